What follows belongs to an exercise in optimizing a design on an open flow for small area, a short achievable clock period and few clock cycles per item; a production flow would make more cautious choices.
Where RTL was checked, it was by simulation tests only, not by an equivalence proof against the original.
Runs are listed by start time; runs that overlapped did not see each other's results, and the first one shown may already differ from the original design.
Not every run is shown, and edits may drop behaviour that the tests do not exercise.
For runs 2 and 3, only the layout was checked, not whether the RTL still works.
Power and IR drop assume default switching activity.

**run.sh**
```bash
#!/bin/bash
# synth_recipe.tcl (not shown) runs the flow's synth.tcl, then flattens the netlist and writes it again
# the make line also repeats each setting of config.mk as NAME=value (left out here)
make -C /OpenROAD-flow-scripts/flow DESIGN_CONFIG=/design/flow/config.mk WORK_HOME=/design/flow/orfs CLKGATE_MAP_FILE= SYNTH_SCRIPT=/design/flow/synth_recipe.tcl finish
```
**config.mk**
```make
export PLATFORM = sky130hd
export DESIGN_NAME = RV32I
export DESIGN_NICKNAME = RV32I
export VERILOG_FILES = /design/flow/design.v
export SDC_FILE = /design/flow/constraint.sdc
export NUM_CORES = 8
export LEC_CHECK = 0
export CAP_MARGIN = 20
export CORE_MARGIN = 2
export CORE_UTILIZATION = 40
export SLEW_MARGIN = 20
```
**constraint.sdc**
```tcl
create_clock -name core_clock -period 11.0 [get_ports {clk}]
set_input_delay 2.2000 -clock core_clock [delete_from_list [all_inputs] [get_ports {clk}]]
set_output_delay 2.2000 -clock core_clock [all_outputs]
set_load 0.01 [all_outputs]
```
**design.v**
```verilog
`timescale 1ns / 1ps
module PC_gen(clk,br_ctrl,rst,pc_br,pc);
    input clk, rst,br_ctrl;
    input [31:0] pc_br;
    output reg[31:0] pc;
     always @ (posedge clk) begin  
    if(rst)  
      pc <= 0;
    else if(br_ctrl == 1)
      pc <= pc_br;  
    else  
      pc <= pc + 4;  
  end  
endmodule
`timescale 1ns / 1ps
module Read(clk,PC,br_ctrl,rst,ins_dec_in,
            alu_out,alu_reg_w_en,alu_rd,
            wb_val,wb_en,wb_reg,
            alu_in1,alu_in2,alu_in3,ins_dec_out,pc2
            );
    input clk,rst,wb_en,alu_reg_w_en,br_ctrl;
    input [31:0]ins_dec_in,alu_out,wb_val,PC;
    input[4:0] wb_reg,alu_rd;
    output reg[31:0] ins_dec_out,alu_in3,pc2, alu_in1,alu_in2;
    localparam [31:0] nop = 32'h00000033;
    reg[4:0] r1,r2;
    wire[31:0] rso1,rso2;
    regf regfile(clk,rst,wb_en,br_ctrl,
        r1,r2,wb_reg,
        wb_val,
        rso1,rso2);
    reg[31:0] hz1,hz2;
    reg [31:0] imm1,imm2,imm3,imm4,imm5;
    always@(posedge clk) begin
        ins_dec_out <= (rst == 1 || br_ctrl == 1) ? nop : ins_dec_in;
        pc2 <= PC;
        r1 <= ins_dec_in[19:15];
        r2 <= ins_dec_in[24:20];
        imm1 <= {ins_dec_in[31:12],12'b0};  
        imm2 <= {{12{ins_dec_in[31]}},ins_dec_in[19:12],ins_dec_in[20],ins_dec_in[30:21],1'b0};        
        imm3 <= {{20{ins_dec_in[31]}},ins_dec_in[7],ins_dec_in[30:25],ins_dec_in[11:8],1'b0};   
        imm4 <= {{20{ins_dec_in[31]}},ins_dec_in[31:20]};         
        imm5 <= {{20{ins_dec_in[31]}},ins_dec_in[31:25],ins_dec_in[11:7]};          
    end
    always@(*)begin
        casez(ins_dec_out[6:0])
            7'b0110011:begin alu_in3 = 0 ; end    
            7'b0010011:begin alu_in3 = imm4 ; end    
            7'b0000011:begin alu_in3 = imm4 ; end    
            7'b0100011:begin alu_in3 = imm5 ; end  
            7'b0110111:begin alu_in3 = imm1 ;  end   
            7'b0010111:begin alu_in3 = imm1 ;  end   
            7'b1101111:begin alu_in3 = imm2 ;  end 
            7'b1100111:begin alu_in3 = imm4 ; end  
            7'b1100011:begin alu_in3 = imm3 ; end  
            default: begin
                alu_in3 = 0;
            end
        endcase
     hz1  = r1 == 0 ? 0: (wb_en == 1 ? (wb_reg == r1 ? wb_val : rso1) : rso1 );
     hz2  = r2 == 0 ? 0: (wb_en == 1 ? (wb_reg == r2 ? wb_val : rso2) : rso2 );
     if(br_ctrl == 1)begin
        alu_in1=0;
        alu_in2=0;
     end
     else begin
         alu_in1 = r1 == 0 ? 0 :(alu_reg_w_en == 1 ? (alu_rd == r1 ? alu_out : hz1) : hz1 );
         alu_in2 = r2 == 0 ? 0 :(alu_reg_w_en == 1 ? (alu_rd == r2 ? alu_out : hz2) : hz2 );
     end
    end
endmodule
module regf( clk,rst,wen1,br_ctrl,
        rs1,rs2,wr1,
        wval1,
        rso1,rso2);
    input clk,rst,wen1,br_ctrl;
    input[4:0] rs1,rs2,wr1;
    input[31:0] wval1;
    output [31:0] rso1,rso2;
    reg[31:0] mem[0:31];
    integer i;
    always@(posedge clk)begin
        if(rst==1)begin
            for (i = 0; i < 32; i = i + 1)
                mem[i] <= 0;
        end
        else begin
            if(wen1==1)begin
                mem[wr1] <= wr1==0? 0: wval1;
            end
            else begin
                mem[0] <= 0;
            end
        end
    end
    assign rso1 = mem[rs1];
    assign rso2 = mem[rs2];
endmodule
`timescale 1ns / 1ps
module ALU(clk,rst,ins_dec_out,alu_in1,alu_in2,alu_in3,pc2,
        alu_out,alu_reg_w_en,alu_rd,
        f3,d_r_en,d_w_en,d_add,
        br_ctrl,pc_out);
    input[31:0] ins_dec_out,alu_in1, alu_in2,pc2,alu_in3 ;
    input clk,rst;
    output reg [4:0] alu_rd;
    output reg [31:0] alu_out,d_add,pc_out;
    output reg alu_reg_w_en, d_w_en, d_r_en,br_ctrl;
    output reg [2:0] f3;
    reg[31:0] arg1,arg2,ins,pc_in,in1,in2,in3;
    reg[6:0] op,f7;
    reg[4:0] rd;
    reg lr,al;
    wire[31:0] sum,diff,shift_out,xor_out,and_out,or_out;
    wire[31:0] s_comp, us_comp;
    shift    shf   (lr,al,arg1,arg2,shift_out);
    adder    add12 (arg1,arg2,sum,diff);
    compare  comp  (arg1,arg2,s_comp,us_comp);
    gate_l   g1    (arg1,arg2,xor_out,or_out,and_out);
    wire[31:0] pc_sum1,pc_sum2;
    PCadder pca(pc_in,in3,pc_sum1,pc_sum2);
    localparam [31:0] nop = 32'h00000033;
    always@(posedge clk) begin
    if(rst==1 || br_ctrl ==1) begin
            ins <=nop;
        end
        else begin
            ins  <= ins_dec_out;
            in1 <= alu_in1;
            in2 <= alu_in2;
            in3 <= alu_in3;
            pc_in <= pc2;
        end
   end
   always@(*)begin
     f3 = ins[14:12];
     op = ins[6:0];
     rd = ins[11:7];
     f7 = ins[31:25];
       lr = f3==3'b001 ? 1'b1 : 1'b0;
       al = f7==7'b0   ? 1'b0 : 1'b1;
       alu_rd = rd;
       arg1 = in1;
       arg2 = in3;
       d_r_en = 0;
       d_w_en = 0;
       alu_reg_w_en = 0;
       alu_out = 0;
       br_ctrl = 0;
       pc_out = 0;
       d_add = sum;
       casez(op)
            7'b0110011:begin
                arg1 = in1;
                arg2 = in2;
                alu_reg_w_en = 1'b1;
                case(f3)
                    3'b000:begin alu_out = (f7==7'b0)?sum:diff; end         
                    3'b001:begin alu_out=shift_out  ;end            
                    3'b010:begin alu_out=s_comp;end    
                    3'b011:begin alu_out=us_comp; end  
                    3'b100:begin alu_out=xor_out ;end                       
                    3'b101:begin alu_out=shift_out; end                      
                    3'b110:begin alu_out=or_out ;end                        
                    3'b111:begin alu_out=and_out ;end
                    default:begin alu_out=sum;end                       
                endcase
            end
            7'b0010011: begin
                arg1= in1;
                arg2= in3;
                alu_reg_w_en = 1'b1;
                casez(f3)
                    3'b000:begin alu_out = sum; end  
                    3'b010:begin alu_out={31'b0,s_comp[0]};end    
                    3'b011:begin alu_out={31'b0,us_comp[0]}; end  
                    3'b100:begin alu_out=xor_out; end  
                    3'b110:begin alu_out=or_out; end   
                    3'b111:begin alu_out=and_out; end  
                    3'b001:begin alu_out=shift_out;  end  
                    3'b101:begin alu_out=shift_out;  end   
                    default:begin alu_out =sum ; end
                endcase
            end
            7'b0000011:begin
                arg1=in1;
                arg2=in3;
                d_r_en =1'b1;
                d_add = sum;
            end
            7'b0100011:begin
                arg1=in1;
                arg2=in3;
                d_w_en =1'b1;
                d_add = sum;
                alu_out = in2;
            end
            7'b0110111:begin  
                alu_reg_w_en = 1;
                alu_out = in3;
            end
            7'b0010111:begin 
                arg1=pc_in;
                arg2=in3;
                alu_reg_w_en = 1;
                alu_out = sum;
             end
             7'b1101111:begin  
                arg1=pc_in;
                arg2=in3;
                alu_reg_w_en = 1;
                alu_out = pc_sum2; 
                pc_out = sum;
                br_ctrl = 1;
             end
             7'b1100111:begin  
                arg1=in1;
                arg2=in3;
                alu_reg_w_en = 1;
                alu_out = pc_sum2; 
                pc_out = {sum[31:1],1'b0};
                br_ctrl = 1;
             end
             7'b1100011:begin  
                arg1=in1;
                arg2=in2;
                pc_out = pc_sum1;
                case(f3)
                    3'b000:begin
                        br_ctrl = in1 == in2 ? 1: 0;
                    end
                    3'b001:begin
                        br_ctrl = in1 != in2 ? 1: 0;
                    end
                    3'b100:begin
                        br_ctrl = s_comp[0];
                    end
                    3'b101:begin
                        br_ctrl = ~s_comp[0];
                    end
                    3'b110:begin
                        br_ctrl = us_comp[0];
                    end
                    3'b111:begin
                        br_ctrl = ~us_comp[0];
                    end
                    default:begin
                        br_ctrl = 0;
                    end
                endcase
            end
            default:begin
            end
        endcase
    end
endmodule
module adder(arg1,arg2,sum,diff);
    input[31:0] arg1,arg2;
    output[31:0] sum,diff;
    assign sum  = $signed(($signed(arg1) + $signed(arg2)));
    assign diff = $signed(($signed(arg1) - $signed(arg2)));
endmodule
module PCadder(PC,arg,sum1,sum2);
    input[31:0] PC,arg;
    output[31:0] sum1,sum2;
    assign sum1  = $signed(($signed(PC) + $signed(arg)));
    assign sum2 = $signed(($signed(PC) + 4));
endmodule
module shift(lr,al,arg1,arg2,shift_out);
    input lr,al;
    input[31:0] arg1,arg2;
    output[31:0] shift_out;
    wire[31:0] sll,srl,sra;
    assign sll = arg1 << arg2[4:0];
    assign srl = arg1 >> arg2[4:0];
    assign sra = $signed(arg1)>>>arg2[4:0];
    assign shift_out = (lr == 1'b1 ? sll : (al == 1'b0 ? srl : sra ) );
endmodule
module compare(arg1,arg2,s_comp,us_comp);
    input[31:0] arg1,arg2;
    output[31:0] s_comp, us_comp;
    assign s_comp = ($signed(arg1) < $signed(arg2)) ? 1 : 0;
    assign us_comp = (arg1 < arg2) ? 1 : 0;
endmodule
module gate_l(in1,in2,xor_out,or_out,and_out);
    input[31:0] in1,in2;
    output[31:0] xor_out,or_out,and_out;
    assign xor_out = in1 ^ in2;
    assign and_out = in1 & in2;
    assign or_out = in1 | in2;
endmodule
`timescale 1ns / 1ps
module DataMem(clk,rst,d_r_en,d_w_en,f3,d_add,data_in,d_out,ld,
               mem_addr,mem_re,mem_we,mem_wstrb,mem_wdata,mem_rdata);
    input clk,rst,d_w_en,d_r_en;
    input [2:0] f3;
    input [31:0]d_add,data_in;
    output reg[31:0] d_out;
    output reg ld;
    output [31:0] mem_addr,mem_wdata;
    output mem_re,mem_we;
    output reg [3:0] mem_wstrb;
    input [31:0] mem_rdata;
    reg[31:0] d_reg;
    reg[1:0] a_lo;
    assign mem_addr  = d_add;
    assign mem_re    = d_r_en;
    assign mem_we    = d_w_en;
    assign mem_wdata = data_in << {d_add[1:0],3'b000};
    always@(*)begin
        casez(f3[1:0])
            2'b00:   mem_wstrb = 4'b0001 << d_add[1:0];
            2'b01:   mem_wstrb = d_add[1] ? 4'b1100 : 4'b0011;
            default: mem_wstrb = 4'b1111;
        endcase
    end
    always@(posedge clk)begin
        if(rst)begin
             d_reg<=0;
             ld<=0;
             a_lo<=0;
        end
        else begin
            ld<=d_r_en & ~d_w_en;
            a_lo<=d_add[1:0];
            if(d_w_en==1'b1)
                d_reg<=0;
            else
                d_reg<=data_in;
        end
    end
    always@(*)begin
        if(ld)
            d_out = mem_rdata >> {a_lo,3'b000};
        else
            d_out = d_reg;
    end
endmodule
`timescale 1ns / 1ps
module Control(clk,rst,
                alu_rd,d_out,alu_reg_w_en,
                f3_in,d_r_en,d_w_en,ld,
                wb_en,wb_reg,wb_val);
    input [4:0] alu_rd;
    input[2:0] f3_in;
    input [31:0] d_out;
    input rst,clk,d_r_en,d_w_en,alu_reg_w_en,ld;
    reg[2:0]f3;
    output reg wb_en;
    output reg [4:0] wb_reg;
    output reg [31:0] wb_val;
    always@(posedge clk)begin
            wb_reg <= alu_rd;
            wb_en <= rst==1 ? 0 : (d_r_en | alu_reg_w_en) ;
            f3<=f3_in;
    end
   always@(*)begin
        if(ld == 0)
            wb_val = d_out;
        else begin
            casez(f3)
                3'b000:begin
                    wb_val = {{24{d_out[7]}},d_out[7:0]};
                end
                3'b001:begin
                    wb_val = {{16{d_out[15]}},d_out[15:0]};
                end
                3'b010:begin
                   wb_val = d_out ;
                end
                3'b100:begin
                    wb_val = {24'b0,d_out[7:0]};
                end
                3'b101:begin
                    wb_val = {16'b0,d_out[15:0]};
                end
                default: begin
                    wb_val = 0;
                end
            endcase
        end
    end
endmodule
`timescale 1ns / 100ps
module RV32I(
    input         clk,
    input         rst,
    output [31:0] imem_addr,
    input  [31:0] imem_rdata,
    output [31:0] dmem_addr,
    output        dmem_re,
    output        dmem_we,
    output [3:0]  dmem_wstrb,
    output [31:0] dmem_wdata,
    input  [31:0] dmem_rdata,
    output        wb_valid,
    output [4:0]  wb_rd,
    output [31:0] wb_data
    );
    wire[31:0] PC;
    wire [31:0]ins_dec_in,alu_out,alu_in1,alu_in2,alu_in3,ins_dec_out,wb_val,d_add,d_out,pc2,pc_out;
    wire [2:0] f3;
    wire[4:0]wb_reg,alu_rd;
    wire wb_en,alu_reg_w_en,d_r_en,d_w_en,br_ctrl,ld;
    assign imem_addr  = PC;
    assign ins_dec_in = imem_rdata;
    assign wb_valid = wb_en & (wb_reg != 5'd0);
    assign wb_rd    = wb_reg;
    assign wb_data  = wb_val;
    PC_gen pcgen(clk,br_ctrl,rst,pc_out,PC);
    Read r1(clk,PC,br_ctrl,rst,ins_dec_in,
            alu_out,alu_reg_w_en,alu_rd,
            wb_val,wb_en,wb_reg,
            alu_in1,alu_in2,alu_in3,ins_dec_out,pc2
            );
    ALU alu1(clk,rst,ins_dec_out,alu_in1,alu_in2,alu_in3,pc2,
        alu_out,alu_reg_w_en,alu_rd,
        f3,d_r_en,d_w_en,d_add,
        br_ctrl,pc_out);
    DataMem data(clk,rst,d_r_en,d_w_en,f3,d_add,alu_out,d_out,ld,
        dmem_addr,dmem_re,dmem_we,dmem_wstrb,dmem_wdata,dmem_rdata);
    Control ctrl(clk,rst,
                alu_rd,d_out,alu_reg_w_en,
                f3,d_r_en,d_w_en,ld,
                wb_en,wb_reg,wb_val);
endmodule
```
==> results by group, run 1 <==
Status
  • Outcome: timing/DRC/antenna clean

Clock tree
  • CTS tree: yes
  • Clk slew on worst S/H paths: 50 ps
  • Setup bufs post-CTS: 0
  • H-tree depth: 4
  • Clock sinks: 1329
  • CTS Hold Buffers Added: 0
  • CTS buffer count: 149
  • Clock Root Buffer: clkbuf_16
  • Max Root-Sink Buffers: 3
  • Post-CTS sizing: 0
  • Clock latency (worst-skew pair): 850 ps

Global routing
  • Largest net degree at the start of global routing: 149
  • First-pass GRT wire length: 513000 um
  • Total GRT Usage: 36.7%
  • Grt met1 use: 44.1%
  • Met2 usage: 56.3%
  • Initial antenna violation count: 18
  • GR Util met3: 10.3%
  • Vias in the first global route: 61300
  • Total gr overflow: 0
  • GRT Max-Usage Layer: met2

Timing
  • Tmin final: 10800 ps
  • Final hold vios: 0
  • Count of pins over their slew limit: 0
  • RSZ-0062 raised after global routing: no
  • Achievable frequency: 92.6 MHz
  • Slew HR: 8.53%
  • Endpoints failing setup: 0
  • Fin crit share: 98.2%
  • Final Skew: 113 ps
  • Worst Tran Pin Value: 1370 ps
  • Setup_tns: 0 ps

Floorplanning
  • Chip Width: 450 um
  • Core Footprint: 197000 um^2
  • Starting density of the core: 40.3%
  • Die Ht: 450 um
  • Full die area: 202000 um^2
  • I/O pin count: 206
  • Row count: 163

Place
  • Hpwl dp: 258000 um
  • GP Congestion: 1.10
  • Port Buffer Count: 205

Detailed routing
  • DRT iter0 DRCs: 9257
  • Drt wl/cell: 39.4 um
  • Vias post-DR: 64000
  • Post-route antenna net violation count: 0
  • WL final: 378000 um
  • Vias/cell: 6.67
  • Drt pass-1 iters: 6
  • DRC Markers: 0

Logic synthesis
  • Adder-cell share of the synthesized area: 2.04%
  • Register bit total from synthesis: 1329
  • Post-Syn Area: 79400 um^2
  • Post-synth EDFFs: 1152
  • Sequential fraction of the synthesis area: 48.0%
  • Synth Instances: 6777
  • Synth Area per Inst: 11.7 um^2
  • Mux contribution to synthesized area: 21.9%
  • Largest family of logic cells by synthesized area: multiplexers
  • XOR/XNOR Fraction of Synth Area: 2.05%
  • Yosys cell types: 115
  • Share of async-settable or async-resettable flops after synthesis: 0%
  • Complex-gate fraction of the synthesized area: 9.57%
  • Ys flop type: edfxtp_1
  • Post-Synth Simple-Gate Area: 12.6%
  • Synth warnings: 6

Finish
  • Filler Cell Count: 18100
  • Max FFs per register: 1024
  • Multi-input gate area: 38600 um^2
  • # nets final: 7028
  • Final Core Density: 45.4%
  • Reg area: 38200 um^2
  • Share of cells above drive strength 1: 19.2%
  • Biggest register: r1.regfile.mem
  • Area Overhead vs Synth: 12.8%
  • Most frequent cells in the layout: nor2_1, edfxtp_1, mux4_2
  • Most common cell after layout, fill and taps aside: nor2_1

Setup path
  • CP Max Fanout: 19
  • Startpoint types: register
  • CP Data Arrival Time: 8600 ps
  • CP required: 8800 ps
  • Crit Path Category: register to output pin
  • Crit. End Element: output pin
  • Reg2Reg Depth: 18

Flow run
  • Max-cap check violation count: 0

Worst hold path
  • Type of the worst min-delay path: register to register
  • Hold Crit Depth: 0

Power and ir drop
  • Power Dens Cells: 166 nW/um^2
  • Max IR drop VDD: 156 uV
  • Pleak: 31.1 nW
==> cell usage after synthesis, types with 102 or more instances <==
cell	instances	area (um^2)
edfxtp_1	1152	34600
nand2_1	517	1940
nor2_1	1349	5060
a21oi_1	267	1340
ha_1	128	1600
nand3_1	107	536
xnor2_1	102	893
buf_1	110	413
inv_1	163	612
dfxtp_1	177	3540
clkbuf_1	448	1680
mux4_2	674	15200
mux2i_1	156	1560
o21ai_0	171	856
==> logic make-up (layout without fill, tap and decap cells) <==
group	count (synthesis)	in the layout
AOI/OAI and AO/OA	1118	1118
muxes	883	883
DFF	1329	1329
other	1	45
xor gates and xnor gates	183	183
adders and majority gates	129	129
buffers and inverters	776	917
and+or+nand+nor	2358	2358
==> stage by stage <==
stage	instance area (um^2)	power [mW]	setup WS [ps]	cells	hold WS, ps
6_report	89600	14.9	195	9602	373
4_1_cts	89500	14.8	624	9589	377
5_1_grt	89500	15.2	353	9589	391
3_5_place_dp	84900	10.0	1500	9322	370
3_3_place_gp	84900	10.0	1550	9322	367
2_1_floorplan	79500	8.05	1940	6808	329
==> critical path, cell delays in order (launching register included) <==
cell and delay [ps]:
dfxtp_1 410, and4bb_1 860, nand3_2 410, buf_4 390, mux2i_4 310, ha_1 680, nand3b_1 220, a31oi_1 500
o211ai_2 310, a41o_1 340, nand2_1 60, o21ai_0 70, o21ai_0 760, nand4_1 900, mux2i_1 800, o21ai_0 210
clkdlybuf4s50_1 520
==> final cells by class <==
class                           count  area share [%]
Antenna cell                       13          0.0363
Clock buffer                      194            4.43
Clock inverter                     73           0.692
Inverter                          170           0.719
Multi-Input combinational cell   4703            43.1
Sequential cell                  1329            42.6
Tap cell                         2640            3.69
Timing Repair Buffer              480            4.69
==> worst paths after layout <==
check                    from        endpoint  slack [ps]
setup / recovery  alu1.ins[3]  dmem_wdata[16]         200
hold / removal    pcgen.pc[8]       r1.pc2[8]         370
setup reg to reg  alu1.ins[3]    alu1.in3[11]        3670
hold reg to reg   pcgen.pc[8]       r1.pc2[8]         370
==> power by group <==
part	internal, mW	total [mW]	switching [mW]
Combinational	1.37	4.13	2.76
Clock	2.62	4.82	2.20
Sequential	5.70	5.95	0.250
Total	9.69	14.9	5.21
==> routing by layer <==
layer  vias up  share of wire (%)
li1      25700                  -
met1     32600                 35
met2      4601                 45
met3      1088                 11
met4         8                9.0
met5         -              0.013
Testbench counts, summed over its fixed seeds: cycles 92,299, instrs 73,713.
==> run 2, diff against run 1 <==
==> design.v (replaced) <==
`timescale 1ns / 1ps
module RV32I(
    input         clk,
    input         rst,
    output [31:0] imem_addr,
    input  [31:0] imem_rdata,
    output [31:0] dmem_addr,
    output        dmem_re,
    output        dmem_we,
    output [3:0]  dmem_wstrb,
    output [31:0] dmem_wdata,
    input  [31:0] dmem_rdata,
    output        wb_valid,
    output [4:0]  wb_rd,
    output [31:0] wb_data
    );
    reg  [31:0] pc_q, tgt_q;
    reg         redir_q;
    reg  [31:0] ir_d, pc_d;
    reg         v_d;
    reg  [31:0] a_e, b_e, t_e;
    reg  [4:0]  rd_e;
    reg         wen_e, ld_e, st_e, br_e, jmp_e, sub_e;
    reg  [2:0]  f3_e;
    reg         s_add_e, s_lt_e, s_ltu_e, s_xor_e, s_or_e, s_and_e,
                s_sll_e, s_sr_e, s_sra_e, s_t_e;
    reg         fa_m, fa_l, fa_w, fa_r;
    reg         fb_m, fb_l, fb_w, fb_r;
    reg         ft_m, ft_l, ft_w, ft_r;
    reg  [31:0] m_res, m_wdata;
    reg  [4:0]  m_rd;
    reg         m_wen, m_ld, m_re, m_we;
    reg  [3:0]  m_wstrb;
    reg  [2:0]  m_f3;
    reg  [31:0] l_res;
    reg  [4:0]  l_rd;
    reg         l_wen, l_ld;
    reg  [2:0]  l_f3;
    reg  [1:0]  l_alo;
    reg  [31:0] w_data;
    reg  [4:0]  w_rd;
    reg         w_wen;
    reg  [31:0] rf [1:31];
    wire [31:0] pc_f = redir_q ? tgt_q : pc_q;
    assign imem_addr  = pc_f;
    assign dmem_addr  = m_res;
    assign dmem_re    = m_re;
    assign dmem_we    = m_we;
    assign dmem_wstrb = m_wstrb;
    assign dmem_wdata = m_wdata;
    assign wb_valid   = w_wen;
    assign wb_rd      = w_rd;
    assign wb_data    = w_data;
    wire [31:0] opa = ({32{fa_m}} & m_res) | ({32{fa_l}} & l_res) |
                      ({32{fa_w}} & w_data) | ({32{fa_r}} & a_e);
    wire [31:0] opb = ({32{fb_m}} & m_res) | ({32{fb_l}} & l_res) |
                      ({32{fb_w}} & w_data) | ({32{fb_r}} & b_e);
    wire [31:0] opt = ({32{ft_m}} & m_res) | ({32{ft_l}} & l_res) |
                      ({32{ft_w}} & w_data) | ({32{ft_r}} & t_e);
    wire [31:0] sum = opa + (opb ^ {32{sub_e}}) + {31'b0, sub_e};
    wire        ltu = (opa < opb);
    wire        lt  = ltu ^ opa[31] ^ opb[31];
    wire        eq  = (opa == opb);
    reg  [31:0] sh_in, shl;
    integer k;
    always @(*) begin
        for (k = 0; k < 32; k = k + 1)
            sh_in[k] = s_sll_e ? opa[31-k] : opa[k];
    end
    wire [32:0] sh33 = $signed({s_sra_e & opa[31], sh_in}) >>> opb[4:0];
    wire [31:0] shr  = sh33[31:0];
    always @(*) begin
        for (k = 0; k < 32; k = k + 1)
            shl[k] = shr[31-k];
    end
    wire [31:0] res =
          ({32{s_add_e}} & sum)
        | ({32{s_lt_e}}  & {31'b0, lt})
        | ({32{s_ltu_e}} & {31'b0, ltu})
        | ({32{s_xor_e}} & (opa ^ opb))
        | ({32{s_or_e}}  & (opa | opb))
        | ({32{s_and_e}} & (opa & opb))
        | ({32{s_sll_e}} & shl)
        | ({32{s_sr_e}}  & shr)
        | ({32{s_t_e}}   & t_e);
    reg taken;
    always @(*) begin
        case (f3_e)
            3'b000:  taken = eq;
            3'b001:  taken = ~eq;
            3'b100:  taken = lt;
            3'b101:  taken = ~lt;
            3'b110:  taken = ltu;
            default: taken = ~ltu;
        endcase
    end
    wire redirect = jmp_e | (br_e & taken);
    wire [31:0] st_data = f3_e[1] ? opt :
                          f3_e[0] ? {opt[15:0], opt[15:0]} :
                                    {4{opt[7:0]}};
    wire [3:0]  st_strb = f3_e[1] ? 4'b1111 :
                          f3_e[0] ? (sum[1] ? 4'b1100 : 4'b0011) :
                                    (4'b0001 << sum[1:0]);
    reg  [31:0] ld_val;
    wire [31:0] ld_sh = dmem_rdata >> {l_alo, 3'b000};
    always @(*) begin
        case (l_f3)
            3'b000:  ld_val = {{24{ld_sh[7]}},  ld_sh[7:0]};
            3'b001:  ld_val = {{16{ld_sh[15]}}, ld_sh[15:0]};
            3'b100:  ld_val = {24'b0, ld_sh[7:0]};
            3'b101:  ld_val = {16'b0, ld_sh[15:0]};
            default: ld_val = dmem_rdata;
        endcase
    end
    wire [6:0] op  = ir_d[6:0];
    wire [2:0] f3  = ir_d[14:12];
    wire [4:0] rs1 = ir_d[19:15];
    wire [4:0] rs2 = ir_d[24:20];
    wire [4:0] rd  = ir_d[11:7];
    wire d_lui   = (op[6:2] == 5'b01101);
    wire d_auipc = (op[6:2] == 5'b00101);
    wire d_jal   = (op[6:2] == 5'b11011);
    wire d_jalr  = (op[6:2] == 5'b11001);
    wire d_br    = (op[6:2] == 5'b11000);
    wire d_ld    = (op[6:2] == 5'b00000);
    wire d_st    = (op[6:2] == 5'b01000);
    wire d_opi   = (op[6:2] == 5'b00100);
    wire d_op    = (op[6:2] == 5'b01100);
    wire d_alu   = d_op | d_opi;
    wire d_wen   = (d_lui | d_auipc | d_jal | d_jalr | d_ld | d_alu) & (rd != 5'd0);
    wire use1    = ~(d_lui | d_auipc | d_jal);
    wire use2    = d_op | d_br;           
    wire use2t   = d_st;                  
    wire [31:0] imm_i = {{20{ir_d[31]}}, ir_d[31:20]};
    wire [31:0] imm_s = {{20{ir_d[31]}}, ir_d[31:25], ir_d[11:7]};
    wire [31:0] imm_b = {{20{ir_d[31]}}, ir_d[7], ir_d[30:25], ir_d[11:8], 1'b0};
    wire [31:0] imm_u = {ir_d[31:12], 12'b0};
    wire [31:0] imm_j = {{12{ir_d[31]}}, ir_d[19:12], ir_d[20], ir_d[30:21], 1'b0};
    wire [31:0] imm   = d_st ? imm_s :
                        (d_lui | d_auipc) ? imm_u :
                        d_jal ? imm_j : imm_i;
    wire [31:0] rf1 = (rs1 == 5'd0) ? 32'd0 :
                      (w_wen && w_rd == rs1) ? w_data : rf[rs1];
    wire [31:0] rf2 = (rs2 == 5'd0) ? 32'd0 :
                      (w_wen && w_rd == rs2) ? w_data : rf[rs2];
    wire [31:0] pc_add = pc_d + (d_br ? imm_b : 32'd4);
    wire hz1   = use1 & m_ld & m_wen & (m_rd == rs1);
    wire hz2   = (use2 | use2t) & m_ld & m_wen & (m_rd == rs2);
    wire stall = v_d & (hz1 | hz2);
    wire go_e  = v_d & ~redirect & ~stall;
    wire a_m = use1 & wen_e & (rd_e == rs1);
    wire a_l = use1 & m_wen & (m_rd == rs1);
    wire a_w = use1 & l_wen & (l_rd == rs1);
    wire b_m = use2 & wen_e & (rd_e == rs2);
    wire b_l = use2 & m_wen & (m_rd == rs2);
    wire b_w = use2 & l_wen & (l_rd == rs2);
    wire t_m = use2t & wen_e & (rd_e == rs2);
    wire t_l = use2t & m_wen & (m_rd == rs2);
    wire t_w = use2t & l_wen & (l_rd == rs2);
    always @(posedge clk) begin
        if (rst) begin
            pc_q    <= 32'd0;
            redir_q <= 1'b0;
        end else begin
            redir_q <= redirect;
            if (!stall)
                pc_q <= pc_f + 32'd4;
        end
        if (redirect)
            tgt_q <= jmp_e ? {sum[31:1], 1'b0} : t_e;
        if (rst || redirect)
            v_d <= 1'b0;
        else if (!stall)
            v_d <= 1'b1;
        if (!stall) begin
            ir_d <= imem_rdata;
            pc_d <= pc_f;
        end
        if (rst || !go_e) begin
            wen_e <= 1'b0;
            ld_e  <= 1'b0;
            st_e  <= 1'b0;
            br_e  <= 1'b0;
            jmp_e <= 1'b0;
        end else begin
            wen_e <= d_wen;
            ld_e  <= d_ld;
            st_e  <= d_st;
            br_e  <= d_br;
            jmp_e <= d_jal | d_jalr;
        end
        a_e   <= (d_jal | d_auipc) ? pc_d : d_lui ? 32'd0 : rf1;
        b_e   <= use2 ? rf2 : imm;
        t_e   <= d_st ? rf2 : pc_add;
        rd_e  <= rd;
        f3_e  <= f3;
        sub_e <= d_op & (f3 == 3'b000) & ir_d[30];
        s_add_e <= (~d_alu & ~d_jal & ~d_jalr) | (d_alu & (f3 == 3'b000));
        s_lt_e  <= d_alu & (f3 == 3'b010);
        s_ltu_e <= d_alu & (f3 == 3'b011);
        s_xor_e <= d_alu & (f3 == 3'b100);
        s_or_e  <= d_alu & (f3 == 3'b110);
        s_and_e <= d_alu & (f3 == 3'b111);
        s_sll_e <= d_alu & (f3 == 3'b001);
        s_sr_e  <= d_alu & (f3 == 3'b101);
        s_sra_e <= ir_d[30] & (f3 == 3'b101);
        s_t_e   <= d_jal | d_jalr;
        fa_m <= a_m;
        fa_l <= ~a_m & a_l;
        fa_w <= ~a_m & ~a_l & a_w;
        fa_r <= ~a_m & ~a_l & ~a_w;
        fb_m <= b_m;
        fb_l <= ~b_m & b_l;
        fb_w <= ~b_m & ~b_l & b_w;
        fb_r <= ~b_m & ~b_l & ~b_w;
        ft_m <= t_m;
        ft_l <= ~t_m & t_l;
        ft_w <= ~t_m & ~t_l & t_w;
        ft_r <= ~t_m & ~t_l & ~t_w;
        if (rst) begin
            m_wen <= 1'b0;
            m_ld  <= 1'b0;
            m_re  <= 1'b0;
            m_we  <= 1'b0;
        end else begin
            m_wen <= wen_e;
            m_ld  <= ld_e;
            m_re  <= ld_e;
            m_we  <= st_e;
        end
        m_res   <= res;
        m_rd    <= rd_e;
        m_f3    <= f3_e;
        m_wdata <= st_data;
        m_wstrb <= st_strb;
        l_wen <= ~rst & m_wen;
        l_ld  <= m_ld;
        l_res <= m_res;
        l_rd  <= m_rd;
        l_f3  <= m_f3;
        l_alo <= m_res[1:0];
        w_wen  <= ~rst & l_wen;
        w_rd   <= l_rd;
        w_data <= l_ld ? ld_val : l_res;
    end
    integer i;
    always @(posedge clk) begin
        for (i = 1; i < 32; i = i + 1)
            if (rst || (w_wen && w_rd == i[4:0]))
                rf[i] <= rst ? 32'd0 : w_data;
    end
endmodule
--- a/config.mk
+++ b/config.mk
@@ -8,4 +8,5 @@
 export CAP_MARGIN = 20
 export CORE_MARGIN = 2
 export CORE_UTILIZATION = 40
+export SETUP_SLACK_MARGIN = 5
 export SLEW_MARGIN = 20
==> run 2 against run 1 <==
  * Critical path depth is 1 lower
  * Synthesized cell count down 13%
  * Final cell count is 13% lower
  * Critical endpoint is now m_res[23]
  * Critical path type is now register to register
  * Still clean on timing, DRC and antenna
  * Combinational power decreased by 19%
  * Global-route usage up 2.5 points
  * Wire length fell by 6.5%
  * Core utilization rose by 1.2 points
==> results by group, run 2 <==
Status
  • Outcome: timing/DRC/antenna clean

Finish
  • # nets final: 6253 (-11%)
  • Biggest register: rf
  • Max FFs per register: 992 (-3.1%)
  • Share of cells above drive strength 1: 11.4% (-7.8 points)
  • Most common cell after layout, fill and taps aside: edfxtp_1
  • Filler Cell Count: 15300 (-16%)
  • Non-Filler Cell Area, Final: 79000 um^2 (-12%)
  • Area Overhead vs Synth: 15.8%
  • Most frequent cells in the layout: edfxtp_1, a22oi_1, nand2_1

Clock tree
  • CTS Hold Buffers Added: 0 (unchanged)
  • Setup bufs post-CTS: 0 (unchanged)
  • CTS buffer count: 150 (+0.67%)
  • Max Root-Sink Buffers: 3 (unchanged)
  • Clock sinks: 1411 (+6.2%)
  • Post-CTS sizing: 0 (unchanged)
  • Clock Root Buffer: clkbuf_16
  • Clock latency (worst-skew pair): 870 ps (+20 ps)
  • H-tree depth: 4 (unchanged)
  • CTS tree: yes
  • Clk slew on worst S/H paths: 70 ps (+20 ps)

Timing
  • Achievable frequency: 180 MHz (+94%)
  • Tmin final: 5560 ps (-5250 ps)
  • Final Skew: 105 ps (-8.33 ps)
  • Endpoints failing setup: 0 (unchanged)
  • Worst Tran Pin Value: 1290 ps (-78.4 ps)
  • RSZ-0062 raised after global routing: no
  • Count of pins over their slew limit: 0 (unchanged)
  • Fin crit share: 50.5% (-48 points)
  • Slew HR: 13.6% (+5.0 points)
  • Setup_tns: 0 ps (unchanged)
  • Final WS setup: 5440 ps (+5250 ps)
  • Final hold vios: 0 (unchanged)

Floorplanning
  • I/O pin count: 206 (unchanged)
  • Full die area: 174000 um^2 (-14%)
  • Die Ht: 417 um (-7.3%)
  • Chip Width: 417 um (-7.3%)
  • Starting density of the core: 40.3% (about the same)
  • Row count: 151 (-7.4%)
  • Core Footprint: 169000 um^2 (-14%)

Setup path
  • Startpoint types: register
  • Crit Path Category: register to register
  • CP required: 11470 ps (+2670 ps)
  • Crit. End Element: register
  • CP Max Fanout: 41 (+22)
  • CP Data Arrival Time: 6020 ps (-2580 ps)

Place
  • Hpwl dp: 218000 um (-15%)
  • DP Area: 73600 um^2 (-13%)
  • Port Buffer Count: 203 (-0.98%)
  • GP Congestion: 1.06 (-2.9%)
  • Worst slack at placement: 5890 ps (+4390 ps)

Detailed routing
  • DRT iter0 DRCs: 13800 (+49%)
  • Vias post-DR: 61800 (-3.5%)
  • Drt pass-1 iters: 13 (+7)
  • Post-route antenna net violation count: 0 (unchanged)
  • Drt wl/cell: 42.2 um (+7.1%)
  • DRC Markers: 0 (unchanged)
  • Vias/cell: 7.37 (+11%)
  • WL final: 354000 um (-6.5%)

Logic synthesis
  • Yosys cell types: 98 (-15%)
  • Post-synth EDFFs: 1086 (-5.7%)
  • Cell taking the most area after synthesis: edfxtp_1
  • Synth warnings: 34 (+28)
  • Synth Area per Inst: 11.6 um^2 (-1.2%)
  • Post-Syn Area: 68200 um^2 (-14%)
  • Ys flop type: edfxtp_1
  • Sequential fraction of the synthesis area: 57.4% (+9.3 points)
  • Share of async-settable or async-resettable flops after synthesis: 0% (unchanged)
  • Synth Instances: 5887 (-13%)
  • Register bit total from synthesis: 1411 (+6.2%)
  • Count leader, synth: edfxtp_1
  • Synth top area share: 47.8% (+4.3 points)
  • Synth area leaders: edfxtp_1, a22oi_1, dfxtp_1
  • Commonest cells post-synth: edfxtp_1, a22oi_1, nand2_1, nor2_1, dfxtp_1

Power and ir drop
  • Pleak: 29.3 nW (-5.8%)
  • Max IR drop VDD: 160 uV (+2.7%)
  • Power Dens Cells: 213 nW/um^2 (+28%)

Global routing
  • Total GRT Usage: 39.2% (+2.5 points)
  • Vias in the first global route: 56400 (-8.0%)
  • Total gr overflow: 0 (unchanged)
  • First-pass GRT wire length: 471000 um (-8.3%)
  • Largest net degree at the start of global routing: 68 (-54%)
  • Initial antenna violation count: 14 (-4)

Worst hold path
  • Type of the worst min-delay path: register to register

Flow run
  • Max-cap check violation count: 0 (unchanged)
[run 2: worst paths after layout]
kind / start / end / slack (ps) / cells after the start
hold reg to reg: m_f3[0] / l_f3[0] / 330 / 0
setup reg to reg: w_data[2] / m_res[23] / 5440 / 15
setup / recovery: w_data[2] / m_res[23] / 5440 / 15
hold / removal: m_f3[0] / l_f3[0] / 330 / 0
[run 2: final cells by class]
| class | count | area, um^2 | share of cell area [%] |
|---|---|---|---|
| Clock buffer | 182 | 3940 | 4.99 |
| Clock inverter | 94 | 1280 | 1.62 |
| Multi-Input combinational cell | 3933 | 27700 | 35.1 |
| Sequential cell | 1411 | 39100 | 49.5 |
| Tap cell | 2218 | 2780 | 3.51 |
| Antenna cell | 15 | 37.5 | 0.0475 |
| Timing Repair Buffer | 405 | 3590 | 4.54 |
| Inverter | 127 | 482 | 0.610 |
[run 2: cells by family (layout without fill, tap and decap cells)]
| kind of cell | after synthesis | after routing | synth area share (%) |
|---|---|---|---|
| AO/OA/AOI/OAI | 1965 | 1965 | 20.8 |
| AND/OR/NAND/NOR | 1451 | 1451 | 10.1 |
| flip-flops | 1411 | 1411 | 57.4 |
| buffers and inverters | 543 | 808 | 3.23 |
| multiplexers | 201 | 201 | 3.56 |
| adder cells (fa/ha/maj) | 159 | 159 | 2.94 |
| XOR/XNOR | 157 | 157 | 2.02 |
| other | 0 | 15 | 0 |
[run 2: critical path, cell delays in order, from the launching register on]
cell	delay, ps
dfxtp_1	810
a22oi_1	240
nand2_1	120
buf_4	450
inv_2	420
xnor2_1	230
ha_1	370
and2_1	160
nand2_1	60
a211oi_2	290
nor4_2	90
nor2_2	330
a21oi_1	240
and3_1	240
o21ai_0	510
o2111ai_1	600
[run 2: power by group]
| part | internal, mW | switching, mW | total, mW | leakage, nW |
|---|---|---|---|---|
| clock network | 3.06 | 2.35 | 5.41 | 2.52 |
| logic | 1.04 | 2.32 | 3.36 | 12.9 |
| registers | 6.99 | 1.06 | 8.05 | 13.8 |
[run 2: routing by layer]
metal	track usage, %	wire length [um]	part of all wire [%]	vias to the layer above
met5	0.111	109	0.031	-
met4	30.6	34600	9.8	14
met3	16.8	58400	17	1835
met2	54.4	141000	40	6663
met1	47.5	119000	34	29800
li1	-	-	-	23500
[run 2: per-stage QoR]
step                hold WS [ps]  power (mW)  util [%]  cells
floorplan                    310        9.09         -   5887
global placement             311        11.1      43.5   8091
detailed placement           316        11.2      43.5   8092
CTS                          332        16.5      46.6   8368
global route                 345        17.1      46.6   8371
finish                       330        16.8      46.7   8385
==> run 3, diff against run 2 <==
--- a/design.v
+++ b/design.v
@@ -16,9 +16,8 @@
     );
     reg  [31:0] pc_q, tgt_q;
     reg         redir_q;
-    reg  [31:0] ir_d, pc_d;
-    reg         v_d;
     reg  [31:0] a_e, b_e, t_e;
+    reg  [12:0] i_e;
     reg  [4:0]  rd_e;
     reg         wen_e, ld_e, st_e, br_e, jmp_e, sub_e;
     reg  [2:0]  f3_e;
@@ -61,6 +60,7 @@
     wire        ltu = (opa < opb);
     wire        lt  = ltu ^ opa[31] ^ opb[31];
     wire        eq  = (opa == opb);
+    wire [31:0] tadd = t_e + {{19{i_e[12]}}, i_e};
     reg  [31:0] sh_in, shl;
     integer k;
     always @(*) begin
@@ -82,7 +82,7 @@
         | ({32{s_and_e}} & (opa & opb))
         | ({32{s_sll_e}} & shl)
         | ({32{s_sr_e}}  & shr)
-        | ({32{s_t_e}}   & t_e);
+        | ({32{s_t_e}}   & tadd);
     reg taken;
     always @(*) begin
         case (f3_e)
@@ -112,11 +112,12 @@
             default: ld_val = dmem_rdata;
         endcase
     end
-    wire [6:0] op  = ir_d[6:0];
-    wire [2:0] f3  = ir_d[14:12];
-    wire [4:0] rs1 = ir_d[19:15];
-    wire [4:0] rs2 = ir_d[24:20];
-    wire [4:0] rd  = ir_d[11:7];
+    wire [31:0] ins = imem_rdata;
+    wire [6:0] op  = ins[6:0];
+    wire [2:0] f3  = ins[14:12];
+    wire [4:0] rs1 = ins[19:15];
+    wire [4:0] rs2 = ins[24:20];
+    wire [4:0] rd  = ins[11:7];
     wire d_lui   = (op[6:2] == 5'b01101);
     wire d_auipc = (op[6:2] == 5'b00101);
     wire d_jal   = (op[6:2] == 5'b11011);
@@ -131,11 +132,11 @@
     wire use1    = ~(d_lui | d_auipc | d_jal);
     wire use2    = d_op | d_br;           
     wire use2t   = d_st;                  
-    wire [31:0] imm_i = {{20{ir_d[31]}}, ir_d[31:20]};
-    wire [31:0] imm_s = {{20{ir_d[31]}}, ir_d[31:25], ir_d[11:7]};
-    wire [31:0] imm_b = {{20{ir_d[31]}}, ir_d[7], ir_d[30:25], ir_d[11:8], 1'b0};
-    wire [31:0] imm_u = {ir_d[31:12], 12'b0};
-    wire [31:0] imm_j = {{12{ir_d[31]}}, ir_d[19:12], ir_d[20], ir_d[30:21], 1'b0};
+    wire [31:0] imm_i = {{20{ins[31]}}, ins[31:20]};
+    wire [31:0] imm_s = {{20{ins[31]}}, ins[31:25], ins[11:7]};
+    wire [31:0] imm_u = {ins[31:12], 12'b0};
+    wire [31:0] imm_j = {{12{ins[31]}}, ins[19:12], ins[20], ins[30:21], 1'b0};
+    wire [12:0] imm_b = {ins[31], ins[7], ins[30:25], ins[11:8], 1'b0};
     wire [31:0] imm   = d_st ? imm_s :
                         (d_lui | d_auipc) ? imm_u :
                         d_jal ? imm_j : imm_i;
@@ -143,11 +144,10 @@
                       (w_wen && w_rd == rs1) ? w_data : rf[rs1];
     wire [31:0] rf2 = (rs2 == 5'd0) ? 32'd0 :
                       (w_wen && w_rd == rs2) ? w_data : rf[rs2];
-    wire [31:0] pc_add = pc_d + (d_br ? imm_b : 32'd4);
     wire hz1   = use1 & m_ld & m_wen & (m_rd == rs1);
     wire hz2   = (use2 | use2t) & m_ld & m_wen & (m_rd == rs2);
-    wire stall = v_d & (hz1 | hz2);
-    wire go_e  = v_d & ~redirect & ~stall;
+    wire stall = hz1 | hz2;
+    wire go_e  = ~redirect & ~stall;
     wire a_m = use1 & wen_e & (rd_e == rs1);
     wire a_l = use1 & m_wen & (m_rd == rs1);
     wire a_w = use1 & l_wen & (l_rd == rs1);
@@ -163,19 +163,10 @@
             redir_q <= 1'b0;
         end else begin
             redir_q <= redirect;
-            if (!stall)
-                pc_q <= pc_f + 32'd4;
+            pc_q    <= stall ? pc_f : pc_f + 32'd4;
         end
         if (redirect)
-            tgt_q <= jmp_e ? {sum[31:1], 1'b0} : t_e;
-        if (rst || redirect)
-            v_d <= 1'b0;
-        else if (!stall)
-            v_d <= 1'b1;
-        if (!stall) begin
-            ir_d <= imem_rdata;
-            pc_d <= pc_f;
-        end
+            tgt_q <= jmp_e ? {sum[31:1], 1'b0} : tadd;
         if (rst || !go_e) begin
             wen_e <= 1'b0;
             ld_e  <= 1'b0;
@@ -189,12 +180,13 @@
             br_e  <= d_br;
             jmp_e <= d_jal | d_jalr;
         end
-        a_e   <= (d_jal | d_auipc) ? pc_d : d_lui ? 32'd0 : rf1;
+        a_e   <= (d_jal | d_auipc) ? pc_f : d_lui ? 32'd0 : rf1;
         b_e   <= use2 ? rf2 : imm;
-        t_e   <= d_st ? rf2 : pc_add;
+        t_e   <= d_st ? rf2 : pc_f;
+        i_e   <= d_br ? imm_b : 13'd4;
         rd_e  <= rd;
         f3_e  <= f3;
-        sub_e <= d_op & (f3 == 3'b000) & ir_d[30];
+        sub_e <= d_op & (f3 == 3'b000) & ins[30];
         s_add_e <= (~d_alu & ~d_jal & ~d_jalr) | (d_alu & (f3 == 3'b000));
         s_lt_e  <= d_alu & (f3 == 3'b010);
         s_ltu_e <= d_alu & (f3 == 3'b011);
@@ -203,7 +195,7 @@
         s_and_e <= d_alu & (f3 == 3'b111);
         s_sll_e <= d_alu & (f3 == 3'b001);
         s_sr_e  <= d_alu & (f3 == 3'b101);
-        s_sra_e <= ir_d[30] & (f3 == 3'b101);
+        s_sra_e <= ins[30] & (f3 == 3'b101);
         s_t_e   <= d_jal | d_jalr;
         fa_m <= a_m;
         fa_l <= ~a_m & a_l;
==> flow/run.sh (new file) <==
#!/bin/bash
# Layout flow: the standard synthesis, then the standard ORFS steps with
# two changes in how the layout is made:
#   - timing repair aims for a larger setup slack (SETUP_SLACK_MARGIN),
#   - the port buffers are buf_4 cells instead of the default pick.
# Each tool's output goes to a log file of its own in this folder.
set -euo pipefail
W=$(pwd)
MARGIN=${MARGIN:-7}

# standard synthesis, unchanged
bash standard.sh synth > synth.log 2>&1

# remaining steps
make -C "$FLOW_HOME" DESIGN_CONFIG="$FLOW_CONFIG" WORK_HOME="$W/orfs" \
  CLKGATE_MAP_FILE= SYNTH_SCRIPT="$W/synth_recipe.tcl" \
  SETUP_SLACK_MARGIN=$MARGIN \
  "BUFFER_PORTS_ARGS=-buffer_cell sky130_fd_sc_hd__buf_4" \
  finish > layout.log 2>&1

R="$W/orfs/results/$FLOW_PLATFORM/RV32I/base"
: # left out here: write the final layout as DEF
==> standard.sh (new file) <==
#!/bin/bash
# synth_recipe.tcl (not shown) runs the flow's synth.tcl, then flattens the netlist and writes it again
# the make line also repeats each setting of config.mk as NAME=value (left out here)
make -C /OpenROAD-flow-scripts/flow DESIGN_CONFIG=/design/flow/config.mk WORK_HOME=/design/flow/orfs CLKGATE_MAP_FILE= SYNTH_SCRIPT=/design/flow/synth_recipe.tcl "${@:-finish}"
--- a/config.mk
+++ b/config.mk
@@ -8,5 +8,4 @@
 export CAP_MARGIN = 20
 export CORE_MARGIN = 2
 export CORE_UTILIZATION = 40
-export SETUP_SLACK_MARGIN = 5
 export SLEW_MARGIN = 20
removed: run.sh
==> run 3 against run 2 <==
  * Still clean on timing, DRC and antenna
  * First-iteration DRC count rose by 17%
  * Largest cell class unchanged
  * Largest power group unchanged
  * Critical endpoint is now imem_addr[26]
  * Setup slack improved by 1000 ps
  * Register-to-register slack improved by 1200 ps
  * Cell area rose by 7.0%
  * Die area fell by 1.7%
==> results by group, run 3 <==
Place
  • Hpwl dp: 220000 um (+0.69%)
  • GP Congestion: 1.09 (+2.4%)
  • Port Buffer Count: 203 (unchanged)

Clock tree
  • Clock sinks: 1360 (-3.6%)
  • CTS buffer count: 146 (-2.7%)
  • H-tree depth: 4 (unchanged)
  • Clk slew on worst S/H paths: 60 ps (about the same)
  • Clock latency (worst-skew pair): 860 ps (about the same)
  • Clock Root Buffer: clkbuf_16
  • CTS tree: yes
  • Max Root-Sink Buffers: 3 (unchanged)

Setup path
  • Worst R2R Setup Slack: 6600 ps (+1160 ps)
  • CP max stage cell: dfxtp_4
  • Slowest stage delay, CP: 510 ps (-300 ps)
  • Worst r2r src: fb_w
  • CP Data Arrival Time: 2350 ps (-3670 ps)
  • Reg2Reg Depth: 14 (-1)
  • Crit Path Category: register to output pin
  • CP required: 8800 ps (-2670 ps)
  • CP Max Fanout: 5 (-88%)
  • FF-to-FF End: m_res[10]
  • CP Cell Sequence: buf_12 > buf_16 > mux2i_1 > buf_4 > clkinvlp_4 > buf_6
  • Crit. End Element: output pin
  • Startpoint types: register

Global routing
  • First-pass GRT wire length: 502000 um (+6.8%)
  • Total gr overflow: 0 (unchanged)
  • Initial antenna violation count: 26 (+12)
  • Largest net degree at the start of global routing: 65 (-4.4%)
  • Vias in the first global route: 59100 (+4.7%)
  • Total GRT Usage: 43.0% (+3.8 points)

Floorplanning
  • Die Ht: 413 um (-0.84%)
  • Row count: 150 (-0.66%)
  • Starting density of the core: 40.2% (-0.10 points)
  • I/O pin count: 206 (unchanged)
  • Chip Width: 413 um (-0.84%)
  • Core Footprint: 167000 um^2 (-1.4%)
  • Full die area: 171000 um^2 (-1.7%)

Finish
  • Area Overhead vs Synth: 26.1%
  • Max FFs per register: 992 (unchanged)
  • Most common cell after layout, fill and taps aside: edfxtp_1
  • # nets final: 6608 (+5.7%)
  • Biggest register: rf
  • Share of cells above drive strength 1: 25.1% (+14 points)
  • Most frequent cells in the layout: edfxtp_1, a22oi_1, buf_4

Detailed routing
  • Post-route antenna net violation count: 0 (unchanged)
  • Vias post-DR: 66800 (+8.1%)
  • DRC Markers: 0 (unchanged)
  • Drt pass-1 iters: 14 (+1)
  • WL final: 386000 um (+9.3%)
  • Drt wl/cell: 44.2 um (+4.9%)
  • DRT iter0 DRCs: 16100 (+17%)
  • Vias/cell: 7.64 (+3.7%)

Logic synthesis
  • Commonest cells post-synth: edfxtp_1, a22oi_1, nand2_1, dfxtp_1, clkbuf_1
  • Ys flop type: edfxtp_1
  • Yosys cell types: 104 (+6.1%)
  • Share of async-settable or async-resettable flops after synthesis: 0% (unchanged)
  • Synth Area per Inst: 11.4 um^2 (-1.6%)
  • Cell taking the most area after synthesis: edfxtp_1
  • Count leader, synth: edfxtp_1
  • Synth warnings: 34 (unchanged)
  • Synth top area share: 45.9% (-2.0 points)
  • Post-Syn Area: 67000 um^2 (-1.7%)
  • Synth Instances: 5884 (-0.051%)
  • Sequential fraction of the synthesis area: 55.9% (-1.5 points)
  • Post-synth EDFFs: 1024 (-5.7%)
  • Register bit total from synthesis: 1360 (-3.6%)
  • Synth area leaders: edfxtp_1, a22oi_1, dfxtp_1

Timing
  • Achievable frequency: 220 MHz (+22%)
  • Setup_tns: 0 ps (unchanged)
  • RSZ-0062 raised after global routing: yes
  • Worst Tran Pin Value: 1200 ps (-92.4 ps)
  • Final Skew: 79.0 ps (-25.8 ps)
  • Endpoints failing setup: 0 (unchanged)
  • Fin crit share: 41.3% (-9.2 points)
  • Final hold vios: 0 (unchanged)
  • Count of pins over their slew limit: 0 (unchanged)
  • Tmin final: 4550 ps (-1010 ps)
  • Slew HR: 19.9% (+6.4 points)

Worst hold path
  • Type of the worst min-delay path: register to register
  • Origin of the worst min-delay path: m_f3[1]
  • Hold Crit Depth: 0 (unchanged)
  • Worst Hold Path EP: l_f3[1]

Power and ir drop
  • Power Dens Cells: 202 nW/um^2 (-5.0%)
  • Pleak: 31.2 nW (+6.7%)
  • Max IR drop VDD: 174 uV (+8.9%)
  • Overall Power: 17.1 mW (+1.6%)

Flow run
  • Max-cap check violation count: 0 (unchanged)

Status
  • Outcome: timing/DRC/antenna clean
-- run 3: repair_timing --
| item | in CTS | in global routing |
|---|---|---|
| resized for setup | 509 | 301 |
| cloned | 36 | 9 |
| pin swaps | 92 | 139 |
| buffers inserted | 178 | 157 |
| hold buffers | 0 | 0 |
| endpoints found under the setup margin | 305 | 189 |
-- run 3: metal layers --
| layer | global-route usage (%) | wire (um) | part of all wire (%) | vias to the layer above |
|---|---|---|---|---|
| li1 | - | - | - | 24500 |
| met1 | 53.0 | 128000 | 33 | 31900 |
| met2 | 56.2 | 144000 | 37 | 8114 |
| met3 | 22.5 | 75100 | 19 | 2267 |
| met4 | 31.9 | 39200 | 10 | 28 |
| met5 | 0.678 | 427 | 0.11 | - |
-- run 3: layout make-up --
class	count	area, um^2
fill	14400	82300
tap	2204	2760
clock inverter	79	890
inverter	145	598
multi-input combinational	3960	30600
clock buffer	191	3970
timing repair buffer	769	8100
antenna	30	75.1
sequential	1360	37500
timing repair inverter	1	8.76
-- run 3: worst max path at each step --
stage                         startpoint       endpoint  slack (ps)  depth (start not counted)
after floorplan                      rst      rf[21][0]        6480                          4
final                            redir_q  imem_addr[26]        6450                          6
after global routing             redir_q   imem_addr[7]        6460                          5
after CTS                        redir_q  imem_addr[16]        6490                          4
after global placement    imem_rdata[24]        t_e[15]        4770                         10
after detailed placement  imem_rdata[24]        t_e[15]        4780                         10
-- run 3: worst max-delay path, delay by kind of cell (launching register included) --
family / cells / cell delay (ps)
buffers and inverters: 5 / 810
DFF: 1 / 510
muxes: 1 / 190
-- run 3: cells by family (layout without fill, tap and decap cells) --
logic type	count (synthesis)	after routing	synth area share [%]
muxes	171	171	3.00
DFF	1360	1360	55.9
and+or+nand+nor	1417	1433	10.5
other	0	30	0
xor gates and xnor gates	151	151	1.97
AOI/OAI and AO/OA	2046	2046	22.0
buffers and inverters	580	1185	3.65
adders and majority gates	159	159	2.99
-- run 3: metrics by stage --
stage / hold slack [ps] / worst slack, ps / utilization [%] / cells / instance area [um^2]
2_1_floorplan: 310 / 6480 / - / 5884 / 68500
3_3_place_gp: 315 / 4770 / 43.2 / 8057 / 72100
3_5_place_dp: 326 / 4780 / 43.2 / 8057 / 72100
4_1_cts: 339 / 6490 / 48.8 / 8541 / 81500
5_1_grt: 342 / 6460 / 50.6 / 8710 / 84500
6_report: 338 / 6450 / 50.7 / 8739 / 84500
-- run 3: power breakdown --
group          leakage (nW)  switching [mW]  internal [mW]
registers              13.2           0.994           6.76
logic                  15.7            2.86           1.41
clock network          2.33            2.32           2.74
==> run 4, diff against run 3 <==
--- a/design.v
+++ b/design.v
@@ -14,12 +14,12 @@
     output [4:0]  wb_rd,
     output [31:0] wb_data
     );
-    reg  [31:0] pc_q, tgt_q;
-    reg         redir_q;
+    reg  [31:0] pc_f;
+    reg         kill_e;
     reg  [31:0] a_e, b_e, t_e;
     reg  [12:0] i_e;
     reg  [4:0]  rd_e;
-    reg         wen_e, ld_e, st_e, br_e, jmp_e, sub_e;
+    reg         wen_e, ld_e, st_e, br_e, p_e, jmp_e, sub_e;
     reg  [2:0]  f3_e;
     reg         s_add_e, s_lt_e, s_ltu_e, s_xor_e, s_or_e, s_and_e,
                 s_sll_e, s_sr_e, s_sra_e, s_t_e;
@@ -39,8 +39,7 @@
     reg  [31:0] w_data;
     reg  [4:0]  w_rd;
     reg         w_wen;
-    reg  [31:0] rf [1:31];
-    wire [31:0] pc_f = redir_q ? tgt_q : pc_q;
+    reg  [32*32-1:32] rfv;      
     assign imem_addr  = pc_f;
     assign dmem_addr  = m_res;
     assign dmem_re    = m_re;
@@ -94,7 +93,8 @@
             default: taken = ~ltu;
         endcase
     end
-    wire redirect = jmp_e | (br_e & taken);
+    wire redirect = ~kill_e & (jmp_e | (br_e & (taken ^ p_e)));
+    wire [31:0] target = jmp_e ? {sum[31:1], 1'b0} : tadd;
     wire [31:0] st_data = f3_e[1] ? opt :
                           f3_e[0] ? {opt[15:0], opt[15:0]} :
                                     {4{opt[7:0]}};
@@ -112,6 +112,7 @@
             default: ld_val = dmem_rdata;
         endcase
     end
+    wire [31:0] l_val = l_ld ? ld_val : l_res;
     wire [31:0] ins = imem_rdata;
     wire [6:0] op  = ins[6:0];
     wire [2:0] f3  = ins[14:12];
@@ -137,53 +138,63 @@
     wire [31:0] imm_u = {ins[31:12], 12'b0};
     wire [31:0] imm_j = {{12{ins[31]}}, ins[19:12], ins[20], ins[30:21], 1'b0};
     wire [12:0] imm_b = {ins[31], ins[7], ins[30:25], ins[11:8], 1'b0};
+    wire        d_bp  = d_br & ins[31];
+    wire [13:0] bp_lo = {1'b0, pc_f[12:0]} + {1'b0, imm_b};
+    wire [18:0] pc_hm = pc_f[31:13] - 19'd1;
+    wire [31:0] bp_tgt = {bp_lo[13] ? pc_f[31:13] : pc_hm, bp_lo[12:0]};
     wire [31:0] imm   = d_st ? imm_s :
                         (d_lui | d_auipc) ? imm_u :
                         d_jal ? imm_j : imm_i;
-    wire [31:0] rf1 = (rs1 == 5'd0) ? 32'd0 :
-                      (w_wen && w_rd == rs1) ? w_data : rf[rs1];
-    wire [31:0] rf2 = (rs2 == 5'd0) ? 32'd0 :
-                      (w_wen && w_rd == rs2) ? w_data : rf[rs2];
+    reg  [31:0] rf1, rf2;
+    integer j;
+    always @(*) begin
+        rf1 = 32'd0;
+        rf2 = 32'd0;
+        for (j = 1; j < 32; j = j + 1) begin
+            rf1 = rf1 | ({32{rs1 == j[4:0]}} & rfv[32*j +: 32]);
+            rf2 = rf2 | ({32{rs2 == j[4:0]}} & rfv[32*j +: 32]);
+        end
+    end
     wire hz1   = use1 & m_ld & m_wen & (m_rd == rs1);
     wire hz2   = (use2 | use2t) & m_ld & m_wen & (m_rd == rs2);
     wire stall = hz1 | hz2;
-    wire go_e  = ~redirect & ~stall;
-    wire a_m = use1 & wen_e & (rd_e == rs1);
+    wire e_wen = wen_e & ~kill_e;
+    wire a_m = use1 & e_wen & (rd_e == rs1);
     wire a_l = use1 & m_wen & (m_rd == rs1);
     wire a_w = use1 & l_wen & (l_rd == rs1);
-    wire b_m = use2 & wen_e & (rd_e == rs2);
+    wire b_m = use2 & e_wen & (rd_e == rs2);
     wire b_l = use2 & m_wen & (m_rd == rs2);
     wire b_w = use2 & l_wen & (l_rd == rs2);
-    wire t_m = use2t & wen_e & (rd_e == rs2);
+    wire t_m = use2t & e_wen & (rd_e == rs2);
     wire t_l = use2t & m_wen & (m_rd == rs2);
     wire t_w = use2t & l_wen & (l_rd == rs2);
     always @(posedge clk) begin
-        if (rst) begin
-            pc_q    <= 32'd0;
-            redir_q <= 1'b0;
-        end else begin
-            redir_q <= redirect;
-            pc_q    <= stall ? pc_f : pc_f + 32'd4;
-        end
-        if (redirect)
-            tgt_q <= jmp_e ? {sum[31:1], 1'b0} : tadd;
-        if (rst || !go_e) begin
+        if (rst)
+            pc_f <= 32'd0;
+        else if (redirect)
+            pc_f <= target;
+        else if (!stall)
+            pc_f <= d_bp ? bp_tgt : pc_f + 32'd4;
+        kill_e <= ~rst & redirect;
+        if (rst || stall) begin
             wen_e <= 1'b0;
             ld_e  <= 1'b0;
             st_e  <= 1'b0;
             br_e  <= 1'b0;
+            p_e   <= 1'b0;
             jmp_e <= 1'b0;
         end else begin
             wen_e <= d_wen;
             ld_e  <= d_ld;
             st_e  <= d_st;
             br_e  <= d_br;
+            p_e   <= d_bp;
             jmp_e <= d_jal | d_jalr;
         end
         a_e   <= (d_jal | d_auipc) ? pc_f : d_lui ? 32'd0 : rf1;
         b_e   <= use2 ? rf2 : imm;
         t_e   <= d_st ? rf2 : pc_f;
-        i_e   <= d_br ? imm_b : 13'd4;
+        i_e   <= (d_br & ~d_bp) ? imm_b : 13'd4;
         rd_e  <= rd;
         f3_e  <= f3;
         sub_e <= d_op & (f3 == 3'b000) & ins[30];
@@ -215,10 +226,10 @@
             m_re  <= 1'b0;
             m_we  <= 1'b0;
         end else begin
-            m_wen <= wen_e;
-            m_ld  <= ld_e;
-            m_re  <= ld_e;
-            m_we  <= st_e;
+            m_wen <= e_wen;
+            m_ld  <= ld_e & ~kill_e;
+            m_re  <= ld_e & ~kill_e;
+            m_we  <= st_e & ~kill_e;
         end
         m_res   <= res;
         m_rd    <= rd_e;
@@ -233,12 +244,12 @@
         l_alo <= m_res[1:0];
         w_wen  <= ~rst & l_wen;
         w_rd   <= l_rd;
-        w_data <= l_ld ? ld_val : l_res;
+        w_data <= l_val;
     end
     integer i;
     always @(posedge clk) begin
         for (i = 1; i < 32; i = i + 1)
-            if (rst || (w_wen && w_rd == i[4:0]))
-                rf[i] <= rst ? 32'd0 : w_data;
+            if (rst || (l_wen && l_rd == i[4:0]))
+                rfv[32*i +: 32] <= rst ? 32'd0 : l_val;
     end
 endmodule
==> run 4 against run 3 <==
  * Maximum frequency up 6.4%
  * Non-clock buffer count down 154
  * Combinational power down 17%
  * Setup slack better by 280 ps
  * Clock skew down 21 ps
  * Core utilization down 0.89 points
  * Die area down 4.3%
  * Highest routed layer unchanged
  * First-iteration DRC count down 18%
  * Synthesized cell count down 6.2%
==> results by group, run 4 <==
Global routing
  • Total gr overflow: 0 (unchanged)
  • Total GRT Usage: 41.7% (-1.2 points)
  • Initial antenna violation count: 23 (-12%)
  • First-pass GRT wire length: 470000 um (-6.5%)
  • Vias in the first global route: 56100 (-5.0%)
  • Largest net degree at the start of global routing: 59 (-9.2%)

Timing
  • Endpoints failing setup: 0 (unchanged)
  • Setup_tns: 0 ps (unchanged)
  • Fin crit share: 38.8% (-2.5 points)
  • Worst Tran Pin Value: 1300 ps (+98.6 ps)
  • Slew HR: 13.3% (-6.6 points)
  • Final hold vios: 0 (unchanged)
  • Final Skew: 57.8 ps (-21.1 ps)
  • RSZ-0062 raised after global routing: yes
  • Count of pins over their slew limit: 0 (unchanged)
  • Tmin final: 4270 ps (-275 ps)
  • Achievable frequency: 234 MHz (+6.4%)

Place
  • Hpwl dp: 215000 um (-2.4%)
  • Port Buffer Count: 203 (unchanged)
  • GP Congestion: 1.03 (-5.9%)
  • DP Area: 68900 um^2 (-4.4%)

Logic synthesis
  • Synth top area share: 46.5% (+0.58 points)
  • Post-Syn Area: 64100 um^2 (-4.3%)
  • Share of async-settable or async-resettable flops after synthesis: 0% (unchanged)
  • Register bit total from synthesis: 1329 (-2.3%)
  • Post-synth EDFFs: 992 (-3.1%)
  • Synth Instances: 5517 (-6.2%)
  • Sequential fraction of the synthesis area: 57.0% (+1.1 points)
  • Synth area leaders: edfxtp_1, dfxtp_1, a22oi_1
  • Yosys cell types: 84 (-19%)
  • Count leader, synth: edfxtp_1
  • Commonest cells post-synth: edfxtp_1, a22oi_1, nand2_1, dfxtp_1, clkbuf_1
  • Synth warnings: 1 (-97%)
  • Cell taking the most area after synthesis: edfxtp_1
  • Synth Area per Inst: 11.6 um^2 (+2.0%)
  • Ys flop type: edfxtp_1

Finish
  • Non-Filler Cell Area, Final: 79000 um^2 (-6.5%)
  • Most frequent cells in the layout: edfxtp_1, a22oi_1, buf_4
  • Max FFs per register: 992 (unchanged)
  • Filler Cell Count: 13900 (-3.8%)
  • Multi-input gate area: 28600 um^2 (-6.6%)
  • # nets final: 6140 (-7.1%)
  • Most common cell after layout, fill and taps aside: edfxtp_1
  • Biggest register: rfv
  • Reg area: 36600 um^2 (-2.5%)
  • Area Overhead vs Synth: 23.2%
  • Share of cells above drive strength 1: 23.3% (-1.8 points)

Setup path
  • CP Data Arrival Time: 5000 ps (+2650 ps)
  • Worst r2r src: fa_m
  • FF-to-FF End: pc_f[18]
  • Crit. End Element: register
  • Slowest stage delay, CP: 560 ps (+50 ps)
  • CP required: 11730 ps (+2930 ps)
  • CP Buf/Inv Count: 6 (+1)
  • CP Max Fanout: 5 (unchanged)
  • CP delay by family, top: compound AO/OA/AOI/OAI gates
  • CP max stage cell: a311o_2
  • Reg2Reg Depth: 17 (+3)
  • Crit Path Category: register to register
  • CP Cell Sequence: buf_12 > a22o_4 > or2_4 > ha_4 > nor4_4 > buf_6 > nand4_1 > buf_6 > inv_4 > o41ai_4 > a311o_2 > a2111o_1 > buf_4 > buf_4 > o211ai_4 > nand2_1 > o211a_1
  • Startpoint types: register
  • Worst R2R Setup Slack: 6730 ps (+130 ps)

Clock tree
  • Clock Root Buffer: clkbuf_16
  • CTS tree: yes
  • H-tree depth: 4 (unchanged)
  • CTS buffer count: 149 (+2.1%)
  • CTS Hold Buffers Added: 0 (unchanged)
  • Clk slew on worst S/H paths: 60 ps (about the same)
  • Max Root-Sink Buffers: 3 (unchanged)
  • Clock sinks: 1329 (-2.3%)
  • Clock latency (worst-skew pair): 850 ps (about the same)

Worst hold path
  • Hold Crit Depth: 0 (unchanged)
  • Worst Hold Path EP: l_f3[2]
  • Origin of the worst min-delay path: m_f3[2]
  • Type of the worst min-delay path: register to register

Floorplanning
  • Chip Width: 404 um (-2.2%)
  • Full die area: 164000 um^2 (-4.3%)
  • Row count: 146 (-2.7%)
  • Core Footprint: 159000 um^2 (-4.9%)
  • I/O pin count: 206 (unchanged)
  • Die Ht: 404 um (-2.2%)
  • Starting density of the core: 40.4% (+0.22 points)

Detailed routing
  • DRT iter0 DRCs: 13200 (-18%)
  • Drt pass-1 iters: 13 (-1)
  • Vias/cell: 7.43 (-2.8%)
  • Vias post-DR: 60300 (-9.8%)
  • DRC Markers: 0 (unchanged)
  • Post-route antenna net violation count: 0 (unchanged)
  • Drt wl/cell: 43.6 um (-1.3%)
  • WL final: 354000 um (-8.4%)

Power and ir drop
  • Pleak: 29.2 nW (-6.5%)
  • Power Dens Cells: 207 nW/um^2 (+2.5%)
  • Max IR drop VDD: 186 uV (+7.1%)

Status
  • Outcome: timing/DRC/antenna clean

Flow run
  • Max-cap check violation count: 0 (unchanged)
run 4: kinds of logic after synthesis:
logic type               count (synthesis)  synth area share (%)
XOR/XNOR                               142                  1.94
AO/OA/AOI/OAI                         1911                  22.2
buffers and inverters                  504                  2.99
flip-flops                            1329                  57.0
other                                    1               0.00585
adder cells (fa/ha/maj)                174                  3.43
AND/OR/NAND/NOR                       1326                  9.80
multiplexers                           130                  2.69
run 4: worst max path at each step:
stage / start / endpoint / cells after the start
after global placement: fb_m / pc_f[14] / 14
final: fa_m / pc_f[18] / 17
after CTS: fb_r / m_res[30] / 16
after floorplan: imem_rdata[8] / pc_f[25] / 14
after detailed placement: fb_m / pc_f[14] / 14
after global routing: fa_m / pc_f[18] / 17
run 4: report_power, final:
part / switching (mW) / internal, mW
clock: 2.27 / 2.96
combinational: 2.38 / 1.17
sequential: 0.958 / 6.64
total: 5.61 / 10.8
run 4: cell type report:
cell class	instances	area share [%]
flip-flops and latches	1329	46.3
multi-input cells	3690	36.2
repair buffers	615	7.11
clock buffers	179	5.05
well taps	2072	3.28
clock inverters	97	1.40
inverters	114	0.600
diodes	15	0.0475
repair inverters	1	0.00633
run 4: repair_timing:
item,4_1_cts,5_1_grt
gates resized for setup,402,155
setup endpoints to repair,1158,431
setup buffers,169,71
pin swaps,96,93
gates cloned,19,3
run 4: through the flow:
step	setup slack [ps]	utilization (%)	total power, mW	hold slack (ps)	cells
global route	6710	49.8	16.7	332	8101
floorplan	6520	-	8.68	310	5517
global placement	5060	43.4	10.5	312	7559
CTS	6860	48.9	15.9	329	8023
finish	6730	49.8	16.4	329	8112
detailed placement	5050	43.4	10.5	315	7559
run 4: metal layers:
| layer | up-vias | share of wire (%) | track usage, % |
|---|---|---|---|
| met1 | 29000 | 32 | 47.6 |
| met3 | 1993 | 16 | 18.1 |
| met2 | 6326 | 40 | 59.5 |
| li1 | 22900 | - | - |
| met4 | 20 | 11 | 36.4 |
| met5 | - | 0.079 | 0.803 |
Testbench counts for the RTL of run 4, summed over its fixed seeds: cycles 81,095, instrs 73,713.
==> run 5, diff against run 4 <==
--- a/design.v
+++ b/design.v
@@ -23,9 +23,6 @@
     reg  [2:0]  f3_e;
     reg         s_add_e, s_lt_e, s_ltu_e, s_xor_e, s_or_e, s_and_e,
                 s_sll_e, s_sr_e, s_sra_e, s_t_e;
-    reg         fa_m, fa_l, fa_w, fa_r;
-    reg         fb_m, fb_l, fb_w, fb_r;
-    reg         ft_m, ft_l, ft_w, ft_r;
     reg  [31:0] m_res, m_wdata;
     reg  [4:0]  m_rd;
     reg         m_wen, m_ld, m_re, m_we;
@@ -49,14 +46,12 @@
     assign wb_valid   = w_wen;
     assign wb_rd      = w_rd;
     assign wb_data    = w_data;
-    wire [31:0] opa = ({32{fa_m}} & m_res) | ({32{fa_l}} & l_res) |
-                      ({32{fa_w}} & w_data) | ({32{fa_r}} & a_e);
-    wire [31:0] opb = ({32{fb_m}} & m_res) | ({32{fb_l}} & l_res) |
-                      ({32{fb_w}} & w_data) | ({32{fb_r}} & b_e);
-    wire [31:0] opt = ({32{ft_m}} & m_res) | ({32{ft_l}} & l_res) |
-                      ({32{ft_w}} & w_data) | ({32{ft_r}} & t_e);
-    wire [31:0] sum = opa + (opb ^ {32{sub_e}}) + {31'b0, sub_e};
-    wire        ltu = (opa < opb);
+    wire [31:0] opa = a_e;
+    wire [31:0] opb = b_e;
+    wire [31:0] opt = t_e;
+    wire [32:0] sum33 = {1'b0, opa} + {1'b0, opb ^ {32{sub_e}}} + {32'b0, sub_e};
+    wire [31:0] sum = sum33[31:0];
+    wire        ltu = ~sum33[32];
     wire        lt  = ltu ^ opa[31] ^ opb[31];
     wire        eq  = (opa == opb);
     wire [31:0] tadd = t_e + {{19{i_e[12]}}, i_e};
@@ -191,13 +186,21 @@
             p_e   <= d_bp;
             jmp_e <= d_jal | d_jalr;
         end
-        a_e   <= (d_jal | d_auipc) ? pc_f : d_lui ? 32'd0 : rf1;
-        b_e   <= use2 ? rf2 : imm;
-        t_e   <= d_st ? rf2 : pc_f;
+        a_e   <= ({32{a_m}} & res) | ({32{~a_m & a_l}} & m_res) |
+                 ({32{~a_m & ~a_l & a_w}} & l_val) |
+                 ({32{~a_m & ~a_l & ~a_w}} &
+                  ((d_jal | d_auipc) ? pc_f : d_lui ? 32'd0 : rf1));
+        b_e   <= ({32{b_m}} & res) | ({32{~b_m & b_l}} & m_res) |
+                 ({32{~b_m & ~b_l & b_w}} & l_val) |
+                 ({32{~b_m & ~b_l & ~b_w}} & (use2 ? rf2 : imm));
+        t_e   <= ({32{t_m}} & res) | ({32{~t_m & t_l}} & m_res) |
+                 ({32{~t_m & ~t_l & t_w}} & l_val) |
+                 ({32{~t_m & ~t_l & ~t_w}} & (d_st ? rf2 : pc_f));
         i_e   <= (d_br & ~d_bp) ? imm_b : 13'd4;
         rd_e  <= rd;
         f3_e  <= f3;
-        sub_e <= d_op & (f3 == 3'b000) & ins[30];
+        sub_e <= d_br | (d_alu & (f3 == 3'b010 || f3 == 3'b011)) |
+                 (d_op & (f3 == 3'b000) & ins[30]);
         s_add_e <= (~d_alu & ~d_jal & ~d_jalr) | (d_alu & (f3 == 3'b000));
         s_lt_e  <= d_alu & (f3 == 3'b010);
         s_ltu_e <= d_alu & (f3 == 3'b011);
@@ -208,18 +211,6 @@
         s_sr_e  <= d_alu & (f3 == 3'b101);
         s_sra_e <= ins[30] & (f3 == 3'b101);
         s_t_e   <= d_jal | d_jalr;
-        fa_m <= a_m;
-        fa_l <= ~a_m & a_l;
-        fa_w <= ~a_m & ~a_l & a_w;
-        fa_r <= ~a_m & ~a_l & ~a_w;
-        fb_m <= b_m;
-        fb_l <= ~b_m & b_l;
-        fb_w <= ~b_m & ~b_l & b_w;
-        fb_r <= ~b_m & ~b_l & ~b_w;
-        ft_m <= t_m;
-        ft_l <= ~t_m & t_l;
-        ft_w <= ~t_m & ~t_l & t_w;
-        ft_r <= ~t_m & ~t_l & ~t_w;
         if (rst) begin
             m_wen <= 1'b0;
             m_ld  <= 1'b0;
==> flow/run.sh (replaced) <==
#!/bin/bash
# Layout flow: the standard synthesis, then the standard ORFS steps with
# two changes in how the layout is made:
#   - timing repair aims for a larger setup slack (SETUP_SLACK_MARGIN),
#   - the port buffers are buf_2 cells instead of the default pick.
# Each tool's output goes to a log file of its own in this folder.
set -euo pipefail
W=$(pwd)
MARGIN=${MARGIN:-7}

# standard synthesis, unchanged
bash standard.sh synth > synth.log 2>&1

# remaining steps
make -C "$FLOW_HOME" DESIGN_CONFIG="$FLOW_CONFIG" WORK_HOME="$W/orfs" \
  CLKGATE_MAP_FILE= SYNTH_SCRIPT="$W/synth_recipe.tcl" \
  SETUP_SLACK_MARGIN=$MARGIN \
  "BUFFER_PORTS_ARGS=-buffer_cell sky130_fd_sc_hd__buf_2" \
  finish > layout.log 2>&1

R="$W/orfs/results/$FLOW_PLATFORM/RV32I/base"
: # left out here: write the final layout as DEF
--- a/config.mk
+++ b/config.mk
@@ -8,4 +8,5 @@
 export CAP_MARGIN = 20
 export CORE_MARGIN = 2
 export CORE_UTILIZATION = 40
+export CTS_BUF_LIST = sky130_fd_sc_hd__clkbuf_4 sky130_fd_sc_hd__clkbuf_8
 export SLEW_MARGIN = 20
==> run 5 against run 4 <==
  * Synthesized cell count grew 0.62%
  * Register-to-register slack improved by 70 ps
  * Core utilization rose by 0.79 points
  * Critical path type is now primary input to register
  * Critical endpoint is now t_e[1]
  * Largest cell class unchanged
  * Highest routed layer unchanged
==> results by group, run 5 <==
Status
  • Outcome: timing/DRC/antenna clean

Finish
  • # nets final: 6303 (+2.7%)
  • Max FFs per register: 992 (unchanged)
  • Biggest register: rfv
  • Most common cell after layout, fill and taps aside: edfxtp_1
  • Most frequent cells in the layout: edfxtp_1, a22oi_1, nand2_1
  • Share of cells above drive strength 1: 27.6% (+4.4 points)
  • Final Core Density: 50.6% (+0.79 points)
  • Area Overhead vs Synth: 25.6%

Place
  • Port Buffer Count: 203 (unchanged)
  • Hpwl dp: 219000 um (+1.9%)
  • Worst slack at placement: 4530 ps (-522 ps)
  • GP Congestion: 1.05 (+2.7%)

Setup path
  • Crit Path Category: primary input to register
  • Slowest stage delay, CP: 890 ps (+330 ps)
  • CP Cell Sequence: buf_16 > nand3b_1 > buf_4 > buf_4 > nor2_4 > buf_6 > a22oi_2 > and4_1 > nand4_1 > or3_4 > nand2_2 > nand2_2 > a222oi_1 > nand2_1
  • CP delay by family, top: simple AND/OR/NAND/NOR gates
  • CP Data Arrival Time: 5140 ps (+140 ps)
  • CP Buf/Inv Count: 4 (-2)
  • Startpoint types: primary input
  • CP required: 11800 ps (+70 ps)
  • CP Max Fanout: 9 (+4)
  • Crit. End Element: register
  • CP max stage cell: a222oi_1

Detailed routing
  • Post-route antenna net violation count: 0 (unchanged)
  • Drt pass-1 iters: 14 (+1)
  • DRT iter0 DRCs: 15300 (+16%)
  • DRC Markers: 0 (unchanged)
  • Vias post-DR: 62400 (+3.5%)
  • Drt wl/cell: 44.2 um (+1.4%)
  • WL final: 370000 um (+4.6%)
  • Vias/cell: 7.45 (+0.26%)

Logic synthesis
  • Commonest cells post-synth: edfxtp_1, a22oi_1, nand2_1, dfxtp_1, nor2_1
  • Synth top area share: 46.7% (+0.26 points)
  • Synth warnings: 1 (unchanged)
  • Register bit total from synthesis: 1317 (-0.90%)
  • Post-Syn Area: 63800 um^2 (-0.55%)
  • Synth Instances: 5551 (+0.62%)
  • Yosys cell types: 94 (+12%)
  • Cell taking the most area after synthesis: edfxtp_1
  • Share of async-settable or async-resettable flops after synthesis: 0% (unchanged)
  • Count leader, synth: edfxtp_1
  • Ys flop type: edfxtp_1
  • Post-synth EDFFs: 992 (unchanged)
  • Sequential fraction of the synthesis area: 56.9% (-0.064 points)
  • Synth area leaders: edfxtp_1, a22oi_1, dfxtp_1
  • Synth Area per Inst: 11.5 um^2 (-1.2%)

Power and ir drop
  • Pleak: 30.2 nW (+3.4%)
  • Power Dens Cells: 198 nW/um^2 (-4.4%)
  • Overall Power: 15.9 mW (-3.1%)
  • Max IR drop VDD: 151 uV (-19%)

Timing
  • Setup_tns: 0 ps (unchanged)
  • Achievable frequency: 231 MHz (-1.4%)
  • Tmin final: 4340 ps (+62.6 ps)
  • Final WS setup: 6660 ps (-62.6 ps)
  • Hold_ws: 329 ps (+0.417 ps)
  • Fin crit share: 39.4% (+0.57 points)
  • Final hold vios: 0 (unchanged)
  • Final Skew: 108 ps (+49.7 ps)
  • RSZ-0062 raised after global routing: yes
  • Endpoints failing setup: 0 (unchanged)
  • Slew HR: 10.7% (-2.7 points)
  • Worst Tran Pin Value: 1330 ps (+35.1 ps)
  • Count of pins over their slew limit: 0 (unchanged)

Global routing
  • Total gr overflow: 0 (unchanged)
  • Total GRT Usage: 43.1% (+1.4 points)
  • Vias in the first global route: 56200 (+0.19%)
  • Largest net degree at the start of global routing: 54 (-8.5%)
  • Initial antenna violation count: 26 (+13%)
  • First-pass GRT wire length: 479000 um (+2.1%)

Floorplanning
  • Row count: 146 (unchanged)
  • Chip Width: 403 um (-0.27%)
  • I/O pin count: 206 (unchanged)
  • Die Ht: 403 um (-0.27%)
  • Full die area: 163000 um^2 (-0.54%)
  • Core Footprint: 158000 um^2 (-0.23%)
  • Starting density of the core: 40.3% (-0.13 points)

Clock tree
  • Clock Root Buffer: clkbuf_8
  • H-tree depth: 4 (unchanged)
  • Clock sinks: 1317 (-0.90%)
  • CTS tree: yes
  • Clock latency (worst-skew pair): 1050 ps (+200 ps)
  • Clk slew on worst S/H paths: 60 ps (about the same)
  • CTS buffer count: 216 (+45%)
  • Max Root-Sink Buffers: 3 (unchanged)

Worst hold path
  • Type of the worst min-delay path: register to register

Flow run
  • Max-cap check violation count: 0 (unchanged)
-- run 5: cell count changes in the layout (fill, tap and decap cells not counted), sizes merged, moves of 28 or more --
cell	change
nor3	+59
buf	+96
a22oi	+183
a222oi	+42
a211oi	+43
nand3	-84
clkbuf	+141
ha	-31
a221oi	-166
nand2	+48
nor2	+36
a31oi	-28
and3	+28
a22o	-194
-- run 5: logic make-up after synthesis --
group	Yosys count	synth area share [%]
AO/OA/AOI/OAI	1849	21.3
XOR/XNOR	150	2.06
adder cells (fa/ha/maj)	143	2.84
buffers and inverters	533	3.33
flip-flops	1317	56.9
multiplexers	140	2.96
other	1	0.00588
AND/OR/NAND/NOR	1418	10.6
-- run 5: timing repair --
action                                  4_1_cts  5_1_grt
cloned                                       18       18
pin swaps                                    98      138
endpoints found under the setup margin      475      119
buffers inserted                            174      117
hold buffers                                  0        0
gates resized for setup                     437      275
-- run 5: stage by stage --
stage	cell area [um^2]	std cells
after floorplan	65900	5551
after global placement	68700	7608
after detailed placement	68800	7609
after CTS	77200	8203
after global routing	80000	8353
final	80100	8373
-- run 5: path summary, 6_finish.rpt --
path                                startpoint      end  slack, ps  depth (start not counted)
worst max register to register         a_e[19]  pc_f[3]       6800                         11
worst min-delay path                   m_f3[1]  l_f3[1]        330                          0
worst max-delay path            imem_rdata[22]   t_e[1]       6660                         14
worst min register to register         m_f3[1]  l_f3[1]        330                          0
-- run 5: cell type report --
cell class,instances,area (um^2)
fillers,13600,78300
clock inverters,99,853
flip-flops and latches,1317,36400
repair inverters,1,5.00
clock buffers,303,3720
well taps,2072,2590
inverters,129,492
multi-input cells,3703,28700
repair buffers,726,7260
diodes,23,57.6
-- run 5: per-layer routing --
layer  global-route usage (%)  up-vias  share of wire [%]
met4                     37.0       22                 12
met2                     61.1     7099                 40
met5                    0.773        -               0.15
li1                         -    23200                  -
met3                     20.7     2337                 17
met1                     48.4    29700                 31
-- run 5: power by group --
group          internal, mW  leakage (nW)  total, mW  switching, mW
clock network          2.43          2.41       4.62           2.20
registers              6.60          12.8       7.48          0.879
logic                  1.16          14.9       3.77           2.61
total                  10.2          30.2       15.9           5.69
Testbench counts for the RTL of run 5, summed over its fixed seeds: cycles 81,095, instrs 73,713.
==> run 6, diff against run 5 <==
--- a/design.v
+++ b/design.v
@@ -16,6 +16,7 @@
     );
     reg  [31:0] pc_f;
     reg         kill_e;
+    reg         rst_q;      
     reg  [31:0] a_e, b_e, t_e;
     reg  [12:0] i_e;
     reg  [4:0]  rd_e;
@@ -23,6 +24,9 @@
     reg  [2:0]  f3_e;
     reg         s_add_e, s_lt_e, s_ltu_e, s_xor_e, s_or_e, s_and_e,
                 s_sll_e, s_sr_e, s_sra_e, s_t_e;
+    reg         fa_m, fa_l, fa_w, fa_r;
+    reg         fb_m, fb_l, fb_w, fb_r;
+    reg         ft_m, ft_l, ft_w, ft_r;
     reg  [31:0] m_res, m_wdata;
     reg  [4:0]  m_rd;
     reg         m_wen, m_ld, m_re, m_we;
@@ -46,9 +50,12 @@
     assign wb_valid   = w_wen;
     assign wb_rd      = w_rd;
     assign wb_data    = w_data;
-    wire [31:0] opa = a_e;
-    wire [31:0] opb = b_e;
-    wire [31:0] opt = t_e;
+    wire [31:0] opa = ({32{fa_m}} & m_res) | ({32{fa_l}} & l_res) |
+                      ({32{fa_w}} & w_data) | ({32{fa_r}} & a_e);
+    wire [31:0] opb = ({32{fb_m}} & m_res) | ({32{fb_l}} & l_res) |
+                      ({32{fb_w}} & w_data) | ({32{fb_r}} & b_e);
+    wire [31:0] opt = ({32{ft_m}} & m_res) | ({32{ft_l}} & l_res) |
+                      ({32{ft_w}} & w_data) | ({32{ft_r}} & t_e);
     wire [32:0] sum33 = {1'b0, opa} + {1'b0, opb ^ {32{sub_e}}} + {32'b0, sub_e};
     wire [31:0] sum = sum33[31:0];
     wire        ltu = ~sum33[32];
@@ -152,7 +159,7 @@
     end
     wire hz1   = use1 & m_ld & m_wen & (m_rd == rs1);
     wire hz2   = (use2 | use2t) & m_ld & m_wen & (m_rd == rs2);
-    wire stall = hz1 | hz2;
+    wire stall = hz1 | hz2 | rst_q;
     wire e_wen = wen_e & ~kill_e;
     wire a_m = use1 & e_wen & (rd_e == rs1);
     wire a_l = use1 & m_wen & (m_rd == rs1);
@@ -164,6 +171,7 @@
     wire t_l = use2t & m_wen & (m_rd == rs2);
     wire t_w = use2t & l_wen & (l_rd == rs2);
     always @(posedge clk) begin
+        rst_q <= rst;
         if (rst)
             pc_f <= 32'd0;
         else if (redirect)
@@ -186,16 +194,9 @@
             p_e   <= d_bp;
             jmp_e <= d_jal | d_jalr;
         end
-        a_e   <= ({32{a_m}} & res) | ({32{~a_m & a_l}} & m_res) |
-                 ({32{~a_m & ~a_l & a_w}} & l_val) |
-                 ({32{~a_m & ~a_l & ~a_w}} &
-                  ((d_jal | d_auipc) ? pc_f : d_lui ? 32'd0 : rf1));
-        b_e   <= ({32{b_m}} & res) | ({32{~b_m & b_l}} & m_res) |
-                 ({32{~b_m & ~b_l & b_w}} & l_val) |
-                 ({32{~b_m & ~b_l & ~b_w}} & (use2 ? rf2 : imm));
-        t_e   <= ({32{t_m}} & res) | ({32{~t_m & t_l}} & m_res) |
-                 ({32{~t_m & ~t_l & t_w}} & l_val) |
-                 ({32{~t_m & ~t_l & ~t_w}} & (d_st ? rf2 : pc_f));
+        a_e   <= (d_jal | d_auipc) ? pc_f : d_lui ? 32'd0 : rf1;
+        b_e   <= use2 ? rf2 : imm;
+        t_e   <= d_st ? rf2 : pc_f;
         i_e   <= (d_br & ~d_bp) ? imm_b : 13'd4;
         rd_e  <= rd;
         f3_e  <= f3;
@@ -211,6 +212,18 @@
         s_sr_e  <= d_alu & (f3 == 3'b101);
         s_sra_e <= ins[30] & (f3 == 3'b101);
         s_t_e   <= d_jal | d_jalr;
+        fa_m <= a_m;
+        fa_l <= ~a_m & a_l;
+        fa_w <= ~a_m & ~a_l & a_w;
+        fa_r <= ~a_m & ~a_l & ~a_w;
+        fb_m <= b_m;
+        fb_l <= ~b_m & b_l;
+        fb_w <= ~b_m & ~b_l & b_w;
+        fb_r <= ~b_m & ~b_l & ~b_w;
+        ft_m <= t_m;
+        ft_l <= ~t_m & t_l;
+        ft_w <= ~t_m & ~t_l & t_w;
+        ft_r <= ~t_m & ~t_l & ~t_w;
         if (rst) begin
             m_wen <= 1'b0;
             m_ld  <= 1'b0;
@@ -240,7 +253,7 @@
     integer i;
     always @(posedge clk) begin
         for (i = 1; i < 32; i = i + 1)
-            if (rst || (l_wen && l_rd == i[4:0]))
-                rfv[32*i +: 32] <= rst ? 32'd0 : l_val;
+            if (rst_q || (l_wen && l_rd == i[4:0]))
+                rfv[32*i +: 32] <= rst_q ? 32'd0 : l_val;
     end
 endmodule
==> run 6 against run 5 <==
  * Die area about the same
  * Largest cell class unchanged
  * Synthesized cell count decreased by 1.6%
  * Area after synthesis hardly changed
  * Setup slack got worse by 280 ps
  * Global-route usage is 2.2 points lower
  * Sequential cell count grew 13
  * Highest routed layer unchanged
  * Clock skew fell by 7.6 ps
  * Via count shrank 3.7%
  * Still clean
  * Sequential share of layout area grew 3.0 points
  * Critical path depth is 2 higher
  * First-iteration DRC count down 16%
  * Wire length shrank 6.1%
==> results by group, run 6 <==
Status
  • Outcome: timing/DRC/antenna clean

Logic synthesis
  • Sequential fraction of the synthesis area: 57.4% (+0.44 points)
  • Synth Instances: 5461 (-1.6%)
  • Register bit total from synthesis: 1330 (+0.99%)
  • Synth warnings: 1 (unchanged)
  • Ys flop type: edfxtp_1
  • Post-Syn Area: 63700 um^2 (about the same)
  • Share of async-settable or async-resettable flops after synthesis: 0% (unchanged)
  • Count leader, synth: edfxtp_1
  • Synth area leaders: edfxtp_1, dfxtp_1, a22oi_1
  • Post-synth EDFFs: 992 (unchanged)
  • Cell taking the most area after synthesis: edfxtp_1
  • Yosys cell types: 93 (-1.1%)
  • Synth Area per Inst: 11.7 um^2 (+1.6%)
  • Commonest cells post-synth: edfxtp_1, a22oi_1, nand2_1, clkbuf_1, dfxtp_1
  • Synth top area share: 46.7% (about the same)

Setup path
  • CP Launch Point: fa_w
  • CP required: 11830 ps (+30 ps)
  • Crit. End Element: register
  • Startpoint types: register
  • Worst r2r src: fa_w
  • Crit Path Category: register to register
  • CP Data Arrival Time: 5440 ps (+300 ps)
  • CP Max Fanout: 16 (+7)

Power and ir drop
  • Switching pwr: 5.51 mW (-3.1%)
  • Switch share: 35.4% (-0.40 points)
  • Sequential share of power: 48.4% (+1.3 points)
  • Internal: 10.0 mW (-1.4%)
  • Logic pwr share: 22.0% (-1.8 points)
  • Power Dens Cells: 205 nW/um^2 (+3.6%)
  • Overall Power: 15.6 mW (-2.0%)
  • Max IR drop VDD: 165 uV (+9.7%)
  • Clock power frac: 29.6% (+0.5 points)
  • Pleak: 27.9 nW (-7.5%)

Finish
  • Reg area: 36700 um^2 (+0.76%)
  • Filler Cell Count: 14200 (+4.6%)
  • Most frequent cells in the layout: edfxtp_1, a22oi_1, nand2_1
  • Most common cell after layout, fill and taps aside: edfxtp_1
  • Share of cells above drive strength 1: 23.3% (-4.4 points)
  • Biggest register: rfv
  • Multi-input gate area: 27200 um^2 (-5.3%)
  • Non-Filler Cell Area, Final: 75700 um^2 (-5.4%)
  • Area Overhead vs Synth: 18.8%
  • Max FFs per register: 992 (unchanged)
  • # nets final: 6007 (-4.7%)

Timing
  • Worst Tran Pin Value: 1220 ps (-118 ps)
  • Achievable frequency: 217 MHz (-6.1%)
  • Final Skew: 99.9 ps (-7.60 ps)
  • RSZ-0062 raised after global routing: yes
  • Slew HR: 18.8% (+8.2 points)
  • Endpoints failing setup: 0 (unchanged)
  • Final hold vios: 0 (unchanged)
  • Setup_tns: 0 ps (unchanged)
  • Hold_ws: 326 ps (-3.10 ps)
  • Count of pins over their slew limit: 0 (unchanged)
  • Fin crit share: 42.0% (+2.6 points)
  • Tmin final: 4620 ps (+281 ps)

Global routing
  • Met2 usage: 57.3% (-3.8 points)
  • Total GRT Usage: 40.9% (-2.2 points)
  • Grt met1 use: 48.2% (-0.26 points)
  • GRT Max-Usage Layer: met2
  • GR Util met3: 18.4% (-2.3 points)
  • Vias in the first global route: 54900 (-2.3%)
  • Largest net degree at the start of global routing: 54 (unchanged)
  • First-pass GRT wire length: 459000 um (-4.3%)
  • Initial antenna violation count: 29 (+12%)
  • Total gr overflow: 0 (unchanged)

Flow run
  • Max-cap check violation count: 0 (unchanged)

Floorplanning
  • Chip Width: 403 um (about the same)
  • Die Ht: 403 um (about the same)
  • I/O pin count: 206 (unchanged)
  • Core Footprint: 158000 um^2 (unchanged)
  • Row count: 146 (unchanged)
  • Starting density of the core: 40.2% (about the same)
  • Full die area: 163000 um^2 (about the same)

Detailed routing
  • Vias/cell: 7.44 (-0.12%)
  • Vias post-DR: 60000 (-3.7%)
  • Post-route antenna net violation count: 0 (unchanged)
  • Drt pass-1 iters: 12 (-2)
  • WL final: 348000 um (-6.1%)
  • DRT iter0 DRCs: 12800 (-16%)
  • DRC Markers: 0 (unchanged)
  • Drt wl/cell: 43.1 um (-2.6%)

Worst hold path
  • Origin of the worst min-delay path: m_f3[0]
  • Type of the worst min-delay path: register to register

Place
  • DP Area: 68000 um^2 (-1.2%)
  • Hpwl dp: 208000 um (-5.1%)
  • Port Buffer Count: 203 (unchanged)
  • GP Congestion: 1.09 (+3.9%)

Clock tree
  • Clock Root Buffer: clkbuf_8
  • Max Root-Sink Buffers: 3 (unchanged)
  • Clock sinks: 1330 (+0.99%)
  • CTS tree: yes
  • Clock latency (worst-skew pair): 1050 ps (about the same)
  • Clk slew on worst S/H paths: 60 ps (about the same)
  • CTS buffer count: 216 (unchanged)
  • H-tree depth: 4 (unchanged)
run 6: cell count changes in the layout (fill, tap and decap cells not counted), moves of 34 or more:
cell | previous run | this run
a221oi_1 | 30 | 210
a22o_1 | 24 | 200
a22oi_1 | 833 | 710
nand2_1 | 490 | 371
buf_4 | 324 | 241
nand3_1 | 111 | 179
buf_12 | 78 | 20
a31oi_1 | 27 | 76
a222oi_1 | 111 | 64
o21ai_1 | 49 | 11
and3_1 | 51 | 17
run 6: path summary, 6_finish.rpt:
check             endpoint  slack (ps)  depth (start not counted)
setup / recovery  pc_f[29]        6380                         16
hold / removal     l_f3[0]         330                          0
setup reg to reg  pc_f[29]        6380                         16
hold reg to reg    l_f3[0]         330                          0
run 6: metal layers:
metal	vias up	part of all wire (%)
met5	-	0.22
met4	38	10
met3	1885	16
met2	6329	40
met1	29200	33
li1	22600	-
run 6: cell type report:
class | count | share of cell area [%]
Sequential cell | 1330 | 48.4
Multi-Input combinational cell | 3615 | 35.9
Timing Repair Buffer | 524 | 5.53
Clock buffer | 292 | 4.81
Tap cell | 2072 | 3.42
Clock inverter | 103 | 1.14
Inverter | 110 | 0.671
Antenna cell | 23 | 0.0760
Timing Repair inverter | 1 | 0.0149
run 6: stage by stage:
stage	setup slack (ps)	std cells	util, %
6_report	6380	8070	47.8
5_1_grt	6350	8052	47.8
4_1_cts	6540	7965	46.9
3_5_place_dp	4890	7497	42.9
3_3_place_gp	4910	7497	42.9
2_1_floorplan	6490	5461	-
run 6: critical path, cell delays in order, from the launching register on:
cell,delay (ps)
dfxtp_4,350
buf_12,160
a22oi_2,540
nand2_2,140
buf_4,190
ha_1,300
nor4_2,450
nand4_1,170
nor2_1,300
xnor2_1,170
or3_1,200
o41ai_4,100
a311o_2,470
buf_6,160
or3_4,450
nand3_4,170
a211oi_2,110
run 6: cell families (layout without fill, tap and decap cells):
kind of cell / after synthesis / in the layout / share of synthesized area (%)
AOI/OAI and AO/OA: 1854 / 1854 / 21.8
DFF: 1330 / 1330 / 57.4
adders and majority gates: 143 / 143 / 2.84
and+or+nand+nor: 1330 / 1332 / 9.92
xor gates and xnor gates: 148 / 148 / 2.03
muxes: 137 / 137 / 2.92
buffers and inverters: 518 / 1030 / 3.14
other: 1 / 24 / 0.00588
run 6: power groups by stage:
stage | Clock (mW) | Combinational [mW] | Sequential, mW
6_report | 4.61 | 3.42 | 7.52
3_5_place_dp | 0 | 2.91 | 7.53
5_1_grt | 4.80 | 3.46 | 7.55
4_1_cts | 4.58 | 3.06 | 7.44
2_1_floorplan | 0 | 1.45 | 7.20
3_3_place_gp | 0 | 2.90 | 7.52
run 6: timing repair:
action	4_1_cts	5_1_grt
setup endpoints to repair	483	458
buffers inserted	64	74
pin swaps	58	49
gates resized for setup	275	166
hold buffers	0	0
gates cloned	9	8
Testbench counts for the RTL of run 6, summed over its fixed seeds: cycles 81,143, instrs 73,713.
==> run 7, diff against run 6 <==
--- a/config.mk
+++ b/config.mk
@@ -8,5 +8,7 @@
 export CAP_MARGIN = 20
 export CORE_MARGIN = 2
 export CORE_UTILIZATION = 40
-export CTS_BUF_LIST = sky130_fd_sc_hd__clkbuf_4 sky130_fd_sc_hd__clkbuf_8
+export CTS_BUF_LIST = sky130_fd_sc_hd__clkbuf_8 sky130_fd_sc_hd__clkbuf_16
+export CTS_CLUSTER_DIAMETER = 100
+export CTS_CLUSTER_SIZE = 24
 export SLEW_MARGIN = 20
==> run 7 against run 6 <==
  * Still clean
  * Highest routed layer unchanged
  * Sequential share of layout area is 0.80 points higher
  * Maximum frequency decreased by 1.3%
  * Count of clock-buffer cells in the layout down 225
  * Critical endpoint is now pc_f[28]
  * Critical path type unchanged
==> results by group, run 7 <==
Global routing
  • GR Util met3: 17.4% (-0.96 points)
  • Largest net degree at the start of global routing: 54 (unchanged)
  • GRT Max-Usage Layer: met2
  • Grt met1 use: 48.0% (-0.18 points)
  • Vias in the first global route: 54100 (-1.5%)
  • Initial antenna violation count: 23 (-21%)
  • Total GRT Usage: 40.8% (-0.11 points)
  • First-pass GRT wire length: 458000 um (-0.13%)
  • Met2 usage: 58.2% (+0.83 points)
  • Total gr overflow: 0 (unchanged)

Clock tree
  • CTS buffer count: 67 (-69%)
  • CTS Hold Buffers Added: 0 (unchanged)
  • Max Root-Sink Buffers: 3 (unchanged)
  • Clock Root Buffer: clkbuf_16
  • CTS tree: yes
  • Clk slew on worst S/H paths: 100 ps (+40 ps)
  • H-tree depth: 3 (-1)
  • Clock sinks: 1330 (unchanged)
  • Clock latency (worst-skew pair): 750 ps (-300 ps)

Floorplanning
  • Die Ht: 403 um (unchanged)
  • Core Footprint: 158000 um^2 (unchanged)
  • Chip Width: 403 um (unchanged)
  • Full die area: 163000 um^2 (unchanged)
  • I/O pin count: 206 (unchanged)
  • Row count: 146 (unchanged)
  • Starting density of the core: 40.2% (unchanged)

Setup path
  • Crit Path Category: register to register
  • CP Max Fanout: 16 (unchanged)
  • CP max stage cell: ha_1
  • Crit. End Element: register
  • Startpoint types: register
  • Slowest stage delay, CP: 480 ps (-60 ps)
  • CP required: 11630 ps (-200 ps)
  • CP Data Arrival Time: 5310 ps (-130 ps)
  • CP Cell Sequence: buf_4 > clkbuf_16 > a22oi_1 > nand2_1 > ha_1 > nor4_1 > nand4_1 > nor2_1 > xnor2_1 > or3_1 > o41ai_4 > a311o_2 > buf_6 > o21ai_4 > buf_12 > nand3_4 > o32ai_2

Logic synthesis
  • Synth area leaders: edfxtp_1, dfxtp_1, a22oi_1
  • Post-synth EDFFs: 992 (unchanged)
  • Register bit total from synthesis: 1330 (unchanged)
  • Synth Area per Inst: 11.7 um^2 (unchanged)
  • Cell taking the most area after synthesis: edfxtp_1
  • Synth Instances: 5461 (unchanged)
  • Yosys cell types: 93 (unchanged)
  • Post-Syn Area: 63700 um^2 (unchanged)
  • Synth warnings: 1 (unchanged)
  • Commonest cells post-synth: edfxtp_1, a22oi_1, nand2_1, clkbuf_1, dfxtp_1
  • Sequential fraction of the synthesis area: 57.4% (unchanged)
  • Share of async-settable or async-resettable flops after synthesis: 0% (unchanged)
  • Synth top area share: 46.7% (unchanged)
  • Ys flop type: edfxtp_1
  • Count leader, synth: edfxtp_1

Detailed routing
  • Vias post-DR: 59200 (-1.3%)
  • WL final: 347000 um (-0.24%)
  • DRC Markers: 0 (unchanged)
  • Drt pass-1 iters: 12 (unchanged)
  • DRT iter0 DRCs: 12800 (+0.22%)
  • Vias/cell: 7.60 (+2.1%)
  • Drt wl/cell: 44.5 um (+3.2%)
  • Post-route antenna net violation count: 0 (unchanged)

Timing
  • Tmin final: 4680 ps (+59.7 ps)
  • Final hold vios: 0 (unchanged)
  • Count of pins over their slew limit: 0 (unchanged)
  • Final WS setup: 6320 ps (-59.7 ps)
  • Achievable frequency: 214 MHz (-1.3%)
  • Slew HR: 20.7% (+1.9 points)
  • Endpoints failing setup: 0 (unchanged)
  • Final Skew: 63.3 ps (-36.7 ps)
  • Fin crit share: 42.5% (+0.54 points)
  • Worst Tran Pin Value: 1190 ps (-28.3 ps)
  • RSZ-0062 raised after global routing: yes
  • Setup_tns: 0 ps (unchanged)
  • Hold_ws: 337 ps (+11.1 ps)

Finish
  • Share of cells above drive strength 1: 20.2% (-3.1 points)
  • Max FFs per register: 992 (unchanged)
  • Biggest register: rfv
  • Most common cell after layout, fill and taps aside: edfxtp_1
  • Filler Cell Count: 14200 (-0.13%)
  • Non-Filler Cell Area, Final: 74300 um^2 (-1.8%)
  • Area Overhead vs Synth: 16.6%
  • # nets final: 5885 (-2.0%)
  • Most frequent cells in the layout: edfxtp_1, a22oi_1, nand2_1

Power and ir drop
  • Pleak: 26.9 nW (-3.6%)
  • Max IR drop VDD: 125 uV (-25%)
  • Overall Power: 13.9 mW (-11%)
  • Power Dens Cells: 187 nW/um^2 (-9.1%)

Status
  • Outcome: timing/DRC/antenna clean

Worst hold path
  • Type of the worst min-delay path: register to register

Flow run
  • Max-cap check violation count: 0 (unchanged)

Place
  • Hpwl dp: 208000 um (unchanged)
  • DP Area: 68000 um^2 (unchanged)
  • Port Buffer Count: 203 (unchanged)
  • Worst slack at placement: 4890 ps (unchanged)
  • GP Congestion: 1.09 (unchanged)
==> run 7: cell counts after synthesis <==
Identical to the previous run, type by type.
==> run 7: final timing paths <==
path | slack (ps) | cells after the start | to | startpoint
worst max-delay path | 6320 | 17 | pc_f[28] | fb_r
worst max register to register | 6320 | 17 | pc_f[28] | fb_r
worst min register to register | 340 | 0 | l_f3[0] | m_f3[0]
worst min-delay path | 340 | 0 | l_f3[0] | m_f3[0]
==> run 7: report_power, final <==
part | internal (mW) | total [mW] | switching [mW]
combinational | 1.04 | 3.49 | 2.46
clock | 1.15 | 2.89 | 1.74
sequential | 6.62 | 7.50 | 0.871
==> run 7: cells by family (layout without fill, tap and decap cells) <==
kind of cell / after synthesis / in the layout / share of synthesized area, %
AO/OA/AOI/OAI: 1854 / 1854 / 21.8
XOR/XNOR: 148 / 148 / 2.03
adder cells (fa/ha/maj): 143 / 143 / 2.84
buffers and inverters: 518 / 752 / 3.14
flip-flops: 1330 / 1330 / 57.4
multiplexers: 137 / 137 / 2.92
other: 1 / 29 / 0.00588
AND/OR/NAND/NOR: 1330 / 1334 / 9.92
==> run 7: worst max-delay path: cells and delay by family, from the launching register on <==
kind / cells / cell delay [ps]
xor gates and xnor gates: 1 / 160
buffers and inverters: 4 / 660
and+or+nand+nor: 6 / 1640
AOI/OAI and AO/OA: 5 / 1250
adders and majority gates: 1 / 480
DFF: 1 / 360
==> run 7: routing by layer <==
metal | share of wire (%) | routed length [um]
met5 | 0.10 | 348
met4 | 11 | 37000
met3 | 16 | 55800
met2 | 40 | 140000
met1 | 33 | 114000
==> run 7: area by class of cell <==
class	count	area (um^2)	area share (%)
clock inverters	25	280	0.377
clock buffers	67	1680	2.26
flip-flops and latches	1330	36600	49.2
well taps	2072	2590	3.49
inverters	110	502	0.675
repair buffers	550	4940	6.65
multi-input cells	3617	27700	37.2
diodes	28	70.1	0.0942
==> run 7: through the flow <==
stage	util, %	std cells
after floorplan	-	5461
after global placement	42.9	7497
after detailed placement	42.9	7497
after CTS	46.0	7717
after global routing	46.9	7777
final	46.9	7799
==> run 7: what timing repair did <==
item                       4_1_cts  5_1_grt
pin swaps                       79       80
hold endpoints to repair         0        0
cloned                          14        6
setup buffers                  114       48
resized for setup              381      217
setup endpoints to repair      941      674
==> run 8, diff against run 7 <==
--- a/design.v
+++ b/design.v
@@ -18,7 +18,6 @@
     reg         kill_e;
     reg         rst_q;      
     reg  [31:0] a_e, b_e, t_e;
-    reg  [12:0] i_e;
     reg  [4:0]  rd_e;
     reg         wen_e, ld_e, st_e, br_e, p_e, jmp_e, sub_e;
     reg  [2:0]  f3_e;
@@ -56,12 +55,10 @@
                       ({32{fb_w}} & w_data) | ({32{fb_r}} & b_e);
     wire [31:0] opt = ({32{ft_m}} & m_res) | ({32{ft_l}} & l_res) |
                       ({32{ft_w}} & w_data) | ({32{ft_r}} & t_e);
-    wire [32:0] sum33 = {1'b0, opa} + {1'b0, opb ^ {32{sub_e}}} + {32'b0, sub_e};
-    wire [31:0] sum = sum33[31:0];
-    wire        ltu = ~sum33[32];
+    wire [31:0] sum = opa + (opb ^ {32{sub_e}}) + {31'b0, sub_e};
+    wire        ltu = (opa < opb);
     wire        lt  = ltu ^ opa[31] ^ opb[31];
     wire        eq  = (opa == opb);
-    wire [31:0] tadd = t_e + {{19{i_e[12]}}, i_e};
     reg  [31:0] sh_in, shl;
     integer k;
     always @(*) begin
@@ -83,7 +80,7 @@
         | ({32{s_and_e}} & (opa & opb))
         | ({32{s_sll_e}} & shl)
         | ({32{s_sr_e}}  & shr)
-        | ({32{s_t_e}}   & tadd);
+        | ({32{s_t_e}}   & t_e);
     reg taken;
     always @(*) begin
         case (f3_e)
@@ -96,7 +93,7 @@
         endcase
     end
     wire redirect = ~kill_e & (jmp_e | (br_e & (taken ^ p_e)));
-    wire [31:0] target = jmp_e ? {sum[31:1], 1'b0} : tadd;
+    wire [31:0] target = jmp_e ? {sum[31:1], 1'b0} : t_e;
     wire [31:0] st_data = f3_e[1] ? opt :
                           f3_e[0] ? {opt[15:0], opt[15:0]} :
                                     {4{opt[7:0]}};
@@ -140,10 +137,14 @@
     wire [31:0] imm_u = {ins[31:12], 12'b0};
     wire [31:0] imm_j = {{12{ins[31]}}, ins[19:12], ins[20], ins[30:21], 1'b0};
     wire [12:0] imm_b = {ins[31], ins[7], ins[30:25], ins[11:8], 1'b0};
+    wire [13:0] bt_lo = {1'b0, pc_f[12:0]} + {1'b0, imm_b};
+    wire [18:0] pc_hp = pc_f[31:13] + 19'd1;
+    wire [18:0] pc_hm = pc_f[31:13] - 19'd1;
+    wire [31:0] br_tgt = {imm_b[12] ? (bt_lo[13] ? pc_f[31:13] : pc_hm)
+                                    : (bt_lo[13] ? pc_hp : pc_f[31:13]),
+                          bt_lo[12:0]};
+    wire [31:0] pc4 = pc_f + 32'd4;
     wire        d_bp  = d_br & ins[31];
-    wire [13:0] bp_lo = {1'b0, pc_f[12:0]} + {1'b0, imm_b};
-    wire [18:0] pc_hm = pc_f[31:13] - 19'd1;
-    wire [31:0] bp_tgt = {bp_lo[13] ? pc_f[31:13] : pc_hm, bp_lo[12:0]};
     wire [31:0] imm   = d_st ? imm_s :
                         (d_lui | d_auipc) ? imm_u :
                         d_jal ? imm_j : imm_i;
@@ -177,7 +178,7 @@
         else if (redirect)
             pc_f <= target;
         else if (!stall)
-            pc_f <= d_bp ? bp_tgt : pc_f + 32'd4;
+            pc_f <= d_bp ? br_tgt : pc4;
         kill_e <= ~rst & redirect;
         if (rst || stall) begin
             wen_e <= 1'b0;
@@ -196,12 +197,10 @@
         end
         a_e   <= (d_jal | d_auipc) ? pc_f : d_lui ? 32'd0 : rf1;
         b_e   <= use2 ? rf2 : imm;
-        t_e   <= d_st ? rf2 : pc_f;
-        i_e   <= (d_br & ~d_bp) ? imm_b : 13'd4;
+        t_e   <= d_st ? rf2 : (d_br & ~d_bp) ? br_tgt : pc4;
         rd_e  <= rd;
         f3_e  <= f3;
-        sub_e <= d_br | (d_alu & (f3 == 3'b010 || f3 == 3'b011)) |
-                 (d_op & (f3 == 3'b000) & ins[30]);
+        sub_e <= d_op & (f3 == 3'b000) & ins[30];
         s_add_e <= (~d_alu & ~d_jal & ~d_jalr) | (d_alu & (f3 == 3'b000));
         s_lt_e  <= d_alu & (f3 == 3'b010);
         s_ltu_e <= d_alu & (f3 == 3'b011);
==> run 8 against run 7 <==
  * Still clean on timing, DRC and antenna
  * Register-to-register slack gained 380 ps
  * Maximum frequency grew 8.9%
  * Synthesized cell count shrank 2.2%
  * Via count grew 0.10%
  * Setup slack gained 380 ps
  * Die area shrank 1.3%
  * Largest cell class unchanged
  * Highest routed layer unchanged
==> results by group, run 8 <==
Global routing
  • Vias in the first global route: 54400 (+0.42%)
  • First-pass GRT wire length: 462000 um (+0.83%)
  • Largest net degree at the start of global routing: 52 (-3.7%)
  • Total GRT Usage: 41.6% (+0.80 points)
  • Total gr overflow: 0 (unchanged)
  • Initial antenna violation count: 26 (+13%)

Clock tree
  • Clock sinks: 1318 (-0.90%)
  • CTS tree: yes
  • Max Root-Sink Buffers: 3 (unchanged)
  • CTS buffer count: 67 (unchanged)
  • Clock latency (worst-skew pair): 770 ps (+20 ps)
  • H-tree depth: 3 (unchanged)
  • Clock Root Buffer: clkbuf_16
  • CTS Hold Buffers Added: 0 (unchanged)
  • Clk slew on worst S/H paths: 100 ps (about the same)

Timing
  • Endpoints failing setup: 0 (unchanged)
  • Final Skew: 47.7 ps (-15.6 ps)
  • Tmin final: 4290 ps (-382 ps)
  • Slew HR: 17.6% (-3.2 points)
  • Count of pins over their slew limit: 0 (unchanged)
  • Worst Tran Pin Value: 1240 ps (+47.5 ps)
  • Final hold vios: 0 (unchanged)
  • Setup_tns: 0 ps (unchanged)
  • Fin crit share: 39.0% (-3.5 points)
  • Achievable frequency: 233 MHz (+8.9%)
  • RSZ-0062 raised after global routing: yes
  • Final WS setup: 6710 ps (+382 ps)

Place
  • Worst slack at placement: 4960 ps (+67.1 ps)
  • Hpwl dp: 196000 um (-5.5%)
  • Port Buffer Count: 203 (unchanged)
  • DP Area: 67300 um^2 (-1.0%)
  • GP Congestion: 1.06 (-3.2%)

Finish
  • # nets final: 5805 (-1.4%)
  • Share of cells above drive strength 1: 23.9% (+3.7 points)
  • Most common cell after layout, fill and taps aside: edfxtp_1
  • Filler Cell Count: 13800 (-2.7%)
  • Most frequent cells in the layout: edfxtp_1, a22oi_1, nand2_1
  • Non-Filler Cell Area, Final: 75400 um^2 (+1.4%)
  • Max FFs per register: 992 (unchanged)
  • Biggest register: rfv
  • Area Overhead vs Synth: 19.8%

Logic synthesis
  • Synth top area share: 47.3% (+0.61 points)
  • Synth Area per Inst: 11.8 um^2 (+0.96%)
  • Count leader, synth: edfxtp_1
  • Synth warnings: 1 (unchanged)
  • Commonest cells post-synth: edfxtp_1, a22oi_1, nand2_1, clkbuf_1, dfxtp_1
  • Synth area leaders: edfxtp_1, dfxtp_1, a22oi_1
  • Ys flop type: edfxtp_1
  • Post-synth EDFFs: 992 (unchanged)
  • Register bit total from synthesis: 1318 (-0.90%)
  • Cell taking the most area after synthesis: edfxtp_1
  • Share of async-settable or async-resettable flops after synthesis: 0% (unchanged)
  • Yosys cell types: 92 (-1.1%)
  • Sequential fraction of the synthesis area: 57.7% (+0.36 points)
  • Synth Instances: 5340 (-2.2%)
  • Post-Syn Area: 62900 um^2 (-1.3%)

Setup path
  • CP Max Fanout: 8 (-8)
  • CP Cell Sequence: buf_12 > buf_12 > a22oi_2 > nand2_4 > ha_4 > nor2b_4 > o21a_1 > o31ai_4 > a41oi_4 > or3b_4 > a211oi_4 > buf_12 > xnor2_4 > a31o_4 > buf_12 > buf_16 > buf_4 > a211oi_2 > a211oi_2
  • Crit Path Category: register to register
  • CP required: 11620 ps (about the same)
  • Crit. End Element: register
  • Slowest stage delay, CP: 470 ps (about the same)
  • CP Buf/Inv Count: 6 (+2)
  • CP Data Arrival Time: 4920 ps (-390 ps)
  • Most common cell on crit path: buf_12
  • CP delay by family, top: compound AO/OA/AOI/OAI gates
  • CP max stage cell: or3b_4
  • Startpoint types: register

Status
  • Outcome: timing/DRC/antenna clean

Flow run
  • Max-cap check violation count: 0 (unchanged)

Detailed routing
  • DRT iter0 DRCs: 12700 (-1.2%)
  • Drt pass-1 iters: 11 (-1)
  • Vias post-DR: 59300 (+0.10%)
  • Vias/cell: 7.70 (+1.4%)
  • Post-route antenna net violation count: 0 (unchanged)
  • DRC Markers: 0 (unchanged)
  • WL final: 349000 um (+0.67%)
  • Drt wl/cell: 45.4 um (+2.0%)

Power and ir drop
  • Pleak: 26.9 nW (about the same)
  • Max IR drop VDD: 132 uV (+5.9%)
  • Power Dens Cells: 185 nW/um^2 (-0.70%)

Floorplanning
  • Die Ht: 401 um (-0.64%)
  • I/O pin count: 206 (unchanged)
  • Core Footprint: 156000 um^2 (-1.4%)
  • Starting density of the core: 40.3% (about the same)
  • Row count: 145 (-0.68%)
  • Chip Width: 401 um (-0.64%)
  • Full die area: 160000 um^2 (-1.3%)

Worst hold path
  • Type of the worst min-delay path: register to register
## run 8: changes by cell type after synthesis, sizes merged, moves of 12 or more
cell	before	now
nand4	124	104
a31oi	80	57
nand2	423	383
dfxtp	338	326
nor2	294	281
or3	32	20
a221o	11	31
## run 8: kinds of logic after synthesis
logic type      after synthesis  synth area share [%]
buf+inv                     514                  3.13
flops                      1318                  57.7
compound gates             1839                  22.1
simple gates               1253                  9.50
fa+ha+maj                   143                  2.87
mux                         127                  2.68
xor+xnor                    146                  2.04
## run 8: worst paths after layout
check / start / endpoint / cells after the start / slack, ps
worst max-delay path: fb_m / pc_f[3] / 19 / 6710
worst min-delay path: m_f3[2] / l_f3[2] / 0 / 340
worst max register to register: fb_m / pc_f[3] / 19 / 6710
worst min register to register: m_f3[2] / l_f3[2] / 0 / 340
## run 8: final cells by class
type | count | area [um^2] | share of cell area, %
sequential | 1318 | 36400 | 48.2
multi-input combinational | 3510 | 28400 | 37.7
timing repair buffer | 597 | 5570 | 7.39
tap | 2058 | 2570 | 3.42
clock buffer | 69 | 1720 | 2.28
inverter | 101 | 444 | 0.589
clock inverter | 25 | 265 | 0.352
antenna | 19 | 47.5 | 0.0631
timing repair inverter | 1 | 11.3 | 0.0149
## run 8: metal layers
layer	up-vias	global-route usage [%]	wire length, um
met4	25	33.8	38300
met2	6558	58.1	139000
met3	2107	20.5	60600
met1	28700	47.9	111000
met5	-	1.22	464
li1	21900	-	-
## run 8: repair_timing
| action | 4_1_cts | 5_1_grt |
|---|---|---|
| gates resized for setup | 490 | 328 |
| gates cloned | 19 | 7 |
| setup endpoints to repair | 604 | 872 |
| pin swaps | 99 | 146 |
| buffers inserted | 131 | 76 |
## run 8: power by group
part / total [mW] / leakage, nW / internal, mW / switching [mW]
clock: 2.96 / 1.00 / 1.20 / 1.76
sequential: 7.51 / 12.8 / 6.57 / 0.934
combinational: 3.52 / 13.1 / 1.14 / 2.37
## run 8: per-stage QoR
step	total power, mW	util, %	std cells	hold slack [ps]
after floorplan	8.59	-	5340	310
after detailed placement	10.3	43.1	7352	315
final	14.0	48.3	7698	336
after CTS	13.4	46.8	7596	337
after global routing	14.2	48.2	7680	344
after global placement	10.2	43.1	7352	312
Testbench counts for the RTL of run 8, summed over its fixed seeds: cycles 81,143, instrs 73,713.
==> run 9, diff against run 8 <==
--- a/design.v
+++ b/design.v
@@ -19,7 +19,8 @@
     reg         rst_q;      
     reg  [31:0] a_e, b_e, t_e;
     reg  [4:0]  rd_e;
-    reg         wen_e, ld_e, st_e, br_e, p_e, jmp_e, sub_e;
+    reg         wen_e, ld_e, st_e, jmp_e, sub_e;
+    reg         c_eq, c_ne, c_lt, c_ge, c_ltu, c_geu;    
     reg  [2:0]  f3_e;
     reg         s_add_e, s_lt_e, s_ltu_e, s_xor_e, s_or_e, s_and_e,
                 s_sll_e, s_sr_e, s_sra_e, s_t_e;
@@ -81,18 +82,8 @@
         | ({32{s_sll_e}} & shl)
         | ({32{s_sr_e}}  & shr)
         | ({32{s_t_e}}   & t_e);
-    reg taken;
-    always @(*) begin
-        case (f3_e)
-            3'b000:  taken = eq;
-            3'b001:  taken = ~eq;
-            3'b100:  taken = lt;
-            3'b101:  taken = ~lt;
-            3'b110:  taken = ltu;
-            default: taken = ~ltu;
-        endcase
-    end
-    wire redirect = ~kill_e & (jmp_e | (br_e & (taken ^ p_e)));
+    wire redirect = (c_eq & eq) | (c_ne & ~eq) | (c_lt & lt) | (c_ge & ~lt) |
+                    (c_ltu & ltu) | (c_geu & ~ltu);
     wire [31:0] target = jmp_e ? {sum[31:1], 1'b0} : t_e;
     wire [31:0] st_data = f3_e[1] ? opt :
                           f3_e[0] ? {opt[15:0], opt[15:0]} :
@@ -140,11 +131,12 @@
     wire [13:0] bt_lo = {1'b0, pc_f[12:0]} + {1'b0, imm_b};
     wire [18:0] pc_hp = pc_f[31:13] + 19'd1;
     wire [18:0] pc_hm = pc_f[31:13] - 19'd1;
-    wire [31:0] br_tgt = {imm_b[12] ? (bt_lo[13] ? pc_f[31:13] : pc_hm)
-                                    : (bt_lo[13] ? pc_hp : pc_f[31:13]),
-                          bt_lo[12:0]};
-    wire [31:0] pc4 = pc_f + 32'd4;
+    wire [31:0] fw_tgt = {bt_lo[13] ? pc_hp : pc_f[31:13], bt_lo[12:0]};
+    wire [31:0] bw_tgt = {bt_lo[13] ? pc_f[31:13] : pc_hm, bt_lo[12:0]};
+    wire [11:0] pc4_lo = {1'b0, pc_f[12:2]} + 12'd1;
+    wire [31:0] pc4 = {pc4_lo[11] ? pc_hp : pc_f[31:13], pc4_lo[10:0], pc_f[1:0]};
     wire        d_bp  = d_br & ins[31];
+    wire [2:0]  fr   = {f3[2:1], f3[0] ^ d_bp};
     wire [31:0] imm   = d_st ? imm_s :
                         (d_lui | d_auipc) ? imm_u :
                         d_jal ? imm_j : imm_i;
@@ -161,6 +153,7 @@
     wire hz1   = use1 & m_ld & m_wen & (m_rd == rs1);
     wire hz2   = (use2 | use2t) & m_ld & m_wen & (m_rd == rs2);
     wire stall = hz1 | hz2 | rst_q;
+    wire        go_c = ~rst & ~stall & ~redirect;
     wire e_wen = wen_e & ~kill_e;
     wire a_m = use1 & e_wen & (rd_e == rs1);
     wire a_l = use1 & m_wen & (m_rd == rs1);
@@ -178,26 +171,28 @@
         else if (redirect)
             pc_f <= target;
         else if (!stall)
-            pc_f <= d_bp ? br_tgt : pc4;
+            pc_f <= d_bp ? bw_tgt : pc4;
         kill_e <= ~rst & redirect;
+        c_eq  <= go_c & ((d_br & (fr == 3'b000)) | d_jal | d_jalr);
+        c_ne  <= go_c & ((d_br & (fr == 3'b001)) | d_jal | d_jalr);
+        c_lt  <= go_c & d_br & (fr == 3'b100);
+        c_ge  <= go_c & d_br & (fr == 3'b101);
+        c_ltu <= go_c & d_br & (fr == 3'b110);
+        c_geu <= go_c & d_br & (fr == 3'b111);
         if (rst || stall) begin
             wen_e <= 1'b0;
             ld_e  <= 1'b0;
             st_e  <= 1'b0;
-            br_e  <= 1'b0;
-            p_e   <= 1'b0;
             jmp_e <= 1'b0;
         end else begin
             wen_e <= d_wen;
             ld_e  <= d_ld;
             st_e  <= d_st;
-            br_e  <= d_br;
-            p_e   <= d_bp;
             jmp_e <= d_jal | d_jalr;
         end
         a_e   <= (d_jal | d_auipc) ? pc_f : d_lui ? 32'd0 : rf1;
         b_e   <= use2 ? rf2 : imm;
-        t_e   <= d_st ? rf2 : (d_br & ~d_bp) ? br_tgt : pc4;
+        t_e   <= d_st ? rf2 : (d_br & ~d_bp) ? fw_tgt : pc4;
         rd_e  <= rd;
         f3_e  <= f3;
         sub_e <= d_op & (f3 == 3'b000) & ins[30];
--- a/config.mk
+++ b/config.mk
@@ -9,6 +9,6 @@
 export CORE_MARGIN = 2
 export CORE_UTILIZATION = 40
 export CTS_BUF_LIST = sky130_fd_sc_hd__clkbuf_8 sky130_fd_sc_hd__clkbuf_16
-export CTS_CLUSTER_DIAMETER = 100
-export CTS_CLUSTER_SIZE = 24
+export CTS_CLUSTER_DIAMETER = 80
+export CTS_CLUSTER_SIZE = 20
 export SLEW_MARGIN = 20
==> run 9 against run 8 <==
  * Still clean
  * Area after synthesis up 0.84%
  * Non-clock buffer count increased by 26
  * Setup slack got worse by 170 ps
  * Final cell count grew 2.0%
  * Power grew 18%
  * Hold slack worse by 2.6 ps
  * Critical endpoint is now pc_f[29]
==> results by group, run 9 <==
Status
  • Outcome: timing/DRC/antenna clean

Clock tree
  • Clk slew on worst S/H paths: 90 ps (about the same)
  • Clock Root Buffer: clkbuf_16
  • CTS tree: yes
  • H-tree depth: 3 (unchanged)
  • CTS buffer count: 84 (+25%)
  • Max Root-Sink Buffers: 3 (unchanged)
  • Clock latency (worst-skew pair): 790 ps (+20 ps)
  • CTS Hold Buffers Added: 0 (unchanged)
  • Clock sinks: 1322 (+0.30%)

Setup path
  • CP Cell Sequence: buf_12 > a22o_4 > a221oi_4 > inv_2 > ha_4 > or4_4 > nor4_4 > buf_4 > a21boi_4 > o31ai_4 > o2111ai_4 > a221oi_4 > a211o_4 > buf_12 > a211oi_4 > a311oi_2
  • CP max stage cell: or4_4
  • CP Max Fanout: 8 (unchanged)
  • Crit. End Element: register
  • CP required: 11610 ps (about the same)
  • Slowest stage delay, CP: 580 ps (+110 ps)
  • CP Buf/Inv Count: 4 (-2)
  • Crit Path Category: register to register
  • CP Data Arrival Time: 5070 ps (+150 ps)
  • CP Launch Point: fa_w
  • CP delay by family, top: compound AO/OA/AOI/OAI gates
  • Startpoint types: register
  • Worst r2r src: fa_w

Place
  • Dpl cells: 7441 (+1.2%)
  • GP Congestion: 1.04 (-2.0%)
  • Port Buffer Count: 203 (unchanged)
  • Hpwl dp: 205000 um (+4.8%)
  • DP Area: 67800 um^2 (+0.81%)

Flow run
  • Max-cap check violation count: 0 (unchanged)

Logic synthesis
  • Synth area leaders: edfxtp_1, dfxtp_1, a22oi_1
  • Share of async-settable or async-resettable flops after synthesis: 0% (unchanged)
  • Commonest cells post-synth: edfxtp_1, a22oi_1, nand2_1, clkbuf_1, dfxtp_1
  • Synth warnings: 1 (unchanged)
  • Register bit total from synthesis: 1322 (+0.30%)
  • XOR/XNOR Fraction of Synth Area: 1.96% (-0.084 points)
  • Mux contribution to synthesized area: 3.06% (+0.38 points)
  • Count leader, synth: edfxtp_1
  • Synth Instances: 5416 (+1.4%)
  • Synth top area share: 46.9% (-0.39 points)
  • Synth Area per Inst: 11.7 um^2 (-0.58%)
  • Largest family of logic cells by synthesized area: compound AO/OA/AOI/OAI gates
  • Yosys cell types: 88 (-4.3%)
  • Complex-gate fraction of the synthesized area: 22.2% (+0.095 points)
  • Post-Syn Area: 63400 um^2 (+0.84%)
  • Post-Synth Simple-Gate Area: 9.39% (-0.11 points)
  • Adder-cell share of the synthesized area: 2.84% (-0.024 points)
  • Ys flop type: edfxtp_1
  • Post-synth EDFFs: 992 (unchanged)
  • Cell taking the most area after synthesis: edfxtp_1
  • Sequential fraction of the synthesis area: 57.4% (-0.35 points)

Global routing
  • Total GRT Usage: 42.0% (+0.40 points)
  • Vias in the first global route: 54700 (+0.65%)
  • Initial antenna violation count: 40 (+54%)
  • First-pass GRT wire length: 466000 um (+1.0%)
  • Largest net degree at the start of global routing: 56 (+7.7%)
  • Total gr overflow: 0 (unchanged)

Finish
  • Area Overhead vs Synth: 20.2%
  • Biggest register: rfv
  • Most frequent cells in the layout: edfxtp_1, a22oi_1, nand2_1
  • Share of cells above drive strength 1: 23.1% (-0.81 points)
  • Most common cell after layout, fill and taps aside: edfxtp_1
  • Non-Filler Cell Area, Final: 76200 um^2 (+1.1%)
  • # nets final: 5923 (+2.0%)
  • Final cell count without fillers: 7849 (+2.0%)
  • Max FFs per register: 992 (unchanged)

Timing
  • Final hold vios: 0 (unchanged)
  • Count of pins over their slew limit: 0 (unchanged)
  • Slew HR: 21.8% (+4.2 points)
  • Worst Tran Pin Value: 1170 ps (-63.6 ps)
  • Final Skew: 76.3 ps (+28.6 ps)
  • Achievable frequency: 224 MHz (-3.7%)
  • Fin crit share: 40.5% (+1.5 points)
  • Setup_tns: 0 ps (unchanged)
  • RSZ-0062 raised after global routing: yes
  • Endpoints failing setup: 0 (unchanged)
  • Tmin final: 4460 ps (+166 ps)

Floorplanning
  • Chip Width: 402 um (+0.41%)
  • I/O pin count: 206 (unchanged)
  • Row count: 146 (+0.69%)
  • Die Ht: 402 um (+0.41%)
  • Starting density of the core: 40.2% (-0.13 points)
  • Full die area: 162000 um^2 (+0.83%)
  • Core Footprint: 158000 um^2 (+1.2%)

Detailed routing
  • Drt wl/cell: 45.3 um (-0.26%)
  • Drt pass-1 iters: 13 (+2)
  • WL final: 355000 um (+1.7%)
  • Vias post-DR: 59800 (+0.80%)
  • DRT iter0 DRCs: 12600 (-0.39%)
  • Vias/cell: 7.62 (-1.1%)
  • Post-route antenna net violation count: 0 (unchanged)
  • DRC Markers: 0 (unchanged)

Power and ir drop
  • Pleak: 27.3 nW (+1.4%)
  • Max IR drop VDD: 175 uV (+33%)
  • Power Dens Cells: 216 nW/um^2 (+16%)

Worst hold path
  • Type of the worst min-delay path: register to register
  • Origin of the worst min-delay path: f3_e[2]
run 9: metal layers:
layer	vias up	share of wire, %	track usage, %
met3	2082	17	20.2
met5	-	0.15	0.387
met1	28800	32	47.5
met2	6615	40	59.6
li1	22200	-	-
met4	30	11	35.4
run 9: per-stage QoR:
| stage | hold slack [ps] | power (mW) | setup WS (ps) | util, % |
|---|---|---|---|---|
| 2_1_floorplan | 310 | 9.53 | 6510 | - |
| 3_3_place_gp | 311 | 11.9 | 4800 | 42.9 |
| 3_5_place_dp | 314 | 11.9 | 4710 | 42.9 |
| 4_1_cts | 334 | 15.8 | 6700 | 47.0 |
| 5_1_grt | 338 | 16.7 | 6540 | 48.2 |
| 6_report | 333 | 16.4 | 6540 | 48.2 |
run 9: repair_timing:
action | in CTS | in global routing
setup buffers | 142 | 86
endpoints found under the hold margin | 0 | 0
pin swaps | 109 | 98
endpoints found under the setup margin | 720 | 714
gates cloned | 19 | 11
resized for setup | 467 | 225
run 9: worst reg2reg max path, cell delays in order (launching register included):
cell and delay (ps):
dfxtp_4 400, buf_12 170, a22o_4 270, a221oi_4 320, inv_2 110, ha_4 240, or4_4 580, nor4_4 150
buf_4 200, a21boi_4 340, o31ai_4 100, o2111ai_4 140, a221oi_4 180, a211o_4 390, buf_12 160, a211oi_4 480
a311oi_2 70
run 9: layout make-up:
| type | instances | area, um^2 |
|---|---|---|
| repair buffers | 623 | 5720 |
| flip-flops and latches | 1322 | 36400 |
| clock buffers | 88 | 2170 |
| well taps | 2072 | 2590 |
| fillers | 14000 | 81800 |
| diodes | 28 | 70.1 |
| repair inverters | 1 | 8.76 |
| multi-input cells | 3565 | 28300 |
| clock inverters | 33 | 443 |
| inverters | 117 | 518 |
run 9: cells by family after synthesis:
family                   Yosys count
AND/OR/NAND/NOR                 1255
XOR/XNOR                         142
flip-flops                      1322
multiplexers                     147
adder cells (fa/ha/maj)          143
AO/OA/AOI/OAI                   1876
buffers and inverters            531
run 9: final timing paths:
| path | endpoint | slack (ps) | cells after the start |
|---|---|---|---|
| worst max-delay path | pc_f[29] | 6540 | 16 |
| worst min-delay path | m_f3[2] | 330 | 0 |
| worst max register to register | pc_f[29] | 6540 | 16 |
| worst min register to register | m_f3[2] | 330 | 0 |
run 9: where the power goes:
| group | leakage, nW | switching [mW] | internal (mW) |
|---|---|---|---|
| combinational | 13.1 | 3.25 | 1.70 |
| clock | 1.29 | 1.88 | 1.53 |
| sequential | 12.9 | 1.36 | 6.73 |
Testbench counts for the RTL of run 9, summed over its fixed seeds: cycles 81,143, instrs 73,713.
==> run 10, diff against run 9 <==
==> design.v: back to that of run 8 <==
==> run 10 against run 9 <==
  * Register-to-register slack better by 140 ps
  * Final cell count down 1.8%
  * Core utilization about the same
  * Sequential power down 7.2%
  * Synthesized cell count down 1.4%
  * Maximum frequency up 2.3%
  * Area after synthesis down 0.83%
  * Largest power group unchanged
==> results by group, run 10 <==
Status
  • Outcome: timing/DRC/antenna clean

Floorplanning
  • Starting density of the core: 40.3% (+0.13 points)
  • I/O pin count: 206 (unchanged)
  • Core Footprint: 156000 um^2 (-1.1%)
  • Full die area: 160000 um^2 (-0.82%)
  • Chip Width: 401 um (-0.41%)
  • Row count: 145 (-0.68%)
  • Die Ht: 401 um (-0.41%)

Place
  • Hpwl dp: 196000 um (-4.6%)
  • Port Buffer Count: 203 (unchanged)
  • GP Congestion: 1.06 (+2.0%)

Logic synthesis
  • Sequential fraction of the synthesis area: 57.7% (+0.35 points)
  • Ys flop type: edfxtp_1
  • Register bit total from synthesis: 1318 (-0.30%)
  • Synth top area share: 47.3% (+0.39 points)
  • Synth warnings: 1 (unchanged)
  • Count leader, synth: edfxtp_1
  • Synth Instances: 5340 (-1.4%)
  • Post-Syn Area: 62900 um^2 (-0.83%)
  • Synth Area per Inst: 11.8 um^2 (+0.58%)
  • Commonest cells post-synth: edfxtp_1, a22oi_1, nand2_1, clkbuf_1, dfxtp_1
  • Cell taking the most area after synthesis: edfxtp_1
  • Share of async-settable or async-resettable flops after synthesis: 0% (unchanged)
  • Post-synth EDFFs: 992 (unchanged)
  • Yosys cell types: 92 (+4.5%)
  • Synth area leaders: edfxtp_1, dfxtp_1, a22oi_1

Finish
  • Multi-input gate area: 28200 um^2 (-0.27%)
  • Filler Cell Count: 13800 (-1.0%)
  • Reg area: 36400 um^2 (-0.21%)
  • Area Overhead vs Synth: 19.9%
  • # nets final: 5800 (-2.1%)
  • Most frequent cells in the layout: edfxtp_1, a22oi_1, nand2_1
  • Final Core Density: 48.3% (about the same)
  • Max FFs per register: 992 (unchanged)
  • Share of cells above drive strength 1: 23.6% (+0.51 points)
  • Biggest register: rfv
  • Most common cell after layout, fill and taps aside: edfxtp_1

Timing
  • Slew HR: 17.1% (-4.7 points)
  • Hold_ws: 334 ps (+0.591 ps)
  • Final hold vios: 0 (unchanged)
  • Worst Tran Pin Value: 1240 ps (+70.5 ps)
  • Setup_tns: 0 ps (unchanged)
  • Fin crit share: 39.6% (-0.91 points)
  • Endpoints failing setup: 0 (unchanged)
  • RSZ-0062 raised after global routing: yes
  • Count of pins over their slew limit: 0 (unchanged)
  • Tmin final: 4360 ps (-101 ps)
  • Achievable frequency: 229 MHz (+2.3%)
  • Final Skew: 63.6 ps (-12.7 ps)

Setup path
  • Startpoint types: primary input
  • Worst R2R Setup Slack: 6680 ps (+140 ps)
  • Crit Path Category: primary input to register
  • CP Max Fanout: 6 (-2)
  • CP max stage cell: o21ai_4
  • Crit. End Element: register
  • Slowest stage delay, CP: 670 ps (+90 ps)
  • CP required: 11640 ps (+30 ps)
  • CP Data Arrival Time: 5000 ps (-70 ps)
  • CP Cell Sequence: buf_2 > ha_2 > o21a_2 > o21ai_4 > a21o_4 > a21o_4 > nor3b_4 > a32oi_2 > o21ai_4 > xnor2_1 > o21ai_1

Detailed routing
  • Vias/cell: 7.67 (+0.72%)
  • DRC Markers: 0 (unchanged)
  • DRT iter0 DRCs: 13000 (+3.1%)
  • WL final: 349000 um (-1.8%)
  • Drt wl/cell: 45.3 um (about the same)
  • Drt pass-1 iters: 12 (-1)
  • Vias post-DR: 59100 (-1.1%)
  • Post-route antenna net violation count: 0 (unchanged)

Power and ir drop
  • Power Dens Cells: 189 nW/um^2 (-12%)
  • Pleak: 26.9 nW (-1.3%)
  • Max IR drop VDD: 176 uV (+0.23%)
  • Overall Power: 14.3 mW (-13%)

Global routing
  • Grt met1 use: 47.8% (+0.39 points)
  • Total GRT Usage: 41.6% (-0.41 points)
  • Total gr overflow: 0 (unchanged)
  • GR Util met3: 20.8% (+0.61 points)
  • Initial antenna violation count: 35 (-13%)
  • GRT Max-Usage Layer: met2
  • First-pass GRT wire length: 462000 um (-1.0%)
  • Met2 usage: 58.3% (-1.3 points)
  • Largest net degree at the start of global routing: 52 (-7.1%)
  • Vias in the first global route: 54500 (-0.31%)

Flow run
  • Max-cap check violation count: 0 (unchanged)

Clock tree
  • Clk slew on worst S/H paths: 90 ps (about the same)
  • Clock sinks: 1318 (-0.30%)
  • Clock latency (worst-skew pair): 780 ps (about the same)
  • CTS buffer count: 83 (-1.2%)
  • H-tree depth: 3 (unchanged)
  • Clock Root Buffer: clkbuf_16
  • Max Root-Sink Buffers: 3 (unchanged)
  • CTS tree: yes

Worst hold path
  • Type of the worst min-delay path: register to register
-- run 10: final timing paths --
kind	end	start	cells past startpoint
setup reg to reg	pc_f[2]	fb_w	21
hold / removal	l_f3[0]	m_f3[0]	0
setup / recovery	t_e[23]	imem_rdata[11]	11
hold reg to reg	l_f3[0]	m_f3[0]	0
-- run 10: layer usage --
layer / part of all wire [%] / wire [um] / vias up
met5: 0.11 / 379 / -
met4: 10 / 36600 / 40
met3: 17 / 61000 / 1992
met2: 40 / 140000 / 6563
met1: 32 / 110000 / 28600
li1: - / - / 21900
-- run 10: timing repair --
action	CTS	global route
gates cloned	15	6
hold endpoints to repair	0	0
hold buffers	0	0
setup buffers	130	61
pin swaps	122	102
endpoints found under the setup margin	605	837
resized for setup	525	246
-- run 10: logic make-up after synthesis --
| logic type | Yosys count | share of synthesized area, % |
|---|---|---|
| compound gates | 1839 | 22.1 |
| flops | 1318 | 57.7 |
| simple gates | 1253 | 9.50 |
| buf+inv | 514 | 3.13 |
| xor+xnor | 146 | 2.04 |
| fa+ha+maj | 143 | 2.87 |
| mux | 127 | 2.68 |
-- run 10: power breakdown --
| group | internal (mW) | switching, mW |
|---|---|---|
| clock | 1.46 | 1.84 |
| sequential | 6.58 | 0.932 |
| combinational | 1.10 | 2.38 |
| total | 9.13 | 5.15 |
-- run 10: layout make-up --
| cell class | instances | area share, % |
|---|---|---|
| Antenna cell | 23 | 0.0763 |
| Clock buffer | 84 | 2.77 |
| Clock inverter | 35 | 0.526 |
| Inverter | 101 | 0.589 |
| Multi-Input combinational cell | 3510 | 37.4 |
| Sequential cell | 1318 | 48.2 |
| Tap cell | 2058 | 3.41 |
| Timing Repair Buffer | 576 | 7.01 |
| Timing Repair inverter | 1 | 0.0149 |
-- run 10: critical path: cells and delay by family --
family / cells / cell delay (ps)
fa+ha+maj: 1 / 460
simple gates: 1 / 240
xor+xnor: 1 / 200
buf+inv: 1 / 230
compound gates: 7 / 1640
-- run 10: metrics by stage --
stage / cell area, um^2 / cells / setup WS [ps]
6_report: 75400 / 7706 / 6640
5_1_grt: 75400 / 7683 / 6650
4_1_cts: 73700 / 7616 / 6790
3_5_place_dp: 67300 / 7352 / 4960
3_3_place_gp: 67300 / 7352 / 4960
2_1_floorplan: 63900 / 5340 / 6530
Testbench counts for the RTL of run 10, summed over its fixed seeds: cycles 81,143, instrs 73,713.
==> run 11, diff against run 10 <==
--- a/design.v
+++ b/design.v
@@ -15,9 +15,11 @@
     output [31:0] wb_data
     );
     reg  [31:0] pc_f;
+    reg         hfix;       
     reg         kill_e;
     reg         rst_q;      
     reg  [31:0] a_e, b_e, t_e;
+    reg         t_c;        
     reg  [4:0]  rd_e;
     reg         wen_e, ld_e, st_e, br_e, p_e, jmp_e, sub_e;
     reg  [2:0]  f3_e;
@@ -33,9 +35,11 @@
     reg  [2:0]  m_f3;
     reg  [31:0] l_res;
     reg  [4:0]  l_rd;
-    reg         l_wen, l_ld;
-    reg  [2:0]  l_f3;
-    reg  [1:0]  l_alo;
+    reg         l_wen, l_nld;
+    reg  [3:0]  l_b;        
+    reg         l_h1, l_h3, l_w;    
+    reg  [3:0]  l_sb;       
+    reg  [1:0]  l_sh;       
     reg  [31:0] w_data;
     reg  [4:0]  w_rd;
     reg         w_wen;
@@ -93,25 +97,23 @@
         endcase
     end
     wire redirect = ~kill_e & (jmp_e | (br_e & (taken ^ p_e)));
-    wire [31:0] target = jmp_e ? {sum[31:1], 1'b0} : t_e;
+    wire [17:0] t_hi   = t_e[31:14] + {17'd0, t_c};
+    wire [31:0] target = jmp_e ? {sum[31:1], 1'b0} : {t_hi, t_e[13:0]};
     wire [31:0] st_data = f3_e[1] ? opt :
                           f3_e[0] ? {opt[15:0], opt[15:0]} :
                                     {4{opt[7:0]}};
     wire [3:0]  st_strb = f3_e[1] ? 4'b1111 :
                           f3_e[0] ? (sum[1] ? 4'b1100 : 4'b0011) :
                                     (4'b0001 << sum[1:0]);
-    reg  [31:0] ld_val;
-    wire [31:0] ld_sh = dmem_rdata >> {l_alo, 3'b000};
-    always @(*) begin
-        case (l_f3)
-            3'b000:  ld_val = {{24{ld_sh[7]}},  ld_sh[7:0]};
-            3'b001:  ld_val = {{16{ld_sh[15]}}, ld_sh[15:0]};
-            3'b100:  ld_val = {24'b0, ld_sh[7:0]};
-            3'b101:  ld_val = {16'b0, ld_sh[15:0]};
-            default: ld_val = dmem_rdata;
-        endcase
-    end
-    wire [31:0] l_val = l_ld ? ld_val : l_res;
+    wire [31:0] d  = dmem_rdata;
+    wire        sb = |(l_sb & {d[31], d[23], d[15], d[7]});
+    wire        sh = |(l_sh & {d[31], d[15]});
+    wire [31:0] l_val =
+          {24'd0, ({8{l_b[0]}} & d[7:0])   | ({8{l_b[1]}} & d[15:8]) |
+                  ({8{l_b[2]}} & d[23:16]) | ({8{l_b[3]}} & d[31:24])}
+        | {16'd0, ({8{l_h1}} & d[15:8]) | ({8{l_h3}} & d[31:24]) | {8{sb}}, 8'd0}
+        | {({16{l_w}} & d[31:16]) | {16{sb | sh}}, 16'd0}
+        | ({32{l_nld}} & l_res);
     wire [31:0] ins = imem_rdata;
     wire [6:0] op  = ins[6:0];
     wire [2:0] f3  = ins[14:12];
@@ -137,13 +139,14 @@
     wire [31:0] imm_u = {ins[31:12], 12'b0};
     wire [31:0] imm_j = {{12{ins[31]}}, ins[19:12], ins[20], ins[30:21], 1'b0};
     wire [12:0] imm_b = {ins[31], ins[7], ins[30:25], ins[11:8], 1'b0};
-    wire [13:0] bt_lo = {1'b0, pc_f[12:0]} + {1'b0, imm_b};
-    wire [18:0] pc_hp = pc_f[31:13] + 19'd1;
-    wire [18:0] pc_hm = pc_f[31:13] - 19'd1;
-    wire [31:0] br_tgt = {imm_b[12] ? (bt_lo[13] ? pc_f[31:13] : pc_hm)
-                                    : (bt_lo[13] ? pc_hp : pc_f[31:13]),
-                          bt_lo[12:0]};
-    wire [31:0] pc4 = pc_f + 32'd4;
+    wire [17:0] pc_hi  = pc_f[31:14];
+    wire [17:0] pc_him = pc_hi - 18'd1;
+    wire [31:0] pcx    = {hfix ? pc_him : pc_hi, pc_f[13:0]};
+    wire [14:0] bt_lo  = {1'b0, pc_f[13:0]} + {1'b0, imm_b[12], imm_b};
+    wire [31:0] br_tgt = {pcx[31:14], bt_lo[13:0]};
+    wire [12:0] pc4_lo = {1'b0, pc_f[13:2]} + 13'd1;
+    wire [17:0] pc_hip = hfix ? pc_hi : pc_hi + 18'd1;
+    wire [31:0] pc4    = {pc4_lo[12] ? pc_hip : pcx[31:14], pc4_lo[11:0], 2'b00};
     wire        d_bp  = d_br & ins[31];
     wire [31:0] imm   = d_st ? imm_s :
                         (d_lui | d_auipc) ? imm_u :
@@ -173,6 +176,10 @@
     wire t_w = use2t & l_wen & (l_rd == rs2);
     always @(posedge clk) begin
         rst_q <= rst;
+        if (rst || redirect)
+            hfix <= 1'b0;
+        else if (!stall)
+            hfix <= d_bp & ~bt_lo[14];
         if (rst)
             pc_f <= 32'd0;
         else if (redirect)
@@ -195,9 +202,10 @@
             p_e   <= d_bp;
             jmp_e <= d_jal | d_jalr;
         end
-        a_e   <= (d_jal | d_auipc) ? pc_f : d_lui ? 32'd0 : rf1;
+        a_e   <= (d_jal | d_auipc) ? pcx : d_lui ? 32'd0 : rf1;
         b_e   <= use2 ? rf2 : imm;
         t_e   <= d_st ? rf2 : (d_br & ~d_bp) ? br_tgt : pc4;
+        t_c   <= d_br & ~d_bp & bt_lo[14];
         rd_e  <= rd;
         f3_e  <= f3;
         sub_e <= d_op & (f3 == 3'b000) & ins[30];
@@ -240,11 +248,26 @@
         m_wdata <= st_data;
         m_wstrb <= st_strb;
         l_wen <= ~rst & m_wen;
-        l_ld  <= m_ld;
-        l_res <= m_res;
+        l_res <= rst ? 32'd0 : m_res;
+        l_nld <= rst | ~m_ld;
+        if (rst || !m_ld) begin
+            l_b  <= 4'd0;
+            l_h1 <= 1'b0;
+            l_h3 <= 1'b0;
+            l_w  <= 1'b0;
+            l_sb <= 4'd0;
+            l_sh <= 2'd0;
+        end else begin
+            l_b  <= m_f3[1] ? 4'b0001 :
+                    m_f3[0] ? (m_res[1] ? 4'b0100 : 4'b0001) :
+                              (4'b0001 << m_res[1:0]);
+            l_h1 <= m_f3[1] | (m_f3[0] & ~m_res[1]);
+            l_h3 <= ~m_f3[1] & m_f3[0] & m_res[1];
+            l_w  <= m_f3[1];
+            l_sb <= (m_f3 == 3'b000) ? (4'b0001 << m_res[1:0]) : 4'd0;
+            l_sh <= (m_f3 == 3'b001) ? (m_res[1] ? 2'b10 : 2'b01) : 2'd0;
+        end
         l_rd  <= m_rd;
-        l_f3  <= m_f3;
-        l_alo <= m_res[1:0];
         w_wen  <= ~rst & l_wen;
         w_rd   <= l_rd;
         w_data <= l_val;
@@ -253,6 +276,6 @@
     always @(posedge clk) begin
         for (i = 1; i < 32; i = i + 1)
             if (rst_q || (l_wen && l_rd == i[4:0]))
-                rfv[32*i +: 32] <= rst_q ? 32'd0 : l_val;
+                rfv[32*i +: 32] <= l_val;
     end
 endmodule
==> run 11 against run 10 <==
  * Still clean
  * Critical path depth is 8 higher
  * Clock skew shrank 20 ps
  * Cell area shrank 0.65%
  * Sequential share of layout area grew 0.62 points
  * Via count decreased by 0.21%
  * First-iteration DRC count increased by 1.9%
  * Sequential cell count rose by 12
  * Core utilization fell by 0.37 points
  * Sequential power is 2% lower
  * Die area is 0.30% higher
  * Register-to-register slack better by 90 ps
  * Critical path type is now register to register
==> results by group, run 11 <==
Status
  • Outcome: timing/DRC/antenna clean

Worst hold path
  • Hold Crit Depth: 0 (unchanged)
  • Worst Hold Path EP: l_rd[3]
  • Type of the worst min-delay path: register to register
  • Origin of the worst min-delay path: m_rd[3]

Detailed routing
  • Vias/cell: 7.62 (-0.64%)
  • Drt wl/cell: 44.8 um (-1.1%)
  • WL final: 346000 um (-0.67%)
  • Vias post-DR: 59000 (-0.21%)
  • DRC Markers: 0 (unchanged)
  • DRT iter0 DRCs: 13300 (+1.9%)
  • Drt pass-1 iters: 10 (-2)
  • Post-route antenna net violation count: 0 (unchanged)

Global routing
  • First-pass GRT wire length: 455000 um (-1.5%)
  • Total gr overflow: 0 (unchanged)
  • Total GRT Usage: 40.8% (-0.79 points)
  • Initial antenna violation count: 34 (-2.9%)
  • Vias in the first global route: 53600 (-1.6%)
  • Largest net degree at the start of global routing: 60 (+15%)

Flow run
  • Max-cap check violation count: 0 (unchanged)

Place
  • Hpwl dp: 202000 um (+2.8%)
  • GP Congestion: 1.03 (-2.9%)
  • DP Area: 67300 um^2 (+0.13%)
  • Port Buffer Count: 203 (unchanged)

Finish
  • Area Overhead vs Synth: 18.7%
  • Most common cell after layout, fill and taps aside: edfxtp_1
  • Share of cells above drive strength 1: 22.0% (-1.7 points)
  • # nets final: 5838 (+0.66%)
  • Non-Filler Cell Area, Final: 74900 um^2 (-0.65%)
  • Biggest register: rfv
  • Max FFs per register: 992 (unchanged)
  • Most frequent cells in the layout: edfxtp_1, a22oi_1, dfxtp_1

Timing
  • Fin crit share: 38.5% (-1.1 points)
  • Worst Tran Pin Value: 1260 ps (+14.2 ps)
  • Slew HR: 15.8% (-1.3 points)
  • Hold_ws: 392 ps (+58.5 ps)
  • Setup_tns: 0 ps (unchanged)
  • Endpoints failing setup: 0 (unchanged)
  • Final Skew: 44.0 ps (-19.6 ps)
  • Achievable frequency: 236 MHz (+2.9%)
  • RSZ-0062 raised after global routing: yes
  • Final hold vios: 0 (unchanged)
  • Tmin final: 4230 ps (-125 ps)
  • Count of pins over their slew limit: 0 (unchanged)

Logic synthesis
  • Sequential fraction of the synthesis area: 57.9% (+0.20 points)
  • Synth warnings: 1 (unchanged)
  • Commonest cells post-synth: edfxtp_1, a22oi_1, nand2_1, clkbuf_1, dfxtp_1
  • Cell taking the most area after synthesis: edfxtp_1
  • Count leader, synth: edfxtp_1
  • Synth Area per Inst: 11.8 um^2 (+0.29%)
  • Yosys cell types: 88 (-4.3%)
  • Ys flop type: edfxtp_1
  • Post-Syn Area: 63100 um^2 (+0.31%)
  • Synth top area share: 47.2% (-0.14 points)
  • Synth area leaders: edfxtp_1, dfxtp_1, a22oi_1
  • Register bit total from synthesis: 1330 (+0.91%)
  • Post-synth EDFFs: 992 (unchanged)
  • Share of async-settable or async-resettable flops after synthesis: 0% (unchanged)
  • Synth Instances: 5341 (+0.019%)

Power and ir drop
  • Overall Power: 14.0 mW (-2.0%)
  • Pleak: 26.9 nW (-0.19%)
  • Max IR drop VDD: 152 uV (-13%)
  • Power Dens Cells: 187 nW/um^2 (-1.3%)

Floorplanning
  • Row count: 145 (unchanged)
  • I/O pin count: 206 (unchanged)
  • Starting density of the core: 40.4% (+0.076 points)
  • Core Footprint: 156000 um^2 (+0.12%)
  • Chip Width: 401 um (+0.15%)
  • Die Ht: 401 um (+0.15%)
  • Full die area: 161000 um^2 (+0.30%)

Setup path
  • Crit. End Element: register
  • Crit Path Category: register to register
  • Worst R2R Setup Slack: 6770 ps (+90 ps)
  • CP required: 11660 ps (+20 ps)
  • CP Data Arrival Time: 4900 ps (-100 ps)
  • Reg2Reg Depth: 19 (-9.5%)
  • FF-to-FF End: pc_f[27]
  • Startpoint types: register
  • CP Max Fanout: 16 (+10)
  • Worst r2r src: fb_l

Clock tree
  • CTS tree: yes
  • CTS buffer count: 85 (+2.4%)
  • Max Root-Sink Buffers: 3 (unchanged)
  • Clk slew on worst S/H paths: 80 ps (about the same)
  • Clock Root Buffer: clkbuf_16
  • Clock latency (worst-skew pair): 780 ps (about the same)
  • H-tree depth: 3 (unchanged)
  • Clock sinks: 1330 (+0.91%)
  • CTS Hold Buffers Added: 0 (unchanged)
run 11: cell types whose count changed in the layout (fill, tap and decap cells not counted), sizes merged, moves of 20 or more:
| cell | before | now |
|---|---|---|
| nor2 | 281 | 301 |
| xnor2 | 68 | 115 |
| buf | 563 | 589 |
| nor2b | 21 | 44 |
| nand2 | 384 | 363 |
| and2 | 43 | 8 |
| o22ai | 2 | 27 |
run 11: layout make-up:
| class | instances | area, um^2 |
|---|---|---|
| fillers | 14000 | 81400 |
| diodes | 20 | 50.0 |
| flip-flops and latches | 1330 | 36600 |
| repair inverters | 2 | 13.8 |
| clock buffers | 88 | 2190 |
| well taps | 2058 | 2570 |
| multi-input cells | 3495 | 27400 |
| clock inverters | 34 | 447 |
| repair buffers | 603 | 5270 |
| inverters | 109 | 434 |
run 11: worst max-delay path by stage:
| stage | startpoint | end | cells after the start |
|---|---|---|---|
| 2_1_floorplan | imem_rdata[3] | pc_f[12] | 11 |
| 3_3_place_gp | imem_rdata[18] | a_e[18] | 9 |
| 3_5_place_dp | imem_rdata[18] | a_e[18] | 9 |
| 4_1_cts | imem_rdata[20] | t_e[11] | 10 |
| 5_1_grt | fb_l | pc_f[7] | 20 |
| 6_report | fb_l | pc_f[27] | 19 |
run 11: report_power, final:
| group | internal, mW | switching, mW |
|---|---|---|
| clock | 1.53 | 1.88 |
| sequential | 6.57 | 0.811 |
| combinational | 1.03 | 2.18 |
run 11: logic make-up (layout without fill, tap and decap cells):
kind of cell / count (synthesis) / after routing / synth area share [%]
other cells: 0 / 20 / 0
flops: 1330 / 1330 / 57.9
xor+xnor: 174 / 174 / 2.43
compound gates: 1847 / 1847 / 22.0
simple gates: 1232 / 1234 / 9.41
fa+ha+maj: 146 / 146 / 2.92
mux: 94 / 94 / 2.14
buf+inv: 518 / 836 / 3.18
run 11: timing repair:
action                                  CTS  global route
gates resized for setup                 332           227
gates cloned                             15            10
setup buffers                           112            92
endpoints found under the setup margin  678           146
pin swaps                                66           108
run 11: through the flow:
stage / cells / setup WS [ps] / util (%)
5_1_grt: 7721 / 6770 / 47.9
4_1_cts: 7615 / 6930 / 46.5
3_3_place_gp: 7365 / 4800 / 43.0
3_5_place_dp: 7366 / 4810 / 43.1
6_report: 7739 / 6770 / 47.9
2_1_floorplan: 5341 / 6730 / -
run 11: per-layer routing:
layer | GRT usage (%) | part of all wire [%] | wire (um) | up-vias
met2 | 58.7 | 41 | 140000 | 6558
met1 | 48.0 | 32 | 111000 | 28400
met5 | 0.595 | 0.12 | 408 | -
met4 | 30.3 | 10 | 36200 | 34
met3 | 18.0 | 17 | 58900 | 2048
li1 | - | - | - | 22000
run 11: worst max-delay path, cell delays in order (launching register included):
cell and delay (ps):
dfxtp_4 370, buf_12 140, buf_16 170, a22oi_2 170, nand2_2 120, buf_4 160, ha_4 280, nor2b_1 60
o21ai_2 230, a21boi_1 120, o31ai_2 420, nand4_1 310, o21a_2 330, or4_4 450, nand3_4 110, buf_12 170
buf_16 160, buf_4 130, nor2_4 40, a211oi_2 140
Testbench counts for the RTL of run 11, summed over its fixed seeds: cycles 81,143, instrs 73,713.
==> run 12, diff against run 11 <==
--- a/design.v
+++ b/design.v
@@ -248,8 +248,8 @@
         m_wdata <= st_data;
         m_wstrb <= st_strb;
         l_wen <= ~rst & m_wen;
-        l_res <= rst ? 32'd0 : m_res;
-        l_nld <= rst | ~m_ld;
+        l_res <= m_res;
+        l_nld <= ~rst & ~m_ld;
         if (rst || !m_ld) begin
             l_b  <= 4'd0;
             l_h1 <= 1'b0;
==> run 12 against run 11 <==
  * Still clean
  * Via count rose by 1.5%
  * Die area rose by 0.21%
  * Final cell count rose by 0.21%
  * Hold slack improved by 8.0 ps
  * Setup slack improved by 15 ps
  * Non-clock buffer count did not move
  * First-iteration DRC count fell by 3.5%
  * Critical path depth rose by 1
  * Clock power rose by 2%
  * Area after synthesis rose by 0.21%
  * Critical path type unchanged
==> results by group, run 12 <==
Finish
  • Max FFs per register: 992 (unchanged)
  • Final Core Density: 48.3% (+0.37 points)
  • Area Overhead vs Synth: 19.5%
  • Most frequent cells in the layout: edfxtp_1, a22oi_1, dfxtp_1
  • # nets final: 5835 (-0.051%)
  • Most common cell after layout, fill and taps aside: edfxtp_1
  • Share of cells above drive strength 1: 22.6% (+0.63 points)
  • Biggest register: rfv
  • Non-Filler Cell Area, Final: 75600 um^2 (+0.88%)

Logic synthesis
  • Register bit total from synthesis: 1330 (unchanged)
  • Synth Instances: 5335 (-0.11%)
  • Post-Synth Simple-Gate Area: 9.34% (-0.069 points)
  • Ys flop type: edfxtp_1
  • Synth warnings: 1 (unchanged)
  • Post-synth EDFFs: 992 (unchanged)
  • Cell taking the most area after synthesis: edfxtp_1
  • XOR/XNOR Fraction of Synth Area: 2.30% (-0.13 points)
  • Commonest cells post-synth: edfxtp_1, a22oi_1, nand2_1, dfxtp_1, clkbuf_1
  • Synth Area per Inst: 11.9 um^2 (+0.32%)
  • Mux contribution to synthesized area: 2.54% (+0.41 points)
  • Post-Syn Area: 63200 um^2 (+0.21%)
  • Yosys cell types: 98 (+11%)
  • Synth area leaders: edfxtp_1, dfxtp_1, a22oi_1
  • Count leader, synth: edfxtp_1
  • Sequential fraction of the synthesis area: 57.8% (-0.12 points)
  • Share of async-settable or async-resettable flops after synthesis: 0% (unchanged)
  • Complex-gate fraction of the synthesized area: 21.8% (-0.17 points)
  • Adder-cell share of the synthesized area: 2.91% (-0.0061 points)
  • Largest family of logic cells by synthesized area: compound AO/OA/AOI/OAI gates
  • Synth top area share: 47.1% (-0.099 points)

Clock tree
  • Clk slew on worst S/H paths: 80 ps (about the same)
  • CTS Hold Buffers Added: 0 (unchanged)
  • Clock sinks: 1330 (unchanged)
  • CTS buffer count: 86 (+1.2%)
  • CTS tree: yes
  • H-tree depth: 3 (unchanged)
  • Max Root-Sink Buffers: 3 (unchanged)
  • Clock latency (worst-skew pair): 800 ps (+20 ps)
  • Clock Root Buffer: clkbuf_16

Floorplanning
  • Starting density of the core: 40.4% (about the same)
  • Row count: 145 (unchanged)
  • Full die area: 161000 um^2 (+0.21%)
  • Core Footprint: 157000 um^2 (+0.12%)
  • Die Ht: 402 um (+0.10%)
  • Chip Width: 402 um (+0.10%)
  • I/O pin count: 206 (unchanged)

Timing
  • Fin crit share: 38.4% (-0.13 points)
  • Worst Tran Pin Value: 1310 ps (+51.2 ps)
  • RSZ-0062 raised after global routing: yes
  • Achievable frequency: 237 MHz (+0.35%)
  • Endpoints failing setup: 0 (unchanged)
  • Setup_tns: 0 ps (unchanged)
  • Tmin final: 4220 ps (-14.7 ps)
  • Final hold vios: 0 (unchanged)
  • Count of pins over their slew limit: 0 (unchanged)
  • Final Skew: 97.7 ps (+53.7 ps)
  • Hold_ws: 400 ps (+7.99 ps)
  • Slew HR: 12.1% (-3.7 points)

Power and ir drop
  • Power Dens Cells: 190 nW/um^2 (+1.7%)
  • Pleak: 27.2 nW (+1.0%)
  • Max IR drop VDD: 141 uV (-7.5%)

Setup path
  • Startpoint types: register
  • CP Max Fanout: 8 (-8)
  • CP required: 11670 ps (about the same)
  • CP Data Arrival Time: 4890 ps (about the same)
  • Crit Path Category: register to register
  • Crit. End Element: register

Place
  • Port Buffer Count: 203 (unchanged)
  • GP Congestion: 1.08 (+4.6%)
  • DP Area: 67600 um^2 (+0.43%)
  • Hpwl dp: 222000 um (+10%)

Detailed routing
  • Vias/cell: 7.72 (+1.3%)
  • Vias post-DR: 59900 (+1.5%)
  • Post-route antenna net violation count: 0 (unchanged)
  • WL final: 368000 um (+6.3%)
  • Drt wl/cell: 47.5 um (+6.1%)
  • Drt pass-1 iters: 13 (+3)
  • DRT iter0 DRCs: 12800 (-3.5%)
  • DRC Markers: 0 (unchanged)

Global routing
  • Total GRT Usage: 44.0% (+3.1 points)
  • First-pass GRT wire length: 482000 um (+6.0%)
  • Vias in the first global route: 54400 (+1.4%)
  • Total gr overflow: 0 (unchanged)
  • Initial antenna violation count: 42 (+24%)
  • Largest net degree at the start of global routing: 68 (+13%)

Status
  • Outcome: timing/DRC/antenna clean

Worst hold path
  • Type of the worst min-delay path: register to register

Flow run
  • Max-cap check violation count: 0 (unchanged)
==> run 12: cell types whose count changed after synthesis, sizes merged, moves of 17 or more <==
cell / before / now
a22oi: 748 / 712
xor2: 59 / 81
xnor2: 115 / 85
nand2: 362 / 384
nor2b: 44 / 9
clkbuf: 344 / 327
a221oi: 209 / 227
a21oi: 167 / 136
==> run 12: layout make-up <==
cell class	count	area, um^2
antenna	30	75.1
tap	2058	2570
clock inverter	46	556
timing repair buffer	603	5360
clock buffer	86	2150
multi-input combinational	3494	27900
fill	14000	81000
sequential	1330	36600
inverter	107	430
timing repair inverter	1	8.76
==> run 12: timing repair <==
action	CTS	global route
pin swaps	102	85
setup buffers	129	52
gates resized for setup	467	193
endpoints found under the setup margin	674	123
gates cloned	19	1
==> run 12: power breakdown <==
part | internal [mW] | switching [mW]
Combinational | 1.04 | 2.35
Sequential | 6.59 | 0.911
Clock | 1.58 | 1.89
Total | 9.21 | 5.16
==> run 12: worst paths after layout <==
kind / start / slack, ps / to / cells past startpoint
worst max-delay path: fb_m / 6780 / pc_f[19] / 20
worst min-delay path: m_rd[4] / 400 / l_rd[4] / 0
worst max register to register: fb_m / 6780 / pc_f[19] / 20
worst min register to register: m_rd[4] / 400 / l_rd[4] / 0
==> run 12: through the flow <==
step | setup slack (ps) | total power, mW | instances
2_1_floorplan | 6650 | 8.48 | 5335
3_3_place_gp | 4990 | 10.2 | 7391
3_5_place_dp | 4970 | 10.2 | 7391
4_1_cts | 6860 | 13.9 | 7671
5_1_grt | 6770 | 14.5 | 7730
6_report | 6780 | 14.4 | 7755
==> run 12: metal layers <==
metal,track usage (%),part of all wire (%)
met1,50.3,32
met2,62.4,41
met3,19.4,16
met4,37.9,11
met5,0,0.055
==> run 12: critical path, stage by stage, from the launching register on <==
cell and delay [ps]:
dfxtp_4 400, buf_12 160, buf_12 150, a22oi_2 170, nand2_2 130, buf_12 150
ha_4 270, inv_2 40, a221oi_4 430, o21bai_2 120, o41ai_4 340, buf_4 190
nand4_1 170, nor3b_4 240, buf_6 130, o311ai_4 250, buf_6 190, buf_6 130
buf_16 170, nor2_4 30, a32o_1 200
==> run 12: kinds of logic after synthesis <==
group,count (synthesis)
compound gates,1819
xor+xnor,166
fa+ha+maj,146
buf+inv,511
flops,1330
mux,116
simple gates,1247
Testbench counts for the RTL of run 12, summed over its fixed seeds: cycles 81,143, instrs 73,713.

## static timing again, ports no longer ideal
The flow's constraints put no driver on any port. The routed layouts listed below were extracted and timed again, unchanged, in two steps. Step 1, drivers: a clkbuf_16 drives clk and a buf_2 each remaining input, both assumed. Step 2 moves the port delays by t, midway between the first and last clock arrival at a register: inputs arrive t later, outputs are due t later. That takes back most of the time a late clock gives input paths. Slacks: ideal ports / drivers / drivers and shift; pairs: ideal ports / drivers.
| run | t, ns | slack for setup (ns) | slew at the worst register clock pin (ns) | worst data-port slew with drivers (ns) |
|---|---|---|---|---|
| run 1 | 0.879 | 0.195 / 0.112 / 0.990 | 0.09 / 0.09 | 0.05 |
| run 2 | 0.900 | 5.445 / 5.445 / 5.445 | 0.07 / 0.07 | 0.06 |
| run 3 | 0.891 | 6.452 / 6.377 / 5.849 | 0.08 / 0.08 | 0.30 |
| run 4 | 0.901 | 6.727 / 6.727 / 5.948 | 0.07 / 0.07 | 0.23 |
| run 5 | 1.080 | 6.665 / 6.596 / 5.515 | 0.07 / 0.07 | 0.31 |
| run 6 | 1.080 | 6.383 / 6.383 / 5.456 | 0.07 / 0.07 | 0.18 |
| run 7 | 0.801 | 6.324 / 6.324 / 5.668 | 0.11 / 0.11 | 0.18 |
| run 8 | 0.828 | 6.706 / 6.563 / 5.735 | 0.12 / 0.12 | 0.26 |
| run 9 | 0.839 | 6.540 / 6.431 / 5.592 | 0.10 / 0.10 | 0.27 |
| run 10 | 0.832 | 6.641 / 6.482 / 5.651 | 0.10 / 0.10 | 0.29 |
| run 11 | 0.845 | 6.765 / 6.765 / 6.075 | 0.09 / 0.09 | 0.26 |
| run 12 | 0.836 | 6.780 / 6.780 / 5.985 | 0.10 / 0.10 | 0.22 |
After both steps every run listed still meets setup and hold. The setup slack of run 5, which loses most, moves by -0.069 ns with the drivers and by -1.150 ns with both steps.
